Source: an optimization exercise on an open RTL-to-GDS flow (aim: small area). Production flows keep margins and buffers that such runs may drop.
Where RTL was checked, it was by simulation tests only, not by an equivalence proof against the original.
The runs stand in the order in which they began. Some may have run side by side, so a run need not build on the results above it, and the first need not be the original design.
Not every run is shown, and edits may drop behaviour that the tests do not exercise.
For runs 4 to 8, 12, 13, 15 to 17, 20, 22, 24, 26, 27 and 30, only the layout was checked, not whether the RTL still works.

<file path="flow/design.v">
module dct_1d(
    input clk,
    input rst_n,
    input enable,
    input signed [10-1:0] x0,
    input signed [10-1:0] x1,
    input signed [10-1:0] x2,
    input signed [10-1:0] x3,
    input signed [10-1:0] x4,
    input signed [10-1:0] x5,
    input signed [10-1:0] x6,
    input signed [10-1:0] x7,
    output reg signed [11-1:0] y0,
    output reg signed [11-1:0] y1,
    output reg signed [11-1:0] y2,
    output reg signed [11-1:0] y3,
    output reg signed [11-1:0] y4,
    output reg signed [11-1:0] y5,
    output reg signed [11-1:0] y6,
    output reg signed [11-1:0] y7,
    output valid
);
reg signed [10-1:0] x0_ff, x1_ff, x2_ff, x3_ff, x4_ff, x5_ff, x6_ff, x7_ff;
reg signed [23:0] Ax0, Ax1, Ax2, Ax3, Bx0, Bx1, Bx2, Bx3, Cx0, Cx1, Cx2, Cx3, Dx4, Dx5, Dx6, Dx7, Ex4, Ex5, Ex6, Ex7, Fx4, Fx5, Fx6, Fx7, Gx4, Gx5, Gx6, Gx7;
reg signed [23:0] Ax0_ff, Ax1_ff, Ax2_ff, Ax3_ff, Bx0_ff, Bx1_ff, Bx2_ff, Bx3_ff, Cx0_ff, Cx1_ff, Cx2_ff, Cx3_ff, Dx4_ff, Dx5_ff, Dx6_ff, Dx7_ff, Ex4_ff, Ex5_ff, Ex6_ff, Ex7_ff, Fx4_ff, Fx5_ff, Fx6_ff, Fx7_ff, Gx4_ff, Gx5_ff, Gx6_ff, Gx7_ff;
reg signed [11-1:0] x_0, x_1, x_2, x_3, x_4, x_5, x_6, x_7;
reg signed [11-1:0] x_0_ff, x_1_ff, x_2_ff, x_3_ff, x_4_ff, x_5_ff, x_6_ff, x_7_ff;
reg signed [11-1:0] y0_next, y1_next, y2_next, y3_next, y4_next, y5_next, y6_next, y7_next;
reg signed [24:0] y0_pre, y1_pre, y2_pre, y3_pre, y4_pre, y5_pre, y6_pre, y7_pre;
reg signed [24:0] y0_pre_ff, y1_pre_ff, y2_pre_ff, y3_pre_ff, y4_pre_ff, y5_pre_ff, y6_pre_ff, y7_pre_ff;
reg signed [24:0] Ax0pAx1, Ax2pAx3, Bx0pCx1, Cx2pBx3, Ax0mAx1 , Ax2mAx3, Cx0mBx1, Bx2mCx3, Dx4pEx5, Fx6pGx7, Ex4mGx5, Dx6pFx7, Fx4mDx5, Gx6pEx7, Gx4mFx5, Ex6mDx7;
reg signed [24:0] Ax0pAx1_ff, Ax2pAx3_ff, Bx0pCx1_ff, Cx2pBx3_ff, Ax0mAx1_ff, Ax2mAx3_ff, Cx0mBx1_ff, Bx2mCx3_ff, Dx4pEx5_ff, Fx6pGx7_ff, Ex4mGx5_ff, Dx6pFx7_ff, Fx4mDx5_ff, Gx6pEx7_ff, Gx4mFx5_ff, Ex6mDx7_ff;
parameter A = 5793;  
parameter B = 7568;
parameter C = 3135;
parameter D = 8035;
parameter E = 6811;
parameter F = 4551;
parameter G = 1598;
reg [5:0] pipeline;
always @ (posedge clk) begin
    if(!rst_n) begin
        pipeline <= 6'd0;
    end
    else begin
        pipeline <= {pipeline[4:0], enable};
    end
end
assign valid = pipeline[5];
always @(posedge clk) begin
    if(!rst_n) begin
        x0_ff <= 0; x1_ff <= 0; x2_ff <= 0; x3_ff <= 0;
        x4_ff <= 0; x5_ff <= 0; x6_ff <= 0; x7_ff <= 0;
    end
    else begin
        x0_ff <= x0; x1_ff <= x1; x2_ff <= x2; x3_ff <= x3;
        x4_ff <= x4; x5_ff <= x5; x6_ff <= x6; x7_ff <= x7;
    end
end
always @(posedge clk) begin
    if(!rst_n) begin
        x_0 <= 0;
        x_1 <= 0;
        x_2 <= 0;
        x_3 <= 0;
        x_4 <= 0;
        x_5 <= 0;
        x_6 <= 0;
        x_7 <= 0;
    end
    else begin
        x_0 <= x_0_ff;
        x_1 <= x_1_ff;
        x_2 <= x_2_ff;
        x_3 <= x_3_ff;
        x_4 <= x_4_ff;
        x_5 <= x_5_ff;
        x_6 <= x_6_ff;
        x_7 <= x_7_ff;   
    end
end
always @* begin
        x_0_ff = x0_ff + x7_ff;
        x_1_ff = x1_ff + x6_ff;
        x_2_ff = x2_ff + x5_ff;
        x_3_ff = x3_ff + x4_ff;
        x_4_ff = x0_ff - x7_ff;
        x_5_ff = x1_ff - x6_ff;
        x_6_ff = x2_ff - x5_ff;
        x_7_ff = x3_ff - x4_ff;   
end
always @(posedge clk) begin
    if(!rst_n) begin
        y0 <= 0;
        y1 <= 0;
        y2 <= 0;
        y3 <= 0;
        y4 <= 0;
        y5 <= 0;
        y6 <= 0;
        y7 <= 0;
    end
    else begin
        y0 <= y0_next;
        y1 <= y1_next;
        y2 <= y2_next;
        y3 <= y3_next;
        y4 <= y4_next;
        y5 <= y5_next;
        y6 <= y6_next;
        y7 <= y7_next;
    end
end
always @(posedge clk) begin
    if(!rst_n) begin
        Ax0 <= 0;
        Ax1 <= 0;
        Ax2 <= 0;
        Ax3 <= 0;
        Bx0 <= 0;
        Bx1 <= 0;
        Bx2 <= 0;
        Bx3 <= 0;
        Cx0 <= 0;
        Cx1 <= 0;
        Cx2 <= 0;
        Cx3 <= 0;
        Dx4 <= 0;
        Dx5 <= 0;
        Dx6 <= 0;
        Dx7 <= 0;
        Ex4 <= 0;
        Ex5 <= 0;
        Ex6 <= 0;
        Ex7 <= 0;
        Fx4 <= 0;
        Fx5 <= 0;
        Fx6 <= 0;
        Fx7 <= 0;
        Gx4 <= 0;
        Gx5 <= 0;
        Gx6 <= 0;
        Gx7 <= 0;
    end
    else begin
        Ax0 <= Ax0_ff;
        Ax1 <= Ax1_ff;
        Ax2 <= Ax2_ff;
        Ax3 <= Ax3_ff;
        Bx0 <= Bx0_ff;
        Bx1 <= Bx1_ff;
        Bx2 <= Bx2_ff;
        Bx3 <= Bx3_ff;
        Cx0 <= Cx0_ff;
        Cx1 <= Cx1_ff;
        Cx2 <= Cx2_ff;
        Cx3 <= Cx3_ff;
        Dx4 <= Dx4_ff;
        Dx5 <= Dx5_ff;
        Dx6 <= Dx6_ff;
        Dx7 <= Dx7_ff;
        Ex4 <= Ex4_ff;
        Ex5 <= Ex5_ff;
        Ex6 <= Ex6_ff;
        Ex7 <= Ex7_ff;
        Fx4 <= Fx4_ff;
        Fx5 <= Fx5_ff;
        Fx6 <= Fx6_ff;
        Fx7 <= Fx7_ff;
        Gx4 <= Gx4_ff;
        Gx5 <= Gx5_ff;
        Gx6 <= Gx6_ff;
        Gx7 <= Gx7_ff;
    end
end
always @* begin
    Ax0_ff = A*x_0;
    Ax1_ff = A*x_1;
    Ax2_ff = A*x_2;
    Ax3_ff = A*x_3;
    Bx0_ff = B*x_0;
    Bx1_ff = B*x_1;
    Bx2_ff = B*x_2;
    Bx3_ff = B*x_3;
    Cx0_ff = C*x_0;
    Cx1_ff = C*x_1;
    Cx2_ff = C*x_2;
    Cx3_ff = C*x_3;
    Dx4_ff = D*x_4;
    Dx5_ff = D*x_5;
    Dx6_ff = D*x_6;
    Dx7_ff = D*x_7;
    Ex4_ff = E*x_4;
    Ex5_ff = E*x_5;
    Ex6_ff = E*x_6;
    Ex7_ff = E*x_7;
    Fx4_ff = F*x_4;
    Fx5_ff = F*x_5;
    Fx6_ff = F*x_6;
    Fx7_ff = F*x_7;
    Gx4_ff = G*x_4;
    Gx5_ff = G*x_5;
    Gx6_ff = G*x_6;
    Gx7_ff = G*x_7;
end
always @(posedge clk) begin
    if(!rst_n) begin
        Ax0pAx1 <= 0;
        Ax2pAx3 <= 0;
        Bx0pCx1 <= 0;
        Cx2pBx3 <= 0;
        Ax0mAx1 <= 0;
        Ax2mAx3 <= 0;
        Cx0mBx1 <= 0;
        Bx2mCx3 <= 0;
        Dx4pEx5 <= 0;
        Fx6pGx7 <= 0;
        Ex4mGx5 <= 0;
        Dx6pFx7 <= 0;
        Fx4mDx5 <= 0;
        Gx6pEx7 <= 0;
        Gx4mFx5 <= 0;
        Ex6mDx7 <= 0;
    end
    else begin
        Ax0pAx1 <= Ax0pAx1_ff;
        Ax2pAx3 <= Ax2pAx3_ff;
        Bx0pCx1 <= Bx0pCx1_ff;
        Cx2pBx3 <= Cx2pBx3_ff;
        Ax0mAx1 <= Ax0mAx1_ff;
        Ax2mAx3 <= Ax2mAx3_ff;
        Cx0mBx1 <= Cx0mBx1_ff;
        Bx2mCx3 <= Bx2mCx3_ff;
        Dx4pEx5 <= Dx4pEx5_ff;
        Fx6pGx7 <= Fx6pGx7_ff;
        Ex4mGx5 <= Ex4mGx5_ff;
        Dx6pFx7 <= Dx6pFx7_ff;
        Fx4mDx5 <= Fx4mDx5_ff;
        Gx6pEx7 <= Gx6pEx7_ff;
        Gx4mFx5 <= Gx4mFx5_ff;
        Ex6mDx7 <= Ex6mDx7_ff;
    end
end
always @* begin
    Ax0pAx1_ff = Ax0 + Ax1;
    Ax2pAx3_ff = Ax2 + Ax3;
    Bx0pCx1_ff = Bx0 + Cx1;
    Cx2pBx3_ff = Cx2 + Bx3;
    Ax0mAx1_ff = Ax0 - Ax1;
    Ax2mAx3_ff = Ax2 - Ax3;
    Cx0mBx1_ff = Cx0 - Bx1;
    Bx2mCx3_ff = Bx2 - Cx3;
    Dx4pEx5_ff = Dx4 + Ex5;
    Fx6pGx7_ff = Fx6 + Gx7;
    Ex4mGx5_ff = Ex4 - Gx5;
    Dx6pFx7_ff = Dx6 + Fx7;
    Fx4mDx5_ff = Fx4 - Dx5;
    Gx6pEx7_ff = Gx6 + Ex7;
    Gx4mFx5_ff = Gx4 - Fx5;
    Ex6mDx7_ff = Ex6 - Dx7;
end
always @(posedge clk) begin
    if(!rst_n) begin
        y0_pre <= 0;
        y1_pre <= 0;
        y2_pre <= 0;
        y3_pre <= 0;
        y4_pre <= 0;
        y5_pre <= 0;
        y6_pre <= 0;
        y7_pre <= 0;
    end
    else begin
        y0_pre <= y0_pre_ff;
        y1_pre <= y1_pre_ff;
        y2_pre <= y2_pre_ff;
        y3_pre <= y3_pre_ff;
        y4_pre <= y4_pre_ff;
        y5_pre <= y5_pre_ff;
        y6_pre <= y6_pre_ff;
        y7_pre <= y7_pre_ff;
    end
end
always @* begin
        y0_pre_ff = Ax0pAx1 + Ax2pAx3;
        y2_pre_ff = Bx0pCx1 - Cx2pBx3;
        y4_pre_ff = Ax0mAx1 - Ax2mAx3;
        y6_pre_ff = Cx0mBx1 + Bx2mCx3;
        y1_pre_ff = Dx4pEx5 + Fx6pGx7;
        y3_pre_ff = Ex4mGx5 - Dx6pFx7;
        y5_pre_ff = Fx4mDx5 + Gx6pEx7;
        y7_pre_ff = Gx4mFx5 + Ex6mDx7;
end
always @* begin
    y0_next = y0_pre[24:14] + y0_pre[13];
    y1_next = y1_pre[24:14] + y1_pre[13];
    y2_next = y2_pre[24:14] + y2_pre[13];
    y3_next = y3_pre[24:14] + y3_pre[13];
    y4_next = y4_pre[24:14] + y4_pre[13];
    y5_next = y5_pre[24:14] + y5_pre[13];
    y6_next = y6_pre[24:14] + y6_pre[13];
    y7_next = y7_pre[24:14] + y7_pre[13];
end
endmodule
</file>
<file path="flow/run.sh">
#!/bin/bash
# synth_recipe.tcl (not shown) runs the flow's synth.tcl, then flattens the netlist and writes it again
# the make line also repeats each setting of config.mk as NAME=value (left out here)
make -C /OpenROAD-flow-scripts/flow DESIGN_CONFIG=/design/flow/config.mk WORK_HOME=/design/flow/orfs CLKGATE_MAP_FILE= SYNTH_SCRIPT=/design/flow/synth_recipe.tcl finish
</file>
<file path="flow/config.mk">
export PLATFORM = sky130hd
export DESIGN_NAME = dct_1d
export DESIGN_NICKNAME = dct_1d
export VERILOG_FILES = /design/flow/design.v
export SDC_FILE = /design/flow/constraint.sdc
export NUM_CORES = 4
export LEC_CHECK = 0
export CAP_MARGIN = 20
export CORE_MARGIN = 2
export CORE_UTILIZATION = 40
export SLEW_MARGIN = 20
</file>
<file path="flow/constraint.sdc">
create_clock -name core_clock -period 6.0 [get_ports {clk}]
set_input_delay 1.2000 -clock core_clock [delete_from_list [all_inputs] [get_ports {clk}]]
set_output_delay 1.2000 -clock core_clock [all_outputs]
set_load 0.01 [all_outputs]
</file>
==> impl_metrics.ini, run 1 <==
[detailed_routing]
post_drt_via_cell_ratio = 4.96
dr.pass1.iters = 6
wire_per_inst_um = 19.1
drt_iter0_drc = 5071
drtAntennaViolNets = 0
remaining_drc_errors = 0
vias = 89800
drt_wl_total_um = 345000

[synth]
ys_ff_latch = 1340
synth_area_um2 = 123000
synth_area_leaders = ha_1 24%, dfxtp_1 22%, fa_1 17%
synth_edf_count = 0
yosysMostFrequentCell = inv_1
synth_top_cell_by_area = ha_1
synth_cell_types = 85
ys_seq_area_frac = 0.218
ys_warn_count = 1
synth_common_cells = 2479 x inv_1, 2337 x ha_1, 1340 x dfxtp_1
yosys.area.top_type_share = 0.238
synth_cells = 13500
synth.avg_cell_area_um2 = 9.10
synth_ff_type = dfxtp_1
ys_async_sr_fraction = 0

[clock_network]
clk-insertion-delay-late_ns = 0.86
cts_root_buf = clkbuf_16
cts_tree = done
clk_pin_slew_ns = 0.07
postCtsSetupBuffers = 0
cts_buffers = 169
cts_max_level = 4
cts.sinks = 1340
clk_path_buf_depth = 4

[placement]
place_congestion = 0.955
placed_area_um2 = 130000
portBuffers = 171
dp.final_hpwl_um = 290000

[floorplanning]
core_region_area_um2 = 306000
num_rows = 203
io_pins = 172
die_h_um = 558
dieArea_um2 = 312000
die_x_um = 558
initial_core_util = 0.402

[critical_path]
startpoint_type = register
r2r-start = x_0[3]
crit_type = reg -> reg
r2r_setup_slack_ns = 0.33
critPathMaxFanout = 7
arrival_ns = 6.40
crit_required_ns = 6.73
crit_path_end_kind = register
r2r_end = Cx0[21]
r2r.worst_path.cells = 20

[sta]
post-route-period-util = 0.946
final.setup_skew_ns = 0.0570
relSlewSlack = 0.198
fin_setup_tns_ns = 0
worstMarginPinSlew_ns = 1.19
hold_slack_ns = 0.420
maxSlewViolCount = 0
setup_viol = 0
period_minus_slack_ns = 5.67
hold_violations = 0
fmax_ghz = 0.176
rsz0062_at_grt = false

[final_layout]
nNetsFinal = 17300
synthToLayoutAreaGrowth_pct = 11.2
fin_area_um2 = 137000
drive_above_1_share = 0.0404

[hold_path]
hold_end = Bx0pCx1[3]
min_from = Cx1[3]
hold_class = reg -> reg
worstHoldPathCells = 1

[job]
max_cap_violations = 0

[global_routing]
grt_pass1_wl_um = 534000
grt.total_usage = 0.222
grt_max_degree = 171
grt_pass1_vias = 91600
antenna_found_initial = 24
grt-ovfl-total = 0

[status]
status = finished clean
worst max-delay path by stage:
stage           start       to  slack [ns]  cells after the start
5_1_grt        x_4[8]  Ex4[21]       0.007                     22
2_1_floorplan  x_4[4]  Dx4[23]        0.49                     18
3_3_place_gp   x_4[2]  Dx4[23]        0.41                     18
4_1_cts        x_4[2]  Dx4[23]        0.32                     18
6_report       x_0[3]  Cx0[21]        0.33                     20
3_5_place_dp   x_4[2]  Dx4[23]        0.34                     18
layout make-up:
class / count / area (µm²)
clock inverter: 100 / 1540
tap: 4100 / 5130
multi-input combinational: 9480 / 86000
inverter: 2479 / 9310
fill: 30200 / 169000
timing repair buffer: 349 / 3120
antenna: 56 / 140
sequential: 1340 / 26800
clock buffer: 206 / 4620
flip-flops by register name, summed over array words and instances (netlist names), 25 cells and up:
signal and cells:
Cx0mBx1 25, Cx2pBx3 25, Bx0pCx1 25, Ax0pAx1 25, Bx2mCx3 25, Ax2pAx3 25
placed cells by master (no fill, tap or decap), types with 45 or more instances in the layout:
cell type           n
nor2_1           1276
diode_2            56
nand3_1           182
ha_1             2337
clkdlybuf4s50_1   170
and2_1            279
nor2b_1           165
o21ai_0           403
xnor2_1           454
a211oi_1           86
clkbuf_16         169
nor3_1            259
nand2_1           381
a21oi_1           683
fa_1             1031
buf_4             173
nand2b_1          149
o31ai_1            45
nor3b_1            54
o21a_1             97
dfxtp_1          1339
and3_1             88
xor2_1            362
inv_1            2478
o21bai_1          115
nand4_1            59
a31oi_1            91
a21o_1            339
or3_1              76
kinds of logic after synthesis:
logic type / share of synthesized area
adder cells (fa/ha/maj): 0.406
AO/OA/AOI/OAI: 0.113
XOR/XNOR: 0.0581
AND/OR/NAND/NOR: 0.121
flip-flops: 0.218
buffers and inverters: 0.0825
multiplexers: 0.00163
worst max-delay path: stages, from the launching register on:
cell and delay [ns]:
dfxtp_1 0.43, fa_1 0.61, inv_1 0.08, fa_1 0.54
inv_1 0.04, ha_1 0.30, fa_1 0.54, inv_1 0.05
fa_1 0.53, inv_1 0.04, ha_1 0.28, inv_1 0.06
o21ai_0 0.21, a21oi_1 0.16, o21ai_0 0.42, a41oi_1 0.29
o311ai_0 0.49, buf_4 0.20, a31oi_1 0.09, xor2_1 0.14
nor2_1 0.06
routing by layer:
layer	track usage	wire [µm]	share of wire	vias up
met5	0	11	0.000032	-
met4	0.0999	17000	0.049	2
met3	0.0264	14900	0.043	480
met2	0.367	158000	0.46	1657
met1	0.290	155000	0.45	42800
li1	-	-	-	44900
through the flow:
stage               instances  setup slack (ns)   util
floorplan               13500             0.486      -
global placement        17700             0.410  0.426
detailed placement      17700             0.342  0.426
CTS                     18100             0.321  0.447
global route            18100           0.00651  0.447
finish                  18100             0.326  0.447
repair_timing:
item / in CTS / in global routing
hold buffers: 0 / 0
endpoints found under the setup margin: 0 / 6
resized for setup: 0 / 4
Power of run 1 is not shown: the default activity estimate is doubtful for this run.
==> run 2: too many edits to list; what changed since run 1 <==
flow/design.v: 304 -> 2737 lines; modules unchanged: 0
  dct_1d: edited, 304 -> 2726 lines, shown in part
  fa_cell: new, 4 lines
  maj_cell: new, 3 lines
  ha_cell: new, 4 lines
==> module dct_1d, changes in run 2, first 30 of 3019 lines <==
@@ -4,301 +4,2723 @@
     input enable,
-    input signed [10-1:0] x0,
-    input signed [10-1:0] x1,
-    input signed [10-1:0] x2,
-    input signed [10-1:0] x3,
-    input signed [10-1:0] x4,
-    input signed [10-1:0] x5,
-    input signed [10-1:0] x6,
-    input signed [10-1:0] x7,
-    output reg signed [11-1:0] y0,
-    output reg signed [11-1:0] y1,
-    output reg signed [11-1:0] y2,
-    output reg signed [11-1:0] y3,
-    output reg signed [11-1:0] y4,
-    output reg signed [11-1:0] y5,
-    output reg signed [11-1:0] y6,
-    output reg signed [11-1:0] y7,
+    input signed [9:0] x0, input signed [9:0] x1, input signed [9:0] x2, input signed [9:0] x3,
+    input signed [9:0] x4, input signed [9:0] x5, input signed [9:0] x6, input signed [9:0] x7,
+    output reg signed [10:0] y0, output reg signed [10:0] y1, output reg signed [10:0] y2, output reg signed [10:0] y3,
+    output reg signed [10:0] y4, output reg signed [10:0] y5, output reg signed [10:0] y6, output reg signed [10:0] y7,
     output valid
 );
-reg signed [10-1:0] x0_ff, x1_ff, x2_ff, x3_ff, x4_ff, x5_ff, x6_ff, x7_ff;
-reg signed [23:0] Ax0, Ax1, Ax2, Ax3, Bx0, Bx1, Bx2, Bx3, Cx0, Cx1, Cx2, Cx3, Dx4, Dx5, Dx6, Dx7, Ex4, Ex5, Ex6, Ex7, Fx4, Fx5, Fx6, Fx7, Gx4, Gx5, Gx6, Gx7;
-reg signed [23:0] Ax0_ff, Ax1_ff, Ax2_ff, Ax3_ff, Bx0_ff, Bx1_ff, Bx2_ff, Bx3_ff, Cx0_ff, Cx1_ff, Cx2_ff, Cx3_ff, Dx4_ff, Dx5_ff, Dx6_ff, Dx7_ff, Ex4_ff, Ex5_ff, Ex6_ff, Ex7_ff, Fx4_ff, Fx5_ff, Fx6_ff, Fx7_ff, Gx4_ff, Gx5_ff, Gx6_ff, Gx7_ff;
-reg signed [11-1:0] x_0, x_1, x_2, x_3, x_4, x_5, x_6, x_7;
-reg signed [11-1:0] x_0_ff, x_1_ff, x_2_ff, x_3_ff, x_4_ff, x_5_ff, x_6_ff, x_7_ff;
-reg signed [11-1:0] y0_next, y1_next, y2_next, y3_next, y4_next, y5_next, y6_next, y7_next;
==> module fa_cell as of run 2 <==
module fa_cell(input a, input b, input c, output s, output co);
assign s = a ^ b ^ c;
assign co = (a & b) | (a & c) | (b & c);
endmodule
==> module maj_cell as of run 2 <==
module maj_cell(input a, input b, input c, output co);
assign co = (a & b) | (a & c) | (b & c);
endmodule
==> module ha_cell as of run 2 <==
module ha_cell(input a, input b, output s, output co);
assign s = a ^ b;
assign co = a & b;
endmodule
--- a/flow/config.mk
+++ b/flow/config.mk
@@ -7,2 +7,3 @@
 export LEC_CHECK = 0
+export ABC_AREA = 1
 export CAP_MARGIN = 20
@@ -11 +12,2 @@
 export SLEW_MARGIN = 20
+export SYNTH_HIERARCHICAL = 1
==> run 2 against run 1 <==
  * Synthesized cell count down 78%
  * Sequential share of layout area down 10 points
  * Flip-flop and latch count down 1158
  * Wire length down 74%
  * Critical endpoint is now f0_r[10]
  * Highest routed layer unchanged
==> impl_metrics.ini, run 2 <==
[final_layout]
fin_util = 0.468
final_cell_mix = 1050 x fa_1, 688 x inv_1, 346 x nand2_1
synthToLayoutAreaGrowth_pct = 15.5
nFillCells = 7627
nNetsFinal = 4638
final_common_cell = fa_1
drive_above_1_share = 0.0958

[synth]
synth_cell_types = 42
ys_seq_area_frac = 0.107
ys_warn_count = 7
synth_ff_type = dfxtp_1
synth_area_leaders = fa_1 63%, dfxtp_1 11%, inv_1 7.7%
ys_async_sr_fraction = 0
synth_edf_count = 0
yosys.area.top_type_share = 0.627
synth_common_cells = 1066 x fa_1, 695 x inv_1, 349 x nand2_1
synth_area_um2 = 34000
yosysMostFrequentCell = fa_1
synth_top_cell_by_area = fa_1
synth.avg_cell_area_um2 = 11.6
synth_cells = 2931
ys_ff_latch = 182

[sta]
fmax_ghz = 0.174
setup_viol = 0
relSlewSlack = 0.507
period_minus_slack_ns = 5.76
post-route-period-util = 0.960
final.setup_skew_ns = 0.0190
maxSlewViolCount = 0
rsz0062_at_grt = false
worstMarginPinSlew_ns = 0.739
hold_violations = 0

[global_routing]
grt_pass1_vias = 24000
antenna_found_initial = 8
grt_max_degree = 20
grt_pass1_wl_um = 141000
grt.total_usage = 0.224
grt-ovfl-total = 0

[clock_network]
cts_tree = done
cts_max_level = 4
cts.sinks = 182
clk_path_buf_depth = 2
cts_root_buf = clkbuf_16
ctsHoldBuffers = 0
cts_buffers = 17
clk_pin_slew_ns = 0.07
clk-insertion-delay-late_ns = 0.52

[detailed_routing]
wire_per_inst_um = 20.2
drt_wl_total_um = 89500
drtAntennaViolNets = 0
drt_iter0_drc = 1208
dr.pass1.iters = 5
vias = 21100
post_drt_via_cell_ratio = 4.77
remaining_drc_errors = 0

[critical_path]
crit_path_end_kind = register
crit_type = in -> reg
cp_common_cell = fa_1
crit_buf_inv = 3
cp_cell_sequence = clkdlybuf4s50_1 -> ha_1 -> fa_1 -> buf_4 -> fa_1 -> fa_1 -> fa_1 -> fa_1 -> fa_1 -> fa_1 -> fa_1 -> nor2_1 -> nor2_1 -> o21bai_1 -> fa_1 -> inv_1
cpPeakStageDelay_ns = 0.52
critPathMaxFanout = 2
startpoint_type = input pin
cp_slowest_cell = fa_1
crit_required_ns = 6.45
arrival_ns = 6.21
critical_path.top_delay_family = adder cells

[floorplanning]
die_x_um = 296
core_region_area_um2 = 84000
num_rows = 106
die_h_um = 296
io_pins = 172
dieArea_um2 = 87400
initial_core_util = 0.405

[status]
status = finished clean

[placement]
portBuffers = 171
place_congestion = 0.930
dp.final_hpwl_um = 77200

[job]
max_cap_violations = 0

[hold_path]
hold_class = reg -> reg
==> run 2: cell count changes in the layout (fill, tap and decap cells not counted), sizes merged, moves of 321 or more <==
cell,previous run,this run
a21o,340,5
ha,2337,202
a21oi,685,60
xor2,362,41
inv,2492,703
dfxtp,1340,182
nor2,1276,96
xnor2,454,21
o21ai,415,21
==> run 2: layout make-up <==
type / count / area [µm²] / area share
Multi-Input combinational cell: 2050 / 27800 / 0.708
Sequential cell: 182 / 3700 / 0.0941
Timing Repair Buffer: 340 / 3160 / 0.0805
Inverter: 696 / 2620 / 0.0665
Tap cell: 1134 / 1420 / 0.0361
Clock buffer: 17 / 425 / 0.0108
Clock inverter: 15 / 160 / 0.00407
Antenna cell: 1 / 2.50 / 0.0000636
==> run 2: kinds of logic (layout without fill, tap and decap cells) <==
family          count (synthesis)  count (layout)  share of synthesized area
compound gates                123             123                     0.0210
xor+xnor                       62              62                     0.0160
fa+ha+maj                    1268            1268                      0.701
buf+inv                       699            1068                     0.0772
flops                         182             182                      0.107
mux                             1               1                   0.000331
other cells                     0               1                          0
simple gates                  596             596                     0.0769
==> run 2: worst min-delay path: stages (launching register included) <==
cell,delay (ns)
dfxtp_1,0.31
nand2_1,0.05
inv_1,0.04
==> run 2: repair_timing <==
item | 4_1_cts | 5_1_grt
buffers inserted | 0 | 1
resized for setup | 2 | 53
pin swaps | 0 | 14
endpoints found under the setup margin | 4 | 35
==> run 2: routing by layer <==
layer | GRT usage | routed length [µm] | vias to the layer above
met4 | 0.0714 | 2550 | 8
met5 | 0.00776 | 129 | -
met1 | 0.295 | 37400 | 11100
li1 | - | - | 9294
met3 | 0.0732 | 7540 | 124
met2 | 0.349 | 41800 | 621
==> run 2: per-module statistics from Yosys, one instance, submodules excluded <==
module,flip-flops and latches,copies in the design
fa_cell,0,1031
maj_cell,0,24
dct_1d,182,1
ha_cell,0,35
==> run 2: final timing paths <==
kind            from  cells past startpoint        to  slack [ns]
max reg2reg  d1_r[3]                     18     y7[4]        0.24
min reg2reg    vp[0]                      2     vp[1]        0.42
min            vp[0]                      2     vp[1]        0.42
max            x4[0]                     16  f0_r[10]        0.24
==> run 2: through the flow <==
stage	hold slack, ns	TNS [ns]	worst slack, ns	instances	instance area [µm²]
2_1_floorplan	0.390	-0.0347	-0.0347	2931	34000
3_3_place_gp	0.394	-1.48	-0.284	4401	38600
3_5_place_dp	0.401	-1.78	-0.321	4401	38600
4_1_cts	0.418	0	0.0113	4433	39200
5_1_grt	0.440	0	0.00681	4434	39300
6_report	0.419	0	0.241	4435	39300
Power of run 2 is left out: the tool's default activity adds up to more than one toggle a clock period on the data nets, which glitch-free logic cannot reach.
==> run 3: too many edits to list; what changed since run 2 <==
flow/design.v: 2737 -> 2859 lines; modules unchanged: 3
  dct_1d: edited, 2726 -> 2848 lines, shown in part
==> module dct_1d as of run 3, first 52 of 2848 lines <==
module dct_1d(
    input clk,
    input rst_n,
    input enable,
    input signed [9:0] x0, input signed [9:0] x1, input signed [9:0] x2, input signed [9:0] x3,
    input signed [9:0] x4, input signed [9:0] x5, input signed [9:0] x6, input signed [9:0] x7,
    output reg signed [10:0] y0, output reg signed [10:0] y1, output reg signed [10:0] y2, output reg signed [10:0] y3,
    output reg signed [10:0] y4, output reg signed [10:0] y5, output reg signed [10:0] y6, output reg signed [10:0] y7,
    output valid
);
reg [1:0] vp;
always @(posedge clk) if (!rst_n) vp <= 2'd0; else vp <= {vp[0:0], enable};
assign valid = vp[1];
wire a0, a1; ha_cell u_a0 (.a(x0[0]), .b(x7[0]), .s(a0), .co(a1));
wire a2, a3; fa_cell u_a2 (.a(x0[1]), .b(x7[1]), .c(a1), .s(a2), .co(a3));
wire a4, a5; fa_cell u_a4 (.a(x0[2]), .b(x7[2]), .c(a3), .s(a4), .co(a5));
wire a6 = x0[3] ^ x7[3];
wire a7 = x0[3] & x7[3];
wire a8 = x0[4] ^ x7[4];
wire a9 = x0[4] & x7[4];
wire a10 = x0[5] ^ x7[5];
wire a11 = x0[5] & x7[5];
wire a12 = x0[6] ^ x7[6];
wire a13 = x0[6] & x7[6];
wire a14 = x0[7] ^ x7[7];
wire a15 = x0[7] & x7[7];
wire a16 = x0[8] ^ x7[8];
wire a17 = x0[8] & x7[8];
wire a18 = x0[9] ^ x7[9];
wire a19 = x0[9] & x7[9];
wire a20 = x0[9] ^ x7[9];
wire a21 = x0[9] & x7[9];
wire a22 = a7 | (a6 & a5);
wire a23 = a11 | (a10 & a9);
wire a24 = a10 & a8;
wire a25 = a15 | (a14 & a13);
wire a26 = a14 & a12;
wire a27 = a19 | (a18 & a17);
wire a28 = a18 & a16;
wire a29 = a9 | (a8 & a22);
wire a30 = a23 | (a24 & a22);
wire a31 = a17 | (a16 & a25);
wire a32 = a16 & a26;
wire a33 = a27 | (a28 & a25);
wire a34 = a28 & a26;
wire a35 = a13 | (a12 & a30);
wire a36 = a25 | (a26 & a30);
wire a37 = a31 | (a32 & a30);
wire a38 = a33 | (a34 & a30);
wire a39 = a21 | (a20 & a38);
wire a40 = a6 ^ a5;
wire a41 = a8 ^ a22;
==> run 3 against run 2 <==
  * Fmax shrank 1.0%
  * Critical endpoint is now y1[5]
  * Sequential share of layout area grew 0.26 points
  * Via count grew 0.23%
  * Worst setup slack lost 0.060 ns
  * Synthesized cell count shrank 0.48%
  * Largest cell class unchanged
==> impl_metrics.ini, run 3 <==
[status]
status = finished clean

[floorplanning]
initial_core_util = 0.404
dieArea_um2 = 83500
num_rows = 104
core_region_area_um2 = 80400
die_h_um = 289
die_x_um = 289
io_pins = 172

[placement]
place_congestion = 0.975
dp.cells = 4329
portBuffers = 171
dp.final_hpwl_um = 79500

[detailed_routing]
drt_iter0_drc = 1272
post_drt_via_cell_ratio = 4.84
dr.pass1.iters = 5
remaining_drc_errors = 0
drt_wl_total_um = 91100
drtAntennaViolNets = 0
wire_per_inst_um = 20.8
vias = 21200

[final_layout]
n_antenna_cell = 0
final_common_cell = fa_1
drive_above_1_share = 0.105
nFillCells = 7529
nNetsFinal = 4571
final_cells = 4376
final_cell_mix = 926 x fa_1, 721 x inv_1, 348 x nand2_1
fin_util = 0.471
synthToLayoutAreaGrowth_pct = 16.6

[synth]
synth_edf_count = 0
synth_cells = 2917
ys_warn_count = 7
yosysMostFrequentCell = fa_1
synth_ff_type = dfxtp_1
synth_common_cells = 945 x fa_1, 730 x inv_1, 354 x nand2_1
synth_cell_types = 40
synth_area_leaders = fa_1 58%, dfxtp_1 11%, ha_1 9.2%
synth_area_um2 = 32500
ys_seq_area_frac = 0.112
ys_async_sr_fraction = 0
synth.avg_cell_area_um2 = 11.1
synth_top_cell_by_area = fa_1
ys_ff_latch = 182
yosys.area.top_type_share = 0.583

[sta]
post-route-period-util = 0.970
maxSlewViolCount = 0
relSlewSlack = 0.495
final.setup_skew_ns = 0.0278
period_minus_slack_ns = 5.82
rsz0062_at_grt = true
setup_viol = 0
worstMarginPinSlew_ns = 0.756
hold_violations = 0
fmax_ghz = 0.172

[clock_network]
cts_root_buf = clkbuf_16
clk_pin_slew_ns = 0.08
cts_tree = done
cts_max_level = 4
clk-insertion-delay-late_ns = 0.51
cts_buffers = 17
cts.sinks = 182
clk_path_buf_depth = 2

[critical_path]
arrival_ns = 6.20
crit_type = reg -> reg
critPathMaxFanout = 3
crit_required_ns = 6.38
startpoint_type = register
crit_path_end_kind = register
r2r-start = d1_r[1]
cpPeakStageDelay_ns = 0.51
cp_slowest_cell = fa_1
cp_common_cell = fa_1
startpoint = d1_r[1]
r2r.worst_path.cells = 25

[global_routing]
grt-ovfl-total = 0
grt_pass1_wl_um = 141000
grt_max_degree = 17
antenna_found_initial = 1
grt.total_usage = 0.235
grt_pass1_vias = 23300

[job]
max_cap_violations = 0

[hold_path]
worstHoldPathCells = 2
min_from = vp[0]
hold_class = reg -> reg
## run 3: repair_timing
item,4_1_cts,5_1_grt
hold buffers,0,0
pin swaps,0,28
gates resized for setup,1,67
hold endpoints to repair,0,0
buffers inserted,0,16
setup endpoints to repair,1,43
## run 3: cell type report
cell class                 instances  area, µm²  area share
tap                             1060       1330      0.0350
timing repair buffer             370       3230      0.0854
multi-input combinational       2002      26300       0.694
inverter                         731       2760      0.0728
sequential                       182       3660      0.0967
clock inverter                    13        169     0.00446
clock buffer                      18        439      0.0116
## run 3: worst max-delay path, delay by kind of cell, from the launching register on
family | cells | cell delay [ns]
adders and majority gates | 10 | 3.82
buffers and inverters | 5 | 0.35
and+or+nand+nor | 7 | 0.74
xor gates and xnor gates | 1 | 0.16
DFF | 1 | 0.33
AOI/OAI and AO/OA | 2 | 0.31
## run 3: worst paths after layout
path	slack, ns	to
worst min-delay path	0.41	vp[1]
worst max register to register	0.18	y1[5]
worst min register to register	0.41	vp[1]
worst max-delay path	0.18	y1[5]
## run 3: routing by layer
metal	GRT usage	wire length (µm)	vias up	share of wire
li1	-	-	9349	-
met2	0.377	43300	712	0.48
met1	0.308	37000	11000	0.41
met5	0	0	-	0
met3	0.0639	7590	163	0.083
met4	0.0765	3180	0	0.035
## run 3: cell families (layout without fill, tap and decap cells)
kind of cell / Yosys count / count (layout) / share of synthesized area
AO/OA/AOI/OAI: 139 / 139 / 0.0252
XOR/XNOR: 85 / 85 / 0.0229
adder cells (fa/ha/maj): 1184 / 1184 / 0.675
buffers and inverters: 733 / 1132 / 0.0848
flip-flops: 182 / 182 / 0.112
multiplexers: 1 / 1 / 0.000347
AND/OR/NAND/NOR: 593 / 593 / 0.0798
## run 3: stage by stage
stage	setup WS, ns	setup TNS (ns)	instance area, µm²	hold slack [ns]
after floorplan	0.0537	0	32500	0.386
after global placement	-0.222	-0.814	36900	0.392
after detailed placement	-0.266	-1.28	36900	0.400
after CTS	0.00219	0	37500	0.413
after global routing	-0.0301	-0.106	37900	0.431
final	0.180	0	37900	0.410
## run 3: Yosys stat by module (local to each module, per instance)
module	flops+latches	cells	times used	cell area, µm²
dct_1d	182	1897	1	13600
fa_cell	0	1	896	20.0
ha_cell	0	1	36	12.5
maj_cell	0	4	22	21.3
Power of run 3 is left out for the same reason.
## Run 4: large edit since run 3, in outline
flow/design.v: 2859 -> 2672 lines; modules unchanged: 3
  dct_1d: edited, 2848 -> 2661 lines, shown in part
==> module dct_1d, changes in run 4, first 56 of 5437 lines <==
@@ -14,4 +14,6 @@
 wire a0, a1; ha_cell u_a0 (.a(x0[0]), .b(x7[0]), .s(a0), .co(a1));
-wire a2, a3; fa_cell u_a2 (.a(x0[1]), .b(x7[1]), .c(a1), .s(a2), .co(a3));
-wire a4, a5; fa_cell u_a4 (.a(x0[2]), .b(x7[2]), .c(a3), .s(a4), .co(a5));
+wire a2 = x0[1] ^ x7[1];
+wire a3 = x0[1] & x7[1];
+wire a4 = x0[2] ^ x7[2];
+wire a5 = x0[2] & x7[2];
 wire a6 = x0[3] ^ x7[3];
@@ -32,387 +34,512 @@
 wire a21 = x0[9] & x7[9];
-wire a22 = a7 | (a6 & a5);
-wire a23 = a11 | (a10 & a9);
-wire a24 = a10 & a8;
-wire a25 = a15 | (a14 & a13);
-wire a26 = a14 & a12;
-wire a27 = a19 | (a18 & a17);
-wire a28 = a18 & a16;
-wire a29 = a9 | (a8 & a22);
-wire a30 = a23 | (a24 & a22);
-wire a31 = a17 | (a16 & a25);
-wire a32 = a16 & a26;
-wire a33 = a27 | (a28 & a25);
-wire a34 = a28 & a26;
-wire a35 = a13 | (a12 & a30);
-wire a36 = a25 | (a26 & a30);
-wire a37 = a31 | (a32 & a30);
-wire a38 = a33 | (a34 & a30);
-wire a39 = a21 | (a20 & a38);
-wire a40 = a6 ^ a5;
-wire a41 = a8 ^ a22;
-wire a42 = a10 ^ a29;
-wire a43 = a12 ^ a30;
-wire a44 = a14 ^ a35;
-wire a45 = a16 ^ a36;
-wire a46 = a18 ^ a37;
-wire a47 = a20 ^ a38;
-wire a48, a49; ha_cell u_a48 (.a(x1[0]), .b(x6[0]), .s(a48), .co(a49));
-wire a50, a51; fa_cell u_a50 (.a(x1[1]), .b(x6[1]), .c(a49), .s(a50), .co(a51));
-wire a52, a53; fa_cell u_a52 (.a(x1[2]), .b(x6[2]), .c(a51), .s(a52), .co(a53));
-wire a54 = x1[3] ^ x6[3];
-wire a55 = x1[3] & x6[3];
-wire a56 = x1[4] ^ x6[4];
-wire a57 = x1[4] & x6[4];
-wire a58 = x1[5] ^ x6[5];
-wire a59 = x1[5] & x6[5];
-wire a60 = x1[6] ^ x6[6];
-wire a61 = x1[6] & x6[6];
-wire a62 = x1[7] ^ x6[7];
-wire a63 = x1[7] & x6[7];
-wire a64 = x1[8] ^ x6[8];
-wire a65 = x1[8] & x6[8];
-wire a66 = x1[9] ^ x6[9];
-wire a67 = x1[9] & x6[9];
-wire a68 = x1[9] ^ x6[9];
-wire a69 = x1[9] & x6[9];
--- a/flow/config.mk
+++ b/flow/config.mk
@@ -10,3 +10,3 @@
 export CORE_MARGIN = 2
-export CORE_UTILIZATION = 40
+export CORE_UTILIZATION = 65
 export SLEW_MARGIN = 20
==> run 4 against run 3 <==
  * Still clean on timing, DRC and antenna
  * Non-clock buffer count grew 52
  * Fmax shrank 0.95%
  * Die area decreased by 38%
  * First-iteration DRC count grew 39%
  * Worst setup slack lost 0.056 ns
  * Clock skew increased by 0.0038 ns
  * Via count up 3.7%
  * Final cell count is 11% lower
  * Critical path type is now in -> reg
==> impl_metrics.ini, run 4 <==
[detailed_routing]
drtAntennaViolNets = 0
vias = 22000
drt_iter0_drc = 1772
wire_per_inst_um = 24.8
post_drt_via_cell_ratio = 5.62
dr.pass1.iters = 5
drt_wl_total_um = 96900
remaining_drc_errors = 0

[synth]
synth_cells = 2786
synth_edf_count = 0
ys_seq_area_frac = 0.113
synth_area_leaders = fa_1 60%, dfxtp_1 11%, ha_1 9.1%
synth_area_um2 = 32700
ys_ff_latch = 184
synth_cell_types = 42
ys_warn_count = 7
synth_ff_type = dfxtp_1
yosysMostFrequentCell = fa_1
synth_common_cells = 984 x fa_1, 693 x inv_1, 306 x nand2_1
synth_top_cell_by_area = fa_1
ys_async_sr_fraction = 0
yosys.area.top_type_share = 0.603
synth.avg_cell_area_um2 = 11.7

[critical_path]
arrival_ns = 6.25
cp_common_cell = fa_1
crit_required_ns = 6.37
crit_type = in -> reg
critPathMaxFanout = 2
startpoint_type = input pin
cp_cell_sequence = clkdlybuf4s50_1 -> ha_1 -> fa_2 -> inv_1 -> fa_1 -> fa_2 -> fa_1 -> fa_1 -> fa_1 -> fa_1 -> fa_2 -> fa_1 -> inv_1 -> ha_1 -> nor2_1 -> xor2_1
crit_path_end_kind = register
r2r-start = d1_r[2]
r2r.worst_path.cells = 16
r2r_setup_slack_ns = 0.14
cpPeakStageDelay_ns = 0.68
r2r_end = y5[5]
cp_slowest_cell = fa_2

[clock_network]
cts_max_level = 4
cts.sinks = 184
clk-insertion-delay-late_ns = 0.51
cts_tree = done
clk_path_buf_depth = 2
cts_buffers = 17
clk_pin_slew_ns = 0.08
cts_root_buf = clkbuf_16

[final_layout]
nNetsFinal = 4531
reg_top3 = g0_r (13), g1_r (13)
final_common_cell = fa_1
synthToLayoutAreaGrowth_pct = 16.3
drive_above_1_share = 0.125
nFillCells = 3317
n_antenna_cell = 0
fin_area_um2 = 38000
fin_util = 0.762
final_cell_mix = 971 x fa_1, 688 x inv_1, 302 x nand2_1

[job]
max_cap_violations = 0

[floorplanning]
die_h_um = 228
num_rows = 82
initial_core_util = 0.656
dieArea_um2 = 52100
core_region_area_um2 = 49900
die_x_um = 228
io_pins = 172

[global_routing]
grt-ovfl-total = 0
grt.total_usage = 0.400
grt_pass1_wl_um = 149000
antenna_found_initial = 2
grt_pass1_vias = 25200
grt_max_degree = 20

[status]
status = finished clean

[placement]
dp.final_hpwl_um = 83900
placed_area_um2 = 37200
portBuffers = 171
place_congestion = 0.994

[hold_path]
min_from = vp[0]
hold_class = reg -> reg
hold_end = vp[1]
worstHoldPathCells = 2

[sta]
setup_viol = 0
fmax_ghz = 0.170
worstMarginPinSlew_ns = 0.803
final.setup_skew_ns = 0.0315
period_minus_slack_ns = 5.88
relSlewSlack = 0.463
maxSlewViolCount = 0
post-route-period-util = 0.979
hold_violations = 0
hold_slack_ns = 0.416
## run 4: how the worst max path moves through the flow
stage	start	endpoint	slack (ns)	cells after the start
floorplan	d0_r[1]	y1[6]	-0.001	26
global placement	x0[0]	f0_r[10]	-0.33	16
detailed placement	x0[0]	f0_r[10]	-0.48	16
CTS	d1_r[1]	y5[4]	-0.002	25
global route	d0_r[0]	y3[4]	-0.04	22
finish	x0[0]	f0_r[10]	0.12	16
## run 4: routing by layer
| metal | routed length (µm) | vias to the layer above | track usage |
|---|---|---|---|
| met5 | 13 | - | 0 |
| met4 | 4370 | 2 | 0.156 |
| met3 | 11000 | 259 | 0.111 |
| met2 | 44400 | 1181 | 0.613 |
| met1 | 37200 | 11500 | 0.553 |
| li1 | - | 9038 | - |
## run 4: logic make-up after synthesis
group           count (synthesis)  share of synthesized area
compound gates                 96                     0.0194
xor+xnor                       86                     0.0233
fa+ha+maj                    1221                      0.693
buf+inv                       701                     0.0805
flops                         184                      0.113
simple gates                  498                     0.0707
## run 4: what timing repair did
action                     in CTS  in global routing
setup endpoints to repair      10                 30
gates resized for setup         7                 32
pin swaps                       1                  8
setup buffers                   0                  8
hold buffers                    0                  0
## run 4: final cells by class
| type | instances | area (µm²) | area share |
|---|---|---|---|
| Tap cell | 672 | 841 | 0.0221 |
| Inverter | 701 | 2640 | 0.0693 |
| Clock buffer | 18 | 429 | 0.0113 |
| Clock inverter | 14 | 155 | 0.00408 |
| Multi-Input combinational cell | 1901 | 26500 | 0.697 |
| Timing Repair Buffer | 422 | 3760 | 0.0990 |
| Sequential cell | 184 | 3700 | 0.0973 |
## run 4: through the flow
stage,setup WS (ns),TNS [ns],cells
detailed placement,-0.481,-3.56,3872
finish,0.124,0,3912
global route,-0.0439,-0.163,3912
global placement,-0.333,-1.91,3872
floorplan,-0.00109,-0.00109,2786
CTS,-0.00153,-0.00153,3904
## run 4: Yosys stat by module, one instance, submodules excluded
| module | cell area, µm² | cells inside | flip-flops and latches |
|---|---|---|---|
| maj_cell | 21.3 | 4 | 0 |
| dct_1d | 12900 | 1670 | 184 |
| ha_cell | 12.5 | 1 | 0 |
| fa_cell | 20.0 | 1 | 0 |
## run 4: critical path, delay by kind of cell
kind / cells / cell delay (ns)
xor gates and xnor gates: 1 / 0.14
and+or+nand+nor: 1 / 0.05
buffers and inverters: 3 / 0.63
adders and majority gates: 11 / 4.23
Power of run 4 is left out for the same reason.
==> inputs of run 5 (changes only) <==
--- a/flow/config.mk
+++ b/flow/config.mk
@@ -10,3 +10,3 @@
 export CORE_MARGIN = 2
-export CORE_UTILIZATION = 65
+export CORE_UTILIZATION = 40
 export SLEW_MARGIN = 20
==> run 5 against run 4 <==
  * Final cell count rose by 9.0%
  * Global-route usage is 17 points lower
  * Fmax barely moved
  * Wire length fell by 6.3%
  * Synthesized cell count stayed put
  * Still clean on timing, DRC and antenna
==> impl_metrics.ini, run 5 <==
[job]
max_cap_violations = 0

[floorplanning]
core_region_area_um2 = 80700
die_x_um = 290
dieArea_um2 = 84000
initial_core_util = 0.405
io_pins = 172
num_rows = 104
die_h_um = 290

[clock_network]
cts_max_level = 4
ctsHoldBuffers = 0
cts_root_buf = clkbuf_16
clk-insertion-delay-late_ns = 0.51
clk_pin_slew_ns = 0.08
cts_tree = done
cts_buffers = 17
clk_path_buf_depth = 2
cts.sinks = 184

[detailed_routing]
vias = 20500
dr.pass1.iters = 5
wire_per_inst_um = 21.3
drt_iter0_drc = 1318
remaining_drc_errors = 0
drt_wl_total_um = 90900
post_drt_via_cell_ratio = 4.81
drtAntennaViolNets = 0

[synth]
ys_ff_latch = 184
yosys.area.top_type_share = 0.603
synth_edf_count = 0
synth_common_cells = 984 x fa_1, 693 x inv_1, 306 x nand2_1
ys_async_sr_fraction = 0
synth_cells = 2786
synth_area_um2 = 32700
yosysMostFrequentCell = fa_1
synth_top_cell_by_area = fa_1
synth_cell_types = 42
synth_area_leaders = fa_1 60%, dfxtp_1 11%, ha_1 9.1%
synth_ff_type = dfxtp_1
ys_seq_area_frac = 0.113
ys_warn_count = 7
synth.avg_cell_area_um2 = 11.7

[critical_path]
startpoint_type = register
arrival_ns = 6.27
crit_required_ns = 6.39
critPathMaxFanout = 4
r2r-start = d1_r[4]
r2r_setup_slack_ns = 0.13
r2r.worst_path.cells = 22
r2r_end = y1[6]
crit_path_end_kind = register
crit_type = reg -> reg

[status]
status = finished clean

[placement]
place_congestion = 0.965
dp.final_hpwl_um = 80600
portBuffers = 171

[sta]
hold_violations = 0
relSlewSlack = 0.520
worstMarginPinSlew_ns = 0.718
setup_viol = 0
final.setup_skew_ns = 0.0203
maxSlewViolCount = 0
post-route-period-util = 0.979
period_minus_slack_ns = 5.87
fmax_ghz = 0.170
rsz0062_at_grt = true

[final_layout]
synthToLayoutAreaGrowth_pct = 16.7
fin_util = 0.473
n_antenna_cell = 0
nNetsFinal = 4497
reg_top3 = g0_r (13), g1_r (13)
nFillCells = 7311
final_cell_mix = 976 x fa_1, 687 x inv_1, 303 x nand2_1
drive_above_1_share = 0.116
final_common_cell = fa_1

[global_routing]
grt-ovfl-total = 0
grt.total_usage = 0.231
antenna_found_initial = 1
grt_max_degree = 18
grt_pass1_vias = 23100
grt_pass1_wl_um = 141000

[hold_path]
hold_end = vp[1]
min_from = vp[0]
hold_class = reg -> reg
worstHoldPathCells = 2
## run 5: cell counts after synthesis
No cell type changed its count.
## run 5: logic make-up (layout without fill, tap and decap cells)
group                      after synthesis  count (layout)  synth area share
AOI/OAI and AO/OA                       96              96            0.0194
DFF                                    184             184             0.113
and+or+nand+nor                        498             498            0.0707
adders and majority gates             1221            1221             0.693
buffers and inverters                  701            1121            0.0805
xor gates and xnor gates                86              86            0.0233
## run 5: metal layers
layer | vias up | track usage | share of wire
li1 | 8968 | - | -
met1 | 10700 | 0.308 | 0.42
met2 | 646 | 0.361 | 0.46
met3 | 147 | 0.0630 | 0.078
met4 | 0 | 0.0915 | 0.040
met5 | - | 0 | 0
## run 5: worst max-delay path: stages (launching register included)
cell	delay, ns
dfxtp_2	0.38
clkinvlp_4	0.20
ha_4	0.34
nand3_1	0.09
nand3_2	0.13
nand4_1	0.17
o311ai_4	0.13
inv_1	0.10
fa_2	0.59
inv_2	0.07
fa_1	0.47
fa_1	0.51
inv_1	0.05
fa_1	0.38
fa_1	0.41
fa_1	0.38
ha_1	0.32
inv_1	0.09
nor3_1	0.05
a211oi_1	0.19
nand2_1	0.14
fa_1	0.39
xor2_1	0.16
## run 5: Yosys stat by module, one instance, submodules excluded
module    flip-flops and latches  area, µm²  cells inside
ha_cell                        0       12.5             1
dct_1d                       184      12900          1670
maj_cell                       0       21.3             4
fa_cell                        0       20.0             1
## run 5: worst max-delay path by stage
stage                     cells after the start    start  endpoint  slack, ns
final                                        22  d1_r[4]     y1[6]       0.13
after global routing                         22  d1_r[4]     y1[6]      -0.04
after CTS                                    23  d1_r[1]     y1[6]       0.04
after detailed placement                     16    x0[0]  f0_r[10]      -0.46
after global placement                       16    x0[0]  f0_r[10]      -0.41
after floorplan                              26  d0_r[1]     y1[6]     -0.001
## run 5: metrics by stage
step	instance area, µm²	hold WS (ns)	std cells	setup TNS [ns]	setup WS (ns)
final	38200	0.412	4266	0	0.126
after global routing	38200	0.436	4266	-0.0406	-0.0387
after CTS	38000	0.418	4263	0	0.0363
after detailed placement	37400	0.405	4231	-4.57	-0.461
after global placement	37400	0.393	4231	-3.27	-0.413
after floorplan	32700	0.386	2786	-0.00109	-0.00109
## run 5: timing repair
| action | in CTS | in global routing |
|---|---|---|
| setup endpoints to repair | 1 | 30 |
| setup buffers | 0 | 3 |
| endpoints found under the hold margin | 0 | 0 |
| pin swaps | 0 | 5 |
| resized for setup | 1 | 36 |
## run 5: cell type report
class,count,area (µm²),area share
sequential,184,3700,0.0970
clock inverter,14,136,0.00357
clock buffer,18,439,0.0115
timing repair buffer,388,3430,0.0900
tap,1060,1330,0.0348
multi-input combinational,1901,26500,0.694
inverter,701,2640,0.0691
Power of run 5 is left out for the same reason.
==> run 6: too many edits to list; what changed since run 5 <==
flow/design.v: 2672 -> 2367 lines; modules unchanged: 3
  dct_1d: edited, 2661 -> 2340 lines, shown in part
  xor_cell: new, 3 lines
  and_cell: new, 3 lines
  or_cell: new, 3 lines
  ao_cell: new, 3 lines
  fa1_cell: new, 4 lines
==> module dct_1d as of run 6, first 56 of 2340 lines <==
module dct_1d(
    input clk,
    input rst_n,
    input enable,
    input signed [9:0] x0, input signed [9:0] x1, input signed [9:0] x2, input signed [9:0] x3,
    input signed [9:0] x4, input signed [9:0] x5, input signed [9:0] x6, input signed [9:0] x7,
    output reg signed [10:0] y0, output reg signed [10:0] y1, output reg signed [10:0] y2, output reg signed [10:0] y3,
    output reg signed [10:0] y4, output reg signed [10:0] y5, output reg signed [10:0] y6, output reg signed [10:0] y7,
    output valid
);
reg [1:0] vp;
always @(posedge clk) if (!rst_n) vp <= 2'd0; else vp <= {vp[0:0], enable};
assign valid = vp[1];
wire a0, a1; ha_cell u_a0 (.a(x0[0]), .b(x7[0]), .s(a0), .co(a1));
wire a2 = x0[1] ^ x7[1];
wire a3 = x0[1] & x7[1];
wire a4 = x0[2] ^ x7[2];
wire a5 = x0[2] & x7[2];
wire a6 = x0[3] ^ x7[3];
wire a7 = x0[3] & x7[3];
wire a8 = x0[4] ^ x7[4];
wire a9 = x0[4] & x7[4];
wire a10 = x0[5] ^ x7[5];
wire a11 = x0[5] & x7[5];
wire a12 = x0[6] ^ x7[6];
wire a13 = x0[6] & x7[6];
wire a14 = x0[7] ^ x7[7];
wire a15 = x0[7] & x7[7];
wire a16 = x0[8] ^ x7[8];
wire a17 = x0[8] & x7[8];
wire a18 = x0[9] ^ x7[9];
wire a19 = x0[9] & x7[9];
wire a20 = x0[9] ^ x7[9];
wire a21 = x0[9] & x7[9];
wire a22 = a3 | (a2 & a1);
wire a23 = a7 | (a6 & a5);
wire a24 = a6 & a4;
wire a25 = a11 | (a10 & a9);
wire a26 = a10 & a8;
wire a27 = a15 | (a14 & a13);
wire a28 = a14 & a12;
wire a29 = a19 | (a18 & a17);
wire a30 = a18 & a16;
wire a31 = a5 | (a4 & a22);
wire a32 = a23 | (a24 & a22);
wire a33 = a13 | (a12 & a25);
wire a34 = a12 & a26;
wire a35 = a27 | (a28 & a25);
wire a36 = a28 & a26;
wire a37 = a21 | (a20 & a29);
wire a38 = a20 & a30;
wire a39 = a9 | (a8 & a32);
wire a40 = a25 | (a26 & a32);
wire a41 = a33 | (a34 & a32);
wire a42 = a35 | (a36 & a32);
wire a43 = a17 | (a16 & a42);
==> module xor_cell as of run 6 <==
module xor_cell(input a, input b, output y);
assign y = a ^ b;
endmodule
==> module and_cell as of run 6 <==
module and_cell(input a, input b, output y);
assign y = a & b;
endmodule
==> module or_cell as of run 6 <==
module or_cell(input a, input b, output y);
assign y = a | b;
endmodule
==> module ao_cell as of run 6 <==
module ao_cell(input a, input b, input c, output y);
assign y = (a & b) | c;
endmodule
==> module fa1_cell as of run 6 <==
module fa1_cell(input a, input b, output s, output co);
assign s = ~(a ^ b);
assign co = a | b;
endmodule
==> run 6 against run 5 <==
  * Fmax about the same
  * Synthesized area down 1.3%
  * Utilization up 1.4 points
  * Die area down 1.3%
  * Synthesized cell count down 15%
  * Clock skew up 0.0041 ns
  * Sequential share of layout area down 0.18 points
  * Hold slack better by 0.0035 ns
  * Flip-flop and latch count unchanged
  * Critical path depth down 4
  * Register-to-register slack about the same
  * Via count down 3.3%
  * Largest cell class unchanged
==> impl_metrics.ini, run 6 <==
[sta]
setup_viol = 0
final.setup_skew_ns = 0.0244
maxSlewViolCount = 0
period_minus_slack_ns = 5.87
fmax_ghz = 0.170
worstMarginPinSlew_ns = 0.767
hold_slack_ns = 0.416
post-route-period-util = 0.978
relSlewSlack = 0.487
rsz0062_at_grt = true
postLayoutSetupSlackWorst_ns = 0.130
hold_violations = 0

[placement]
place_congestion = 1.03
dp.cells = 3977
dp_slack_ns = -0.410
dp.final_hpwl_um = 89600
portBuffers = 171

[hold_path]
hold_class = reg -> reg
min_from = vp[0]
worstHoldPathCells = 2
hold_end = vp[1]

[floorplanning]
die_h_um = 288
die_x_um = 288
io_pins = 172
initial_core_util = 0.403
core_region_area_um2 = 80200
dieArea_um2 = 82900
num_rows = 104

[global_routing]
grt_pass1_wl_um = 149000
grtUsageMet3 = 0.0758
met1_usage = 0.330
grt_max_degree = 18
antenna_found_initial = 1
use_met2 = 0.412
busiest_layer = met2
grt-ovfl-total = 0
grt.total_usage = 0.257
grt_pass1_vias = 23700

[final_layout]
multi_input_area_um2 = 27600
nFillCells = 7158
synthToLayoutAreaGrowth_pct = 21.0
final_cell_mix = 1030 x fa_1, 363 x inv_1, 320 x buf_4
n_antenna_cell = 0
final_common_cell = fa_1
fin_util = 0.487
nNetsFinal = 4328
drive_above_1_share = 0.172
reg_top3 = g0_r (13), g1_r (13)
final_cells = 4034
seq_area_um2 = 3720

[detailed_routing]
drt_iter0_drc = 1271
dr.pass1.iters = 7
vias = 19800
remaining_drc_errors = 0
wire_per_inst_um = 24.4
drt_wl_total_um = 98600
post_drt_via_cell_ratio = 4.92
drtAntennaViolNets = 0

[synth]
yosys.area.top_type_share = 0.678
synth.avg_cell_area_um2 = 13.6
yosysMostFrequentCell = fa_1
ys_ff_latch = 184
synth_cell_types = 38
synth_top_cell_by_area = fa_1
synth_common_cells = 1093 x fa_1, 382 x inv_1, 198 x nand2_1
synth_area_leaders = fa_1 68%, dfxtp_1 11%, ha_1 7.4%
synth_ff_type = dfxtp_1
synth_cells = 2369
ys_seq_area_frac = 0.114
ys_warn_count = 7
synth_area_um2 = 32300
ys_async_sr_fraction = 0
synth_edf_count = 0

[critical_path]
r2r.worst_path.cells = 18
cpPeakStageDelay_ns = 0.60
critPathMaxFanout = 4
crit_type = reg -> reg
startpoint_type = register
cp_common_cell = fa_1
crit_buf_inv = 3
cp_cell_sequence = clkinvlp_4 -> buf_4 -> fa_2 -> fa_1 -> fa_1 -> fa_1 -> fa_1 -> fa_1 -> fa_2 -> fa_2 -> ha_1 -> nand2_1 -> nor3_4 -> nand2_4 -> nand2_4 -> inv_1 -> fa_1 -> xnor2_1
arrival_ns = 6.26
r2r-start = d0_r[5]
r2r_setup_slack_ns = 0.13
critical_path.top_delay_family = adder cells
crit_path_end_kind = register
crit_required_ns = 6.39
r2r_end = y1[6]
cp_slowest_cell = fa_2

[clock_network]
cts_max_level = 4
clk_path_buf_depth = 2
clk-insertion-delay-late_ns = 0.51
ctsHoldBuffers = 0
cts_tree = done
cts_buffers = 17
clk_pin_slew_ns = 0.08
cts_root_buf = clkbuf_16
cts.sinks = 184

[status]
status = finished clean

[job]
max_cap_violations = 0
-- run 6: changes by cell type in the layout (fill, tap and decap cells not counted), moves of 8 or more --
cell / change
buf_4: +111
nand2_1: -105
nand2_2: -8
fa_1: +54
ha_1: -51
clkinvlp_4: +8
inv_1: -324
nor2_1: -13
dfxtp_2: -8
fa_2: +55
conb_1: +69
nand3_2: -35
-- run 6: worst max path at each step --
stage	start	to	cells after the start
after floorplan	d0_r[1]	y3[1]	18
after global placement	x3[0]	g1_r[9]	18
after detailed placement	x3[0]	g1_r[9]	18
after CTS	d1_r[1]	y5[5]	24
after global routing	d1_r[1]	y5[5]	22
final	d0_r[5]	y1[6]	18
-- run 6: per-stage QoR --
stage          cell area, µm²  TNS (ns)
2_1_floorplan           32500         0
3_3_place_gp            38000     -7.80
3_5_place_dp            38000    -10.39
4_1_cts                 38600   -0.0257
5_1_grt                 39100   -0.0158
6_report                39100         0
-- run 6: worst min-delay path: stages, from the launching register on --
cell	delay, ns
dfxtp_1	0.31
nand2_1	0.04
inv_1	0.04
-- run 6: Yosys stat by module, one instance, submodules excluded --
module | times used | cell area [µm²]
dct_1d | 1 | 10700
fa_cell | 1036 | 20.0
ha_cell | 66 | 12.5
-- run 6: layout make-up --
class / count / share of cell area
multi-input combinational: 1866 / 0.707
timing repair buffer: 505 / 0.112
sequential: 184 / 0.0952
inverter: 387 / 0.0383
tap: 1060 / 0.0340
clock buffer: 21 / 0.0115
clock inverter: 11 / 0.00266
-- run 6: timing repair --
| action | in CTS | in global routing |
|---|---|---|
| endpoints found under the hold margin | 0 | 0 |
| resized for setup | 17 | 91 |
| pin swaps | 0 | 29 |
| endpoints found under the setup margin | 39 | 40 |
| setup buffers | 3 | 24 |
-- run 6: logic make-up (layout without fill, tap and decap cells) --
kind of cell | Yosys count | count (layout) | synth area share
XOR/XNOR | 81 | 81 | 0.0227
adder cells (fa/ha/maj) | 1284 | 1284 | 0.752
other | 1 | 69 | 0.000116
flip-flops | 184 | 184 | 0.114
AO/OA/AOI/OAI | 103 | 103 | 0.0211
AND/OR/NAND/NOR | 329 | 329 | 0.0446
buffers and inverters | 387 | 924 | 0.0450
-- run 6: routing by layer --
metal / up-vias / part of all wire
met1: 10800 / 0.39
met3: 170 / 0.092
met5: - / 0
met2: 737 / 0.48
li1: 8172 / -
met4: 0 / 0.040
Power of run 6 is left out for the same reason.
==> run 7: too many edits to list; what changed since run 6 <==
flow/design.v: 2367 -> 2548 lines; modules unchanged: 8
  dct_1d: edited, 2340 -> 2521 lines, shown in part
==> module dct_1d as of run 7, first 56 of 2521 lines <==
module dct_1d(
    input clk,
    input rst_n,
    input enable,
    input signed [9:0] x0, input signed [9:0] x1, input signed [9:0] x2, input signed [9:0] x3,
    input signed [9:0] x4, input signed [9:0] x5, input signed [9:0] x6, input signed [9:0] x7,
    output reg signed [10:0] y0, output reg signed [10:0] y1, output reg signed [10:0] y2, output reg signed [10:0] y3,
    output reg signed [10:0] y4, output reg signed [10:0] y5, output reg signed [10:0] y6, output reg signed [10:0] y7,
    output valid
);
reg [1:0] vp;
always @(posedge clk) if (!rst_n) vp <= 2'd0; else vp <= {vp[0:0], enable};
assign valid = vp[1];
wire a0, a1; ha_cell u_a0 (.a(x0[0]), .b(x7[0]), .s(a0), .co(a1));
wire a2 = x0[1] ^ x7[1];
wire a3 = x0[1] & x7[1];
wire a4 = x0[2] ^ x7[2];
wire a5 = x0[2] & x7[2];
wire a6 = x0[3] ^ x7[3];
wire a7 = x0[3] & x7[3];
wire a8 = x0[4] ^ x7[4];
wire a9 = x0[4] & x7[4];
wire a10 = x0[5] ^ x7[5];
wire a11 = x0[5] & x7[5];
wire a12 = x0[6] ^ x7[6];
wire a13 = x0[6] & x7[6];
wire a14 = x0[7] ^ x7[7];
wire a15 = x0[7] & x7[7];
wire a16 = x0[8] ^ x7[8];
wire a17 = x0[8] & x7[8];
wire a18 = x0[9] ^ x7[9];
wire a19 = x0[9] & x7[9];
wire a20 = x0[9] ^ x7[9];
wire a21 = x0[9] & x7[9];
wire a22 = a3 | (a2 & a1);
wire a23 = a7 | (a6 & a5);
wire a24 = a6 & a4;
wire a25 = a11 | (a10 & a9);
wire a26 = a10 & a8;
wire a27 = a15 | (a14 & a13);
wire a28 = a14 & a12;
wire a29 = a19 | (a18 & a17);
wire a30 = a18 & a16;
wire a31 = a5 | (a4 & a22);
wire a32 = a23 | (a24 & a22);
wire a33 = a13 | (a12 & a25);
wire a34 = a12 & a26;
wire a35 = a27 | (a28 & a25);
wire a36 = a28 & a26;
wire a37 = a21 | (a20 & a29);
wire a38 = a20 & a30;
wire a39 = a9 | (a8 & a32);
wire a40 = a25 | (a26 & a32);
wire a41 = a33 | (a34 & a32);
wire a42 = a35 | (a36 & a32);
wire a43 = a17 | (a16 & a42);
==> run 7 against run 6 <==
  * Non-clock buffer count fell by 52
  * Flip-flop and latch count did not move
  * Critical endpoint is now y3[1]
  * Critical path type unchanged
  * Global-route usage rose by 1.6 points
  * Critical path depth did not move
  * Still clean
  * Register-to-register slack improved by 0.04 ns
  * Hold slack improved by 0.014 ns
==> impl_metrics.ini, run 7 <==
[floorplanning]
num_rows = 104
die_x_um = 289
core_region_area_um2 = 80500
die_h_um = 289
io_pins = 172
dieArea_um2 = 83700
initial_core_util = 0.404

[detailed_routing]
drt_wl_total_um = 107000
remaining_drc_errors = 0
top_layer = met4
wl_met1_um = 43500
post_drt_via_cell_ratio = 5.04
dr.pass1.iters = 5
wl_met3_um = 8560
wl_met2_um = 50200
drtAntennaViolNets = 0
vias = 21100
wire_per_inst_um = 25.5
drt_iter0_drc = 1481

[synth]
ys_async_sr_fraction = 0
synth.avg_cell_area_um2 = 12.7
synth_edf_count = 0
yosys.area.top_type_share = 0.657
synth_top_cell_by_area = fa_1
synth_cells = 2574
synth_area_um2 = 32600
synth_cell_types = 41
ys_seq_area_frac = 0.113
yosysMostFrequentCell = fa_1
synth_common_cells = 1069 x fa_1, 422 x inv_1, 298 x nand2_1
ys_ff_latch = 184
synth_area_leaders = fa_1 66%, dfxtp_1 11%, ha_1 6.7%
ys_warn_count = 7
synth_ff_type = dfxtp_1

[final_layout]
final_cells = 4189
synthToLayoutAreaGrowth_pct = 18.9
final_cell_mix = 1063 x fa_1, 415 x inv_1, 298 x nand2_1
final_common_cell = fa_1
nNetsFinal = 4440
reg_top3 = g0_r (13), g1_r (13)
drive_above_1_share = 0.126

[clock_network]
ctsHoldBuffers = 0
cts_max_level = 4
cts_buffers = 17
cts_root_buf = clkbuf_16
clk_pin_slew_ns = 0.09
clk_path_buf_depth = 2
cts.sinks = 184
clk-insertion-delay-late_ns = 0.54
cts_tree = done

[sta]
rsz0062_at_grt = false
fmax_ghz = 0.171
relSlewSlack = 0.504
hold_violations = 0
period_minus_slack_ns = 5.83
worstMarginPinSlew_ns = 0.743
setup_viol = 0
post-route-period-util = 0.972
final.setup_skew_ns = 0.0321
maxSlewViolCount = 0

[critical_path]
critPathMaxFanout = 3
crit_path_end_kind = register
startpoint_type = register
crit_required_ns = 6.43
r2r-start = d3_r[9]
startpoint = d3_r[9]
crit_type = reg -> reg
arrival_ns = 6.26

[global_routing]
grt_max_degree = 21
grt.total_usage = 0.273
antenna_found_initial = 2
grt_pass1_vias = 24300
grt_pass1_wl_um = 159000
grt-ovfl-total = 0

[hold_path]
min_from = vp[0]
hold_class = reg -> reg

[placement]
dp.final_hpwl_um = 95200
dp.cells = 4143
portBuffers = 171
place_congestion = 1.03

[status]
status = finished clean

[job]
max_cap_violations = 0
[run 7: cell families (layout without fill, tap and decap cells)]
family                     count (synthesis)  count (layout)  synth area share
and+or+nand+nor                          518             518            0.0696
other                                      1              72          0.000115
DFF                                      184             184             0.113
AOI/OAI and AO/OA                        119             119            0.0221
buffers and inverters                    429             913            0.0497
xor gates and xnor gates                  79              79            0.0212
adders and majority gates               1244            1244             0.724
[run 7: cell type report]
cell class                 instances  area (µm²)
fill                            7153       41800
clock buffer                      18         429
multi-input combinational       2029       27600
inverter                         428        1620
timing repair buffer             453        3890
sequential                       184        3690
tap                             1060        1330
antenna                            3        7.51
clock inverter                    14         194
[run 7: modules after synthesis, one instance, submodules excluded]
module   area [µm²]  copies in the design  cells inside  flops+latches
dct_1d        11700                     1          1516            184
fa_cell        20.0                  1018             1              0
ha_cell        12.5                    40             1              0
[run 7: final timing paths]
| check | end | slack (ns) | cells after the start |
|---|---|---|---|
| hold / removal | vp[1] | 0.43 | 2 |
| setup / recovery | y3[1] | 0.17 | 18 |
| hold reg to reg | vp[1] | 0.43 | 2 |
| setup reg to reg | y3[1] | 0.17 | 18 |
[run 7: stage by stage]
step	instance area (µm²)	setup TNS (ns)	setup slack, ns	hold WS, ns	util
6_report	38700	0	0.166	0.430	0.481
3_3_place_gp	37900	-4.22	-0.352	0.400	0.471
2_1_floorplan	32800	0	0.114	0.390	-
4_1_cts	38600	0	0.114	0.435	0.479
5_1_grt	38700	0	0.00656	0.449	0.481
3_5_place_dp	38000	-5.61	-0.407	0.412	0.471
[run 7: metal layers]
layer	vias up	global-route usage
met2	775	0.430
met3	187	0.0676
met5	-	0
met4	0	0.0992
li1	8741	-
met1	11400	0.367
[run 7: worst max-delay path, stage by stage, from the launching register on]
cell and delay (ns):
dfxtp_1 0.70, buf_4 0.27, fa_1 0.44, fa_1 0.43, fa_1 0.47, fa_1 0.49
fa_1 0.54, fa_1 0.44, fa_1 0.40, fa_1 0.49, nand2_1 0.05, inv_1 0.08
nand3_2 0.07, nor2_1 0.11, nand3_1 0.08, nand2_1 0.12, inv_1 0.07, fa_1 0.47
inv_1 0.04
[run 7: repair_timing]
action                                  in CTS  in global routing
resized for setup                            0                 23
setup buffers                                0                 11
hold endpoints to repair                     0                  0
endpoints found under the setup margin       0                 32
Power of run 7 is left out for the same reason.
==> run 8: too many edits to list; what changed since run 7 <==
flow/design.v: 2548 -> 2419 lines; modules unchanged: 8
  dct_1d: edited, 2521 -> 2392 lines, shown in part
==> module dct_1d as of run 8, first 56 of 2392 lines <==
module dct_1d(
    input clk,
    input rst_n,
    input enable,
    input signed [9:0] x0, input signed [9:0] x1, input signed [9:0] x2, input signed [9:0] x3,
    input signed [9:0] x4, input signed [9:0] x5, input signed [9:0] x6, input signed [9:0] x7,
    output reg signed [10:0] y0, output reg signed [10:0] y1, output reg signed [10:0] y2, output reg signed [10:0] y3,
    output reg signed [10:0] y4, output reg signed [10:0] y5, output reg signed [10:0] y6, output reg signed [10:0] y7,
    output valid
);
reg [1:0] vp;
always @(posedge clk) if (!rst_n) vp <= 2'd0; else vp <= {vp[0:0], enable};
assign valid = vp[1];
wire a0, a1; ha_cell u_a0 (.a(x0[0]), .b(x7[0]), .s(a0), .co(a1));
wire a2 = x0[1] ^ x7[1];
wire a3 = x0[1] & x7[1];
wire a4 = x0[2] ^ x7[2];
wire a5 = x0[2] & x7[2];
wire a6 = x0[3] ^ x7[3];
wire a7 = x0[3] & x7[3];
wire a8 = x0[4] ^ x7[4];
wire a9 = x0[4] & x7[4];
wire a10 = x0[5] ^ x7[5];
wire a11 = x0[5] & x7[5];
wire a12 = x0[6] ^ x7[6];
wire a13 = x0[6] & x7[6];
wire a14 = x0[7] ^ x7[7];
wire a15 = x0[7] & x7[7];
wire a16 = x0[8] ^ x7[8];
wire a17 = x0[8] & x7[8];
wire a18 = x0[9] ^ x7[9];
wire a19 = x0[9] & x7[9];
wire a20 = x0[9] ^ x7[9];
wire a21 = x0[9] & x7[9];
wire a22 = a3 | (a2 & a1);
wire a23 = a7 | (a6 & a5);
wire a24 = a6 & a4;
wire a25 = a11 | (a10 & a9);
wire a26 = a10 & a8;
wire a27 = a15 | (a14 & a13);
wire a28 = a14 & a12;
wire a29 = a19 | (a18 & a17);
wire a30 = a18 & a16;
wire a31 = a5 | (a4 & a22);
wire a32 = a23 | (a24 & a22);
wire a33 = a13 | (a12 & a25);
wire a34 = a12 & a26;
wire a35 = a27 | (a28 & a25);
wire a36 = a28 & a26;
wire a37 = a21 | (a20 & a29);
wire a38 = a20 & a30;
wire a39 = a9 | (a8 & a32);
wire a40 = a25 | (a26 & a32);
wire a41 = a33 | (a34 & a32);
wire a42 = a35 | (a36 & a32);
wire a43 = a17 | (a16 & a42);
==> run 8 against run 7 <==
  * Critical path type unchanged
  * Clock-buffer cell count is 1 lower
  * Utilization up 0.14 points
  * Fmax down 0.63%
  * Highest routed layer is now met5
  * Synthesized cell count down 3.3%
  * Flip-flop and latch count is the same
==> impl_metrics.ini, run 8 <==
[placement]
place_congestion = 0.991
dp_slack_ns = -0.411
portBuffers = 171
dp.final_hpwl_um = 92000

[clock_network]
cts_tree = done
cts_max_level = 4
cts.sinks = 184
clk-insertion-delay-late_ns = 0.53
clk_pin_slew_ns = 0.08
clk_path_buf_depth = 2
cts_root_buf = clkbuf_16
cts_buffers = 17

[critical_path]
crit_type = reg -> reg
cp_common_cell = fa_1
cp_slowest_cell = fa_1
crit_path_end_kind = register
r2r-start = d0_r[5]
cpPeakStageDelay_ns = 0.56
r2r_setup_slack_ns = 0.13
startpoint_type = register
r2r.worst_path.cells = 18
arrival_ns = 6.27
crit_required_ns = 6.40
r2r_end = y1[5]
cp_cell_sequence = clkinvlp_4 -> buf_4 -> fa_1 -> fa_1 -> fa_1 -> fa_1 -> fa_1 -> fa_1 -> fa_1 -> fa_2 -> ha_1 -> nand2_1 -> nor2_1 -> nand3_1 -> nand2_2 -> inv_1 -> fa_1 -> xnor2_1
critPathMaxFanout = 3

[sta]
final.setup_skew_ns = 0.0324
maxSlewViolCount = 0
hold_violations = 0
fmax_ghz = 0.170
post-route-period-util = 0.978
postLayoutSetupSlackWorst_ns = 0.129
relSlewSlack = 0.406
rsz0062_at_grt = false
worstMarginPinSlew_ns = 0.881
period_minus_slack_ns = 5.87
setup_viol = 0

[synth]
ys_ff_latch = 184
synth_top_cell_by_area = fa_1
synth.avg_cell_area_um2 = 13.1
synth_cell_types = 41
ys_async_sr_fraction = 0
synth_area_um2 = 32600
synth_area_leaders = fa_1 66%, dfxtp_1 11%, ha_1 7.4%
synth_cells = 2489
ys_seq_area_frac = 0.113
yosys.area.top_type_share = 0.663
synth_edf_count = 0
synth_ff_type = dfxtp_1
ys_warn_count = 7
yosysMostFrequentCell = fa_1
synth_common_cells = 1080 x fa_1, 404 x inv_1, 248 x nand2_1

[final_layout]
drive_above_1_share = 0.137
reg_top3 = g0_r (13), g1_r (13)
nFillCells = 7186
nNetsFinal = 4401
synthToLayoutAreaGrowth_pct = 19.3
final_common_cell = fa_1
final_cell_mix = 1075 x fa_1, 395 x inv_1, 288 x buf_4

[global_routing]
grt.total_usage = 0.264
grt_max_degree = 22
grt_pass1_wl_um = 156000
grt_pass1_vias = 24700
antenna_found_initial = 3
grt-ovfl-total = 0

[floorplanning]
die_x_um = 290
core_region_area_um2 = 80700
die_h_um = 290
io_pins = 172
dieArea_um2 = 83800
initial_core_util = 0.404
num_rows = 104

[hold_path]
min_from = vp[0]
hold_end = vp[1]
hold_class = reg -> reg
worstHoldPathCells = 2

[job]
max_cap_violations = 0

[detailed_routing]
post_drt_via_cell_ratio = 4.96
remaining_drc_errors = 0
vias = 20400
drt_wl_total_um = 103000
wire_per_inst_um = 25.0
drtAntennaViolNets = 0
dr.pass1.iters = 5
drt_iter0_drc = 1255

[status]
status = finished clean
[run 8: cell types whose count changed in the layout (fill, tap and decap cells not counted), moves of 8 or more]
cell      delta
nand2_1     -52
o21bai_1     -8
inv_1       -20
fa_1        +12
nor3_1      -10
ha_1        +19
buf_4       +12
nor2_1      -11
nand3_1     -14
o21ai_1     -10
[run 8: repair_timing]
action | in CTS | in global routing
hold buffers | 0 | 0
setup endpoints to repair | 1 | 27
gates resized for setup | 1 | 27
endpoints found under the hold margin | 0 | 0
setup buffers | 2 | 7
[run 8: cell families after synthesis]
kind of cell / share of synthesized area
adder cells (fa/ha/maj): 0.737
AND/OR/NAND/NOR: 0.0585
buffers and inverters: 0.0470
flip-flops: 0.113
AO/OA/AOI/OAI: 0.0218
XOR/XNOR: 0.0222
other: 0.000115
[run 8: how the worst max path moves through the flow]
stage	start	depth (start not counted)	slack, ns	end
floorplan	d0_r[10]	17	0.09	y5[4]
global placement	x0[0]	17	-0.39	f0_r[9]
detailed placement	x0[0]	18	-0.41	g0_r[9]
CTS	d3_r[3]	17	0.02	y3[3]
global route	x2[0]	17	0.0005	g1_r[9]
finish	d0_r[5]	18	0.13	y1[5]
[run 8: routing by layer]
layer	track usage	part of all wire	vias to the layer above
li1	-	-	8471
met1	0.324	0.38	11100
met2	0.460	0.51	644
met3	0.0516	0.059	177
met4	0.102	0.042	6
met5	0	0.00034	-
[run 8: worst max-delay path, delay by kind of cell (launching register included)]
family,cells,cell delay [ns]
buffers and inverters,3,0.52
xor gates and xnor gates,1,0.13
DFF,1,0.39
and+or+nand+nor,4,0.34
adders and majority gates,10,4.40
[run 8: cell type report]
class	count	area, µm²	share of cell area
multi-input cells	1965	27700	0.711
repair buffers	468	4050	0.104
flip-flops and latches	184	3690	0.0950
inverters	408	1550	0.0397
well taps	1060	1330	0.0341
clock buffers	17	425	0.0109
clock inverters	15	191	0.00492
diodes	1	2.50	0.0000643
[run 8: per-stage QoR]
| stage | instance area [µm²] | util | TNS (ns) | instances | hold WS (ns) |
|---|---|---|---|---|---|
| CTS | 38800 | 0.481 | 0 | 4110 | 0.438 |
| finish | 38900 | 0.482 | 0 | 4118 | 0.429 |
| floorplan | 32900 | - | 0 | 2557 | 0.386 |
| global placement | 38200 | 0.473 | -3.74 | 4076 | 0.397 |
| detailed placement | 38200 | 0.473 | -5.53 | 4076 | 0.415 |
| global route | 38900 | 0.482 | 0 | 4117 | 0.449 |
[run 8: Yosys stat by module (local to each module, per instance)]
| module | area (µm²) | cells inside | times used |
|---|---|---|---|
| fa_cell | 20.0 | 1 | 1030 |
| ha_cell | 12.5 | 1 | 59 |
| dct_1d | 11300 | 1400 | 1 |
Power of run 8 is left out for the same reason.
==> inputs of run 9 (changes only) <==
==> flow/design.v: back to that of run 3 <==
--- a/flow/config.mk
+++ b/flow/config.mk
@@ -8,6 +8,7 @@
 export ABC_AREA = 1
-export CAP_MARGIN = 20
+export CAP_MARGIN = 0
 export CORE_MARGIN = 2
 export CORE_UTILIZATION = 40
-export SLEW_MARGIN = 20
+export PLACE_DENSITY = 0.8
+export SLEW_MARGIN = 0
 export SYNTH_HIERARCHICAL = 1
==> run 9 against run 8 <==
  * Still clean
  * Hold slack got worse by 0.017 ns
  * Wire length decreased by 11%
  * Non-clock buffer count shrank 113
  * Design area decreased by 3.2%
  * Fmax up 0.71%
  * Clock-buffer cell count is 1 higher
  * Clock skew shrank 0.017 ns
  * Synthesized cell count is 17% higher
  * Critical path depth increased by 1
  * Register-to-register slack better by 0.04 ns
  * Utilization down 1.4 points
  * Flip-flop and latch count shrank 2
  * Critical endpoint is now y7[3]
  * Largest cell class unchanged
==> impl_metrics.ini, run 9 <==
[placement]
dp.cells = 4322
place_congestion = 0.999
dp_slack_ns = -0.338
dp.final_hpwl_um = 79600
portBuffers = 171

[critical_path]
startpoint_type = register
critPathMaxFanout = 8
arrival_ns = 6.24
cp_cell_sequence = inv_1 -> ha_1 -> a21oi_1 -> nand2_1 -> fa_1 -> xor2_1 -> fa_1 -> fa_1 -> inv_1 -> fa_1 -> fa_1 -> fa_1 -> inv_1 -> nor3_1 -> a211oi_1 -> o31ai_2 -> buf_4 -> ha_1 -> xor2_1
crit_required_ns = 6.41
cp_slowest_cell = xor2_1
cp_common_cell = fa_1
r2r-start = d2_r[4]
cpPeakStageDelay_ns = 0.58
crit_buf_inv = 4
crit_path_end_kind = register
r2r_setup_slack_ns = 0.17
critical_path.top_delay_family = adder cells
r2r_end = y7[3]
r2r.worst_path.cells = 19
startpoint = d2_r[4]
crit_type = reg -> reg

[clock_network]
ctsHoldBuffers = 0
clk_path_buf_depth = 2
cts_buffers = 17
cts_tree = done
clk_pin_slew_ns = 0.08
clk-insertion-delay-late_ns = 0.52
cts_root_buf = clkbuf_16
cts.sinks = 182
cts_max_level = 4

[floorplanning]
initial_core_util = 0.404
num_rows = 104
dieArea_um2 = 83500
die_h_um = 289
die_x_um = 289
io_pins = 172
core_region_area_um2 = 80400

[synth]
synth_edf_count = 0
ys_warn_count = 7
ys_ff_latch = 182
yosysMostFrequentCell = fa_1
synth_cell_types = 40
ys_seq_area_frac = 0.112
synth_area_um2 = 32500
synth_ff_type = dfxtp_1
synth_common_cells = 945 x fa_1, 730 x inv_1, 354 x nand2_1
yosys.area.top_type_share = 0.583
synth_cells = 2917
ys_async_sr_fraction = 0
synth.avg_cell_area_um2 = 11.1
synth_area_leaders = fa_1 58%, dfxtp_1 11%, ha_1 9.2%
synth_top_cell_by_area = fa_1

[detailed_routing]
top_layer = met5
wire_per_inst_um = 21.1
wl_met3_um = 9360
post_drt_via_cell_ratio = 5.02
drt_wl_total_um = 92000
wl_met2_um = 42800
drtAntennaViolNets = 0
wl_met1_um = 34700
drt_iter0_drc = 1686
dr.pass1.iters = 5
remaining_drc_errors = 0
vias = 21900

[hold_path]
hold_end = vp[1]
worstHoldPathCells = 2
min_from = vp[0]
hold_class = reg -> reg

[sta]
final.setup_skew_ns = 0.0150
maxSlewViolCount = 0
hold_violations = 0
relSlewSlack = 0.542
setup_viol = 0
postLayoutSetupSlackWorst_ns = 0.170
period_minus_slack_ns = 5.83
worstMarginPinSlew_ns = 0.685
post-route-period-util = 0.972
fmax_ghz = 0.172

[final_layout]
drive_above_1_share = 0.0966
seq_area_um2 = 3660
final_common_cell = fa_1
multi_input_area_um2 = 26300
nNetsFinal = 4556
final_cells = 4365
synthToLayoutAreaGrowth_pct = 16.0
nFillCells = 7153
final_cell_mix = 926 x fa_1, 724 x inv_1, 349 x nand2_1

[status]
status = finished clean

[global_routing]
grt.total_usage = 0.236
grt-ovfl-total = 0
antenna_found_initial = 5
grt_pass1_wl_um = 144000
grt_pass1_vias = 24500
grt_max_degree = 19

[job]
max_cap_violations = 0
[run 9: changes by cell type after synthesis, moves of 15 or more]
cell     change
fa_1       -135
nand2_2     -16
nor3_1      +16
ha_1        +45
nand3_2     +15
nand3_1     +20
nor2_1      +27
inv_1      +326
nand2_1    +106
[run 9: what timing repair did]
item	4_1_cts	5_1_grt
setup endpoints to repair	7	44
gates resized for setup	11	44
buffers inserted	3	5
endpoints found under the hold margin	0	0
pin swaps	12	23
[run 9: per-layer routing]
metal / GRT usage / vias up
met5: 0 / -
met4: 0.109 / 6
met3: 0.0710 / 275
met2: 0.377 / 1033
met1: 0.297 / 11300
li1: - / 9324
[run 9: worst max path at each step]
stage	cells after the start	endpoint	slack [ns]
final	19	y7[3]	0.17
after global routing	25	y0[10]	-0.02
after CTS	24	y4[8]	0.002
after detailed placement	16	f0_r[10]	-0.34
after global placement	16	f1_r[10]	-0.20
after floorplan	25	y1[5]	0.05
[run 9: area by class of cell]
cell class	instances	share of cell area
Tap cell	1060	0.0352
Timing Repair Buffer	355	0.0826
Multi-Input combinational cell	2002	0.697
Inverter	731	0.0729
Clock inverter	14	0.00372
Sequential cell	182	0.0971
Antenna cell	3	0.000199
Clock buffer	18	0.0114
[run 9: modules after synthesis, one instance, submodules excluded]
| module | flops+latches | times used | cells | area (µm²) |
|---|---|---|---|---|
| dct_1d | 182 | 1 | 1897 | 13600 |
| ha_cell | 0 | 36 | 1 | 12.5 |
| fa_cell | 0 | 896 | 1 | 20.0 |
| maj_cell | 0 | 22 | 4 | 21.3 |
[run 9: worst reg2reg max path, cell delays in order (launching register included)]
cell,delay (ns)
dfxtp_1,0.46
inv_1,0.18
ha_1,0.37
a21oi_1,0.19
nand2_1,0.14
fa_1,0.40
xor2_1,0.58
fa_1,0.56
fa_1,0.51
inv_1,0.05
fa_1,0.46
fa_1,0.42
fa_1,0.37
inv_1,0.10
nor3_1,0.06
a211oi_1,0.24
o31ai_2,0.12
buf_4,0.19
ha_1,0.19
xor2_1,0.13
[run 9: per-stage QoR]
step / util / instance area (µm²) / setup TNS [ns] / hold slack, ns
2_1_floorplan: - / 32500 / 0 / 0.386
3_3_place_gp: 0.458 / 36800 / -0.629 / 0.389
3_5_place_dp: 0.458 / 36800 / -1.44 / 0.403
4_1_cts: 0.466 / 37500 / 0 / 0.416
5_1_grt: 0.468 / 37700 / -0.0294 / 0.453
6_report: 0.468 / 37700 / 0 / 0.412
[run 9: logic make-up (layout without fill, tap and decap cells)]
group | after synthesis | in the layout | share of synthesized area
adder cells (fa/ha/maj) | 1184 | 1184 | 0.675
buffers and inverters | 733 | 1118 | 0.0848
AND/OR/NAND/NOR | 593 | 593 | 0.0798
flip-flops | 182 | 182 | 0.112
AO/OA/AOI/OAI | 139 | 139 | 0.0252
XOR/XNOR | 85 | 85 | 0.0229
multiplexers | 1 | 1 | 0.000347
other | 0 | 3 | 0
Power of run 9 is left out for the same reason.
==> inputs of run 10 (changes only) <==
--- a/flow/config.mk
+++ b/flow/config.mk
@@ -11,3 +11,2 @@
 export CORE_UTILIZATION = 40
-export PLACE_DENSITY = 0.8
 export SLEW_MARGIN = 0
==> run 10 against run 9 <==
  * Still clean
  * Hold slack lost 0.0014 ns
  * Utilization grew 0.25 points
  * Critical path depth is 6 higher
  * Wire length shrank 1.0%
  * Die area is the same
  * Flip-flop and latch count is the same
  * Non-clock buffer count rose by 15
  * Global-route usage decreased by 0.19 points
  * Sequential share of layout area barely moved
  * Via count shrank 3.2%
==> impl_metrics.ini, run 10 <==
[clock_network]
cts_root_buf = clkbuf_16
ctsHoldBuffers = 0
cts.sinks = 182
cts_buffers = 17
clk_pin_slew_ns = 0.08
cts_tree = done
clk_path_buf_depth = 2
cts_max_level = 4
clk-insertion-delay-late_ns = 0.51

[synth]
synth_top_cell_by_area = fa_1
yosys.area.top_type_share = 0.583
synth_area_um2 = 32500
synth.avg_cell_area_um2 = 11.1
yosysMostFrequentCell = fa_1
synth_cells = 2917
ys_warn_count = 7
synth_common_cells = 945 x fa_1, 730 x inv_1, 354 x nand2_1
synth_cell_types = 40
synth_ff_type = dfxtp_1
synth_area_leaders = fa_1 58%, dfxtp_1 11%, ha_1 9.2%
synth_edf_count = 0
ys_async_sr_fraction = 0
ys_ff_latch = 182
ys_seq_area_frac = 0.112

[sta]
hold_slack_ns = 0.410
setup_viol = 0
post-route-period-util = 0.970
maxSlewViolCount = 0
hold_violations = 0
period_minus_slack_ns = 5.82
relSlewSlack = 0.495
rsz0062_at_grt = true
worstMarginPinSlew_ns = 0.756
fmax_ghz = 0.172
final.setup_skew_ns = 0.0278

[critical_path]
r2r.worst_path.cells = 25
crit_path_end_kind = register
crit_required_ns = 6.38
crit_type = reg -> reg
arrival_ns = 6.20
r2r_setup_slack_ns = 0.18
critPathMaxFanout = 3
startpoint_type = register

[detailed_routing]
drt_iter0_drc = 1272
vias = 21200
remaining_drc_errors = 0
drt_wl_total_um = 91100
wire_per_inst_um = 20.8
drtAntennaViolNets = 0
dr.pass1.iters = 5
post_drt_via_cell_ratio = 4.84

[placement]
place_congestion = 0.975
dp.cells = 4329
portBuffers = 171
dp.final_hpwl_um = 79500

[final_layout]
nNetsFinal = 4571
final_common_cell = fa_1
final_cell_mix = 926 x fa_1, 721 x inv_1, 348 x nand2_1
synthToLayoutAreaGrowth_pct = 16.6
final_cells = 4376
fin_util = 0.471
drive_above_1_share = 0.105
n_antenna_cell = 0

[job]
max_cap_violations = 0

[global_routing]
grt_pass1_vias = 23300
busiest_layer = met2
antenna_found_initial = 1
grt_pass1_wl_um = 141000
grt_max_degree = 17
grt.total_usage = 0.235
use_met2 = 0.377
grtUsageMet3 = 0.0639
met1_usage = 0.308
grt-ovfl-total = 0

[floorplanning]
dieArea_um2 = 83500
initial_core_util = 0.404
io_pins = 172
die_h_um = 289
core_region_area_um2 = 80400
num_rows = 104
die_x_um = 289

[status]
status = finished clean

[hold_path]
hold_class = reg -> reg
worstHoldPathCells = 2
-- run 10: cell counts after synthesis --
No cell type changed its count.
-- run 10: timing repair --
action,in CTS,in global routing
hold endpoints to repair,0,0
buffers inserted,0,16
resized for setup,1,67
pin swaps,0,28
setup endpoints to repair,1,43
-- run 10: final timing paths --
kind	startpoint	to
setup reg to reg	d1_r[1]	y1[5]
hold reg to reg	vp[0]	vp[1]
setup / recovery	d1_r[1]	y1[5]
hold / removal	vp[0]	vp[1]
-- run 10: layer usage --
| metal | vias up | wire length [µm] |
|---|---|---|
| met2 | 712 | 43300 |
| met4 | 0 | 3180 |
| li1 | 9349 | - |
| met3 | 163 | 7590 |
| met1 | 11000 | 37000 |
| met5 | - | 0 |
-- run 10: metrics by stage --
| stage | area (µm²) | TNS [ns] | worst slack (ns) |
|---|---|---|---|
| detailed placement | 36900 | -1.28 | -0.266 |
| global placement | 36900 | -0.814 | -0.222 |
| global route | 37900 | -0.106 | -0.0301 |
| CTS | 37500 | 0 | 0.00219 |
| finish | 37900 | 0 | 0.180 |
| floorplan | 32500 | 0 | 0.0537 |
-- run 10: area by class of cell --
cell class	instances	area [µm²]
tap	1060	1330
inverter	731	2760
timing repair buffer	370	3230
clock inverter	13	169
multi-input combinational	2002	26300
fill	7529	42500
clock buffer	18	439
sequential	182	3660
-- run 10: Yosys stat by module (local to each module, per instance) --
| module | copies in the design | flops+latches |
|---|---|---|
| dct_1d | 1 | 182 |
| maj_cell | 22 | 0 |
| fa_cell | 896 | 0 |
| ha_cell | 36 | 0 |
-- run 10: cells by family (layout without fill, tap and decap cells) --
| kind of cell | Yosys count | after routing | synth area share |
|---|---|---|---|
| DFF | 182 | 182 | 0.112 |
| and+or+nand+nor | 593 | 593 | 0.0798 |
| adders and majority gates | 1184 | 1184 | 0.675 |
| muxes | 1 | 1 | 0.000347 |
| xor gates and xnor gates | 85 | 85 | 0.0229 |
| AOI/OAI and AO/OA | 139 | 139 | 0.0252 |
| buffers and inverters | 733 | 1132 | 0.0848 |
-- run 10: worst max-delay path, stage by stage, from the launching register on --
cell and delay, ns:
dfxtp_2 0.33, inv_1 0.07, ha_1 0.20, fa_2 0.37, nand3_1 0.10, nand2_2 0.11
a31oi_4 0.21, nor2_1 0.07, nor2_2 0.17, o21bai_2 0.10, inv_1 0.07, fa_1 0.44
inv_2 0.11, fa_1 0.44, fa_1 0.51, inv_1 0.05, fa_1 0.38, fa_1 0.42
fa_1 0.38, ha_1 0.31, nand2_1 0.06, inv_1 0.05, nand4_1 0.08, nand3b_1 0.15
fa_2 0.37, xor2_1 0.16
Power of run 10 is left out for the same reason.
==> inputs of run 11 (changes only) <==
--- a/flow/config.mk
+++ b/flow/config.mk
@@ -8,6 +8,7 @@
 export ABC_AREA = 1
-export CAP_MARGIN = 0
+export CAP_MARGIN = 20
 export CORE_MARGIN = 2
 export CORE_UTILIZATION = 40
-export SLEW_MARGIN = 0
+export GPL_TIMING_DRIVEN = 0
+export SLEW_MARGIN = 20
 export SYNTH_HIERARCHICAL = 1
==> run 11 against run 10 <==
  * Die area stayed put
  * Global-route usage down 0.31 points
  * Design area is essentially flat
  * First-iteration DRC count fell by 6.9%
  * Synthesized cell count did not move
  * Final cell count down 1.6%
  * Register-to-register slack got worse by 0.12 ns
  * Wire length shrank 0.82%
  * Clock-buffer cell count down 1
  * Via count decreased by 0.36%
  * Critical endpoint is now y1[4]
==> impl_metrics.ini, run 11 <==
[synth]
synth_common_cells = 945 x fa_1, 730 x inv_1, 354 x nand2_1
synth_edf_count = 0
synth_ff_type = dfxtp_1
synthSimpleGateAreaFrac = 0.0798
ys_ff_latch = 182
synth_top_family_by_area = adder cells
synth.avg_cell_area_um2 = 11.1
yosysMostFrequentCell = fa_1
synth_area_um2 = 32500
synth_top_cell_by_area = fa_1
ys_warn_count = 7
ys_seq_area_frac = 0.112
synth_area_leaders = fa_1 58%, dfxtp_1 11%, ha_1 9.2%
synth_fa_ha_area_frac = 0.675
synth_cell_types = 40
synth_cells = 2917
synth_mux_area_frac = 0.000347
synth_compound_area_frac = 0.0252
ys_async_sr_fraction = 0
synthXorXnorAreaFrac = 0.0229
yosys.area.top_type_share = 0.583

[placement]
dp.final_hpwl_um = 72500
place_congestion = 0.921
portBuffers = 171
dp_slack_ns = -1.52

[detailed_routing]
post_drt_via_cell_ratio = 4.91
drt_wl_total_um = 90400
vias = 21100
wire_per_inst_um = 21.0
dr.pass1.iters = 5
remaining_drc_errors = 0
drtAntennaViolNets = 0
drt_iter0_drc = 1184

[critical_path]
cp_common_cell = fa_1
critPathMaxFanout = 4
crit_required_ns = 6.39
cpPeakStageDelay_ns = 0.62
cp_cell_sequence = clkinvlp_4 -> ha_4 -> nand3_4 -> nand2_4 -> a31oi_4 -> nor2_1 -> nor2_2 -> o21bai_1 -> inv_1 -> fa_2 -> inv_4 -> fa_1 -> fa_1 -> inv_1 -> fa_1 -> fa_1 -> fa_2 -> ha_4 -> nand2_2 -> inv_2 -> nand4_1 -> nand3b_1 -> fa_2
crit_path_end_kind = register
startpoint_type = register
arrival_ns = 6.32
crit_type = reg -> reg
cp_slowest_cell = fa_2

[sta]
maxSlewViolCount = 0
hold_violations = 0
final.setup_skew_ns = 0.0170
period_minus_slack_ns = 5.94
rsz0062_at_grt = true
setup_viol = 0
worstMarginPinSlew_ns = 1.04
post-route-period-util = 0.989
fmax_ghz = 0.168
relSlewSlack = 0.304
postLayoutSetupSlackWorst_ns = 0.0645

[global_routing]
grt_pass1_wl_um = 139000
grt-ovfl-total = 0
antenna_found_initial = 3
grt_pass1_vias = 23200
grt_max_degree = 20
grt.total_usage = 0.231

[clock_network]
clk_pin_slew_ns = 0.08
cts_max_level = 4
ctsHoldBuffers = 0
clk_path_buf_depth = 2
cts_tree = done
cts_root_buf = clkbuf_16
cts.sinks = 182
clk-insertion-delay-late_ns = 0.52
cts_buffers = 17

[floorplanning]
initial_core_util = 0.404
die_h_um = 289
core_region_area_um2 = 80400
io_pins = 172
die_x_um = 289
dieArea_um2 = 83500
num_rows = 104

[final_layout]
final_common_cell = fa_1
final_cell_mix = 915 x fa_1, 705 x inv_1, 346 x nand2_1
nNetsFinal = 4496
synthToLayoutAreaGrowth_pct = 16.6
drive_above_1_share = 0.111

[hold_path]
hold_class = reg -> reg

[status]
status = finished clean

[job]
max_cap_violations = 0
run 11: cell count changes in the layout (fill, tap and decap cells not counted), moves of 7 or more:
cell	delta
inv_2	+7
dfxtp_4	+37
xor2_1	-12
fa_1	-11
xor2_4	+7
dfxtp_1	-35
fa_2	+11
buf_4	-84
inv_1	-16
run 11: critical path: cells and delay by family, from the launching register on:
kind            cells  cell delay (ns)
fa+ha+maj           9             3.92
simple gates        7             0.69
buf+inv             5             0.48
flops               1             0.43
compound gates      2             0.28
run 11: stage by stage:
step	area, µm²	std cells	utilization	hold WS (ns)	setup TNS (ns)
2_1_floorplan	32500	2917	-	0.386	0
3_3_place_gp	35500	4148	0.442	0.395	-60.84
3_5_place_dp	35700	4154	0.444	0.396	-48.76
4_1_cts	36900	4226	0.459	0.411	0
5_1_grt	37900	4302	0.471	0.451	-0.656
6_report	37900	4304	0.471	0.408	0
run 11: final timing paths:
path | startpoint | depth (start not counted) | end | slack, ns
worst min-delay path | vp[0] | 2 | vp[1] | 0.41
worst min register to register | vp[0] | 2 | vp[1] | 0.41
worst max-delay path | d1_r[3] | 23 | y1[4] | 0.06
worst max register to register | d1_r[3] | 23 | y1[4] | 0.06
run 11: cells by family (layout without fill, tap and decap cells):
| kind of cell | count (synthesis) | in the layout |
|---|---|---|
| AOI/OAI and AO/OA | 139 | 139 |
| DFF | 182 | 182 |
| xor gates and xnor gates | 85 | 85 |
| muxes | 1 | 1 |
| buffers and inverters | 733 | 1058 |
| adders and majority gates | 1184 | 1184 |
| and+or+nand+nor | 593 | 593 |
| other | 0 | 2 |
run 11: timing repair:
item | in CTS | in global routing
gates resized for setup | 96 | 79
pin swaps | 9 | 41
buffers inserted | 40 | 76
endpoints found under the setup margin | 59 | 50
run 11: Yosys stat by module (local to each module, per instance):
| module | times used | flip-flops and latches | cells |
|---|---|---|---|
| dct_1d | 1 | 182 | 1897 |
| maj_cell | 22 | 0 | 4 |
| fa_cell | 896 | 0 | 1 |
| ha_cell | 36 | 0 | 1 |
run 11: final cells by class:
class	count	area, µm²
Antenna cell	2	5.00
Buffer	2	10.0
Clock buffer	17	425
Clock inverter	15	163
Fill cell	7404	42600
Inverter	731	2790
Multi-Input combinational cell	2002	26600
Sequential cell	182	3800
Tap cell	1060	1330
Timing Repair Buffer	293	2720
run 11: routing by layer:
layer  vias to the layer above  global-route usage  share of wire  wire length, µm
met5                         -                   0        0.00011               10
met4                         2              0.0799          0.036             3280
met3                       176              0.0587          0.091             8260
met2                       769               0.367           0.47            42200
met1                     11000               0.311           0.40            36600
li1                       9200                   -              -                -
Power of run 11 is left out for the same reason.
--- run 12: outline of the changes from run 11 ---
flow/design.v: 2859 -> 2608 lines; modules unchanged: 3
  dct_1d: edited, 2848 -> 2581 lines, shown in part
  xor_cell: new, 3 lines
  and_cell: new, 3 lines
  or_cell: new, 3 lines
  ao_cell: new, 3 lines
  fa1_cell: new, 4 lines
==> module dct_1d, changes in run 12, first 56 of 5220 lines <==
@@ -14,4 +14,6 @@
 wire a0, a1; ha_cell u_a0 (.a(x0[0]), .b(x7[0]), .s(a0), .co(a1));
-wire a2, a3; fa_cell u_a2 (.a(x0[1]), .b(x7[1]), .c(a1), .s(a2), .co(a3));
-wire a4, a5; fa_cell u_a4 (.a(x0[2]), .b(x7[2]), .c(a3), .s(a4), .co(a5));
+wire a2 = x0[1] ^ x7[1];
+wire a3 = x0[1] & x7[1];
+wire a4 = x0[2] ^ x7[2];
+wire a5 = x0[2] & x7[2];
 wire a6 = x0[3] ^ x7[3];
@@ -32,387 +34,417 @@
 wire a21 = x0[9] & x7[9];
-wire a22 = a7 | (a6 & a5);
-wire a23 = a11 | (a10 & a9);
-wire a24 = a10 & a8;
-wire a25 = a15 | (a14 & a13);
-wire a26 = a14 & a12;
-wire a27 = a19 | (a18 & a17);
-wire a28 = a18 & a16;
-wire a29 = a9 | (a8 & a22);
-wire a30 = a23 | (a24 & a22);
-wire a31 = a17 | (a16 & a25);
-wire a32 = a16 & a26;
-wire a33 = a27 | (a28 & a25);
-wire a34 = a28 & a26;
-wire a35 = a13 | (a12 & a30);
-wire a36 = a25 | (a26 & a30);
-wire a37 = a31 | (a32 & a30);
-wire a38 = a33 | (a34 & a30);
-wire a39 = a21 | (a20 & a38);
-wire a40 = a6 ^ a5;
-wire a41 = a8 ^ a22;
-wire a42 = a10 ^ a29;
-wire a43 = a12 ^ a30;
-wire a44 = a14 ^ a35;
-wire a45 = a16 ^ a36;
-wire a46 = a18 ^ a37;
-wire a47 = a20 ^ a38;
-wire a48, a49; ha_cell u_a48 (.a(x1[0]), .b(x6[0]), .s(a48), .co(a49));
-wire a50, a51; fa_cell u_a50 (.a(x1[1]), .b(x6[1]), .c(a49), .s(a50), .co(a51));
-wire a52, a53; fa_cell u_a52 (.a(x1[2]), .b(x6[2]), .c(a51), .s(a52), .co(a53));
-wire a54 = x1[3] ^ x6[3];
-wire a55 = x1[3] & x6[3];
-wire a56 = x1[4] ^ x6[4];
-wire a57 = x1[4] & x6[4];
-wire a58 = x1[5] ^ x6[5];
-wire a59 = x1[5] & x6[5];
-wire a60 = x1[6] ^ x6[6];
-wire a61 = x1[6] & x6[6];
-wire a62 = x1[7] ^ x6[7];
-wire a63 = x1[7] & x6[7];
-wire a64 = x1[8] ^ x6[8];
-wire a65 = x1[8] & x6[8];
-wire a66 = x1[9] ^ x6[9];
-wire a67 = x1[9] & x6[9];
-wire a68 = x1[9] ^ x6[9];
-wire a69 = x1[9] & x6[9];
==> module xor_cell as of run 12 <==
module xor_cell(input a, input b, output y);
assign y = a ^ b;
endmodule
==> module and_cell as of run 12 <==
module and_cell(input a, input b, output y);
assign y = a & b;
endmodule
==> module or_cell as of run 12 <==
module or_cell(input a, input b, output y);
assign y = a | b;
endmodule
==> module ao_cell as of run 12 <==
module ao_cell(input a, input b, input c, output y);
assign y = (a & b) | c;
endmodule
==> module fa1_cell as of run 12 <==
module fa1_cell(input a, input b, output s, output co);
assign s = ~(a ^ b);
assign co = a | b;
endmodule
--- a/flow/config.mk
+++ b/flow/config.mk
@@ -11,3 +11,3 @@
 export CORE_UTILIZATION = 40
-export GPL_TIMING_DRIVEN = 0
+export PLACE_DENSITY = 0.8
 export SLEW_MARGIN = 20
==> run 12 against run 11 <==
  * The layout now fails its checks (negative setup slack)
  * Wire length rose by 4.3%
  * Critical path depth fell by 1
  * Register-to-register slack got worse by 0.12 ns
  * Worst setup slack got worse by 0.12 ns
  * Die area fell by 0.65%
  * Fmax fell by 1.9%
  * Non-clock buffer count rose by 158
  * Critical path type unchanged
  * Largest cell class unchanged
  * Highest routed layer unchanged
==> impl_metrics.ini, run 12 <==
[synth]
synth.avg_cell_area_um2 = 12.5
synth_edf_count = 0
synth_ff_type = dfxtp_1
synth_cell_types = 46
synth_area_leaders = fa_1 64%, dfxtp_1 11%, ha_1 7.5%
ys_seq_area_frac = 0.113
ys_ff_latch = 182
ys_warn_count = 7
yosysMostFrequentCell = fa_1
synth_top_cell_by_area = fa_1
synth_cells = 2578
yosys.area.top_type_share = 0.642
ys_async_sr_fraction = 0
synth_area_um2 = 32300
synth_common_cells = 1034 x fa_1, 429 x inv_1, 300 x nand2_1

[detailed_routing]
drt_iter0_drc = 1634
wire_per_inst_um = 22.5
dr.pass1.iters = 5
drt_wl_total_um = 94200
drtAntennaViolNets = 0
vias = 21300
post_drt_via_cell_ratio = 5.09
remaining_drc_errors = 0

[clock_network]
clk_pin_slew_ns = 0.09
cts.sinks = 182
cts_tree = done
cts_max_level = 4
cts_root_buf = clkbuf_16
clk-insertion-delay-late_ns = 0.52
ctsHoldBuffers = 0
clk_path_buf_depth = 2
cts_buffers = 17

[final_layout]
final_cell_mix = 1005 x fa_1, 405 x inv_1, 292 x nand2_1
fin_util = 0.482
final_common_cell = fa_1
nNetsFinal = 4427
final_cells = 4192
fin_area_um2 = 38600
drive_above_1_share = 0.151
synthToLayoutAreaGrowth_pct = 19.7

[sta]
post-route-period-util = 1.01
fmax_ghz = 0.165
postLayoutSetupSlackWorst_ns = -0.0507
setup_viol = 2
maxSlewViolCount = 0
relSlewSlack = 0.514
hold_violations = 0
worstMarginPinSlew_ns = 0.724
rsz0062_at_grt = true
period_minus_slack_ns = 6.05
final.setup_skew_ns = 0.0126

[critical_path]
crit_required_ns = 6.41
crit_path_end_kind = register
arrival_ns = 6.46
critPathMaxFanout = 3
startpoint_type = register
crit_type = reg -> reg

[placement]
placed_area_um2 = 37500
portBuffers = 171
dp_slack_ns = -0.525
dp.final_hpwl_um = 84000
dp.cells = 4138
place_congestion = 1.04

[global_routing]
grt.total_usage = 0.242
grt_pass1_wl_um = 145000
grt_max_degree = 21
antenna_found_initial = 8
grt-ovfl-total = 0
grt_pass1_vias = 24000

[floorplanning]
dieArea_um2 = 82900
num_rows = 104
initial_core_util = 0.402
io_pins = 172
core_region_area_um2 = 80200
die_h_um = 288
die_x_um = 288

[status]
status = finished with violations
failed_checks = negative setup slack

[hold_path]
hold_class = reg -> reg

[job]
max_cap_violations = 0
[run 12: cell types whose count changed after synthesis, moves of 5 or more]
cell and delta:
a21oi_1 -13, nand3_1 +16, inv_1 -301, nand2_1 -54
ha_1 -45, nor3_1 -7, a21oi_2 +5, xor2_1 -6
fa_1 +89, nand2_2 +14, o21bai_1 -6, nor2_1 -28
nand3_2 -7
[run 12: critical path, stage by stage (launching register included)]
cell	delay, ns
dfxtp_4	0.37
ha_4	0.16
fa_2	0.34
inv_2	0.07
fa_2	0.45
fa_2	0.35
fa_1	0.48
fa_1	0.51
fa_1	0.43
fa_2	0.35
fa_2	0.34
fa_2	0.34
fa_2	0.35
fa_2	0.36
ha_4	0.17
nand2_1	0.08
o21bai_1	0.08
a31oi_1	0.25
nor2_1	0.10
a21oi_1	0.19
nand2_1	0.07
nand2_1	0.06
nand2_1	0.04
[run 12: stage by stage]
stage | hold WS [ns] | setup TNS [ns]
after floorplan | 0.390 | 0
after global placement | 0.391 | -5.25
after detailed placement | 0.405 | -8.02
after CTS | 0.424 | -0.263
after global routing | 0.448 | -1.51
final | 0.422 | -0.0798
[run 12: worst paths after layout]
path	start	end	slack (ns)	depth (start not counted)
worst max-delay path	e0_r[0]	y0[10]	-0.05	22
worst min-delay path	vp[0]	vp[1]	0.42	2
worst max register to register	e0_r[0]	y0[10]	-0.05	22
worst min register to register	vp[0]	vp[1]	0.42	2
[run 12: per-module statistics from Yosys (local to each module, per instance)]
module   copies in the design  cell area [µm²]  cells
ha_cell                    43             12.5      1
dct_1d                      1            12100   1553
fa_cell                   982             20.0      1
[run 12: logic make-up (layout without fill, tap and decap cells)]
kind of cell / after synthesis / after routing / share of synthesized area
other: 1 / 72 / 0.000116
adder cells (fa/ha/maj): 1229 / 1229 / 0.717
AO/OA/AOI/OAI: 122 / 122 / 0.0231
buffers and inverters: 436 / 919 / 0.0509
flip-flops: 182 / 182 / 0.113
multiplexers: 2 / 2 / 0.000698
XOR/XNOR: 80 / 80 / 0.0217
AND/OR/NAND/NOR: 526 / 526 / 0.0733
[run 12: routing by layer]
| metal | up-vias | GRT usage | part of all wire |
|---|---|---|---|
| li1 | 8781 | - | - |
| met1 | 11200 | 0.304 | 0.37 |
| met2 | 1030 | 0.379 | 0.47 |
| met3 | 316 | 0.0777 | 0.10 |
| met4 | 12 | 0.121 | 0.056 |
| met5 | - | 0 | 0.00070 |
[run 12: timing repair]
item                                    4_1_cts  5_1_grt
gates resized for setup                      27       77
endpoints found under the setup margin       17       49
setup buffers                                 7       13
pin swaps                                    12       14
[run 12: layout make-up]
cell class | instances | area, µm²
fillers | 7017 | 41500
multi-input cells | 2028 | 27500
repair buffers | 453 | 3880
flip-flops and latches | 182 | 3660
inverters | 434 | 1650
well taps | 1060 | 1330
clock buffers | 18 | 429
clock inverters | 14 | 180
diodes | 3 | 7.51
Power of run 12 is left out for the same reason.
--- run 13: outline of the changes from run 12 ---
flow/design.v: 2608 -> 2483 lines; modules unchanged: 8
  dct_1d: edited, 2581 -> 2456 lines, shown in part
==> module dct_1d as of run 13, first 56 of 2456 lines <==
module dct_1d(
    input clk,
    input rst_n,
    input enable,
    input signed [9:0] x0, input signed [9:0] x1, input signed [9:0] x2, input signed [9:0] x3,
    input signed [9:0] x4, input signed [9:0] x5, input signed [9:0] x6, input signed [9:0] x7,
    output reg signed [10:0] y0, output reg signed [10:0] y1, output reg signed [10:0] y2, output reg signed [10:0] y3,
    output reg signed [10:0] y4, output reg signed [10:0] y5, output reg signed [10:0] y6, output reg signed [10:0] y7,
    output valid
);
reg [1:0] vp;
always @(posedge clk) if (!rst_n) vp <= 2'd0; else vp <= {vp[0:0], enable};
assign valid = vp[1];
wire a0, a1; ha_cell u_a0 (.a(x0[0]), .b(x7[0]), .s(a0), .co(a1));
wire a2 = x0[1] ^ x7[1];
wire a3 = x0[1] & x7[1];
wire a4 = x0[2] ^ x7[2];
wire a5 = x0[2] & x7[2];
wire a6 = x0[3] ^ x7[3];
wire a7 = x0[3] & x7[3];
wire a8 = x0[4] ^ x7[4];
wire a9 = x0[4] & x7[4];
wire a10 = x0[5] ^ x7[5];
wire a11 = x0[5] & x7[5];
wire a12 = x0[6] ^ x7[6];
wire a13 = x0[6] & x7[6];
wire a14 = x0[7] ^ x7[7];
wire a15 = x0[7] & x7[7];
wire a16 = x0[8] ^ x7[8];
wire a17 = x0[8] & x7[8];
wire a18 = x0[9] ^ x7[9];
wire a19 = x0[9] & x7[9];
wire a20 = x0[9] ^ x7[9];
wire a21 = x0[9] & x7[9];
wire a22 = a3 | (a2 & a1);
wire a23 = a7 | (a6 & a5);
wire a24 = a6 & a4;
wire a25 = a11 | (a10 & a9);
wire a26 = a10 & a8;
wire a27 = a15 | (a14 & a13);
wire a28 = a14 & a12;
wire a29 = a19 | (a18 & a17);
wire a30 = a18 & a16;
wire a31 = a5 | (a4 & a22);
wire a32 = a23 | (a24 & a22);
wire a33 = a13 | (a12 & a25);
wire a34 = a12 & a26;
wire a35 = a27 | (a28 & a25);
wire a36 = a28 & a26;
wire a37 = a21 | (a20 & a29);
wire a38 = a20 & a30;
wire a39 = a9 | (a8 & a32);
wire a40 = a25 | (a26 & a32);
wire a41 = a33 | (a34 & a32);
wire a42 = a35 | (a36 & a32);
wire a43 = a17 | (a16 & a42);
==> run 13 against run 12 <==
  * The run now finishes clean
  * Critical path depth is 6 lower
  * Global-route usage is 0.088 points higher
  * Fmax increased by 3.3%
  * Clock skew grew 0.0049 ns
  * Critical path type unchanged
  * Largest cell class unchanged
  * Highest routed layer is now met4
==> impl_metrics.ini, run 13 <==
[clock_network]
cts_tree = done
ctsHoldBuffers = 0
clk_path_buf_depth = 2
cts_root_buf = clkbuf_16
cts.sinks = 184
cts_max_level = 4
clk_pin_slew_ns = 0.08
clk-insertion-delay-late_ns = 0.51
cts_buffers = 17

[sta]
postLayoutSetupSlackWorst_ns = 0.145
worstMarginPinSlew_ns = 0.909
period_minus_slack_ns = 5.86
relSlewSlack = 0.392
final.setup_skew_ns = 0.0175
fin_setup_tns_ns = 0
maxSlewViolCount = 0
fmax_ghz = 0.171
rsz0062_at_grt = false
hold_violations = 0
post-route-period-util = 0.976
setup_viol = 0

[detailed_routing]
post_drt_via_cell_ratio = 5.14
drtAntennaViolNets = 0
wire_per_inst_um = 23.2
drt_iter0_drc = 1614
vias = 20900
drt_wl_total_um = 94500
remaining_drc_errors = 0
dr.pass1.iters = 5

[final_layout]
fin_util = 0.475
final_cell_mix = 1064 x fa_1, 396 x inv_1, 276 x nand2_1
final_common_cell = fa_1
nNetsFinal = 4344
final_cells = 4073
drive_above_1_share = 0.106
n_antenna_cell = 0
reg_top3 = g0_r (13), g1_r (13)
synthToLayoutAreaGrowth_pct = 17.8

[placement]
dp_slack_ns = -0.498
dp.final_hpwl_um = 84000
portBuffers = 171
dp.cells = 4038
place_congestion = 1.03

[hold_path]
hold_class = reg -> reg

[floorplanning]
die_h_um = 289
initial_core_util = 0.403
num_rows = 104
dieArea_um2 = 83400
core_region_area_um2 = 80400
die_x_um = 289
io_pins = 172

[job]
max_cap_violations = 0

[synth]
synth.avg_cell_area_um2 = 12.9
synth_cells = 2511
synth_common_cells = 1071 x fa_1, 404 x inv_1, 276 x nand2_1
synth_area_leaders = fa_1 66%, dfxtp_1 11%, ha_1 7.3%
synth_area_um2 = 32400
ys_seq_area_frac = 0.114
synth_top_cell_by_area = fa_1
yosys.area.top_type_share = 0.661
synth_ff_type = dfxtp_1
ys_ff_latch = 184
synth_edf_count = 0
synth_cell_types = 41
yosysMostFrequentCell = fa_1
ys_async_sr_fraction = 0
ys_warn_count = 7

[critical_path]
arrival_ns = 6.27
startpoint = d3_r[6]
critPathMaxFanout = 8
crit_required_ns = 6.42
r2r_end = y5[3]
crit_end = y5[3]
r2r-start = d3_r[6]
startpoint_type = register
crit_type = reg -> reg
r2r.worst_path.cells = 16
crit_path_end_kind = register
r2r_setup_slack_ns = 0.14

[global_routing]
grt.total_usage = 0.243
grt_pass1_vias = 24500
grt_max_degree = 22
grt-ovfl-total = 0
grt_pass1_wl_um = 146000
antenna_found_initial = 0

[status]
status = finished clean
==> run 13: per-layer routing <==
layer	wire [µm]	vias up	track usage
li1	-	8442	-
met1	33800	11000	0.302
met2	43600	1079	0.383
met3	10500	360	0.0694
met4	6560	0	0.136
met5	0	-	0
==> run 13: area by class of cell <==
class,count,area [µm²]
inverters,406,1540
well taps,1060,1330
fillers,6917,42200
flip-flops and latches,184,3690
clock inverters,15,215
multi-input cells,1988,27500
clock buffers,17,425
repair buffers,403,3490
==> run 13: critical path, stage by stage, from the launching register on <==
cell and delay [ns]:
dfxtp_1 0.34, inv_1 0.53, fa_1 0.56, fa_1 0.40, fa_1 0.44, fa_1 0.51
fa_1 0.56, fa_1 0.51, fa_1 0.42, fa_1 0.50, nand2_1 0.06, inv_1 0.06
nand3_1 0.17, o21ai_2 0.23, buf_12 0.14, ha_1 0.15, xor2_1 0.18
==> run 13: kinds of logic (layout without fill, tap and decap cells) <==
group / count (synthesis) / in the layout / share of synthesized area
adders and majority gates: 1261 / 1261 / 0.734
and+or+nand+nor: 453 / 453 / 0.0596
buffers and inverters: 407 / 841 / 0.0473
DFF: 184 / 184 / 0.114
AOI/OAI and AO/OA: 125 / 125 / 0.0231
xor gates and xnor gates: 80 / 80 / 0.0218
other: 1 / 69 / 0.000116
==> run 13: metrics by stage <==
step | hold WS, ns | cell area, µm²
5_1_grt | 0.473 | 38200
4_1_cts | 0.413 | 38100
3_3_place_gp | 0.395 | 37500
6_report | 0.410 | 38200
3_5_place_dp | 0.396 | 37500
2_1_floorplan | 0.390 | 32700
==> run 13: how the worst min path moves through the flow <==
stage / startpoint / endpoint / slack, ns / depth (start not counted)
final: vp[0] / vp[1] / 0.41 / 2
after global routing: vp[0] / vp[1] / 0.47 / 2
after CTS: vp[0] / vp[1] / 0.41 / 2
after detailed placement: vp[0] / vp[1] / 0.40 / 2
after global placement: vp[0] / vp[1] / 0.39 / 2
after floorplan: vp[0] / vp[1] / 0.39 / 2
==> run 13: repair_timing <==
action                                 4_1_cts  5_1_grt
setup endpoints to repair                    0       34
buffers inserted                             0        3
resized for setup                            0       24
endpoints found under the hold margin        0        0
==> run 13: per-module statistics from Yosys (local to each module, per instance) <==
module / flip-flops and latches / copies in the design
fa_cell: 0 / 1023
dct_1d: 184 / 1
ha_cell: 0 / 53
Power of run 13 is left out for the same reason.
==> inputs of run 14 (changes only) <==
==> flow/design.v: back to that of run 3 <==
==> run 14 against run 13 <==
  * Final cell count increased by 7.2%
  * Clock skew down 0.0025 ns
  * Sequential share of layout area is essentially flat
  * Flip-flop and latch count down 2
  * Worst setup slack better by 0.026 ns
  * Synthesized cell count is 16% higher
  * Die area increased by 0.12%
  * Register-to-register slack better by 0.03 ns
  * Clock-buffer cell count up 1
  * Wire length is 2.6% lower
  * Hold slack improved by 0.0020 ns
==> impl_metrics.ini, run 14 <==
[synth]
ys_ff_latch = 182
yosys.area.top_type_share = 0.583
ys_seq_area_frac = 0.112
synth_top_cell_by_area = fa_1
synth_edf_count = 0
synth_cell_types = 40
ys_warn_count = 7
ys_async_sr_fraction = 0
synth_ff_type = dfxtp_1
synth_cells = 2917
synth_common_cells = 945 x fa_1, 730 x inv_1, 354 x nand2_1
synth_area_um2 = 32500
yosysMostFrequentCell = fa_1
synth.avg_cell_area_um2 = 11.1
synth_area_leaders = fa_1 58%, dfxtp_1 11%, ha_1 9.2%

[sta]
setup_viol = 0
period_minus_slack_ns = 5.83
final.setup_skew_ns = 0.0150
relSlewSlack = 0.542
post-route-period-util = 0.972
worstMarginPinSlew_ns = 0.685
maxSlewViolCount = 0
hold_violations = 0
hold_slack_ns = 0.412
fin_setup_tns_ns = 0
fmax_ghz = 0.172

[global_routing]
grtUsageMet3 = 0.0710
grt_pass1_vias = 24500
met1_usage = 0.297
grt-ovfl-total = 0
grt.total_usage = 0.236
use_met2 = 0.377
grt_max_degree = 19
busiest_layer = met2
antenna_found_initial = 5
grt_pass1_wl_um = 144000

[clock_network]
clk_pin_slew_ns = 0.08
cts_tree = done
clk_path_buf_depth = 2
cts_root_buf = clkbuf_16
cts.sinks = 182
cts_max_level = 4
clk-insertion-delay-late_ns = 0.52
cts_buffers = 17

[final_layout]
nFillCells = 7153
final_common_cell = fa_1
drive_above_1_share = 0.0966
final_cell_mix = 926 x fa_1, 724 x inv_1, 349 x nand2_1
synthToLayoutAreaGrowth_pct = 16.0
seq_area_um2 = 3660
multi_input_area_um2 = 26300
nNetsFinal = 4556

[detailed_routing]
wire_per_inst_um = 21.1
post_drt_via_cell_ratio = 5.02
drt_wl_total_um = 92000
drt_iter0_drc = 1686
vias = 21900
drtAntennaViolNets = 0
dr.pass1.iters = 5
remaining_drc_errors = 0

[critical_path]
cp_cell_sequence = inv_1 -> ha_1 -> a21oi_1 -> nand2_1 -> fa_1 -> xor2_1 -> fa_1 -> fa_1 -> inv_1 -> fa_1 -> fa_1 -> fa_1 -> inv_1 -> nor3_1 -> a211oi_1 -> o31ai_2 -> buf_4 -> ha_1 -> xor2_1
cpPeakStageDelay_ns = 0.58
arrival_ns = 6.24
crit_path_end_kind = register
critPathMaxFanout = 8
crit_type = reg -> reg
cp_common_cell = fa_1
startpoint_type = register
crit_required_ns = 6.41
cp_slowest_cell = xor2_1

[placement]
portBuffers = 171
place_congestion = 0.999
dp.final_hpwl_um = 79600

[hold_path]
hold_class = reg -> reg

[floorplanning]
io_pins = 172
core_region_area_um2 = 80400
num_rows = 104
die_h_um = 289
dieArea_um2 = 83500
initial_core_util = 0.404
die_x_um = 289

[job]
max_cap_violations = 0

[status]
status = finished clean
-- run 14: cell count changes after synthesis, sizes merged, moves of 11 or more --
cell / change
nand3: +32
inv: +325
nand2: +70
ha: +49
fa: -126
nor2: +24
a21oi: +11
-- run 14: per-module statistics from Yosys (local to each module, per instance) --
module	cells inside	flip-flops and latches
ha_cell	1	0
maj_cell	4	0
dct_1d	1897	182
fa_cell	1	0
-- run 14: area by class of cell --
type                            count  area share
Inverter                          731      0.0729
Antenna cell                        3    0.000199
Tap cell                         1060      0.0352
Clock buffer                       18      0.0114
Sequential cell                   182      0.0971
Clock inverter                     14     0.00372
Multi-Input combinational cell   2002       0.697
Timing Repair Buffer              355      0.0826
-- run 14: worst max-delay path: cells and delay by family (launching register included) --
family | cells | cell delay [ns]
xor gates and xnor gates | 2 | 0.71
and+or+nand+nor | 2 | 0.20
buffers and inverters | 4 | 0.52
adders and majority gates | 8 | 3.28
DFF | 1 | 0.46
AOI/OAI and AO/OA | 3 | 0.55
-- run 14: what timing repair did --
action / CTS / global route
gates resized for setup: 11 / 44
setup buffers: 3 / 5
setup endpoints to repair: 7 / 44
hold buffers: 0 / 0
pin swaps: 12 / 23
-- run 14: logic make-up (layout without fill, tap and decap cells) --
logic type               after synthesis  count (layout)  share of synthesized area
other                                  0               3                          0
flip-flops                           182             182                      0.112
multiplexers                           1               1                   0.000347
AO/OA/AOI/OAI                        139             139                     0.0252
XOR/XNOR                              85              85                     0.0229
AND/OR/NAND/NOR                      593             593                     0.0798
buffers and inverters                733            1118                     0.0848
adder cells (fa/ha/maj)             1184            1184                      0.675
-- run 14: worst paths after layout --
check / from / end / slack, ns / cells after the start
worst max-delay path: d2_r[4] / y7[3] / 0.17 / 19
worst min-delay path: vp[0] / vp[1] / 0.41 / 2
worst max register to register: d2_r[4] / y7[3] / 0.17 / 19
worst min register to register: vp[0] / vp[1] / 0.41 / 2
-- run 14: through the flow --
step | setup WS, ns | area (µm²) | instances | util
after floorplan | 0.0537 | 32500 | 2917 | -
after global placement | -0.199 | 36800 | 4322 | 0.458
after detailed placement | -0.338 | 36800 | 4322 | 0.458
after CTS | 0.00152 | 37500 | 4357 | 0.466
after global routing | -0.0168 | 37700 | 4363 | 0.468
final | 0.170 | 37700 | 4365 | 0.468
-- run 14: per-layer routing --
metal  vias up  part of all wire
met4         6             0.055
li1       9324                 -
met3       275              0.10
met1     11300              0.38
met5         -           0.00050
met2      1033              0.47
Power of run 14 is left out for the same reason.
--- run 15: outline of the changes from run 14 ---
flow/design.v: 2859 -> 2979 lines; modules unchanged: 3
  dct_1d: edited, 2848 -> 2968 lines, shown in part
==> module dct_1d as of run 15, first 52 of 2968 lines <==
module dct_1d(
    input clk,
    input rst_n,
    input enable,
    input signed [9:0] x0, input signed [9:0] x1, input signed [9:0] x2, input signed [9:0] x3,
    input signed [9:0] x4, input signed [9:0] x5, input signed [9:0] x6, input signed [9:0] x7,
    output reg signed [10:0] y0, output reg signed [10:0] y1, output reg signed [10:0] y2, output reg signed [10:0] y3,
    output reg signed [10:0] y4, output reg signed [10:0] y5, output reg signed [10:0] y6, output reg signed [10:0] y7,
    output valid
);
reg [1:0] vp;
always @(posedge clk) if (!rst_n) vp <= 2'd0; else vp <= {vp[0:0], enable};
assign valid = vp[1];
wire a0, a1; ha_cell u_a0 (.a(x0[0]), .b(x7[0]), .s(a0), .co(a1));
wire a2, a3; fa_cell u_a2 (.a(x0[1]), .b(x7[1]), .c(a1), .s(a2), .co(a3));
wire a4, a5; fa_cell u_a4 (.a(x0[2]), .b(x7[2]), .c(a3), .s(a4), .co(a5));
wire a6 = x0[3] ^ x7[3];
wire a7 = x0[3] & x7[3];
wire a8 = x0[4] ^ x7[4];
wire a9 = x0[4] & x7[4];
wire a10 = x0[5] ^ x7[5];
wire a11 = x0[5] & x7[5];
wire a12 = x0[6] ^ x7[6];
wire a13 = x0[6] & x7[6];
wire a14 = x0[7] ^ x7[7];
wire a15 = x0[7] & x7[7];
wire a16 = x0[8] ^ x7[8];
wire a17 = x0[8] & x7[8];
wire a18 = x0[9] ^ x7[9];
wire a19 = x0[9] & x7[9];
wire a20 = x0[9] ^ x7[9];
wire a21 = x0[9] & x7[9];
wire a22 = a7 | (a6 & a5);
wire a23 = a11 | (a10 & a9);
wire a24 = a10 & a8;
wire a25 = a15 | (a14 & a13);
wire a26 = a14 & a12;
wire a27 = a19 | (a18 & a17);
wire a28 = a18 & a16;
wire a29 = a9 | (a8 & a22);
wire a30 = a23 | (a24 & a22);
wire a31 = a17 | (a16 & a25);
wire a32 = a16 & a26;
wire a33 = a27 | (a28 & a25);
wire a34 = a28 & a26;
wire a35 = a13 | (a12 & a30);
wire a36 = a25 | (a26 & a30);
wire a37 = a31 | (a32 & a30);
wire a38 = a33 | (a34 & a30);
wire a39 = a21 | (a20 & a38);
wire a40 = a6 ^ a5;
wire a41 = a8 ^ a22;
==> run 15 against run 14 <==
  * Fmax fell by 0.67%
  * Non-clock buffer count rose by 20
  * Critical path depth rose by 2
  * Global-route usage fell by 0.38 points
  * Die area rose by 0.65%
  * Design area rose by 1.5%
  * Hold slack improved by 0.0071 ns
==> impl_metrics.ini, run 15 <==
[status]
status = finished clean

[floorplanning]
dieArea_um2 = 84000
die_x_um = 290
io_pins = 172
initial_core_util = 0.405
num_rows = 104
die_h_um = 290
core_region_area_um2 = 80700

[final_layout]
drive_above_1_share = 0.121
final_common_cell = fa_1
final_cell_mix = 918 x fa_1, 729 x inv_1, 338 x nand2_1
synthToLayoutAreaGrowth_pct = 17.0
n_antenna_cell = 0
nNetsFinal = 4624

[clock_network]
cts_buffers = 17
ctsHoldBuffers = 0
cts_root_buf = clkbuf_16
cts_tree = done
cts.sinks = 182
clk_pin_slew_ns = 0.08
clk_path_buf_depth = 2
cts_max_level = 4
clk-insertion-delay-late_ns = 0.52

[synth]
synth_edf_count = 0
ys_ff_latch = 182
ys_seq_area_frac = 0.111
synth_ff_type = dfxtp_1
ys_warn_count = 7
yosysMostFrequentCell = fa_1
yosys.area.top_type_share = 0.581
synth_cell_types = 45
synth_area_leaders = fa_1 58%, dfxtp_1 11%, ha_1 8.7%
synth_common_cells = 949 x fa_1, 750 x inv_1, 351 x nand2_1
synth.avg_cell_area_um2 = 11.0
synth_cells = 2973
ys_async_sr_fraction = 0
synth_area_um2 = 32700
synth_top_cell_by_area = fa_1

[critical_path]
crit_required_ns = 6.40
startpoint_type = register
arrival_ns = 6.27
crit_type = reg -> reg
crit_path_end_kind = register
critPathMaxFanout = 4

[detailed_routing]
wire_per_inst_um = 20.8
remaining_drc_errors = 0
vias = 22500
drtAntennaViolNets = 0
dr.pass1.iters = 6
post_drt_via_cell_ratio = 5.07
drt_iter0_drc = 1646
drt_wl_total_um = 92500

[global_routing]
grt-ovfl-total = 0
grt_pass1_wl_um = 145000
grt_pass1_vias = 25600
grt_max_degree = 19
antenna_found_initial = 5
grt.total_usage = 0.233

[sta]
hold_violations = 0
maxSlewViolCount = 0
period_minus_slack_ns = 5.87
final.setup_skew_ns = 0.0208
setup_viol = 0
hold_slack_ns = 0.419
fmax_ghz = 0.170
worstMarginPinSlew_ns = 1.01
rsz0062_at_grt = true
post-route-period-util = 0.978
relSlewSlack = 0.326

[placement]
dp.final_hpwl_um = 79500
portBuffers = 171
place_congestion = 0.988

[hold_path]
hold_class = reg -> reg

[job]
max_cap_violations = 0
==> run 15: final cells by class <==
type                    instances  area [µm²]
inverters                     753        2850
repair buffers                375        3310
clock inverters                14         135
flip-flops and latches        182        3660
clock buffers                  18         439
multi-input cells            2035       26500
fillers                      7088       42400
well taps                    1060        1330
==> run 15: repair_timing <==
action,4_1_cts,5_1_grt
endpoints found under the hold margin,0,0
resized for setup,9,113
setup buffers,1,15
setup endpoints to repair,23,54
pin swaps,1,49
==> run 15: routing by layer <==
metal | part of all wire | global-route usage | vias to the layer above | routed length [µm]
li1 | - | - | 9512 | -
met1 | 0.36 | 0.285 | 11500 | 33700
met2 | 0.47 | 0.366 | 1163 | 43100
met3 | 0.11 | 0.0794 | 331 | 10500
met4 | 0.056 | 0.119 | 4 | 5160
met5 | 0.00028 | 0 | - | 26
==> run 15: worst max-delay path, cell delays in order (launching register included) <==
cell and delay (ns):
dfxtp_1 0.33, inv_1 0.09, ha_1 0.14, inv_1 0.05, fa_2 0.35, buf_4 0.15, fa_2 0.57, clkinvlp_4 0.21
fa_1 0.50, fa_2 0.36, fa_1 0.49, inv_1 0.05, fa_1 0.46, fa_2 0.36, fa_1 0.58, inv_1 0.07
nand2_1 0.10, o22ai_1 0.09, a21oi_2 0.13, nand2_2 0.12, fa_1 0.39, xor2_1 0.17
==> run 15: logic make-up after synthesis <==
group / Yosys count / synth area share
compound gates: 149 / 0.0274
xor+xnor: 75 / 0.0201
fa+ha+maj: 1178 / 0.669
buf+inv: 756 / 0.0869
flops: 182 / 0.111
simple gates: 633 / 0.0853
==> run 15: final timing paths <==
check | from | endpoint | slack (ns) | cells after the start
hold / removal | vp[0] | vp[1] | 0.42 | 2
setup reg to reg | d3_r[1] | y1[2] | 0.13 | 21
setup / recovery | d3_r[1] | y1[2] | 0.13 | 21
hold reg to reg | vp[0] | vp[1] | 0.42 | 2
==> run 15: stage by stage <==
stage / std cells / TNS, ns / setup slack (ns) / util / cell area (µm²)
6_report: 4437 / 0 / 0.131 / 0.474 / 38200
5_1_grt: 4437 / -0.114 / -0.0430 / 0.474 / 38200
4_1_cts: 4422 / 0 / 0.000831 / 0.468 / 37800
3_5_place_dp: 4389 / -1.26 / -0.249 / 0.461 / 37200
3_3_place_gp: 4389 / -0.435 / -0.156 / 0.461 / 37200
2_1_floorplan: 2973 / -0.00737 / -0.00737 / - / 32700
==> run 15: Yosys stat by module (local to each module, per instance) <==
module / copies in the design / cell area (µm²)
maj_cell: 10 / 21.3
dct_1d: 1 / 14200
ha_cell: 30 / 12.5
fa_cell: 896 / 20.0
Power of run 15 is left out for the same reason.
==> run 16: too many edits to list; what changed since run 15 <==
flow/design.v: 2979 -> 2859 lines; modules unchanged: 2
  dct_1d: edited, 2968 -> 2848 lines, shown in part
  maj_cell: edited, 3 -> 3 lines
==> module dct_1d as of run 16, first 52 of 2848 lines <==
module dct_1d(
    input clk,
    input rst_n,
    input enable,
    input signed [9:0] x0, input signed [9:0] x1, input signed [9:0] x2, input signed [9:0] x3,
    input signed [9:0] x4, input signed [9:0] x5, input signed [9:0] x6, input signed [9:0] x7,
    output reg signed [10:0] y0, output reg signed [10:0] y1, output reg signed [10:0] y2, output reg signed [10:0] y3,
    output reg signed [10:0] y4, output reg signed [10:0] y5, output reg signed [10:0] y6, output reg signed [10:0] y7,
    output valid
);
reg [1:0] vp;
always @(posedge clk) if (!rst_n) vp <= 2'd0; else vp <= {vp[0:0], enable};
assign valid = vp[1];
wire a0, a1; ha_cell u_a0 (.a(x0[0]), .b(x7[0]), .s(a0), .co(a1));
wire a2, a3; fa_cell u_a2 (.a(x0[1]), .b(x7[1]), .c(a1), .s(a2), .co(a3));
wire a4, a5; fa_cell u_a4 (.a(x0[2]), .b(x7[2]), .c(a3), .s(a4), .co(a5));
wire a6 = x0[3] ^ x7[3];
wire a7 = x0[3] & x7[3];
wire a8 = x0[4] ^ x7[4];
wire a9 = x0[4] & x7[4];
wire a10 = x0[5] ^ x7[5];
wire a11 = x0[5] & x7[5];
wire a12 = x0[6] ^ x7[6];
wire a13 = x0[6] & x7[6];
wire a14 = x0[7] ^ x7[7];
wire a15 = x0[7] & x7[7];
wire a16 = x0[8] ^ x7[8];
wire a17 = x0[8] & x7[8];
wire a18 = x0[9] ^ x7[9];
wire a19 = x0[9] & x7[9];
wire a20 = x0[9] ^ x7[9];
wire a21 = x0[9] & x7[9];
wire a22 = a7 | (a6 & a5);
wire a23 = a11 | (a10 & a9);
wire a24 = a10 & a8;
wire a25 = a15 | (a14 & a13);
wire a26 = a14 & a12;
wire a27 = a19 | (a18 & a17);
wire a28 = a18 & a16;
wire a29 = a9 | (a8 & a22);
wire a30 = a23 | (a24 & a22);
wire a31 = a17 | (a16 & a25);
wire a32 = a16 & a26;
wire a33 = a27 | (a28 & a25);
wire a34 = a28 & a26;
wire a35 = a13 | (a12 & a30);
wire a36 = a25 | (a26 & a30);
wire a37 = a31 | (a32 & a30);
wire a38 = a33 | (a34 & a30);
wire a39 = a21 | (a20 & a38);
wire a40 = a6 ^ a5;
wire a41 = a8 ^ a22;
==> module maj_cell as of run 16 <==
module maj_cell(input a, input b, input c, output co);
assign co = (a & b) | (c & (a | b));
endmodule
==> run 16 against run 15 <==
  * Final cell count is 1.9% lower
  * Clock skew decreased by 0.0098 ns
  * Clock-buffer cell count is the same
  * First-iteration DRC count fell by 9.2%
  * Sequential share of layout area increased by 0.13 points
  * Critical path depth up 1
  * Flip-flop and latch count unchanged
  * Register-to-register slack barely moved
==> impl_metrics.ini, run 16 <==
[status]
status = finished clean

[critical_path]
r2r.worst_path.cells = 22
cp_slowest_cell = fa_2
arrival_ns = 6.28
critPathMaxFanout = 5
cp.depth = 22
critical_path.top_delay_family = adder cells
crit_buf_inv = 5
startpoint_type = register
crit_path_end_kind = register
cpPeakStageDelay_ns = 0.74
cp_cell_sequence = inv_1 -> ha_1 -> nand2_1 -> nand2_1 -> nand2_1 -> nand2_2 -> fa_2 -> buf_6 -> fa_1 -> fa_1 -> fa_1 -> inv_1 -> fa_1 -> inv_1 -> ha_1 -> a21oi_2 -> nor2_1 -> nor2_1 -> inv_1 -> a21oi_1 -> nand2_1 -> xnor2_1
crit_required_ns = 6.40
crit_type = reg -> reg

[synth]
synthXorXnorAreaFrac = 0.0233
synth_area_um2 = 32300
ys_async_sr_fraction = 0
ys_seq_area_frac = 0.113
synth_common_cells = 945 x fa_1, 736 x inv_1, 293 x nand2_1
synth.avg_cell_area_um2 = 11.2
synth_cell_types = 43
synth_area_leaders = fa_1 59%, dfxtp_1 11%, ha_1 9.3%
yosysMostFrequentCell = fa_1
synth_edf_count = 0
synth_cells = 2891
ys_warn_count = 7
synthSimpleGateAreaFrac = 0.0702
synth_ff_type = dfxtp_1
yosys.area.top_type_share = 0.585
synth_fa_ha_area_frac = 0.678
ys_ff_latch = 182
synth_compound_area_frac = 0.0296
synth_top_cell_by_area = fa_1
synth_top_family_by_area = adder cells
synth_mux_area_frac = 0.000348

[sta]
hold_violations = 0
maxSlewViolCount = 0
relSlewSlack = 0.278
worstMarginPinSlew_ns = 1.07
period_minus_slack_ns = 5.88
setup_viol = 0
fmax_ghz = 0.170
final.setup_skew_ns = 0.0110
post-route-period-util = 0.979
hold_slack_ns = 0.418

[clock_network]
clk_pin_slew_ns = 0.08
cts_max_level = 4
clk_path_buf_depth = 2
cts_root_buf = clkbuf_16
clk-insertion-delay-late_ns = 0.51
cts_tree = done
cts.sinks = 182
cts_buffers = 17

[placement]
dp.final_hpwl_um = 79300
place_congestion = 1.03
placed_area_um2 = 36800
dp.cells = 4311
portBuffers = 171

[hold_path]
hold_class = reg -> reg
worstHoldPathCells = 2

[final_layout]
drive_above_1_share = 0.102
nNetsFinal = 4547
final_cell_mix = 929 x fa_1, 730 x inv_1, 288 x nand2_1
final_cells = 4354
synthToLayoutAreaGrowth_pct = 16.6
fin_area_um2 = 37700
final_common_cell = fa_1

[global_routing]
grt_pass1_wl_um = 142000
met1_usage = 0.288
grt_pass1_vias = 24600
grtUsageMet3 = 0.0855
grt_max_degree = 20
use_met2 = 0.361
busiest_layer = met2
grt.total_usage = 0.233
antenna_found_initial = 6
grt-ovfl-total = 0

[detailed_routing]
wire_per_inst_um = 20.9
remaining_drc_errors = 0
drt_wl_total_um = 91200
drt_iter0_drc = 1494
post_drt_via_cell_ratio = 5.02
vias = 21800
dr.pass1.iters = 6
drtAntennaViolNets = 0

[floorplanning]
die_h_um = 288
core_region_area_um2 = 80300
initial_core_util = 0.403
io_pins = 172
dieArea_um2 = 83100
num_rows = 104
die_x_um = 288

[job]
max_cap_violations = 0
[run 16: cell count changes after synthesis, sizes merged, moves of 11 or more]
| cell | before | now |
|---|---|---|
| nand3 | 112 | 75 |
| xor2 | 50 | 61 |
| nor2 | 94 | 107 |
| ha | 228 | 239 |
| a21oi | 70 | 93 |
| nand2 | 370 | 308 |
| inv | 752 | 738 |
[run 16: modules after synthesis, one instance, submodules excluded]
module | cell area [µm²] | times used | flip-flops and latches | cells
dct_1d | 13600 | 1 | 182 | 1871
fa_cell | 20.0 | 896 | 0 | 1
maj_cell | 16.3 | 22 | 0 | 4
ha_cell | 12.5 | 36 | 0 | 1
[run 16: worst paths after layout]
kind	from	to	slack (ns)
hold reg to reg	vp[0]	vp[1]	0.42
hold / removal	vp[0]	vp[1]	0.42
setup reg to reg	d3_r[7]	y5[10]	0.12
setup / recovery	d3_r[7]	y5[10]	0.12
[run 16: layout make-up]
class | instances | area (µm²)
multi-input combinational | 1968 | 26100
clock inverter | 14 | 178
antenna | 1 | 2.50
timing repair buffer | 373 | 3260
fill | 7022 | 42600
inverter | 738 | 2770
sequential | 182 | 3660
clock buffer | 18 | 429
tap | 1060 | 1330
[run 16: layer usage]
metal / wire length, µm / up-vias
met1: 33700 / 11100
met4: 5170 / 8
met3: 10500 / 344
li1: - / 9277
met2: 41800 / 1076
met5: 68 / -
[run 16: cells by family (layout without fill, tap and decap cells)]
group           after synthesis  after routing
compound gates              162            162
xor+xnor                     86             86
other cells                   0              1
flops                       182            182
simple gates                535            535
buf+inv                     741           1143
fa+ha+maj                  1184           1184
mux                           1              1
[run 16: metrics by stage]
step / TNS (ns) / worst slack (ns) / util
finish: 0 / 0.125 / 0.470
global route: -0.139 / -0.0342 / 0.470
CTS: 0 / 0.0207 / 0.466
detailed placement: -1.11 / -0.239 / 0.459
global placement: -0.514 / -0.146 / 0.459
floorplan: 0 / 0.0192 / -
[run 16: tightest hold or removal path, stage by stage (launching register included)]
cell     delay (ns)
dfxtp_1        0.30
nand2_1        0.05
inv_1          0.03
[run 16: what timing repair did]
| action | 4_1_cts | 5_1_grt |
|---|---|---|
| resized for setup | 4 | 58 |
| gates cloned | 0 | 0 |
| setup endpoints to repair | 6 | 50 |
| hold buffers | 0 | 0 |
| pin swaps | 0 | 23 |
| buffers inserted | 0 | 10 |
Power of run 16 is left out for the same reason.
## Run 17: large edit since run 16, in outline
flow/design.v: 2859 -> 2743 lines; modules unchanged: 3
  dct_1d: edited, 2848 -> 2732 lines, shown in part
==> module dct_1d as of run 17, first 52 of 2732 lines <==
module dct_1d(
    input clk,
    input rst_n,
    input enable,
    input signed [9:0] x0, input signed [9:0] x1, input signed [9:0] x2, input signed [9:0] x3,
    input signed [9:0] x4, input signed [9:0] x5, input signed [9:0] x6, input signed [9:0] x7,
    output reg signed [10:0] y0, output reg signed [10:0] y1, output reg signed [10:0] y2, output reg signed [10:0] y3,
    output reg signed [10:0] y4, output reg signed [10:0] y5, output reg signed [10:0] y6, output reg signed [10:0] y7,
    output valid
);
reg [1:0] vp;
always @(posedge clk) if (!rst_n) vp <= 2'd0; else vp <= {vp[0:0], enable};
assign valid = vp[1];
wire a0, a1; ha_cell u_a0 (.a(x0[0]), .b(x7[0]), .s(a0), .co(a1));
wire a2, a3; fa_cell u_a2 (.a(x0[1]), .b(x7[1]), .c(a1), .s(a2), .co(a3));
wire a4, a5; fa_cell u_a4 (.a(x0[2]), .b(x7[2]), .c(a3), .s(a4), .co(a5));
wire a6 = x0[3] ^ x7[3];
wire a7 = x0[3] & x7[3];
wire a8 = x0[4] ^ x7[4];
wire a9 = x0[4] & x7[4];
wire a10 = x0[5] ^ x7[5];
wire a11 = x0[5] & x7[5];
wire a12 = x0[6] ^ x7[6];
wire a13 = x0[6] & x7[6];
wire a14 = x0[7] ^ x7[7];
wire a15 = x0[7] & x7[7];
wire a16 = x0[8] ^ x7[8];
wire a17 = x0[8] & x7[8];
wire a18 = x0[9] ^ x7[9];
wire a19 = x0[9] & x7[9];
wire a20 = x0[9] ^ x7[9];
wire a21 = x0[9] & x7[9];
wire a22 = a7 | (a6 & a5);
wire a23 = a11 | (a10 & a9);
wire a24 = a10 & a8;
wire a25 = a15 | (a14 & a13);
wire a26 = a14 & a12;
wire a27 = a19 | (a18 & a17);
wire a28 = a18 & a16;
wire a29 = a9 | (a8 & a22);
wire a30 = a23 | (a24 & a22);
wire a31 = a17 | (a16 & a25);
wire a32 = a16 & a26;
wire a33 = a27 | (a28 & a25);
wire a34 = a28 & a26;
wire a35 = a13 | (a12 & a30);
wire a36 = a25 | (a26 & a30);
wire a37 = a31 | (a32 & a30);
wire a38 = a33 | (a34 & a30);
wire a39 = a21 | (a20 & a38);
wire a40 = a6 ^ a5;
wire a41 = a8 ^ a22;
==> run 17 against run 16 <==
  * Still clean on timing, DRC and antenna
  * Wire length grew 2.7%
  * Utilization shrank 0.14 points
  * Synthesized area shrank 0.43%
  * Sequential share of layout area grew 0.068 points
  * Register-to-register slack lost 0.02 ns
  * Flip-flop and latch count is the same
  * Hold slack lost 0.0029 ns
  * Via count shrank 1.6%
  * Critical path depth shrank 2
==> impl_metrics.ini, run 17 <==
[hold_path]
worstHoldPathCells = 2
hold_end = vp[1]
min_from = vp[0]
hold_class = reg -> reg

[global_routing]
grt.total_usage = 0.241
antenna_found_initial = 7
grt_pass1_wl_um = 145000
grt-ovfl-total = 0
grt_pass1_vias = 24300
grt_max_degree = 20

[critical_path]
arrival_ns = 6.33
critPathMaxFanout = 8
r2r_end = y5[3]
cp_slowest_cell = fa_2
cp_common_cell = fa_1
cp_cell_sequence = inv_1 -> ha_1 -> inv_1 -> fa_2 -> fa_2 -> inv_1 -> fa_1 -> fa_1 -> inv_1 -> fa_1 -> fa_1 -> fa_1 -> fa_1 -> nand2_1 -> a21oi_1 -> nand2_2 -> o31ai_4 -> buf_12 -> ha_1 -> xor2_1
startpoint_type = register
critical_path.top_delay_family = adder cells
crit_path_end_kind = register
cp.depth = 20
crit_required_ns = 6.44
r2r.worst_path.cells = 20
r2r-start = d3_r[1]
r2r_setup_slack_ns = 0.11
cpPeakStageDelay_ns = 0.60
crit_buf_inv = 5
crit_type = reg -> reg

[clock_network]
cts.sinks = 182
cts_tree = done
cts_root_buf = clkbuf_16
clk_path_buf_depth = 2
clk-insertion-delay-late_ns = 0.52
cts_max_level = 4
clk_pin_slew_ns = 0.09
cts_buffers = 17

[synth]
ys_seq_area_frac = 0.113
synth_cell_types = 38
synth_cells = 2817
ys_ff_latch = 182
ys_async_sr_fraction = 0
ys_warn_count = 7
synth_top_cell_by_area = fa_1
synth_area_leaders = fa_1 59%, dfxtp_1 11%, ha_1 9.6%
synth_edf_count = 0
yosys.area.top_type_share = 0.591
yosysMostFrequentCell = fa_1
synth_area_um2 = 32200
synth_ff_type = dfxtp_1
synth.avg_cell_area_um2 = 11.4
synth_common_cells = 951 x fa_1, 742 x inv_1, 247 x ha_1

[detailed_routing]
post_drt_via_cell_ratio = 5.04
drtAntennaViolNets = 0
vias = 21500
wl_met2_um = 43500
wl_met1_um = 33700
top_layer = met5
dr.pass1.iters = 8
wire_per_inst_um = 21.9
remaining_drc_errors = 0
wl_met3_um = 10600
drt_iter0_drc = 1795
drt_wl_total_um = 93700

[sta]
fmax_ghz = 0.170
rsz0062_at_grt = true
fin_setup_tns_ns = 0
period_minus_slack_ns = 5.89
worstMarginPinSlew_ns = 0.882
maxSlewViolCount = 0
relSlewSlack = 0.410
hold_violations = 0
final.setup_skew_ns = 0.0186
setup_viol = 0
post-route-period-util = 0.982

[final_layout]
final_common_cell = fa_1
nNetsFinal = 4473
final_cell_mix = 930 x fa_1, 732 x inv_1, 244 x ha_1
synthToLayoutAreaGrowth_pct = 16.6
drive_above_1_share = 0.102

[placement]
dp.final_hpwl_um = 80800
place_congestion = 1.03
portBuffers = 171

[floorplanning]
num_rows = 104
die_x_um = 288
dieArea_um2 = 82800
core_region_area_um2 = 80200
die_h_um = 288
initial_core_util = 0.402
io_pins = 172

[status]
status = finished clean

[job]
max_cap_violations = 0
-- run 17: cell count changes after synthesis, sizes merged, moves of 8 or more --
cell   change
ha         +8
o21ai      -9
a21o       +8
nor2      -22
inv        +8
nand2     -54
-- run 17: cell families (layout without fill, tap and decap cells) --
family          count (synthesis)  in the layout  synth area share
simple gates                  442            442            0.0576
mux                             1              1          0.000350
flops                         182            182             0.113
other cells                     0              4                 0
buf+inv                       749           1137            0.0874
xor+xnor                       95             95            0.0261
fa+ha+maj                    1198           1198             0.687
compound gates                150            150            0.0279
-- run 17: area by class of cell --
type / count / area, µm²
repair buffers: 359 / 3180
flip-flops and latches: 182 / 3670
clock inverters: 14 / 155
well taps: 1060 / 1330
multi-input cells: 1886 / 25900
clock buffers: 18 / 439
inverters: 746 / 2800
diodes: 4 / 10.0
fillers: 7108 / 42600
-- run 17: through the flow --
| stage | std cells | hold slack, ns | util | setup slack, ns | area (µm²) |
|---|---|---|---|---|---|
| after floorplan | 2817 | 0.386 | - | 0.0207 | 32200 |
| after global placement | 4223 | 0.389 | 0.457 | -0.228 | 36600 |
| after detailed placement | 4223 | 0.406 | 0.457 | -0.303 | 36600 |
| after CTS | 4255 | 0.421 | 0.464 | 0.000575 | 37200 |
| after global routing | 4268 | 0.439 | 0.468 | -0.0558 | 37500 |
| final | 4269 | 0.415 | 0.468 | 0.106 | 37500 |
-- run 17: metal layers --
metal  track usage  vias up
li1              -     8980
met1         0.296    11100
met2         0.377     1128
met3        0.0782      322
met4         0.132        4
met5             0        -
-- run 17: tightest hold or removal path, cell delays in order, from the launching register on --
cell and delay (ns):
dfxtp_1 0.30, nand2_1 0.05, inv_1 0.03
-- run 17: modules after synthesis (local to each module, per instance) --
module,cells,flops+latches,area (µm²),times used
ha_cell,1,0,12.5,41
maj_cell,4,0,16.3,34
fa_cell,1,0,20.0,898
dct_1d,1742,182,13100,1
-- run 17: what timing repair did --
| action | CTS | global route |
|---|---|---|
| resized for setup | 4 | 75 |
| hold buffers | 0 | 0 |
| buffers inserted | 0 | 10 |
| endpoints found under the setup margin | 6 | 46 |
| pin swaps | 0 | 33 |
-- run 17: how the worst max path moves through the flow --
stage	startpoint	to	slack, ns
after detailed placement	x4[0]	e0_r[10]	-0.30
after global placement	x1[0]	f1_r[10]	-0.23
final	d3_r[1]	y5[3]	0.11
after global routing	d3_r[1]	y7[9]	-0.06
after CTS	e1_r[0]	y0[9]	0.0006
after floorplan	d1_r[1]	y1[5]	0.02
Power of run 17 is left out for the same reason.
==> inputs of run 18 (changes only) <==
==> flow/design.v: back to that of run 3 <==
--- a/flow/config.mk
+++ b/flow/config.mk
@@ -7,3 +7,3 @@
 export LEC_CHECK = 0
-export ABC_AREA = 1
+export ABC_AREA = 0
 export CAP_MARGIN = 20
==> run 18 against run 17 <==
  * Now fails the layout checks on negative setup slack
  * Synthesized cell count down 12%
  * Global-route usage rose by 0.46 points
  * Critical path depth up 9
  * Non-clock buffer count up 190
  * Utilization is 3.7 points higher
  * Hold slack improved by 0.019 ns
  * Die area decreased by 2.4%
  * First-iteration DRC count down 21%
  * Synthesized area shrank 2.5%
  * Largest cell class unchanged
  * Highest routed layer is now met4
==> impl_metrics.ini, run 18 <==
[detailed_routing]
drt_wl_total_um = 93600
remaining_drc_errors = 0
drtAntennaViolNets = 0
post_drt_via_cell_ratio = 5.07
dr.pass1.iters = 7
wire_per_inst_um = 22.8
drt_iter0_drc = 1420
vias = 20800

[floorplanning]
io_pins = 172
die_x_um = 284
dieArea_um2 = 80700
core_region_area_um2 = 77600
num_rows = 102
initial_core_util = 0.405
die_h_um = 284

[final_layout]
final_cell_mix = 890 x fa_1, 582 x inv_1, 340 x buf_4
fin_util = 0.505
multi_input_area_um2 = 26400
final_common_cell = fa_1
seq_area_um2 = 3710
nNetsFinal = 4315
drive_above_1_share = 0.221
nFillCells = 6584
synthToLayoutAreaGrowth_pct = 24.7

[global_routing]
grt_pass1_vias = 24600
grt_pass1_wl_um = 146000
grt.total_usage = 0.246
antenna_found_initial = 1
grt_max_degree = 19
grt-ovfl-total = 0

[placement]
dp.final_hpwl_um = 79500
dp_slack_ns = -0.419
portBuffers = 171
place_congestion = 1.05

[synth]
synth_common_cells = 945 x fa_1, 612 x inv_1, 239 x ha_1
synth_ff_type = dfxtp_1
ys_seq_area_frac = 0.116
ys_ff_latch = 182
synth_area_leaders = fa_1 60%, dfxtp_1 12%, ha_1 9.5%
yosysMostFrequentCell = fa_1
synth_top_cell_by_area = fa_1
synth_cells = 2483
yosys.area.top_type_share = 0.603
ys_warn_count = 7
synth.avg_cell_area_um2 = 12.6
synth_cell_types = 69
ys_async_sr_fraction = 0
synth_area_um2 = 31400
synth_edf_count = 0

[critical_path]
critPathMaxFanout = 4
arrival_ns = 6.73
startpoint_type = register
cpPeakStageDelay_ns = 0.60
crit_path_end_kind = register
cp_common_cell = fa_2
crit_required_ns = 6.45
cp_slowest_cell = fa_2
crit_type = reg -> reg

[clock_network]
cts.sinks = 182
cts_tree = done
cts_root_buf = clkbuf_16
cts_max_level = 4
clk-insertion-delay-late_ns = 0.52
clk_pin_slew_ns = 0.09
ctsHoldBuffers = 0
clk_path_buf_depth = 2
cts_buffers = 17

[sta]
fin_setup_tns_ns = -4.09
post-route-period-util = 1.05
hold_violations = 0
worstMarginPinSlew_ns = 0.971
setup_viol = 25
fmax_ghz = 0.159
final.setup_skew_ns = 0.0381
postLayoutSetupSlackWorst_ns = -0.281
rsz0062_at_grt = true
maxSlewViolCount = 0
relSlewSlack = 0.350
period_minus_slack_ns = 6.28

[job]
max_cap_violations = 0

[status]
status = finished with violations
failed_checks = negative setup slack

[hold_path]
hold_class = reg -> reg
run 18: cell types whose count changed in the layout (fill, tap and decap cells not counted), moves of 24 or more:
| cell | previous run | this run |
|---|---|---|
| xnor2_1 | 25 | 59 |
| nor2_1 | 83 | 50 |
| fa_1 | 930 | 890 |
| maj3_2 | 0 | 25 |
| ha_1 | 244 | 220 |
| nand3_1 | 65 | 10 |
| inv_1 | 732 | 582 |
| nand2_1 | 238 | 24 |
| buf_4 | 182 | 340 |
| fa_2 | 21 | 55 |
| a21oi_1 | 86 | 30 |
run 18: layer usage:
layer / wire length (µm) / global-route usage / share of wire
met5: 0 / 0 / 0
met2: 43700 / 0.387 / 0.47
met4: 6400 / 0.135 / 0.068
met3: 9960 / 0.0768 / 0.11
met1: 33500 / 0.301 / 0.36
run 18: layout make-up:
| type | count | share of cell area |
|---|---|---|
| Timing Repair Buffer | 549 | 0.123 |
| Sequential cell | 182 | 0.0947 |
| Clock buffer | 18 | 0.0112 |
| Inverter | 612 | 0.0591 |
| Multi-Input combinational cell | 1686 | 0.674 |
| Clock inverter | 14 | 0.00479 |
| Antenna cell | 2 | 0.000128 |
| Tap cell | 1040 | 0.0332 |
run 18: worst max-delay path: cells and delay by family, from the launching register on:
family	cells	cell delay, ns
flops	1	0.35
simple gates	6	0.67
xor+xnor	1	0.11
buf+inv	4	0.27
fa+ha+maj	8	3.16
compound gates	10	1.66
run 18: path summary, 6_finish.rpt:
kind	cells after the start	endpoint	from	slack, ns
worst min-delay path	1	vp[1]	vp[0]	0.43
worst max-delay path	29	y7[7]	d3_r[1]	-0.28
worst min register to register	1	vp[1]	vp[0]	0.43
worst max register to register	29	y7[7]	d3_r[1]	-0.28
run 18: kinds of logic (layout without fill, tap and decap cells):
group,Yosys count,count (layout),synth area share
XOR/XNOR,125,125,0.0351
multiplexers,2,2,0.000677
AND/OR/NAND/NOR,179,179,0.0285
other,0,2,0
adder cells (fa/ha/maj),1209,1209,0.707
flip-flops,182,182,0.116
AO/OA/AOI/OAI,171,171,0.0393
buffers and inverters,615,1193,0.0738
run 18: metrics by stage:
stage	hold slack, ns	area [µm²]	instances
after floorplan	0.406	31600	2483
after global placement	0.411	37200	4014
after detailed placement	0.420	37200	4014
after CTS	0.439	38600	4088
after global routing	0.471	39200	4101
final	0.434	39200	4103
run 18: what timing repair did:
| item | 4_1_cts | 5_1_grt |
|---|---|---|
| hold endpoints to repair | 0 | 0 |
| gates resized for setup | 111 | 108 |
| gates cloned | 0 | 0 |
| pin swaps | 70 | 92 |
| setup buffers | 43 | 21 |
| setup endpoints to repair | 40 | 50 |
run 18: per-module statistics from Yosys (local to each module, per instance):
| module | copies in the design | area [µm²] |
|---|---|---|
| maj_cell | 22 | 11.3 |
| ha_cell | 36 | 12.5 |
| fa_cell | 896 | 20.0 |
| dct_1d | 1 | 12800 |
Power of run 18 is left out for the same reason.
==> inputs of run 19 (changes only) <==
--- a/flow/config.mk
+++ b/flow/config.mk
@@ -7,3 +7,3 @@
 export LEC_CHECK = 0
-export ABC_AREA = 0
+export ABC_AREA = 1
 export CAP_MARGIN = 20
@@ -11,3 +11,3 @@
 export CORE_UTILIZATION = 40
-export PLACE_DENSITY = 0.8
+export PLACE_DENSITY = 0.9
 export SLEW_MARGIN = 20
==> run 19 against run 18 <==
  * The run now finishes clean
  * Sequential share of layout area up 0.21 points
  * Clock-buffer cell count down 1
  * Synthesized cell count up 17%
==> impl_metrics.ini, run 19 <==
[hold_path]
hold_class = reg -> reg
min_from = vp[0]

[sta]
relSlewSlack = 0.463
worstMarginPinSlew_ns = 0.805
fmax_ghz = 0.169
maxSlewViolCount = 0
setup_viol = 0
postLayoutSetupSlackWorst_ns = 0.0914
post-route-period-util = 0.985
hold_violations = 0
fin_setup_tns_ns = 0
period_minus_slack_ns = 5.91
final.setup_skew_ns = 0.0190

[global_routing]
grt_pass1_vias = 24900
grt-ovfl-total = 0
grt_max_degree = 19
antenna_found_initial = 8
grt.total_usage = 0.240
grt_pass1_wl_um = 145000

[floorplanning]
die_h_um = 289
io_pins = 172
dieArea_um2 = 83500
initial_core_util = 0.404
die_x_um = 289
num_rows = 104
core_region_area_um2 = 80400

[critical_path]
crit_path_end_kind = register
r2r_end = y1[5]
arrival_ns = 6.30
crit_end = y1[5]
startpoint = d1_r[1]
r2r_setup_slack_ns = 0.09
critPathMaxFanout = 3
startpoint_type = register
crit_required_ns = 6.39
r2r.worst_path.cells = 19
crit_type = reg -> reg
r2r-start = d1_r[1]

[clock_network]
cts_buffers = 17
cts_tree = done
clk_pin_slew_ns = 0.08
ctsHoldBuffers = 0
clk_path_buf_depth = 2
cts_root_buf = clkbuf_16
cts_max_level = 4
cts.sinks = 182
clk-insertion-delay-late_ns = 0.50

[final_layout]
drive_above_1_share = 0.107
final_cell_mix = 924 x fa_1, 725 x inv_1, 348 x nand2_1
nNetsFinal = 4577
final_common_cell = fa_1
synthToLayoutAreaGrowth_pct = 16.6

[synth]
synth_common_cells = 945 x fa_1, 730 x inv_1, 354 x nand2_1
ys_ff_latch = 182
ys_warn_count = 7
synth_edf_count = 0
yosysMostFrequentCell = fa_1
synth_top_cell_by_area = fa_1
synth_cells = 2917
synth_cell_types = 40
ys_async_sr_fraction = 0
yosys.area.top_type_share = 0.583
synth_area_um2 = 32500
synth.avg_cell_area_um2 = 11.1
ys_seq_area_frac = 0.112
synth_area_leaders = fa_1 58%, dfxtp_1 11%, ha_1 9.2%
synth_ff_type = dfxtp_1

[detailed_routing]
remaining_drc_errors = 0
drtAntennaViolNets = 0
drt_iter0_drc = 1655
vias = 22200
post_drt_via_cell_ratio = 5.06
dr.pass1.iters = 6
wire_per_inst_um = 21.6
drt_wl_total_um = 94700

[placement]
portBuffers = 171
dp.final_hpwl_um = 82100
place_congestion = 1.05
dp_slack_ns = -0.280

[status]
status = finished clean

[job]
max_cap_violations = 0
## run 19: changes by cell type after synthesis, moves of 14 or more
cell      change
maj3_2       -22
a21o_1       -16
nor2_1       +24
nand3_1      +67
xnor2_1      -45
inv_1       +118
nor2b_1      -14
nand2b_1     -14
nand3_2      +23
a21oi_1      +29
nand2_1     +327
## run 19: area by class of cell
cell class,count,area [µm²]
clock buffer,17,425
timing repair buffer,376,3260
inverter,731,2740
clock inverter,14,139
fill,6954,42500
antenna,2,5.00
tap,1060,1330
sequential,182,3670
multi-input combinational,2002,26300
## run 19: per-stage QoR
step / hold slack [ns] / area [µm²] / cells / util
6_report: 0.423 / 37900 / 4384 / 0.471
5_1_grt: 0.469 / 37900 / 4382 / 0.471
4_1_cts: 0.428 / 37600 / 4375 / 0.468
3_5_place_dp: 0.415 / 37000 / 4343 / 0.460
3_3_place_gp: 0.392 / 37000 / 4343 / 0.460
2_1_floorplan: 0.386 / 32500 / 2917 / -
## run 19: modules after synthesis, one instance, submodules excluded
module    times used  cells inside  flip-flops and latches  cell area (µm²)
dct_1d             1          1897                     182            13600
fa_cell          896             1                       0             20.0
ha_cell           36             1                       0             12.5
maj_cell          22             4                       0             21.3
## run 19: repair_timing
action / CTS / global route
endpoints found under the setup margin: 29 / 46
buffers inserted: 1 / 7
gates resized for setup: 11 / 64
pin swaps: 4 / 35
## run 19: how the worst min path moves through the flow
stage | to | slack (ns) | cells past startpoint
2_1_floorplan | vp[1] | 0.39 | 2
3_3_place_gp | vp[1] | 0.39 | 2
3_5_place_dp | vp[1] | 0.41 | 2
4_1_cts | vp[1] | 0.43 | 2
5_1_grt | vp[1] | 0.47 | 2
6_report | vp[1] | 0.42 | 2
## run 19: worst max-delay path, stage by stage (launching register included)
cell	delay, ns
dfxtp_2	0.34
inv_2	0.08
ha_2	0.17
fa_2	0.19
inv_1	0.05
fa_1	0.77
inv_1	0.26
fa_1	0.47
fa_1	0.45
fa_1	0.50
inv_1	0.05
fa_1	0.49
fa_1	0.45
fa_1	0.39
inv_1	0.07
ha_1	0.24
nand4_1	0.10
nand3b_1	0.17
fa_2	0.39
xor2_1	0.16
## run 19: kinds of logic (layout without fill, tap and decap cells)
logic type | Yosys count | after routing | share of synthesized area
adder cells (fa/ha/maj) | 1184 | 1184 | 0.675
buffers and inverters | 733 | 1138 | 0.0848
AND/OR/NAND/NOR | 593 | 593 | 0.0798
flip-flops | 182 | 182 | 0.112
AO/OA/AOI/OAI | 139 | 139 | 0.0252
XOR/XNOR | 85 | 85 | 0.0229
multiplexers | 1 | 1 | 0.000347
other | 0 | 2 | 0
## run 19: routing by layer
metal  vias up  track usage  routed length, µm
met5         -            0                 92
met4        14        0.120               5490
met3       316       0.0837              10800
met2      1086        0.378              43900
met1     11400        0.293              34400
li1       9371            -                  -
Power of run 19 is left out for the same reason.
## Run 20: large edit since run 19, in outline
flow/design.v: 2859 -> 2909 lines; modules unchanged: 2
  dct_1d: edited, 2848 -> 2898 lines, shown in part
  maj_cell: edited, 3 -> 3 lines
==> module dct_1d, changes in run 20, first 54 of 4387 lines <==
@@ -574,26 +574,25 @@
 wire m139 = m94 ^ m126;
-wire m140 = d0_r[1] ^ d0_r[0];
-wire m141 = ~d0_r[1] & d0_r[0];
-wire m142 = d0_r[2] ^ d0_r[1];
-wire m143 = ~d0_r[2] & ~d0_r[1];
-wire m144 = d0_r[3] ^ d0_r[2];
-wire m145 = ~d0_r[3] & ~d0_r[2];
-wire m146 = d0_r[4] ^ d0_r[3];
-wire m147 = ~d0_r[4] & ~d0_r[3];
-wire m148 = d0_r[5] ^ d0_r[4];
-wire m149 = ~d0_r[5] & ~d0_r[4];
-wire m150 = d0_r[6] ^ d0_r[5];
-wire m151 = ~d0_r[6] & ~d0_r[5];
-wire m152 = d0_r[7] ^ d0_r[6];
-wire m153 = ~d0_r[7] & ~d0_r[6];
-wire m154 = d0_r[8] ^ d0_r[7];
-wire m155 = ~d0_r[8] & ~d0_r[7];
-wire m156 = d0_r[9] ^ d0_r[8];
-wire m157 = ~d0_r[9] & ~d0_r[8];
-wire m158 = d0_r[10] ^ d0_r[9];
-wire m159 = d0_r[10] & ~d0_r[9];
-wire m160 = d0_r[10] ^ d0_r[10];
-wire m161 = d0_r[10] & d0_r[10];
-wire m162 = d0_r[10] ^ d0_r[10];
-wire m163 = d0_r[10] & d0_r[10];
+wire m140, m141; ha_cell u_m140 (.a(d0_r[0]), .b(d1_r[0]), .s(m140), .co(m141));
+wire m142 = d0_r[1] ^ d1_r[1];
+wire m143 = ~d0_r[1] & ~d1_r[1];
+wire m144 = d0_r[2] ^ d1_r[2];
+wire m145 = ~d0_r[2] & ~d1_r[2];
+wire m146 = d0_r[3] ^ d1_r[3];
+wire m147 = ~d0_r[3] & ~d1_r[3];
+wire m148 = d0_r[4] ^ d1_r[4];
+wire m149 = ~d0_r[4] & ~d1_r[4];
+wire m150 = d0_r[5] ^ d1_r[5];
+wire m151 = ~d0_r[5] & ~d1_r[5];
+wire m152 = d0_r[6] ^ d1_r[6];
+wire m153 = ~d0_r[6] & ~d1_r[6];
+wire m154 = d0_r[7] ^ d1_r[7];
+wire m155 = ~d0_r[7] & ~d1_r[7];
+wire m156 = d0_r[8] ^ d1_r[8];
+wire m157 = ~d0_r[8] & ~d1_r[8];
+wire m158 = d0_r[9] ^ d1_r[9];
+wire m159 = ~d0_r[9] & ~d1_r[9];
+wire m160 = d0_r[10] ^ d1_r[10];
+wire m161 = d0_r[10] & d1_r[10];
+wire m162 = d0_r[10] ^ d1_r[10];
+wire m163 = d0_r[10] & d1_r[10];
 wire m164 = m143 | (m142 & m141);
@@ -605,4 +604,4 @@
 wire m170 = m154 & m152;
-wire m171 = m159 | (~m158 & m157);
-wire m172 = ~m158 & m156;
==> module maj_cell as of run 20 <==
module maj_cell(input a, input b, input c, output co);
assign co = (a & b) | (c & (a | b));
endmodule
--- a/flow/config.mk
+++ b/flow/config.mk
@@ -11,3 +11,3 @@
 export CORE_UTILIZATION = 40
-export PLACE_DENSITY = 0.9
+export PLACE_DENSITY = 0.8
 export SLEW_MARGIN = 20
==> run 20 against run 19 <==
  * Still clean on timing, DRC and antenna
  * Hold slack improved by 0.0068 ns
  * Global-route usage increased by 1.3 points
  * Final cell count increased by 2.8%
  * Synthesized cell count increased by 1.3%
  * Largest cell class unchanged
==> impl_metrics.ini, run 20 <==
[status]
status = finished clean

[global_routing]
antenna_found_initial = 3
grt_pass1_vias = 24300
grt.total_usage = 0.253
use_met2 = 0.417
grt_max_degree = 21
met1_usage = 0.303
busiest_layer = met2
grt-ovfl-total = 0
grt_pass1_wl_um = 144000
grtUsageMet3 = 0.0579

[floorplanning]
core_region_area_um2 = 75700
die_h_um = 280
initial_core_util = 0.403
die_x_um = 280
num_rows = 101
io_pins = 172
dieArea_um2 = 78500

[synth]
synth_top_cell_by_area = fa_1
ys_warn_count = 7
yosysMostFrequentCell = fa_1
synth_area_leaders = fa_1 51%, ha_1 12%, dfxtp_1 12%
yosys.area.top_type_share = 0.512
synth_mux_area_frac = 0.000369
synth_edf_count = 0
ys_async_sr_fraction = 0
ys_seq_area_frac = 0.119
synth_area_um2 = 30500
synth_fa_ha_area_frac = 0.632
synth_ff_type = dfxtp_1
synth_common_cells = 781 x fa_1, 769 x inv_1, 353 x nand2_1
synth_cells = 2955
synthSimpleGateAreaFrac = 0.0871
synth.avg_cell_area_um2 = 10.3
synthXorXnorAreaFrac = 0.0327
synth_top_family_by_area = adder cells
synth_cell_types = 42
ys_ff_latch = 182
synth_compound_area_frac = 0.0317

[detailed_routing]
vias = 22200
wire_per_inst_um = 21.2
remaining_drc_errors = 0
dr.pass1.iters = 5
drt_wl_total_um = 95600
drt_iter0_drc = 1314
post_drt_via_cell_ratio = 4.92
drtAntennaViolNets = 0

[sta]
period_minus_slack_ns = 5.89
hold_slack_ns = 0.429
final.setup_skew_ns = 0.0157
worstMarginPinSlew_ns = 0.692
rsz0062_at_grt = true
relSlewSlack = 0.537
fmax_ghz = 0.170
hold_violations = 0
post-route-period-util = 0.981
setup_viol = 0
maxSlewViolCount = 0

[clock_network]
cts.sinks = 182
cts_max_level = 4
clk_pin_slew_ns = 0.08
cts_tree = done
cts_buffers = 17
clk_path_buf_depth = 2
clk-insertion-delay-late_ns = 0.51
ctsHoldBuffers = 0
cts_root_buf = clkbuf_16

[hold_path]
hold_class = reg -> reg

[critical_path]
crit_path_end_kind = register
crit_required_ns = 6.40
critPathMaxFanout = 5
crit_type = reg -> reg
arrival_ns = 6.28
startpoint_type = register

[final_layout]
drive_above_1_share = 0.170
nFillCells = 6640
nNetsFinal = 4670
final_cell_mix = 751 x inv_1, 719 x fa_1, 358 x buf_4
final_common_cell = inv_1
synthToLayoutAreaGrowth_pct = 23.4

[placement]
place_congestion = 1.03
dp.final_hpwl_um = 83700
portBuffers = 171

[job]
max_cap_violations = 0
## run 20: path summary, 6_finish.rpt
check | startpoint | endpoint | slack [ns] | cells after the start
min | vp[0] | vp[1] | 0.43 | 2
min reg2reg | vp[0] | vp[1] | 0.43 | 2
max reg2reg | d0_r[0] | y3[2] | 0.11 | 27
max | d0_r[0] | y3[2] | 0.11 | 27
## run 20: timing repair
item / CTS / global route
pin swaps: 8 / 70
cloned: 1 / 1
buffers inserted: 6 / 21
hold endpoints to repair: 0 / 0
gates resized for setup: 35 / 153
setup endpoints to repair: 28 / 47
## run 20: per-layer routing
metal,vias up,wire [µm]
met4,2,6520
met3,312,7780
li1,9807,-
met5,-,13
met1,11200,35600
met2,859,45700
## run 20: per-stage QoR
step	setup TNS [ns]	instances	util	instance area [µm²]	worst slack, ns
floorplan	0	2955	-	30500	0.0898
global placement	-0.637	4444	0.477	36100	-0.137
detailed placement	-2.49	4444	0.477	36100	-0.242
CTS	0	4483	0.488	36900	0.00407
global route	-0.307	4505	0.497	37600	-0.0809
finish	0	4507	0.497	37700	0.112
## run 20: final cells by class
class | count | area, µm² | area share
antenna | 2 | 5.00 | 0.000133
clock buffer | 17 | 425 | 0.0113
clock inverter | 15 | 200 | 0.00532
inverter | 770 | 2900 | 0.0770
multi-input combinational | 1994 | 24500 | 0.652
sequential | 182 | 3650 | 0.0970
tap | 978 | 1220 | 0.0325
timing repair buffer | 549 | 4700 | 0.125
## run 20: cell families (layout without fill, tap and decap cells)
logic type,count (synthesis),after routing
flops,182,182
mux,1,1
compound gates,167,167
other cells,0,2
simple gates,637,639
buf+inv,781,1351
fa+ha+maj,1073,1073
xor+xnor,114,114
## run 20: per-module statistics from Yosys, one instance, submodules excluded
| module | flops+latches | times used | cell area (µm²) | cells inside |
|---|---|---|---|---|
| dct_1d | 182 | 1 | 15300 | 2106 |
| fa_cell | 0 | 713 | 20.0 | 1 |
| ha_cell | 0 | 48 | 12.5 | 1 |
| maj_cell | 0 | 22 | 16.3 | 4 |
## run 20: worst max-delay path, cell delays in order, from the launching register on
cell	delay [ns]
dfxtp_1	0.32
buf_4	0.15
ha_1	0.20
fa_1	0.39
nand2_1	0.07
nand2_1	0.08
o21ai_4	0.12
buf_4	0.16
o21ai_2	0.06
nand3_1	0.07
nand2_1	0.11
fa_1	0.41
xor2_1	0.19
buf_4	0.17
fa_1	0.46
fa_1	0.40
fa_1	0.47
fa_1	0.39
fa_1	0.36
inv_1	0.06
ha_1	0.23
inv_1	0.06
nor2_1	0.04
a21oi_1	0.15
o21a_2	0.21
nand2_4	0.08
ha_1	0.19
xor2_1	0.15
Power of run 20 is left out for the same reason.
==> inputs of run 21 (changes only) <==
==> flow/design.v: back to that of run 3 <==
--- a/flow/config.mk
+++ b/flow/config.mk
@@ -10,3 +10,3 @@
 export CORE_MARGIN = 2
-export CORE_UTILIZATION = 40
+export CORE_UTILIZATION = 60
 export PLACE_DENSITY = 0.8
==> run 21 against run 20 <==
  * Die area fell by 29%
  * Via count fell by 0.23%
  * Wire length barely moved
  * Synthesized cell count fell by 1.3%
  * Design area fell by 0.39%
  * Still clean on timing, DRC and antenna
  * Hold slack got worse by 0.014 ns
  * Worst setup slack improved by 0.046 ns
==> impl_metrics.ini, run 21 <==
[critical_path]
crit_type = reg -> reg
arrival_ns = 6.23
startpoint_type = register
crit_path_end_kind = register
cpPeakStageDelay_ns = 0.58
cp_common_cell = fa_1
cp_cell_sequence = buf_4 -> buf_4 -> fa_1 -> fa_1 -> fa_1 -> fa_1 -> fa_1 -> inv_1 -> fa_1 -> fa_1 -> inv_1 -> ha_1 -> nand2_1 -> nor3_1 -> a211oi_2 -> o31ai_4 -> buf_4 -> ha_1 -> xor2_1
crit_required_ns = 6.39
cp_slowest_cell = dfxtp_1
critPathMaxFanout = 8

[sta]
relSlewSlack = 0.486
period_minus_slack_ns = 5.84
post-route-period-util = 0.974
worstMarginPinSlew_ns = 0.769
hold_violations = 0
final.setup_skew_ns = 0.0179
postLayoutSetupSlackWorst_ns = 0.159
setup_viol = 0
rsz0062_at_grt = true
maxSlewViolCount = 0
fmax_ghz = 0.171

[clock_network]
cts_tree = done
cts_buffers = 17
cts.sinks = 182
cts_root_buf = clkbuf_16
cts_max_level = 4
ctsHoldBuffers = 0
clk_pin_slew_ns = 0.08
clk_path_buf_depth = 2
clk-insertion-delay-late_ns = 0.51

[synth]
synth_cells = 2917
yosysMostFrequentCell = fa_1
ys_warn_count = 7
ys_seq_area_frac = 0.112
yosys.area.top_type_share = 0.583
synth_top_cell_by_area = fa_1
synth_ff_type = dfxtp_1
synth_cell_types = 40
synth_edf_count = 0
synth_common_cells = 945 x fa_1, 730 x inv_1, 354 x nand2_1
synth_area_um2 = 32500
ys_async_sr_fraction = 0
synth.avg_cell_area_um2 = 11.1
ys_ff_latch = 182
synth_area_leaders = fa_1 58%, dfxtp_1 11%, ha_1 9.2%

[global_routing]
grt_pass1_vias = 25100
grt_max_degree = 19
grt-ovfl-total = 0
antenna_found_initial = 3
grt_pass1_wl_um = 150000
grt.total_usage = 0.372

[final_layout]
nFillCells = 3932
nNetsFinal = 4585
final_cells = 4029
synthToLayoutAreaGrowth_pct = 15.5
final_common_cell = fa_1
drive_above_1_share = 0.108
final_cell_mix = 923 x fa_1, 721 x inv_1, 348 x nand2_1
fin_area_um2 = 37500

[detailed_routing]
post_drt_via_cell_ratio = 5.49
remaining_drc_errors = 0
drtAntennaViolNets = 0
wire_per_inst_um = 23.7
drt_wl_total_um = 95600
vias = 22100
dr.pass1.iters = 8
drt_iter0_drc = 1480

[placement]
dp.final_hpwl_um = 82500
placed_area_um2 = 36600
dp.cells = 3985
dp_slack_ns = -0.264
portBuffers = 171
place_congestion = 0.980

[floorplanning]
die_h_um = 237
die_x_um = 237
num_rows = 85
io_pins = 172
core_region_area_um2 = 53700
dieArea_um2 = 56000
initial_core_util = 0.605

[hold_path]
hold_class = reg -> reg

[status]
status = finished clean

[job]
max_cap_violations = 0
[run 21: cell types whose count changed in the layout (fill, tap and decap cells not counted), moves of 9 or more]
| cell | change |
|---|---|
| buf_4 | -150 |
| ha_1 | -42 |
| nor2_1 | -47 |
| buf_6 | -9 |
| fa_1 | +204 |
| xor2_1 | -26 |
| a21oi_1 | -19 |
| nand3_2 | +18 |
| inv_1 | -30 |
| fa_2 | -40 |
| nand2_2 | -13 |
| nand2_1 | +11 |
[run 21: kinds of logic (layout without fill, tap and decap cells)]
kind of cell	Yosys count	in the layout	synth area share
adder cells (fa/ha/maj)	1184	1184	0.675
other	0	2	0
multiplexers	1	1	0.000347
buffers and inverters	733	1147	0.0848
AND/OR/NAND/NOR	593	593	0.0798
flip-flops	182	182	0.112
XOR/XNOR	85	85	0.0229
AO/OA/AOI/OAI	139	139	0.0252
[run 21: final timing paths]
| check | cells after the start | start | to | slack [ns] |
|---|---|---|---|---|
| max | 19 | d0_r[9] | y7[3] | 0.16 |
| min | 2 | vp[0] | vp[1] | 0.42 |
| max reg2reg | 19 | d0_r[9] | y7[3] | 0.16 |
| min reg2reg | 2 | vp[0] | vp[1] | 0.42 |
[run 21: area by class of cell]
class                      count  area (µm²)  area share
sequential                   182        3660      0.0976
antenna                        2        5.00    0.000133
clock buffer                  18         429      0.0114
inverter                     731        2750      0.0733
tap                          696         871      0.0232
multi-input combinational   2002       26300       0.701
clock inverter                14         156     0.00417
timing repair buffer         384        3360      0.0895
[run 21: critical path: cells and delay by family, from the launching register on]
kind,cells,cell delay [ns]
buf+inv,5,0.83
xor+xnor,1,0.14
compound gates,2,0.39
simple gates,2,0.25
flops,1,0.58
fa+ha+maj,9,3.51
[run 21: repair_timing]
| action | CTS | global route |
|---|---|---|
| pin swaps | 4 | 22 |
| resized for setup | 9 | 59 |
| endpoints found under the setup margin | 16 | 46 |
| setup buffers | 2 | 8 |
[run 21: per-stage QoR]
stage               utilization  setup TNS (ns)  hold slack [ns]
floorplan                     -               0            0.386
global placement          0.682          -0.641            0.387
detailed placement        0.682           -1.58            0.401
CTS                       0.693               0            0.417
global route              0.698          -0.159            0.450
finish                    0.698               0            0.415
[run 21: metal layers]
metal  vias to the layer above  part of all wire  GRT usage
met5                         -                 0          0
met4                         0             0.055      0.165
met3                       272             0.087     0.0937
met2                       935              0.48      0.595
met1                     11500              0.38      0.485
li1                       9386                 -          -
[run 21: modules after synthesis (local to each module, per instance)]
module	flops+latches	area, µm²	cells inside
dct_1d	182	13600	1897
maj_cell	0	21.3	4
fa_cell	0	20.0	1
ha_cell	0	12.5	1
Power of run 21 is left out for the same reason.
## Run 22: large edit since run 21, in outline
flow/design.v: 2859 -> 2918 lines; modules unchanged: 2
  dct_1d: edited, 2848 -> 2907 lines, shown in part
  maj_cell: edited, 3 -> 3 lines
==> module dct_1d, changes in run 22, first 54 of 4395 lines <==
@@ -574,26 +574,25 @@
 wire m139 = m94 ^ m126;
-wire m140 = d0_r[1] ^ d0_r[0];
-wire m141 = ~d0_r[1] & d0_r[0];
-wire m142 = d0_r[2] ^ d0_r[1];
-wire m143 = ~d0_r[2] & ~d0_r[1];
-wire m144 = d0_r[3] ^ d0_r[2];
-wire m145 = ~d0_r[3] & ~d0_r[2];
-wire m146 = d0_r[4] ^ d0_r[3];
-wire m147 = ~d0_r[4] & ~d0_r[3];
-wire m148 = d0_r[5] ^ d0_r[4];
-wire m149 = ~d0_r[5] & ~d0_r[4];
-wire m150 = d0_r[6] ^ d0_r[5];
-wire m151 = ~d0_r[6] & ~d0_r[5];
-wire m152 = d0_r[7] ^ d0_r[6];
-wire m153 = ~d0_r[7] & ~d0_r[6];
-wire m154 = d0_r[8] ^ d0_r[7];
-wire m155 = ~d0_r[8] & ~d0_r[7];
-wire m156 = d0_r[9] ^ d0_r[8];
-wire m157 = ~d0_r[9] & ~d0_r[8];
-wire m158 = d0_r[10] ^ d0_r[9];
-wire m159 = d0_r[10] & ~d0_r[9];
-wire m160 = d0_r[10] ^ d0_r[10];
-wire m161 = d0_r[10] & d0_r[10];
-wire m162 = d0_r[10] ^ d0_r[10];
-wire m163 = d0_r[10] & d0_r[10];
+wire m140, m141; ha_cell u_m140 (.a(d0_r[0]), .b(d1_r[0]), .s(m140), .co(m141));
+wire m142 = d0_r[1] ^ d1_r[1];
+wire m143 = ~d0_r[1] & ~d1_r[1];
+wire m144 = d0_r[2] ^ d1_r[2];
+wire m145 = ~d0_r[2] & ~d1_r[2];
+wire m146 = d0_r[3] ^ d1_r[3];
+wire m147 = ~d0_r[3] & ~d1_r[3];
+wire m148 = d0_r[4] ^ d1_r[4];
+wire m149 = ~d0_r[4] & ~d1_r[4];
+wire m150 = d0_r[5] ^ d1_r[5];
+wire m151 = ~d0_r[5] & ~d1_r[5];
+wire m152 = d0_r[6] ^ d1_r[6];
+wire m153 = ~d0_r[6] & ~d1_r[6];
+wire m154 = d0_r[7] ^ d1_r[7];
+wire m155 = ~d0_r[7] & ~d1_r[7];
+wire m156 = d0_r[8] ^ d1_r[8];
+wire m157 = ~d0_r[8] & ~d1_r[8];
+wire m158 = d0_r[9] ^ d1_r[9];
+wire m159 = ~d0_r[9] & ~d1_r[9];
+wire m160 = d0_r[10] ^ d1_r[10];
+wire m161 = d0_r[10] & d1_r[10];
+wire m162 = d0_r[10] ^ d1_r[10];
+wire m163 = d0_r[10] & d1_r[10];
 wire m164 = m143 | (m142 & m141);
@@ -605,4 +604,4 @@
 wire m170 = m154 & m152;
-wire m171 = m159 | (~m158 & m157);
-wire m172 = ~m158 & m156;
==> module maj_cell as of run 22 <==
module maj_cell(input a, input b, input c, output co);
assign co = (a & b) | (c & (a | b));
endmodule
--- a/flow/config.mk
+++ b/flow/config.mk
@@ -10,3 +10,3 @@
 export CORE_MARGIN = 2
-export CORE_UTILIZATION = 60
+export CORE_UTILIZATION = 40
 export PLACE_DENSITY = 0.8
==> run 22 against run 21 <==
  * Still clean on timing, DRC and antenna
  * Final cell count grew 13%
  * Synthesized cell count grew 5.9%
  * First-iteration DRC count grew 0.47%
  * Via count is essentially flat
  * Synthesized area shrank 4.1%
  * Register-to-register slack is essentially flat
  * Non-clock buffer count grew 32
  * Largest cell class unchanged
  * Highest routed layer is now met5
==> impl_metrics.ini, run 22 <==
[critical_path]
crit_type = reg -> reg
r2r_setup_slack_ns = 0.16
startpoint_type = register
crit_required_ns = 6.39
cpPeakStageDelay_ns = 0.56
cp_common_cell = fa_1
arrival_ns = 6.23
cp_cell_sequence = buf_4 -> inv_1 -> ha_1 -> inv_1 -> fa_1 -> inv_2 -> fa_2 -> fa_1 -> inv_1 -> fa_1 -> fa_1 -> fa_2 -> fa_1 -> fa_1 -> ha_1 -> nand2_2 -> inv_1 -> nand2_1 -> nand2_1 -> a21oi_4 -> nand2_4 -> ha_1 -> xor2_1
cp_slowest_cell = fa_1
crit_path_end_kind = register
critPathMaxFanout = 5

[sta]
fin_setup_tns_ns = 0
setup_viol = 0
fmax_ghz = 0.171
relSlewSlack = 0.501
final.setup_skew_ns = 0.0146
post-route-period-util = 0.973
worstMarginPinSlew_ns = 0.742
period_minus_slack_ns = 5.84
maxSlewViolCount = 0
hold_violations = 0

[synth]
synth_area_leaders = fa_1 48%, ha_1 14%, dfxtp_1 12%
ys_async_sr_fraction = 0
synth_area_um2 = 31100
synth_ff_type = dfxtp_1
synth_cell_types = 48
ys_warn_count = 7
synth.avg_cell_area_um2 = 10.1
synth_edf_count = 0
synth_cells = 3089
ys_ff_latch = 182
synth_top_cell_by_area = fa_1
synth_common_cells = 811 x inv_1, 749 x fa_1, 355 x nand2_1
yosys.area.top_type_share = 0.481
ys_seq_area_frac = 0.117
yosysMostFrequentCell = inv_1

[floorplanning]
io_pins = 172
initial_core_util = 0.403
die_h_um = 283
die_x_um = 283
core_region_area_um2 = 77200
dieArea_um2 = 80100
num_rows = 102

[detailed_routing]
dr.pass1.iters = 5
drt_wl_total_um = 91000
remaining_drc_errors = 0
post_drt_via_cell_ratio = 4.84
drtAntennaViolNets = 0
drt_iter0_drc = 1487
vias = 22100
wire_per_inst_um = 19.9

[final_layout]
final_common_cell = inv_1
final_cells = 4565
multi_input_area_um2 = 24500
fin_area_um2 = 36600
nNetsFinal = 4687
drive_above_1_share = 0.105
final_cell_mix = 809 x inv_1, 739 x fa_1, 354 x nand2_1
nFillCells = 7039
seq_area_um2 = 3650
synthToLayoutAreaGrowth_pct = 17.5

[placement]
place_congestion = 1.02
portBuffers = 171
placed_area_um2 = 35900
dp.final_hpwl_um = 81500
dp.cells = 4530

[global_routing]
grt_pass1_wl_um = 141000
grt_max_degree = 19
grt-ovfl-total = 0
antenna_found_initial = 5
grt.total_usage = 0.237
grt_pass1_vias = 24200

[hold_path]
hold_class = reg -> reg

[clock_network]
cts.sinks = 182
clk-insertion-delay-late_ns = 0.50
ctsHoldBuffers = 0
cts_max_level = 4
cts_buffers = 17
clk_path_buf_depth = 2
clk_pin_slew_ns = 0.07
cts_root_buf = clkbuf_16
cts_tree = done

[job]
max_cap_violations = 0

[status]
status = finished clean
==> run 22: final timing paths <==
| check | endpoint | startpoint | cells after the start |
|---|---|---|---|
| worst max register to register | y5[2] | d0_r[0] | 23 |
| worst min register to register | vp[1] | vp[0] | 2 |
| worst min-delay path | vp[1] | vp[0] | 2 |
| worst max-delay path | y5[2] | d0_r[0] | 23 |
==> run 22: per-stage QoR <==
step           hold slack [ns]  utilization  setup WS (ns)
2_1_floorplan            0.386            -          0.248
3_3_place_gp             0.407        0.465        -0.0753
3_5_place_dp             0.418        0.465         -0.206
4_1_cts                  0.432        0.472         0.0637
5_1_grt                  0.451        0.474        -0.0236
6_report                 0.427        0.474          0.160
==> run 22: cell type report <==
class                      count  area share
inverter                     817      0.0838
timing repair buffer         416      0.0970
antenna                        1   0.0000684
clock inverter                14     0.00376
sequential                   182      0.0999
clock buffer                  18      0.0117
multi-input combinational   2077       0.668
tap                         1040      0.0356
==> run 22: what timing repair did <==
action                                  CTS  global route
gates resized for setup                   0            35
endpoints found under the setup margin    0            31
buffers inserted                          0             1
==> run 22: per-module statistics from Yosys, one instance, submodules excluded <==
module / flip-flops and latches / copies in the design
dct_1d: 182 / 1
fa_cell: 0 / 673
maj_cell: 0 / 39
ha_cell: 0 / 55
==> run 22: routing by layer <==
layer,up-vias,track usage,wire [µm]
li1,9990,-,-
met1,11000,0.289,34900
met2,786,0.392,43400
met3,251,0.0619,7590
met4,6,0.114,5080
met5,-,0,38
==> run 22: cells by family (layout without fill, tap and decap cells) <==
| family | Yosys count | after routing | synth area share |
|---|---|---|---|
| DFF | 182 | 182 | 0.117 |
| buffers and inverters | 831 | 1265 | 0.101 |
| AOI/OAI and AO/OA | 218 | 218 | 0.0407 |
| muxes | 2 | 2 | 0.000723 |
| other | 0 | 1 | 0 |
| and+or+nand+nor | 650 | 651 | 0.0888 |
| xor gates and xnor gates | 113 | 113 | 0.0320 |
| adders and majority gates | 1093 | 1093 | 0.620 |
==> run 22: worst max-delay path: cells and delay by family (launching register included) <==
kind            cells  cell delay [ns]
compound gates      1             0.22
buf+inv             6             0.46
fa+ha+maj          11             4.23
flops               1             0.31
simple gates        4             0.34
xor+xnor            1             0.15
Power of run 22 is left out for the same reason.
## Run 23: large edit since run 22, in outline
flow/design.v: 2918 -> 2915 lines; modules unchanged: 3
  dct_1d: edited, 2907 -> 2904 lines, shown in part
==> module dct_1d as of run 23, first 52 of 2904 lines <==
module dct_1d(
    input clk,
    input rst_n,
    input enable,
    input signed [9:0] x0, input signed [9:0] x1, input signed [9:0] x2, input signed [9:0] x3,
    input signed [9:0] x4, input signed [9:0] x5, input signed [9:0] x6, input signed [9:0] x7,
    output reg signed [10:0] y0, output reg signed [10:0] y1, output reg signed [10:0] y2, output reg signed [10:0] y3,
    output reg signed [10:0] y4, output reg signed [10:0] y5, output reg signed [10:0] y6, output reg signed [10:0] y7,
    output valid
);
reg [1:0] vp;
always @(posedge clk) if (!rst_n) vp <= 2'd0; else vp <= {vp[0:0], enable};
assign valid = vp[1];
wire a0, a1; ha_cell u_a0 (.a(x0[0]), .b(x7[0]), .s(a0), .co(a1));
wire a2, a3; fa_cell u_a2 (.a(x0[1]), .b(x7[1]), .c(a1), .s(a2), .co(a3));
wire a4, a5; fa_cell u_a4 (.a(x0[2]), .b(x7[2]), .c(a3), .s(a4), .co(a5));
wire a6 = x0[3] ^ x7[3];
wire a7 = x0[3] & x7[3];
wire a8 = x0[4] ^ x7[4];
wire a9 = x0[4] & x7[4];
wire a10 = x0[5] ^ x7[5];
wire a11 = x0[5] & x7[5];
wire a12 = x0[6] ^ x7[6];
wire a13 = x0[6] & x7[6];
wire a14 = x0[7] ^ x7[7];
wire a15 = x0[7] & x7[7];
wire a16 = x0[8] ^ x7[8];
wire a17 = x0[8] & x7[8];
wire a18 = x0[9] ^ x7[9];
wire a19 = x0[9] & x7[9];
wire a20 = x0[9] ^ x7[9];
wire a21 = x0[9] & x7[9];
wire a22 = a7 | (a6 & a5);
wire a23 = a11 | (a10 & a9);
wire a24 = a10 & a8;
wire a25 = a15 | (a14 & a13);
wire a26 = a14 & a12;
wire a27 = a19 | (a18 & a17);
wire a28 = a18 & a16;
wire a29 = a9 | (a8 & a22);
wire a30 = a23 | (a24 & a22);
wire a31 = a17 | (a16 & a25);
wire a32 = a16 & a26;
wire a33 = a27 | (a28 & a25);
wire a34 = a28 & a26;
wire a35 = a13 | (a12 & a30);
wire a36 = a25 | (a26 & a30);
wire a37 = a31 | (a32 & a30);
wire a38 = a33 | (a34 & a30);
wire a39 = a21 | (a20 & a38);
wire a40 = a6 ^ a5;
wire a41 = a8 ^ a22;
==> run 23 against run 22 <==
  * Synthesized cell count rose by 2.1%
  * Flip-flop and latch count did not move
  * Critical path type unchanged
  * Critical endpoint is now y5[3]
  * Via count rose by 2.9%
  * Wire length barely moved
  * First-iteration DRC count rose by 2.0%
  * Hold slack got worse by 0.017 ns
  * Global-route usage barely moved
==> impl_metrics.ini, run 23 <==
[status]
status = finished clean

[sta]
post-route-period-util = 0.961
fin_setup_tns_ns = 0
worstMarginPinSlew_ns = 0.856
relSlewSlack = 0.425
maxSlewViolCount = 0
setup_viol = 0
hold_violations = 0
fmax_ghz = 0.173
period_minus_slack_ns = 5.77
final.setup_skew_ns = 0.0187

[synth]
yosysMostFrequentCell = inv_1
synth_area_leaders = fa_1 47%, ha_1 14%, dfxtp_1 12%
synth_cells = 3153
synth_top_cell_by_area = fa_1
synth.avg_cell_area_um2 = 9.91
ys_seq_area_frac = 0.117
synth_common_cells = 830 x inv_1, 737 x fa_1, 389 x nand2_1
synth_cell_types = 39
synth_ff_type = dfxtp_1
ys_warn_count = 7
ys_async_sr_fraction = 0
synth_edf_count = 0
ys_ff_latch = 182
synth_area_um2 = 31200
yosys.area.top_type_share = 0.472

[critical_path]
arrival_ns = 6.16
cp.depth = 22
crit_buf_inv = 7
critical_path.top_delay_family = adder cells
r2r_setup_slack_ns = 0.23
cp_slowest_cell = fa_1
startpoint_type = register
cpPeakStageDelay_ns = 0.50
cp_common_cell = fa_1
r2r.worst_path.cells = 22
critPathMaxFanout = 4
crit_type = reg -> reg
r2r_end = y5[3]
r2r-start = d2_r[0]
crit_path_end_kind = register
cp_cell_sequence = inv_1 -> ha_1 -> inv_1 -> fa_1 -> fa_1 -> inv_1 -> fa_1 -> fa_1 -> fa_1 -> inv_1 -> fa_1 -> inv_1 -> fa_1 -> inv_1 -> ha_1 -> ha_1 -> a21oi_1 -> o21ai_0 -> inv_1 -> nand2_2 -> fa_1 -> xor2_1
crit_required_ns = 6.40

[detailed_routing]
wire_per_inst_um = 19.7
vias = 22700
dr.pass1.iters = 5
remaining_drc_errors = 0
drtAntennaViolNets = 0
drt_wl_total_um = 90900
drt_iter0_drc = 1516
post_drt_via_cell_ratio = 4.94

[clock_network]
cts_tree = done
cts.sinks = 182
cts_max_level = 4
clk_path_buf_depth = 2
clk_pin_slew_ns = 0.08
ctsHoldBuffers = 0
cts_root_buf = clkbuf_16
cts_buffers = 17
clk-insertion-delay-late_ns = 0.50

[global_routing]
grt-ovfl-total = 0
antenna_found_initial = 5
grt_pass1_vias = 24600
grt.total_usage = 0.237
grt_max_degree = 18
grt_pass1_wl_um = 142000

[placement]
place_congestion = 1.07
portBuffers = 171
dp.final_hpwl_um = 79700
placed_area_um2 = 35800
dp.cells = 4564

[floorplanning]
core_region_area_um2 = 77300
die_x_um = 283
initial_core_util = 0.404
dieArea_um2 = 80300
io_pins = 172
num_rows = 102
die_h_um = 283

[job]
max_cap_violations = 0

[final_layout]
fin_area_um2 = 36500
synthToLayoutAreaGrowth_pct = 16.8
nFillCells = 7003
seq_area_um2 = 3660
final_cell_mix = 826 x inv_1, 732 x fa_1, 388 x nand2_1
drive_above_1_share = 0.0919
nNetsFinal = 4723
multi_input_area_um2 = 24500
final_cells = 4604
final_common_cell = inv_1
fin_util = 0.472

[hold_path]
min_from = vp[0]
hold_end = vp[1]
worstHoldPathCells = 2
hold_class = reg -> reg
-- run 23: changes by cell type in the layout (fill, tap and decap cells not counted), sizes merged, moves of 5 or more --
cell    before  now
a21oi      132  150
buf        245  215
fa         749  737
ha         344  357
inv        823  841
nand2      384  411
nand3       90   83
nor2       137  149
o21ai       35   40
o21bai      15    8
xnor2       28   23
-- run 23: metal layers --
metal / vias up / global-route usage / wire [µm]
met5: - / 0 / 0
met3: 260 / 0.0699 / 9370
li1: 10100 / - / -
met1: 11400 / 0.299 / 34900
met2: 991 / 0.371 / 41200
met4: 0 / 0.122 / 5430
-- run 23: stage by stage --
step	setup slack, ns	hold slack [ns]
5_1_grt	-0.0241	0.439
6_report	0.232	0.410
4_1_cts	0.0695	0.414
2_1_floorplan	0.287	0.386
3_3_place_gp	-0.154	0.389
3_5_place_dp	-0.245	0.399
-- run 23: timing repair --
action | 4_1_cts | 5_1_grt
pin swaps | 0 | 2
setup buffers | 0 | 3
gates resized for setup | 1 | 28
setup endpoints to repair | 5 | 38
-- run 23: worst min-delay path, delay by kind of cell (launching register included) --
kind          cells  cell delay (ns)
flops             1             0.30
simple gates      1             0.04
buf+inv           1             0.03
-- run 23: kinds of logic (layout without fill, tap and decap cells) --
group | Yosys count | count (layout) | share of synthesized area
fa+ha+maj | 1094 | 1094 | 0.615
xor+xnor | 110 | 110 | 0.0318
simple gates | 685 | 685 | 0.0917
flops | 182 | 182 | 0.117
buf+inv | 849 | 1255 | 0.103
compound gates | 233 | 233 | 0.0416
other cells | 0 | 5 | 0
-- run 23: per-module statistics from Yosys (local to each module, per instance) --
module	flip-flops and latches	area, µm²	cells inside	copies in the design
dct_1d	182	16500	2238	1
fa_cell	0	20.0	1	660
ha_cell	0	12.5	1	55
maj_cell	0	16.3	4	50
-- run 23: final cells by class --
| class | count | share of cell area |
|---|---|---|
| repair buffers | 386 | 0.0911 |
| multi-input cells | 2122 | 0.670 |
| diodes | 5 | 0.000343 |
| flip-flops and latches | 182 | 0.100 |
| well taps | 1040 | 0.0357 |
| clock inverters | 12 | 0.00384 |
| inverters | 837 | 0.0862 |
| clock buffers | 20 | 0.0122 |
-- run 23: worst max path at each step --
stage | from | end | slack (ns)
6_report | d2_r[0] | y5[3] | 0.23
5_1_grt | d3_r[0] | y7[3] | -0.02
4_1_cts | d3_r[1] | y3[3] | 0.07
3_5_place_dp | x1[0] | e1_r[10] | -0.24
3_3_place_gp | x1[0] | e1_r[10] | -0.15
2_1_floorplan | d1_r[0] | y7[3] | 0.29
Power of run 23 is left out for the same reason.
==> run 24: too many edits to list; what changed since run 23 <==
flow/design.v: 2915 -> 3066 lines; modules unchanged: 3
  dct_1d: edited, 2904 -> 3055 lines, shown in part
==> module dct_1d as of run 24, first 52 of 3055 lines <==
module dct_1d(
    input clk,
    input rst_n,
    input enable,
    input signed [9:0] x0, input signed [9:0] x1, input signed [9:0] x2, input signed [9:0] x3,
    input signed [9:0] x4, input signed [9:0] x5, input signed [9:0] x6, input signed [9:0] x7,
    output reg signed [10:0] y0, output reg signed [10:0] y1, output reg signed [10:0] y2, output reg signed [10:0] y3,
    output reg signed [10:0] y4, output reg signed [10:0] y5, output reg signed [10:0] y6, output reg signed [10:0] y7,
    output valid
);
reg [1:0] vp;
always @(posedge clk) if (!rst_n) vp <= 2'd0; else vp <= {vp[0:0], enable};
assign valid = vp[1];
wire a0, a1; ha_cell u_a0 (.a(x0[0]), .b(x7[0]), .s(a0), .co(a1));
wire a2, a3; fa_cell u_a2 (.a(x0[1]), .b(x7[1]), .c(a1), .s(a2), .co(a3));
wire a4, a5; fa_cell u_a4 (.a(x0[2]), .b(x7[2]), .c(a3), .s(a4), .co(a5));
wire a6 = x0[3] ^ x7[3];
wire a7 = x0[3] & x7[3];
wire a8 = x0[4] ^ x7[4];
wire a9 = x0[4] & x7[4];
wire a10 = x0[5] ^ x7[5];
wire a11 = x0[5] & x7[5];
wire a12 = x0[6] ^ x7[6];
wire a13 = x0[6] & x7[6];
wire a14 = x0[7] ^ x7[7];
wire a15 = x0[7] & x7[7];
wire a16 = x0[8] ^ x7[8];
wire a17 = x0[8] & x7[8];
wire a18 = x0[9] ^ x7[9];
wire a19 = x0[9] & x7[9];
wire a20 = x0[9] ^ x7[9];
wire a21 = x0[9] & x7[9];
wire a22 = a7 | (a6 & a5);
wire a23 = a11 | (a10 & a9);
wire a24 = a10 & a8;
wire a25 = a15 | (a14 & a13);
wire a26 = a14 & a12;
wire a27 = a19 | (a18 & a17);
wire a28 = a18 & a16;
wire a29 = a9 | (a8 & a22);
wire a30 = a23 | (a24 & a22);
wire a31 = a17 | (a16 & a25);
wire a32 = a16 & a26;
wire a33 = a27 | (a28 & a25);
wire a34 = a28 & a26;
wire a35 = a13 | (a12 & a30);
wire a36 = a25 | (a26 & a30);
wire a37 = a31 | (a32 & a30);
wire a38 = a33 | (a34 & a30);
wire a39 = a21 | (a20 & a38);
wire a40 = a6 ^ a5;
wire a41 = a8 ^ a22;
==> run 24 against run 23 <==
  * Wire length barely moved
  * Clock skew grew 0.0025 ns
  * Largest cell class unchanged
  * Non-clock buffer count up 69
  * Global-route usage up 0.66 points
  * Critical path type unchanged
==> impl_metrics.ini, run 24 <==
[clock_network]
ctsHoldBuffers = 0
cts_max_level = 4
clk_pin_slew_ns = 0.08
cts_tree = done
cts_root_buf = clkbuf_16
clk_path_buf_depth = 2
cts.sinks = 182
clk-insertion-delay-late_ns = 0.52
cts_buffers = 17

[final_layout]
nNetsFinal = 4649
synthToLayoutAreaGrowth_pct = 19.8
final_cell_mix = 783 x inv_1, 706 x fa_1, 352 x ha_1
final_cells = 4518
drive_above_1_share = 0.126
nFillCells = 6818
final_common_cell = inv_1
fin_area_um2 = 36800

[sta]
post-route-period-util = 0.964
hold_violations = 0
relSlewSlack = 0.553
worstMarginPinSlew_ns = 0.670
rsz0062_at_grt = true
fmax_ghz = 0.173
maxSlewViolCount = 0
setup_viol = 0
final.setup_skew_ns = 0.0213
period_minus_slack_ns = 5.78
fin_setup_tns_ns = 0

[hold_path]
min_from = vp[0]
worstHoldPathCells = 2
hold_class = reg -> reg
hold_end = vp[1]

[critical_path]
r2r_end = y1[1]
arrival_ns = 6.18
startpoint_type = register
crit_type = reg -> reg
crit_required_ns = 6.40
crit_path_end_kind = register
cpPeakStageDelay_ns = 0.57
r2r.worst_path.cells = 27
r2r-start = d0_r[0]
r2r_setup_slack_ns = 0.22
critPathMaxFanout = 4
cp_slowest_cell = fa_1
critical_path.top_delay_family = adder cells
crit_buf_inv = 7
cp_common_cell = fa_1

[synth]
ys_seq_area_frac = 0.119
synth_ff_type = dfxtp_1
yosys.area.top_type_share = 0.480
synth_area_leaders = fa_1 48%, ha_1 15%, dfxtp_1 12%
synth_edf_count = 0
ys_ff_latch = 182
ys_async_sr_fraction = 0
synth_area_um2 = 30700
synth_common_cells = 796 x inv_1, 736 x fa_1, 357 x ha_1
yosysMostFrequentCell = inv_1
synth.avg_cell_area_um2 = 10.2
synth_top_cell_by_area = fa_1
synth_cells = 3009
synth_cell_types = 43
ys_warn_count = 7

[floorplanning]
initial_core_util = 0.405
die_h_um = 281
io_pins = 172
dieArea_um2 = 79000
num_rows = 101
die_x_um = 281
core_region_area_um2 = 75900

[detailed_routing]
drt_wl_total_um = 90900
wire_per_inst_um = 20.1
vias = 22000
post_drt_via_cell_ratio = 4.87
dr.pass1.iters = 5
drt_iter0_drc = 1563
drtAntennaViolNets = 0
remaining_drc_errors = 0

[placement]
place_congestion = 1.01
dp.final_hpwl_um = 80400
portBuffers = 171
placed_area_um2 = 35700
dp.cells = 4471

[global_routing]
grt-ovfl-total = 0
grt_pass1_wl_um = 140000
grt_max_degree = 20
grt_pass1_vias = 24000
grt.total_usage = 0.244
antenna_found_initial = 4

[job]
max_cap_violations = 0

[status]
status = finished clean
==> run 24: cell types whose count changed after synthesis, sizes merged, moves of 7 or more <==
cell	previous run	this run
a21oi	150	131
clkbuf	1	8
buf	11	2
nor2	149	126
xnor2	23	32
o21bai	8	15
nand2	411	306
xor2	87	96
a211oi	0	7
inv	837	796
==> run 24: worst register-to-register path, stage by stage, from the launching register on <==
cell     delay (ns)
dfxtp_2        0.37
inv_4          0.05
buf_4          0.13
ha_1           0.21
fa_2           0.34
inv_1          0.08
nand2_1        0.07
nand3_2        0.09
nand2_2        0.07
nand2_1        0.06
nand2_1        0.07
nand2_2        0.09
a21o_1         0.15
inv_1          0.06
fa_1           0.52
buf_12         0.17
fa_1           0.43
fa_1           0.57
fa_1           0.41
ha_1           0.32
ha_1           0.34
nand2_1        0.06
nor2_1         0.17
nand3_2        0.11
nand3_2        0.14
inv_1          0.06
fa_1           0.48
inv_1          0.05
==> run 24: worst max path at each step <==
stage               startpoint       end  slack, ns  cells after the start
floorplan              d2_r[4]     y7[2]       0.08                     25
global placement         x0[0]  e0_r[10]      -0.16                     15
detailed placement       x0[0]  e0_r[10]      -0.22                     15
CTS                    d0_r[0]     y3[1]      0.006                     25
global route           d0_r[0]     y3[2]      -0.06                     25
finish                 d0_r[0]     y1[1]       0.22                     27
==> run 24: metrics by stage <==
step | hold WS [ns] | setup slack (ns) | utilization
3_5_place_dp | 0.408 | -0.219 | 0.471
2_1_floorplan | 0.390 | 0.0830 | -
6_report | 0.423 | 0.218 | 0.485
5_1_grt | 0.446 | -0.0601 | 0.485
3_3_place_gp | 0.399 | -0.162 | 0.471
4_1_cts | 0.429 | 0.00620 | 0.479
==> run 24: final cells by class <==
cell class / count / area, µm² / area share
multi-input combinational: 2021 / 24400 / 0.662
clock inverter: 14 / 158 / 0.00428
inverter: 796 / 3000 / 0.0814
clock buffer: 18 / 439 / 0.0119
antenna: 2 / 5.00 / 0.000136
tap: 1030 / 1290 / 0.0350
sequential: 182 / 3660 / 0.0994
timing repair buffer: 455 / 3880 / 0.106
==> run 24: logic make-up after synthesis <==
logic type / after synthesis / share of synthesized area
flip-flops: 182 / 0.119
XOR/XNOR: 128 / 0.0365
AND/OR/NAND/NOR: 555 / 0.0745
adder cells (fa/ha/maj): 1093 / 0.625
AO/OA/AOI/OAI: 242 / 0.0456
buffers and inverters: 806 / 0.0989
multiplexers: 3 / 0.00106
==> run 24: routing by layer <==
metal  vias to the layer above  wire length, µm  global-route usage  part of all wire
li1                       9913                -                   -                 -
met1                     11000            35300               0.304              0.39
met2                       814            42400               0.396              0.47
met3                       247             7780              0.0563             0.086
met4                         2             5400               0.124             0.059
met5                         -               13                   0           0.00014
==> run 24: what timing repair did <==
action | 4_1_cts | 5_1_grt
buffers inserted | 1 | 12
resized for setup | 4 | 118
pin swaps | 2 | 29
setup endpoints to repair | 5 | 40
==> run 24: modules after synthesis (local to each module, per instance) <==
| module | cell area [µm²] | cells |
|---|---|---|
| dct_1d | 16400 | 2191 |
| ha_cell | 12.5 | 1 |
| maj_cell | 16.3 | 4 |
| fa_cell | 20.0 | 1 |
Power of run 24 is left out for the same reason.
==> inputs of run 25 (changes only) <==
==> flow/design.v: back to that of run 23 <==
--- a/flow/config.mk
+++ b/flow/config.mk
@@ -11,2 +11,3 @@
 export CORE_UTILIZATION = 40
+export GPL_TIMING_DRIVEN = 0
 export PLACE_DENSITY = 0.8
==> run 25 against run 24 <==
  * Register-to-register slack got worse by 0.10 ns
  * Still clean on timing, DRC and antenna
  * Sequential share of layout area increased by 0.39 points
  * Global-route usage decreased by 1.3 points
  * Worst setup slack got worse by 0.10 ns
  * Final cell count increased by 0.27%
  * Die area increased by 1.6%
  * Critical path type unchanged
  * Design area decreased by 0.46%
  * Synthesized area increased by 1.7%
==> impl_metrics.ini, run 25 <==
[synth]
synth_area_um2 = 31200
synth.avg_cell_area_um2 = 9.91
synth_edf_count = 0
synth_common_cells = 830 x inv_1, 737 x fa_1, 389 x nand2_1
yosys.area.top_type_share = 0.472
synth_cell_types = 39
synth_area_leaders = fa_1 47%, ha_1 14%, dfxtp_1 12%
synth_cells = 3153
synth_ff_type = dfxtp_1
ys_seq_area_frac = 0.117
ys_warn_count = 7
ys_ff_latch = 182
ys_async_sr_fraction = 0
yosysMostFrequentCell = inv_1
synth_top_cell_by_area = fa_1

[hold_path]
worstHoldPathCells = 2
hold_class = reg -> reg
min_from = vp[0]
hold_end = vp[1]

[global_routing]
grt.total_usage = 0.230
grt_max_degree = 20
antenna_found_initial = 7
grt-ovfl-total = 0
grt_pass1_wl_um = 136000
grt_pass1_vias = 23600

[final_layout]
fin_area_um2 = 36600
final_common_cell = inv_1
nFillCells = 7015
final_cell_mix = 798 x inv_1, 715 x fa_1, 385 x nand2_1
multi_input_area_um2 = 24900
fin_util = 0.474
nNetsFinal = 4650
drive_above_1_share = 0.107
seq_area_um2 = 3790
synthToLayoutAreaGrowth_pct = 17.3

[detailed_routing]
vias = 22500
drt_iter0_drc = 1633
wire_per_inst_um = 20.0
drt_wl_total_um = 90500
remaining_drc_errors = 0
post_drt_via_cell_ratio = 4.97
drtAntennaViolNets = 0
dr.pass1.iters = 5

[job]
max_cap_violations = 0

[sta]
worstMarginPinSlew_ns = 1.12
fmax_ghz = 0.170
hold_violations = 0
fin_setup_tns_ns = 0
relSlewSlack = 0.251
setup_viol = 0
post-route-period-util = 0.981
maxSlewViolCount = 0
final.setup_skew_ns = 0.0141
period_minus_slack_ns = 5.88

[floorplanning]
die_h_um = 283
io_pins = 172
dieArea_um2 = 80300
num_rows = 102
die_x_um = 283
core_region_area_um2 = 77300
initial_core_util = 0.404

[critical_path]
r2r_end = y7[2]
r2r-start = d0_r[3]
crit_path_end_kind = register
arrival_ns = 6.31
crit_type = reg -> reg
r2r_setup_slack_ns = 0.12
startpoint_type = register
r2r.worst_path.cells = 23
crit_required_ns = 6.42
critPathMaxFanout = 4

[placement]
dp.final_hpwl_um = 74700
placed_area_um2 = 34300
portBuffers = 171
place_congestion = 1.03

[status]
status = finished clean

[clock_network]
cts_root_buf = clkbuf_16
cts_max_level = 4
clk_pin_slew_ns = 0.09
cts.sinks = 182
cts_tree = done
clk-insertion-delay-late_ns = 0.51
ctsHoldBuffers = 0
cts_buffers = 17
clk_path_buf_depth = 2
-- run 25: timing repair --
item | CTS | global route
pin swaps | 8 | 20
setup endpoints to repair | 42 | 36
resized for setup | 121 | 75
setup buffers | 42 | 87
-- run 25: critical path, stage by stage (launching register included) --
cell and delay, ns:
dfxtp_4 0.39, clkinvlp_4 0.16, ha_4 0.32, nand2_1 0.09, nand3_4 0.12, inv_1 0.07
fa_2 0.72, clkinvlp_4 0.22, fa_2 0.36, inv_1 0.07, fa_1 0.44, fa_1 0.49
fa_1 0.52, inv_1 0.05, fa_1 0.49, inv_1 0.06, ha_4 0.29, nand2_1 0.05
nor2_1 0.09, nand2_1 0.10, nand2_4 0.10, inv_1 0.05, fa_2 0.51, inv_1 0.03
-- run 25: worst max-delay path by stage --
stage	start	end	slack, ns
finish	d0_r[3]	y7[2]	0.12
CTS	d1_r[3]	y5[10]	-0.0008
floorplan	d1_r[0]	y7[3]	0.29
global route	d1_r[3]	y5[3]	-0.08
global placement	d0_r[2]	y7[2]	-1.21
detailed placement	d0_r[2]	y7[3]	-1.17
-- run 25: through the flow --
stage	setup WS [ns]	hold WS [ns]	cells
detailed placement	-1.17	0.402	4365
finish	0.116	0.410	4530
global route	-0.0756	0.437	4530
CTS	-0.000781	0.417	4439
floorplan	0.287	0.386	3153
global placement	-1.21	0.398	4364
-- run 25: logic make-up (layout without fill, tap and decap cells) --
family                   after synthesis  after routing  synth area share
AO/OA/AOI/OAI                        233            233            0.0416
XOR/XNOR                             110            110            0.0318
adder cells (fa/ha/maj)             1094           1094             0.615
buffers and inverters                849           1182             0.103
flip-flops                           182            182             0.117
other                                  0              4                 0
AND/OR/NAND/NOR                      685            685            0.0917
-- run 25: layout make-up --
| cell class | instances | area share |
|---|---|---|
| Multi-Input combinational cell | 2122 | 0.679 |
| Sequential cell | 182 | 0.103 |
| Inverter | 837 | 0.0883 |
| Timing Repair Buffer | 301 | 0.0745 |
| Tap cell | 1040 | 0.0355 |
| Clock buffer | 17 | 0.0116 |
| Clock inverter | 15 | 0.00505 |
| Buffer | 12 | 0.00201 |
| Antenna cell | 4 | 0.000273 |
-- run 25: Yosys stat by module (local to each module, per instance) --
module | area (µm²) | flip-flops and latches | cells
ha_cell | 12.5 | 0 | 1
fa_cell | 20.0 | 0 | 1
maj_cell | 16.3 | 0 | 4
dct_1d | 16500 | 182 | 2238
-- run 25: routing by layer --
metal	routed length (µm)	vias up	GRT usage
met4	4990	6	0.114
met2	40800	1046	0.359
li1	-	9946	-
met1	35000	11300	0.290
met3	9740	259	0.0714
met5	30	-	0
Power of run 25 is left out for the same reason.
==> run 26: too many edits to list; what changed since run 25 <==
flow/design.v: 2915 -> 3019 lines; modules unchanged: 3
  dct_1d: edited, 2904 -> 3008 lines, shown in part
==> module dct_1d, changes in run 26, first 51 of 4762 lines <==
@@ -574,2331 +574,2435 @@
 wire m139 = m94 ^ m126;
-wire m140, m141; ha_cell u_m140 (.a(d0_r[0]), .b(d1_r[0]), .s(m140), .co(m141));
-wire m142 = d0_r[1] ^ d1_r[1];
-wire m143 = ~d0_r[1] & ~d1_r[1];
-wire m144 = d0_r[2] ^ d1_r[2];
-wire m145 = ~d0_r[2] & ~d1_r[2];
-wire m146 = d0_r[3] ^ d1_r[3];
-wire m147 = ~d0_r[3] & ~d1_r[3];
-wire m148 = d0_r[4] ^ d1_r[4];
-wire m149 = ~d0_r[4] & ~d1_r[4];
-wire m150 = d0_r[5] ^ d1_r[5];
-wire m151 = ~d0_r[5] & ~d1_r[5];
-wire m152 = d0_r[6] ^ d1_r[6];
-wire m153 = ~d0_r[6] & ~d1_r[6];
-wire m154 = d0_r[7] ^ d1_r[7];
-wire m155 = ~d0_r[7] & ~d1_r[7];
-wire m156 = d0_r[8] ^ d1_r[8];
-wire m157 = ~d0_r[8] & ~d1_r[8];
-wire m158 = d0_r[9] ^ d1_r[9];
-wire m159 = ~d0_r[9] & ~d1_r[9];
-wire m160 = d0_r[10] ^ d1_r[10];
-wire m161 = d0_r[10] & d1_r[10];
-wire m162 = d0_r[10] ^ d1_r[10];
-wire m163 = d0_r[10] & d1_r[10];
-wire m164 = m143 | (m142 & m141);
-wire m165 = m147 | (m146 & m145);
-wire m166 = m146 & m144;
-wire m167 = m151 | (m150 & m149);
-wire m168 = m150 & m148;
-wire m169 = m155 | (m154 & m153);
-wire m170 = m154 & m152;
-wire m171 = m159 | (m158 & m157);
-wire m172 = m158 & m156;
-wire m173 = m163 | (m162 & m161);
-wire m174 = m162 & m160;
-wire m175 = m145 | (m144 & m164);
-wire m176 = m165 | (m166 & m164);
-wire m177 = m153 | (m152 & m167);
-wire m178 = m152 & m168;
-wire m179 = m169 | (m170 & m167);
-wire m180 = m170 & m168;
-wire m181 = m161 | (m160 & m171);
-wire m182 = m160 & m172;
+wire m140, m141; ha_cell u_m140 (.a(m58), .b(m0), .s(m140), .co(m141));
+wire m142, m143; fa_cell u_m142 (.a(m59), .b(m58), .c(m141), .s(m142), .co(m143));
+wire m144, m145; fa_cell u_m144 (.a(m60), .b(m59), .c(m143), .s(m144), .co(m145));
+wire m146 = m61 ^ m60;
+wire m147 = m61 & m60;
+wire m148 = m62 ^ m61;
+wire m149 = m62 & m61;
--- a/flow/config.mk
+++ b/flow/config.mk
@@ -11,3 +11,2 @@
 export CORE_UTILIZATION = 40
-export GPL_TIMING_DRIVEN = 0
 export PLACE_DENSITY = 0.8
==> run 26 against run 25 <==
  * The layout now fails its checks (negative setup slack)
  * First-iteration DRC count is 1.8% higher
  * Sequential share of layout area is 0.46 points lower
  * Design area is 1.0% higher
  * Worst setup slack worse by 0.12 ns
  * Flip-flop and latch count stayed put
  * Synthesized area is 2.1% lower
  * Clock-buffer cell count is 2 higher
==> impl_metrics.ini, run 26 <==
[status]
status = finished with violations
failed_checks = negative setup slack

[critical_path]
critical_path.top_delay_family = adder cells
cp.depth = 20
critPathMaxFanout = 3
crit_type = reg -> reg
cpPeakStageDelay_ns = 0.62
crit_buf_inv = 5
startpoint_type = register
arrival_ns = 6.40
r2r.worst_path.cells = 20
crit_path_end_kind = register
crit_required_ns = 6.40
cp_slowest_cell = fa_1
cp_cell_sequence = buf_4 -> ha_2 -> fa_2 -> inv_2 -> fa_2 -> inv_2 -> buf_6 -> fa_1 -> fa_2 -> fa_1 -> fa_2 -> fa_1 -> fa_1 -> ha_4 -> a21o_1 -> a221oi_2 -> inv_1 -> a21oi_2 -> nand2_1 -> xor2_1

[floorplanning]
dieArea_um2 = 78700
io_pins = 172
die_x_um = 280
num_rows = 101
die_h_um = 280
core_region_area_um2 = 75800
initial_core_util = 0.403

[final_layout]
final_common_cell = inv_1
nFillCells = 6738
nNetsFinal = 4689
final_cell_mix = 832 x inv_1, 668 x fa_1, 344 x ha_1
synthToLayoutAreaGrowth_pct = 21.0
drive_above_1_share = 0.150
fin_util = 0.488
fin_area_um2 = 37000

[sta]
postLayoutSetupSlackWorst_ns = -0.00688
fmax_ghz = 0.166
hold_violations = 0
hold_slack_ns = 0.430
fin_setup_tns_ns = -0.00688
post-route-period-util = 1.00
setup_viol = 1
period_minus_slack_ns = 6.01
worstMarginPinSlew_ns = 0.964
maxSlewViolCount = 0
relSlewSlack = 0.351
rsz0062_at_grt = true
final.setup_skew_ns = 0.0249

[hold_path]
hold_class = reg -> reg
worstHoldPathCells = 2

[synth]
synth_cells = 3049
synth_edf_count = 0
synth_cell_types = 44
synth_area_leaders = fa_1 47%, ha_1 15%, dfxtp_1 12%
synth_top_cell_by_area = fa_1
ys_async_sr_fraction = 0
ys_warn_count = 7
yosysMostFrequentCell = inv_1
yosys.area.top_type_share = 0.469
synth_area_um2 = 30600
ys_seq_area_frac = 0.119
synth.avg_cell_area_um2 = 10.0
synth_ff_type = dfxtp_1
ys_ff_latch = 182
synth_common_cells = 851 x inv_1, 716 x fa_1, 356 x ha_1

[global_routing]
grt_pass1_vias = 24200
grt-ovfl-total = 0
grt_pass1_wl_um = 138000
antenna_found_initial = 3
grt_max_degree = 19
grt.total_usage = 0.240

[detailed_routing]
post_drt_via_cell_ratio = 4.95
remaining_drc_errors = 0
wire_per_inst_um = 20.0
dr.pass1.iters = 5
drt_wl_total_um = 90400
vias = 22400
drtAntennaViolNets = 0
drt_iter0_drc = 1663

[placement]
place_congestion = 1.05
portBuffers = 171
placed_area_um2 = 35500
dp.final_hpwl_um = 79300

[clock_network]
cts.sinks = 182
ctsHoldBuffers = 0
clk_pin_slew_ns = 0.09
clk-insertion-delay-late_ns = 0.52
cts_buffers = 17
clk_path_buf_depth = 2
cts_tree = done
cts_max_level = 4
cts_root_buf = clkbuf_16

[job]
max_cap_violations = 0
-- run 26: logic make-up (layout without fill, tap and decap cells) --
group           count (synthesis)  after routing  synth area share
fa+ha+maj                    1073           1073             0.615
buf+inv                       863           1361             0.106
simple gates                  563            563            0.0768
compound gates                226            226            0.0424
flops                         182            182             0.119
xor+xnor                      140            140            0.0401
mux                             2              2          0.000696
other cells                     0              1                 0
-- run 26: through the flow --
step	instances	worst slack, ns
final	4526	-0.00688
after global routing	4525	-0.209
after CTS	4493	0.00647
after detailed placement	4461	-0.299
after global placement	4461	-0.169
after floorplan	3049	0.0837
-- run 26: final timing paths --
check,startpoint,endpoint,slack (ns)
worst min register to register,vp[0],vp[1],0.43
worst max register to register,d0_r[0],y1[9],-0.007
worst max-delay path,d0_r[0],y1[9],-0.007
worst min-delay path,vp[0],vp[1],0.43
-- run 26: tightest hold or removal path: stages, from the launching register on --
cell and delay, ns:
dfxtp_1 0.30, nand2_1 0.05, inv_1 0.03
-- run 26: per-module statistics from Yosys, one instance, submodules excluded --
module / area [µm²] / copies in the design / flip-flops and latches / cells
dct_1d: 16500 / 1 / 182 / 2164
maj_cell: 16.3 / 51 / 0 / 4
ha_cell: 12.5 / 51 / 0 / 1
fa_cell: 20.0 / 630 / 0 / 1
-- run 26: routing by layer --
| metal | track usage | up-vias | wire [µm] |
|---|---|---|---|
| met3 | 0.0565 | 251 | 8600 |
| met1 | 0.298 | 11200 | 33900 |
| met2 | 0.393 | 954 | 43000 |
| li1 | - | 9989 | - |
| met5 | 0 | - | 0 |
| met4 | 0.117 | 0 | 4880 |
-- run 26: layout make-up --
class                           count  area (µm²)  share of cell area
Timing Repair Buffer              477        4060               0.110
Clock buffer                       19         433              0.0117
Inverter                          852        3200              0.0866
Antenna cell                        1        2.50           0.0000676
Sequential cell                   182        3660              0.0988
Multi-Input combinational cell   2004       24300               0.656
Clock inverter                     13         136             0.00368
Tap cell                          978        1220              0.0331
-- run 26: timing repair --
item | in CTS | in global routing
pin swaps | 4 | 93
endpoints found under the hold margin | 0 | 0
gates resized for setup | 23 | 167
buffers inserted | 0 | 33
endpoints found under the setup margin | 29 | 42
Power of run 26 is left out for the same reason.
==> run 27: too many edits to list; what changed since run 26 <==
flow/design.v: 3019 -> 2953 lines; modules unchanged: 3
  dct_1d: edited, 3008 -> 2942 lines, shown in part
==> module dct_1d, changes in run 27, first 55 of 4801 lines <==
@@ -574,2435 +574,2369 @@
 wire m139 = m94 ^ m126;
-wire m140, m141; ha_cell u_m140 (.a(m58), .b(m0), .s(m140), .co(m141));
-wire m142, m143; fa_cell u_m142 (.a(m59), .b(m58), .c(m141), .s(m142), .co(m143));
-wire m144, m145; fa_cell u_m144 (.a(m60), .b(m59), .c(m143), .s(m144), .co(m145));
-wire m146 = m61 ^ m60;
-wire m147 = m61 & m60;
-wire m148 = m62 ^ m61;
-wire m149 = m62 & m61;
-wire m150 = m63 ^ m62;
-wire m151 = m63 & m62;
-wire m152 = m64 ^ m63;
-wire m153 = m64 & m63;
-wire m154 = m65 ^ m64;
-wire m155 = m65 & m64;
-wire m156 = m66 ^ m65;
-wire m157 = m66 & m65;
-wire m158 = m67 ^ m66;
-wire m159 = m67 & m66;
-wire m160 = m68 ^ m67;
-wire m161 = m68 & m67;
-wire m162 = m69 ^ m68;
-wire m163 = m69 & m68;
-wire m164 = m69 ^ m69;
-wire m165 = m69 & m69;
-wire m166 = m69 ^ m69;
-wire m167 = m69 & m69;
-wire m168 = m147 | (m146 & m145);
-wire m169 = m151 | (m150 & m149);
-wire m170 = m150 & m148;
-wire m171 = m155 | (m154 & m153);
-wire m172 = m154 & m152;
-wire m173 = m159 | (m158 & m157);
-wire m174 = m158 & m156;
-wire m175 = m163 | (m162 & m161);
-wire m176 = m162 & m160;
-wire m177 = m167 | (m166 & m165);
-wire m178 = m166 & m164;
-wire m179 = m149 | (m148 & m168);
-wire m180 = m169 | (m170 & m168);
-wire m181 = m157 | (m156 & m171);
-wire m182 = m156 & m172;
+wire m140, m141; ha_cell u_m140 (.a(d0_r[0]), .b(d1_r[0]), .s(m140), .co(m141));
+wire m142 = d0_r[1] ^ d1_r[1];
+wire m143 = ~d0_r[1] & ~d1_r[1];
+wire m144 = d0_r[2] ^ d1_r[2];
+wire m145 = ~d0_r[2] & ~d1_r[2];
+wire m146 = d0_r[3] ^ d1_r[3];
+wire m147 = ~d0_r[3] & ~d1_r[3];
+wire m148 = d0_r[4] ^ d1_r[4];
+wire m149 = ~d0_r[4] & ~d1_r[4];
+wire m150 = d0_r[5] ^ d1_r[5];
+wire m151 = ~d0_r[5] & ~d1_r[5];
+wire m152 = d0_r[6] ^ d1_r[6];
+wire m153 = ~d0_r[6] & ~d1_r[6];
==> run 27 against run 26 <==
  * The run now finishes clean
  * Sequential share of layout area up 0.12 points
  * Fmax rose by 2.9%
  * Design area is 1.3% lower
  * Die area is 2.0% higher
  * Register-to-register slack gained 0.17 ns
  * Wire length rose by 0.76%
  * Worst setup slack better by 0.17 ns
  * Hold slack worse by 0.0087 ns
  * Utilization decreased by 1.6 points
  * Synthesized cell count increased by 2.3%
  * Critical path type unchanged
  * Critical endpoint is now y5[2]
==> impl_metrics.ini, run 27 <==
[critical_path]
crit_path_end_kind = register
critPathMaxFanout = 6
crit_type = reg -> reg
crit_required_ns = 6.42
r2r_setup_slack_ns = 0.16
startpoint_type = register
arrival_ns = 6.26

[sta]
fmax_ghz = 0.171
worstMarginPinSlew_ns = 1.05
post-route-period-util = 0.973
period_minus_slack_ns = 5.84
maxSlewViolCount = 0
relSlewSlack = 0.297
hold_violations = 0
final.setup_skew_ns = 0.0182
setup_viol = 0

[detailed_routing]
drt_wl_total_um = 91100
vias = 22100
dr.pass1.iters = 5
drtAntennaViolNets = 0
drt_iter0_drc = 1456
remaining_drc_errors = 0
post_drt_via_cell_ratio = 4.84
wire_per_inst_um = 19.9

[synth]
ys_async_sr_fraction = 0
synth_cell_types = 46
ys_ff_latch = 182
synth_area_leaders = fa_1 47%, ha_1 14%, dfxtp_1 12%
yosysMostFrequentCell = inv_1
ys_seq_area_frac = 0.117
synth_top_cell_by_area = fa_1
ys_warn_count = 7
synth_area_um2 = 31200
synth.avg_cell_area_um2 = 10.0
synth_ff_type = dfxtp_1
yosys.area.top_type_share = 0.474
synth_edf_count = 0
synth_common_cells = 853 x inv_1, 739 x fa_1, 353 x ha_1
synth_cells = 3119

[global_routing]
grt.total_usage = 0.239
grt_max_degree = 21
antenna_found_initial = 3
grt-ovfl-total = 0
use_met2 = 0.395
grt_pass1_vias = 24400
busiest_layer = met2
grt_pass1_wl_um = 142000
met1_usage = 0.288
grtUsageMet3 = 0.0629

[clock_network]
cts.sinks = 182
cts_root_buf = clkbuf_16
clk_path_buf_depth = 2
cts_buffers = 17
cts_tree = done
cts_max_level = 4
ctsHoldBuffers = 0
clk-insertion-delay-late_ns = 0.53
clk_pin_slew_ns = 0.09

[final_layout]
drive_above_1_share = 0.0921
final_common_cell = inv_1
final_cell_mix = 844 x inv_1, 732 x fa_1, 352 x ha_1
nNetsFinal = 4691
fin_util = 0.473
synthToLayoutAreaGrowth_pct = 17.1

[floorplanning]
dieArea_um2 = 80300
io_pins = 172
die_h_um = 283
initial_core_util = 0.403
core_region_area_um2 = 77300
num_rows = 102
die_x_um = 283

[placement]
portBuffers = 171
place_congestion = 1.06
dp.final_hpwl_um = 81100

[status]
status = finished clean

[job]
max_cap_violations = 0

[hold_path]
hold_class = reg -> reg
==> run 27: changes by cell type in the layout (fill, tap and decap cells not counted), moves of 14 or more <==
| cell | previous run | this run |
|---|---|---|
| a21oi_2 | 18 | 4 |
| o21bai_1 | 8 | 22 |
| buf_4 | 299 | 215 |
| nand2_1 | 272 | 337 |
| nand2_2 | 36 | 20 |
| fa_1 | 668 | 732 |
| fa_2 | 48 | 7 |
==> run 27: final cells by class <==
type,instances,area [µm²]
Antenna cell,5,12.5
Clock inverter,14,174
Fill cell,7157,40800
Tap cell,1040,1300
Timing Repair Buffer,388,3360
Multi-Input combinational cell,2068,24400
Sequential cell,182,3650
Clock buffer,18,439
Inverter,859,3220
==> run 27: path summary, 6_finish.rpt <==
kind	from	end	depth (start not counted)
min reg2reg	vp[0]	vp[1]	2
min	vp[0]	vp[1]	2
max	d2_r[0]	y5[2]	20
max reg2reg	d2_r[0]	y5[2]	20
==> run 27: kinds of logic after synthesis <==
kind of cell / share of synthesized area
and+or+nand+nor: 0.0818
xor gates and xnor gates: 0.0364
muxes: 0.000361
AOI/OAI and AO/OA: 0.0438
adders and majority gates: 0.616
buffers and inverters: 0.105
DFF: 0.117
==> run 27: Yosys stat by module, one instance, submodules excluded <==
module,cells,times used,cell area (µm²),flops+latches
maj_cell,4,52,16.3,0
ha_cell,1,53,12.5,0
dct_1d,2195,1,16400,182
fa_cell,1,663,20.0,0
==> run 27: stage by stage <==
step                      hold WS (ns)  instance area (µm²)  worst slack [ns]  cells  TNS [ns]
after floorplan                  0.390                31200             0.140   3119         0
after global placement           0.393                35800            -0.208   4536    -0.810
after detailed placement         0.404                35800            -0.254   4536     -1.61
after CTS                        0.425                36400            0.0160   4568         0
after global routing             0.432                36500          -0.00336   4570  -0.00611
final                            0.421                36500             0.162   4574         0
==> run 27: repair_timing <==
action / 4_1_cts / 5_1_grt
resized for setup: 2 / 44
endpoints found under the setup margin: 2 / 31
buffers inserted: 0 / 1
pin swaps: 0 / 5
==> run 27: per-layer routing <==
layer | vias to the layer above | part of all wire
li1 | 9985 | -
met1 | 11100 | 0.38
met2 | 799 | 0.48
met3 | 251 | 0.085
met4 | 2 | 0.058
met5 | - | 0.000088
==> run 27: worst max-delay path: stages (launching register included) <==
cell	delay (ns)
dfxtp_4	0.40
inv_1	0.09
ha_1	0.14
inv_1	0.04
fa_1	0.39
fa_1	0.48
inv_1	0.23
fa_1	0.47
fa_1	0.41
fa_1	0.49
inv_1	0.06
fa_1	0.45
fa_1	0.45
ha_1	0.31
ha_1	0.32
nand2_1	0.07
nand3b_1	0.17
nand2_2	0.15
inv_1	0.07
fa_1	0.49
inv_1	0.04
Power of run 27 is left out for the same reason.
==> inputs of run 28 (changes only) <==
==> flow/design.v: back to that of run 23 <==
--- a/flow/config.mk
+++ b/flow/config.mk
@@ -11,3 +11,3 @@
 export CORE_UTILIZATION = 40
-export PLACE_DENSITY = 0.8
+export PLACE_DENSITY = 0.7
 export SLEW_MARGIN = 20
==> run 28 against run 27 <==
  * Highest routed layer unchanged
  * Register-to-register slack about the same
  * Critical endpoint is now y5[3]
  * Clock skew shrank 0.0015 ns
  * Die area about the same
==> impl_metrics.ini, run 28 <==
[synth]
synth_common_cells = 830 x inv_1, 737 x fa_1, 389 x nand2_1
ys_ff_latch = 182
synth_mux_area_frac = 0
ys_warn_count = 7
synth_top_family_by_area = adder cells
synthXorXnorAreaFrac = 0.0318
ys_async_sr_fraction = 0
synth_area_leaders = fa_1 47%, ha_1 14%, dfxtp_1 12%
synth_fa_ha_area_frac = 0.615
ys_seq_area_frac = 0.117
synth_area_um2 = 31200
synth.avg_cell_area_um2 = 9.91
synth_cell_types = 39
synth_cells = 3153
yosys.area.top_type_share = 0.472
synth_edf_count = 0
synth_ff_type = dfxtp_1
synthSimpleGateAreaFrac = 0.0917
synth_compound_area_frac = 0.0416
synth_top_cell_by_area = fa_1
yosysMostFrequentCell = inv_1

[sta]
relSlewSlack = 0.448
final.setup_skew_ns = 0.0167
hold_slack_ns = 0.416
fmax_ghz = 0.172
setup_viol = 0
worstMarginPinSlew_ns = 0.822
post-route-period-util = 0.972
rsz0062_at_grt = false
maxSlewViolCount = 0
period_minus_slack_ns = 5.83
hold_violations = 0

[final_layout]
seq_area_um2 = 3660
synthToLayoutAreaGrowth_pct = 16.9
multi_input_area_um2 = 24500
nNetsFinal = 4727
final_common_cell = inv_1
final_cells = 4604
fin_util = 0.472
nFillCells = 7234
final_cell_mix = 824 x inv_1, 732 x fa_1, 389 x nand2_1
drive_above_1_share = 0.0935

[critical_path]
r2r_setup_slack_ns = 0.17
arrival_ns = 6.24
crit_required_ns = 6.41
r2r-start = d2_r[0]
startpoint_type = register
crit_type = reg -> reg
critPathMaxFanout = 5
crit_path_end_kind = register
r2r.worst_path.cells = 22
r2r_end = y5[3]

[detailed_routing]
dr.pass1.iters = 5
vias = 22300
drtAntennaViolNets = 0
drt_iter0_drc = 1429
post_drt_via_cell_ratio = 4.84
wire_per_inst_um = 19.8
drt_wl_total_um = 91000
remaining_drc_errors = 0

[floorplanning]
core_region_area_um2 = 77300
num_rows = 102
die_x_um = 283
io_pins = 172
die_h_um = 283
dieArea_um2 = 80300
initial_core_util = 0.404

[clock_network]
cts_max_level = 4
cts_buffers = 17
cts.sinks = 182
clk_path_buf_depth = 2
clk_pin_slew_ns = 0.08
cts_tree = done
clk-insertion-delay-late_ns = 0.52
cts_root_buf = clkbuf_16

[hold_path]
hold_class = reg -> reg
worstHoldPathCells = 2
hold_end = vp[1]
min_from = vp[0]

[global_routing]
antenna_found_initial = 5
grt_pass1_wl_um = 142000
grt-ovfl-total = 0
grt.total_usage = 0.240
grt_max_degree = 18
grt_pass1_vias = 23900

[placement]
dp.cells = 4568
place_congestion = 1.03
dp.final_hpwl_um = 80600
portBuffers = 171

[job]
max_cap_violations = 0

[status]
status = finished clean
run 28: changes by cell type in the layout (fill, tap and decap cells not counted), moves of 11 or more:
| cell | previous run | this run |
|---|---|---|
| nand2_1 | 337 | 389 |
| o21bai_1 | 22 | 8 |
| inv_1 | 844 | 824 |
| a21oi_1 | 135 | 146 |
| xnor2_1 | 35 | 23 |
run 28: how the worst max path moves through the flow:
stage | startpoint | cells after the start | end | slack, ns
after floorplan | d1_r[0] | 22 | y7[3] | 0.29
after global placement | x7[0] | 15 | e0_r[10] | -0.15
after detailed placement | x0[0] | 14 | f0_r[10] | -0.23
after CTS | d1_r[0] | 26 | y7[10] | 0.09
after global routing | d0_r[1] | 25 | y3[10] | 0.00008
final | d2_r[0] | 22 | y5[3] | 0.17
run 28: through the flow:
| step | setup slack (ns) | TNS (ns) | area [µm²] |
|---|---|---|---|
| 3_3_place_gp | -0.148 | -0.734 | 35800 |
| 5_1_grt | 0.0000751 | 0 | 36500 |
| 3_5_place_dp | -0.234 | -1.20 | 35800 |
| 6_report | 0.171 | 0 | 36500 |
| 2_1_floorplan | 0.287 | 0 | 31200 |
| 4_1_cts | 0.0936 | 0 | 36400 |
run 28: cells by family after synthesis:
kind of cell / Yosys count
AOI/OAI and AO/OA: 233
xor gates and xnor gates: 110
adders and majority gates: 1094
buffers and inverters: 849
DFF: 182
and+or+nand+nor: 685
run 28: area by class of cell:
| cell class | count | area share |
|---|---|---|
| Antenna cell | 1 | 0.0000685 |
| Sequential cell | 182 | 0.100 |
| Tap cell | 1040 | 0.0356 |
| Timing Repair Buffer | 390 | 0.0919 |
| Inverter | 837 | 0.0860 |
| Clock inverter | 13 | 0.00449 |
| Multi-Input combinational cell | 2122 | 0.670 |
| Clock buffer | 19 | 0.0119 |
run 28: per-module statistics from Yosys, one instance, submodules excluded:
module	cells	flip-flops and latches
dct_1d	2238	182
ha_cell	1	0
maj_cell	4	0
fa_cell	1	0
run 28: critical path, stage by stage, from the launching register on:
cell,delay (ns)
dfxtp_2,0.36
inv_1,0.14
ha_1,0.17
inv_1,0.05
fa_1,0.40
fa_1,0.46
inv_1,0.26
fa_1,0.49
fa_1,0.41
fa_1,0.52
inv_1,0.07
fa_1,0.40
inv_1,0.07
fa_1,0.41
inv_1,0.07
ha_1,0.22
ha_1,0.31
a21oi_1,0.14
o21ai_0,0.09
inv_1,0.07
nand2_2,0.07
fa_1,0.38
xor2_1,0.17
run 28: what timing repair did:
item | in CTS | in global routing
hold buffers | 0 | 0
resized for setup | 0 | 31
endpoints found under the setup margin | 0 | 21
buffers inserted | 0 | 3
run 28: layer usage:
metal  track usage  vias to the layer above  share of wire
met5             0                        -        0.00018
met4         0.115                        2          0.054
met3        0.0711                      207          0.094
met2         0.374                      868           0.45
met1         0.306                    11100           0.40
li1              -                    10100              -
Power of run 28 is left out for the same reason.
==> inputs of run 29 (changes only) <==
--- a/flow/config.mk
+++ b/flow/config.mk
@@ -11,3 +11,4 @@
 export CORE_UTILIZATION = 40
-export PLACE_DENSITY = 0.7
+export GPL_ROUTABILITY_DRIVEN = 0
+export PLACE_DENSITY = 0.8
 export SLEW_MARGIN = 20
==> run 29 against run 28 <==
  * Final cell count down 1.0%
  * Synthesized area unchanged
  * Worst setup slack better by 0.0046 ns
  * Die area unchanged
  * Design area down 1.1%
  * Register-to-register slack about the same
  * Wire length down 0.74%
  * Non-clock buffer count down 50
  * Critical path type unchanged
==> impl_metrics.ini, run 29 <==
[status]
status = finished clean

[placement]
portBuffers = 171
dp.final_hpwl_um = 78200
dp.cells = 4515

[critical_path]
crit_required_ns = 6.41
crit_type = reg -> reg
critPathMaxFanout = 7
cp_cell_sequence = inv_1 -> ha_1 -> fa_1 -> fa_1 -> inv_1 -> fa_1 -> fa_1 -> fa_1 -> fa_1 -> inv_1 -> fa_1 -> inv_1 -> ha_1 -> nand2_1 -> nor2_1 -> nand2_1 -> nand2_1 -> buf_4 -> nand2_1 -> nand2_1 -> inv_1 -> nand2_1 -> nand2_1
cpPeakStageDelay_ns = 0.59
startpoint_type = register
critical_path.top_delay_family = adder cells
r2r_setup_slack_ns = 0.18
arrival_ns = 6.23
crit_buf_inv = 6
crit_path_end_kind = register
cp_slowest_cell = fa_1

[global_routing]
grt_pass1_vias = 24800
grt_pass1_wl_um = 141000
antenna_found_initial = 6
grt.total_usage = 0.235
grt_max_degree = 20
grt-ovfl-total = 0

[clock_network]
cts_max_level = 4
cts_root_buf = clkbuf_16
clk_path_buf_depth = 2
ctsHoldBuffers = 0
cts_buffers = 17
clk_pin_slew_ns = 0.08
cts.sinks = 182
cts_tree = done
clk-insertion-delay-late_ns = 0.53

[sta]
final.setup_skew_ns = 0.0151
maxSlewViolCount = 0
post-route-period-util = 0.971
fin_setup_tns_ns = 0
hold_violations = 0
rsz0062_at_grt = false
fmax_ghz = 0.172
worstMarginPinSlew_ns = 0.849
period_minus_slack_ns = 5.82
setup_viol = 0
relSlewSlack = 0.434

[synth]
synth_common_cells = 830 x inv_1, 737 x fa_1, 389 x nand2_1
ys_ff_latch = 182
synth_cell_types = 39
ys_warn_count = 7
synth_top_cell_by_area = fa_1
synth_area_leaders = fa_1 47%, ha_1 14%, dfxtp_1 12%
synth_edf_count = 0
synth_ff_type = dfxtp_1
synth_cells = 3153
synth.avg_cell_area_um2 = 9.91
synth_area_um2 = 31200
yosysMostFrequentCell = inv_1
ys_async_sr_fraction = 0
yosys.area.top_type_share = 0.472
ys_seq_area_frac = 0.117

[final_layout]
drive_above_1_share = 0.0783
final_cell_mix = 826 x inv_1, 735 x fa_1, 389 x nand2_1
final_cells = 4556
fin_util = 0.467
nFillCells = 7015
final_common_cell = inv_1
synthToLayoutAreaGrowth_pct = 15.6
nNetsFinal = 4677

[floorplanning]
die_h_um = 283
core_region_area_um2 = 77300
dieArea_um2 = 80300
die_x_um = 283
num_rows = 102
io_pins = 172
initial_core_util = 0.404

[detailed_routing]
vias = 22900
wire_per_inst_um = 19.8
post_drt_via_cell_ratio = 5.03
remaining_drc_errors = 0
drtAntennaViolNets = 0
dr.pass1.iters = 8
drt_iter0_drc = 1799
drt_wl_total_um = 90300

[job]
max_cap_violations = 0

[hold_path]
hold_class = reg -> reg
run 29: worst paths after layout:
kind / from / endpoint / cells after the start
worst max-delay path: d2_r[9] / y7[10] / 23
worst min-delay path: vp[0] / vp[1] / 2
worst max register to register: d2_r[9] / y7[10] / 23
worst min register to register: vp[0] / vp[1] / 2
run 29: per-layer routing:
metal  vias up  wire [µm]  GRT usage
met5         -         13          0
met4         2       5660      0.127
met3       353      10200     0.0830
met2      1149      40800      0.366
met1     11400      33600      0.287
li1      10000          -          -
run 29: timing repair:
action	4_1_cts	5_1_grt
hold endpoints to repair	0	0
endpoints found under the setup margin	0	31
buffers inserted	0	6
gates resized for setup	0	21
run 29: through the flow:
stage	hold slack, ns	setup WS, ns	area [µm²]
after detailed placement	0.399	-0.259	35400
after global placement	0.388	-0.160	35400
after floorplan	0.386	0.287	31200
after global routing	0.444	0.00166	36100
after CTS	0.413	0.00294	36000
final	0.410	0.175	36100
run 29: per-module statistics from Yosys (local to each module, per instance):
| module | flops+latches | cells inside | area [µm²] |
|---|---|---|---|
| fa_cell | 0 | 1 | 20.0 |
| ha_cell | 0 | 1 | 12.5 |
| maj_cell | 0 | 4 | 16.3 |
| dct_1d | 182 | 2238 | 16500 |
run 29: layout make-up:
type | instances | area [µm²] | area share
diodes | 3 | 7.51 | 0.000208
repair buffers | 340 | 2980 | 0.0826
well taps | 1040 | 1300 | 0.0360
inverters | 837 | 3150 | 0.0872
flip-flops and latches | 182 | 3660 | 0.101
clock buffers | 17 | 425 | 0.0118
multi-input cells | 2122 | 24400 | 0.677
clock inverters | 15 | 156 | 0.00433
run 29: cells by family (layout without fill, tap and decap cells):
group	after synthesis	count (layout)	share of synthesized area
AOI/OAI and AO/OA	233	233	0.0416
buffers and inverters	849	1209	0.103
xor gates and xnor gates	110	110	0.0318
DFF	182	182	0.117
other	0	3	0
adders and majority gates	1094	1094	0.615
and+or+nand+nor	685	685	0.0917
run 29: tightest hold or removal path, stage by stage (launching register included):
cell and delay, ns:
dfxtp_1 0.30, nand2_1 0.04, inv_1 0.03
Power of run 29 is left out for the same reason.
## Run 30: large edit since run 29, in outline
flow/design.v: 2915 -> 3009 lines; modules unchanged: 3
  dct_1d: edited, 2904 -> 2998 lines, shown in part
==> module dct_1d as of run 30, first 52 of 2998 lines <==
module dct_1d(
    input clk,
    input rst_n,
    input enable,
    input signed [9:0] x0, input signed [9:0] x1, input signed [9:0] x2, input signed [9:0] x3,
    input signed [9:0] x4, input signed [9:0] x5, input signed [9:0] x6, input signed [9:0] x7,
    output reg signed [10:0] y0, output reg signed [10:0] y1, output reg signed [10:0] y2, output reg signed [10:0] y3,
    output reg signed [10:0] y4, output reg signed [10:0] y5, output reg signed [10:0] y6, output reg signed [10:0] y7,
    output valid
);
reg [1:0] vp;
always @(posedge clk) if (!rst_n) vp <= 2'd0; else vp <= {vp[0:0], enable};
assign valid = vp[1];
wire a0, a1; ha_cell u_a0 (.a(x0[0]), .b(x7[0]), .s(a0), .co(a1));
wire a2, a3; fa_cell u_a2 (.a(x0[1]), .b(x7[1]), .c(a1), .s(a2), .co(a3));
wire a4, a5; fa_cell u_a4 (.a(x0[2]), .b(x7[2]), .c(a3), .s(a4), .co(a5));
wire a6 = x0[3] ^ x7[3];
wire a7 = x0[3] & x7[3];
wire a8 = x0[4] ^ x7[4];
wire a9 = x0[4] & x7[4];
wire a10 = x0[5] ^ x7[5];
wire a11 = x0[5] & x7[5];
wire a12 = x0[6] ^ x7[6];
wire a13 = x0[6] & x7[6];
wire a14 = x0[7] ^ x7[7];
wire a15 = x0[7] & x7[7];
wire a16 = x0[8] ^ x7[8];
wire a17 = x0[8] & x7[8];
wire a18 = x0[9] ^ x7[9];
wire a19 = x0[9] & x7[9];
wire a20 = x0[9] ^ x7[9];
wire a21 = x0[9] & x7[9];
wire a22 = a7 | (a6 & a5);
wire a23 = a11 | (a10 & a9);
wire a24 = a10 & a8;
wire a25 = a15 | (a14 & a13);
wire a26 = a14 & a12;
wire a27 = a19 | (a18 & a17);
wire a28 = a18 & a16;
wire a29 = a9 | (a8 & a22);
wire a30 = a23 | (a24 & a22);
wire a31 = a17 | (a16 & a25);
wire a32 = a16 & a26;
wire a33 = a27 | (a28 & a25);
wire a34 = a28 & a26;
wire a35 = a13 | (a12 & a30);
wire a36 = a25 | (a26 & a30);
wire a37 = a31 | (a32 & a30);
wire a38 = a33 | (a34 & a30);
wire a39 = a21 | (a20 & a38);
wire a40 = a6 ^ a5;
wire a41 = a8 ^ a22;
==> run 30 against run 29 <==
  * The layout now fails its checks (negative setup slack)
  * Worst setup slack worse by 0.21 ns
  * Wire length is 2.1% lower
  * Fmax is 3.5% lower
  * Critical path depth stayed put
  * Design area is 0.42% higher
  * Hold slack better by 0.012 ns
  * Non-clock buffer count is 83 higher
  * Final cell count is 4.5% lower
  * Flip-flop and latch count stayed put
  * Via count is 3.6% lower
  * Synthesized area is 3.5% lower
  * Clock skew is 0.010 ns higher
  * Critical endpoint is now y7[2]
  * Largest cell class unchanged
==> impl_metrics.ini, run 30 <==
[status]
status = finished with violations
failed_checks = negative setup slack

[synth]
ys_seq_area_frac = 0.121
yosysMostFrequentCell = inv_1
yosys.area.top_type_share = 0.470
ys_warn_count = 7
synth_cells = 2935
synth_top_cell_by_area = fa_1
synth_area_um2 = 30100
synth_cell_types = 38
synth_edf_count = 0
synth_ff_type = dfxtp_1
ys_async_sr_fraction = 0
ys_ff_latch = 182
synth.avg_cell_area_um2 = 10.3
synth_common_cells = 773 x inv_1, 708 x fa_1, 359 x ha_1
synth_area_leaders = fa_1 47%, ha_1 15%, dfxtp_1 12%

[clock_network]
cts.sinks = 182
cts_tree = done
cts_buffers = 17
clk_pin_slew_ns = 0.10
cts_root_buf = clkbuf_16
clk-insertion-delay-late_ns = 0.52
cts_max_level = 4
clk_path_buf_depth = 2

[sta]
rsz0062_at_grt = true
setup_viol = 1
maxSlewViolCount = 0
period_minus_slack_ns = 6.03
final.setup_skew_ns = 0.0255
relSlewSlack = 0.434
worstMarginPinSlew_ns = 0.841
fmax_ghz = 0.166
post-route-period-util = 1.01
postLayoutSetupSlackWorst_ns = -0.0337
hold_violations = 0

[hold_path]
min_from = vp[0]
hold_class = reg -> reg

[global_routing]
grt_pass1_wl_um = 135000
grt_max_degree = 23
grt.total_usage = 0.234
grt_pass1_vias = 24300
grt-ovfl-total = 0
antenna_found_initial = 4

[critical_path]
crit_required_ns = 6.43
startpoint = d3_r[0]
critPathMaxFanout = 5
crit_type = reg -> reg
arrival_ns = 6.46
startpoint_type = register
crit_path_end_kind = register
r2r-start = d3_r[0]

[floorplanning]
die_h_um = 278
num_rows = 100
core_region_area_um2 = 74400
dieArea_um2 = 77500
die_x_um = 278
io_pins = 172
initial_core_util = 0.405

[detailed_routing]
vias = 22100
remaining_drc_errors = 0
drtAntennaViolNets = 0
drt_iter0_drc = 1774
drt_wl_total_um = 88400
wire_per_inst_um = 20.3
post_drt_via_cell_ratio = 5.07
dr.pass1.iters = 6

[final_layout]
drive_above_1_share = 0.154
synthToLayoutAreaGrowth_pct = 20.3
n_antenna_cell = 0
nNetsFinal = 4521
final_cell_mix = 747 x inv_1, 664 x fa_1, 349 x ha_1
final_common_cell = inv_1

[placement]
dp.final_hpwl_um = 75000
portBuffers = 171
dp_slack_ns = -0.150

[job]
max_cap_violations = 0
-- run 30: per-layer routing --
metal,vias to the layer above,GRT usage,share of wire
li1,9585,-,-
met1,11000,0.278,0.35
met2,1136,0.387,0.47
met3,348,0.0723,0.11
met4,4,0.110,0.059
met5,-,0,0.00034
-- run 30: modules after synthesis (local to each module, per instance) --
module    cells inside  area (µm²)  times used
dct_1d            2059       16200           1
fa_cell              1        20.0         625
maj_cell             4        16.3          50
ha_cell              1        12.5          51
-- run 30: worst paths after layout --
kind | end | slack (ns) | depth (start not counted)
worst max-delay path | y7[2] | -0.03 | 23
worst min-delay path | vp[1] | 0.42 | 2
worst max register to register | y7[2] | -0.03 | 23
worst min register to register | vp[1] | 0.42 | 2
-- run 30: cells by family after synthesis --
family                     Yosys count  synth area share
adders and majority gates         1067             0.620
AOI/OAI and AO/OA                  227            0.0435
xor gates and xnor gates           148            0.0430
DFF                                182             0.121
buffers and inverters              782            0.0974
muxes                                1          0.000332
and+or+nand+nor                    528            0.0753
-- run 30: layout make-up --
cell class	count	area, µm²
clock buffer	17	425
sequential	182	3660
clock inverter	15	209
tap	969	1210
fill	6353	38200
multi-input combinational	1971	24200
timing repair buffer	423	3640
inverter	776	2920
-- run 30: per-stage QoR --
| stage | instance area, µm² | TNS (ns) | util | instances | hold slack [ns] |
|---|---|---|---|---|---|
| finish | 36300 | -0.0337 | 0.487 | 4353 | 0.422 |
| CTS | 35500 | -0.00740 | 0.476 | 4334 | 0.425 |
| global placement | 34800 | -0.241 | 0.467 | 4301 | 0.392 |
| floorplan | 30100 | 0 | - | 2935 | 0.390 |
| detailed placement | 34800 | -1.20 | 0.467 | 4301 | 0.404 |
| global route | 36300 | -3.08 | 0.487 | 4353 | 0.452 |
-- run 30: worst max-delay path, stage by stage, from the launching register on --
cell      delay, ns
dfxtp_4        0.42
ha_4           0.16
inv_4          0.03
fa_2           0.40
o21bai_1       0.20
a21oi_2        0.11
fa_1           0.39
xor2_1         0.28
inv_1          0.17
fa_1           0.50
fa_2           0.39
fa_2           0.58
inv_2          0.04
fa_2           0.52
inv_2          0.04
fa_2           0.51
o21a_1         0.14
nand2_1        0.07
nor2_2         0.17
o21ai_2        0.09
nand2_2        0.12
inv_2          0.06
fa_2           0.52
inv_1          0.04
-- run 30: timing repair --
item,CTS,global route
gates resized for setup,19,206
endpoints found under the setup margin,29,45
hold buffers,0,0
gates cloned,0,0
pin swaps,3,104
buffers inserted,1,20
Power of run 30 is left out for the same reason.

[afterwards: timing with drivers on the ports]
The results above use ideal ports. As a check the final layouts listed here were re-extracted and re-timed, cells and wires unchanged. Step 1, drivers: a clkbuf_16 drives clk and a buf_2 each remaining input, both assumed. Step 2 adds t to the input delays and takes it off the output delays; t is the mean of the earliest and latest rising clock arrival at the registers after step 1. Input paths then give back, and output paths get back, about the clock's delay inside the block. a / b / c = ideal ports / drivers / drivers and shift; a / b = the first two.
run	t, ns	setup WS [ns]	worst setup path at the end	worst register clock-pin slew, ns
run 1	0.942	0.326 / 0.326 / 0.326	register to register	0.07 / 0.07
run 2	0.579	0.241 / 0.242 / -0.294	input to register	0.09 / 0.09
run 3	0.565	0.180 / 0.180 / -0.239	input to register	0.09 / 0.09
run 4	0.561	0.124 / 0.145 / -0.414	input to register	0.10 / 0.10
run 5	0.564	0.126 / 0.126 / -0.348	input to register	0.09 / 0.09
run 6	0.558	0.130 / 0.130 / -0.370	input to register	0.09 / 0.09
run 7	0.592	0.166 / 0.166 / -0.372	input to register	0.11 / 0.11
run 8	0.579	0.129 / 0.129 / -0.323	input to register	0.11 / 0.11
run 9	0.575	0.170 / 0.170 / -0.271	input to register	0.08 / 0.08
run 10	0.565	0.180 / 0.180 / -0.239	input to register	0.09 / 0.09
run 11	0.571	0.065 / 0.065 / -0.350	input to register	0.10 / 0.10
run 12	0.568	-0.051 / -0.051 / -0.341	input to register	0.09 / 0.09
run 13	0.562	0.145 / 0.145 / -0.356	input to register	0.09 / 0.09
run 14	0.575	0.170 / 0.170 / -0.271	input to register	0.08 / 0.08
run 15	0.579	0.131 / 0.131 / -0.218	input to register	0.09 / 0.09
run 16	0.564	0.125 / 0.125 / -0.206	input to register	0.08 / 0.08
run 17	0.585	0.106 / 0.106 / -0.284	input to register	0.09 / 0.09
run 18	0.574	-0.281 / -0.281 / -0.281	register to register	0.10 / 0.10
run 19	0.561	0.091 / 0.091 / -0.249	input to register	0.09 / 0.09
run 20	0.567	0.112 / 0.112 / -0.207	input to register	0.09 / 0.09
run 21	0.563	0.159 / 0.159 / -0.215	input to register	0.09 / 0.09
run 22	0.554	0.160 / 0.160 / -0.170	input to register	0.08 / 0.08
run 23	0.565	0.232 / 0.232 / -0.238	input to register	0.08 / 0.08
run 24	0.567	0.218 / 0.218 / -0.236	input to register	0.09 / 0.09
run 25	0.572	0.116 / 0.116 / -0.376	input to register	0.09 / 0.09
run 26	0.575	-0.007 / -0.007 / -0.294	input to register	0.09 / 0.09
run 27	0.577	0.162 / 0.162 / -0.235	input to register	0.09 / 0.09
run 28	0.574	0.171 / 0.171 / -0.222	input to register	0.09 / 0.09
run 29	0.585	0.175 / 0.175 / -0.257	input to register	0.09 / 0.09
run 30	0.565	-0.034 / -0.034 / -0.127	input to register	0.10 / 0.10
Met with ideal ports but missed after step 2: setup timing in 25 of these runs.
